What follows belongs to an exercise in optimizing a design on an open flow for small area, a short achievable clock period and few clock cycles per item; a production flow would make more cautious choices.
Where RTL was checked, it was by simulation tests only, not by an equivalence proof against the original.
Order is by start time. A run may have started before the one above it ended, and the first run may already hold edits.
Not every run is shown, and edits may drop behaviour that the tests do not exercise.
No functional check of the RTL was part of runs 1 to 4.
No activity file was given, so power comes from the tool's default toggle rates.

==> flow/design.v <==
module divmod
#(parameter WIDTH = 32)
(
    input   wire    [(WIDTH-1):0]  q,            
    input   wire    [(WIDTH-1):0]  b,            
    input   wire    [(WIDTH-1):0]  r,            
    output  wire    [(WIDTH-1):0]  ro,           
    output  wire    [(WIDTH-1):0]  qo            
);
wire [(WIDTH-1):0] next = {r[(WIDTH-2):0], q[WIDTH-1]};
wire [ WIDTH   :0] subt = next - b;
assign ro = subt[WIDTH] ? next : subt[(WIDTH-1):0];
assign qo = {q[(WIDTH-2):0], ~subt[WIDTH]};
endmodule
module div32
(
    input  wire        clk,
    input  wire        rst,
    input  wire        in_valid,
    output wire        in_ready,
    input  wire [31:0] in_q,
    input  wire [31:0] in_b,
    output reg         out_valid,
    output reg  [31:0] out_q,
    output reg  [31:0] out_r
);
localparam depth = 32;
localparam width = 32;
wire [(width-1):0] ro[depth];
wire [(width-1):0] qo[depth];
reg  [(width-1):0] q;
reg  [(width-1):0] b;
reg                v;
wire [(width-1):0] zero = 1'b0;
assign in_ready = 1'b1;
divmod #(.WIDTH( width )) UnitDivMod
(
    .b  (b),
    .q  (q),     .r  (zero),
    .qo (qo[0]), .ro (ro[0])
);
genvar i;
generate
for (i = 0; i < depth-1; i=i+1) begin : DivModX
divmod #(.WIDTH(width)) UnitDivMod
(
    .b  (b),
    .q  (qo[i  ]), .r  (ro[i  ]),
    .qo (qo[i+1]), .ro (ro[i+1])
);
end
endgenerate
always @(posedge clk) begin
    if (rst) begin
        v         <= 1'b0;
        out_valid <= 1'b0;
    end else begin
        v         <= in_valid;
        out_valid <= v;
    end
    if (in_valid) begin
        q <= in_q;
        b <= in_b;
    end
    if (v) begin
        out_q <= qo[depth-1];
        out_r <= ro[depth-1];
    end
end
endmodule
==> flow/run.sh <==
#!/bin/bash
# synth_recipe.tcl (not shown) runs the flow's synth.tcl, then flattens the netlist and writes it again
# the make line also repeats each setting of config.mk as NAME=value (left out here)
make -C /OpenROAD-flow-scripts/flow DESIGN_CONFIG=/design/flow/config.mk WORK_HOME=/design/flow/orfs CLKGATE_MAP_FILE= SYNTH_SCRIPT=/design/flow/synth_recipe.tcl finish
==> flow/config.mk <==
export PLATFORM = sky130hd
export DESIGN_NAME = div32
export DESIGN_NICKNAME = div32
export VERILOG_FILES = /design/flow/design.v
export SDC_FILE = /design/flow/constraint.sdc
export NUM_CORES = 4
export LEC_CHECK = 0
export CAP_MARGIN = 20
export CORE_MARGIN = 2
export CORE_UTILIZATION = 50
export CTS_BUF_LIST = sky130_fd_sc_hd__clkbuf_8 sky130_fd_sc_hd__clkbuf_16
export CTS_CLUSTER_SIZE = 10
export SLEW_MARGIN = 20
==> flow/constraint.sdc <==
create_clock -name core_clock -period 140.0 [get_ports {clk}]
set_input_delay 28.0000 -clock core_clock [delete_from_list [all_inputs] [get_ports {clk}]]
set_output_delay 28.0000 -clock core_clock [all_outputs]
set_load 0.01 [all_outputs]
==> impl_metrics.py, run 1 <==
metrics = {
    "outcome": {
        "outcome": "finished clean",
    },
    "global_route": {
        "grt_use_total_pct": 42.0,
        "antenna_found_initial": 6,
        "grt_pass1_wl_um": 423000,
        "grt_pass1_vias": 67800,
        "grt_use_met1_pct": 57.4,
        "grt_util_met2_pct": 61.5,
        "gr-usage-met3_pct": 9.67,
        "grt-ovfl-total": 0,
        "grt_max_degree": 50,
        "grt-busiest-layer": "met2",
    },
    "yosys": {
        "synth_cells": 9218,
        "synthSimpleGateAreaFrac_pct": 23.0,
        "syn_area_um2": 64300,
        "syn_avg_cell_area_um2": 6.97,
        "synthAdderAreaFrac_pct": 20.3,
        "yosysTopAreaCellShare_pct": 19.3,
        "synth-seq-area-share_pct": 6.04,
        "synth-xor-area-share_pct": 9.50,
        "synth-compound-area-share_pct": 35.0,
        "synthMuxAreaShare_pct": 2.33,
        "synth_warnings": 1,
        "synthTopCellsByArea": "ha_1 (19%), a21oi_1 (6.8%), xnor2_1 (6.3%)",
        "synth_top_family_by_area": "compound AO/OA/AOI/OAI gates",
        "async_flop_share_pct": 0,
        "synth_edf_count": 128,
        "synthFlopType": "edfxtp_1",
        "synth_cell_types": 100,
        "ys_seq_elements": 130,
        "yosysTopAreaCell": "ha_1",
    },
    "sta": {
        "fmaxAchievable_mhz": 8.64,
        "finalCriticalPeriod_ns": 115.70,
        "post-route-period-util_pct": 82.6,
        "setup_violations": 0,
        "setup_ws_ns": 24.30,
        "relSlewSlack_pct": 19.2,
        "setup_tns_ns": 0,
        "tightest_slew_ns": 1.21,
        "hold_viol": 0,
        "rsz0062_at_grt": "false",
        "worst_clock_skew_ns": 0.0357,
        "maxSlewViolCount": 0,
    },
    "setup_path": {
        "cp_data_required_time_ns": 140.26,
        "rr_worst_depth": 408,
        "crit_path_end_kind": "register",
        "critPathArrivalTime_ns": 115.97,
        "crit_path_frequent_cell": "buf_4",
        "critPathLaunchType": "register",
        "slowest_stage": "a221oi_1",
        "critPathMaxFanout": 46,
        "path_class": "register to register",
        "cp_slowest_stage_delay_ns": 0.96,
    },
    "cells_and_area": {
        "area_delta_synth_final_pct": 6.53,
        "nets": 10400,
        "final_common_cell": "ha_1",
        "layout_common_cells": "ha_1 (994), nor2_1 (945), nand2_1 (938)",
        "num_antenna_cells": 0,
        "fin_util_pct": 53.7,
        "instances_no_fill": 10900,
        "layout-drive-gt1-share_pct": 5.02,
    },
    "routing": {
        "viasPerCell": 6.82,
        "drt_iter0_drc": 9652,
        "vias": 74700,
        "detail_route.wl_per_cell_um": 26.4,
        "drt.antenna.violating_nets": 0,
        "drtPass1Iterations": 9,
        "wirelength_um": 289000,
        "drc": 0,
    },
    "worst_hold_path": {
        "holdPathStages": 2,
        "holdCritPathClass": "register to register",
    },
    "floorplanning": {
        "core_area_um2": 128000,
        "initial_core_util_pct": 50.4,
        "die_w_um": 363,
        "die_y_um": 363,
        "die_area_um2": 131000,
        "pin_count": 133,
        "rows": 131,
    },
    "clock_tree": {
        "path_clk_slew_ns": 0.09,
        "cts_tree": "yes",
        "cts_resized": 0,
        "hold_buffers": 0,
        "ctsHtreeMaxLevel": 4,
        "clk_latency_ns": 0.57,
        "postCtsSetupRepairBufs": 0,
        "cts_buffers": 17,
        "clock_path_buffers": 2,
        "clkSinkCount": 130,
        "cts_root_buf": "clkbuf_16",
    },
    "job": {
        "drv_cap": 0,
    },
    "place": {
        "placedCellCount": 10900,
        "preCtsSetupSlack_ns": 28.31,
        "gp_congestion": 1.06,
        "io_buffers": 131,
        "dpl.hpwl_um": 226000,
    },
}
-- worst max-delay path: cells and delay by family (launching register included) --
kind | cells | cell delay (ns)
AO/OA/AOI/OAI | 193 | 56.35
XOR/XNOR | 1 | 0.20
adder cells (fa/ha/maj) | 33 | 11.33
buffers and inverters | 75 | 20.77
flip-flops | 1 | 0.36
multiplexers | 2 | 0.73
AND/OR/NAND/NOR | 104 | 24.92
-- cells in the mapped netlist (all sizes together), types with 32 or more instances --
cell type / number
a2111oi: 32
a31oi: 145
a21o: 357
or2: 50
a311oi: 32
o21a: 262
o31a: 54
a21boi: 52
and3: 90
or3: 92
o31ai: 94
o2111ai: 39
nand3: 220
o21bai: 85
ha: 994
xor2: 235
clkbuf: 175
a211o: 51
a211oi: 104
nor2b: 128
a21oi: 874
and2: 79
nand4: 74
o21ai: 668
edfxtp: 128
o211ai: 128
nor2: 949
nand2b: 155
nor3: 240
mux2i: 45
o221ai: 33
buf: 71
inv: 413
nor4: 41
nand2: 938
mux2: 93
xnor2: 462
-- stage by stage --
stage	hold slack [ns]	area [um^2]
finish	0.653	68500
global route	0.732	68500
CTS	0.663	68500
detailed placement	0.646	67900
global placement	0.669	67900
floorplan	0.568	64300
-- per-layer routing --
layer	part of all wire, %	vias up
li1	-	34600
met1	42	35000
met2	40	4193
met3	12	831
met4	5.8	10
met5	0.024	-
-- sequential cells by signal, indices dropped and copies added, names as in the netlist --
signal     cells
q             32
v              1
b             32
out_q         32
out_r         32
out_valid      1
-- area by class of cell --
class,instances,area (um^2)
fill,12900,59000
multi-input combinational,8439,58100
sequential,130,3890
timing repair buffer,269,2340
tap,1662,2080
inverter,417,1570
clock buffer,17,425
clock inverter,15,128
-- worst paths after layout --
check	startpoint	end	slack [ns]
setup / recovery	b[0]	out_r[12]	24.30
hold / removal	q[0]	out_r[0]	0.65
setup reg to reg	b[0]	out_r[12]	24.30
hold reg to reg	q[0]	out_r[0]	0.65
-- cell families after synthesis --
| logic type | Yosys count |
|---|---|
| simple gates | 3170 |
| flops | 130 |
| xor+xnor | 697 |
| other cells | 2 |
| compound gates | 3393 |
| mux | 138 |
| fa+ha+maj | 1025 |
| buf+inv | 663 |
Power of run 1 is left out: the tool's default activity adds up to more than one toggle a clock period on the data nets, which glitch-free logic cannot reach.
==> run 2: changes to the inputs <==
==> flow/design.v (replaced) <==
module divmod
#(parameter W = 32)
(
    input  wire [W-1:0] n,    
    input  wire [31:0]  b,    
    output wire [W-1:0] ro,   
    output wire         qo    
);
wire [W:0]   c;
wire [W-1:0] x = c[W-1:0] ^ ~b[W-1:0];
assign c[0] = 1'b1;
genvar k;
generate for (k = 0; k < W; k = k + 1) begin : chain
    assign c[k+1] = x[k] ? n[k] : c[k];
end endgenerate
generate if (W < 32) begin : narrow
    assign qo = c[W] & ~|b[31:W];
end else begin : full
    assign qo = c[W];
end endgenerate
assign ro = n ^ ({W{qo}} & x);
endmodule
module div32
(
    input  wire        clk,
    input  wire        rst,
    input  wire        in_valid,
    output wire        in_ready,
    input  wire [31:0] in_q,
    input  wire [31:0] in_b,
    output reg         out_valid,
    output reg  [31:0] out_q,
    output reg  [31:0] out_r
);
assign in_ready = 1'b1;
reg        v0;
reg [31:0] d0;
reg [31:0] b0;
always @(posedge clk) begin
    v0 <= in_valid & ~rst;
    d0 <= in_q;
    b0 <= in_b;
end
wire [0:0] r0;
wire        q0;
divmod #(.W(1)) Stage0 (.n(d0[31]), .b(b0), .ro(r0), .qo(q0));
wire [31:0] e0 = {d0[30:0], q0};
wire [1:0] r1;
wire        q1;
divmod #(.W(2)) Stage1 (.n({r0, e0[31]}), .b(b0), .ro(r1), .qo(q1));
wire [31:0] e1 = {e0[30:0], q1};
wire [2:0] r2;
wire        q2;
divmod #(.W(3)) Stage2 (.n({r1, e1[31]}), .b(b0), .ro(r2), .qo(q2));
wire [31:0] e2 = {e1[30:0], q2};
wire [3:0] r3;
wire        q3;
divmod #(.W(4)) Stage3 (.n({r2, e2[31]}), .b(b0), .ro(r3), .qo(q3));
wire [31:0] e3 = {e2[30:0], q3};
wire [4:0] r4;
wire        q4;
divmod #(.W(5)) Stage4 (.n({r3, e3[31]}), .b(b0), .ro(r4), .qo(q4));
wire [31:0] e4 = {e3[30:0], q4};
wire [5:0] r5;
wire        q5;
divmod #(.W(6)) Stage5 (.n({r4, e4[31]}), .b(b0), .ro(r5), .qo(q5));
wire [31:0] e5 = {e4[30:0], q5};
wire [6:0] r6;
wire        q6;
divmod #(.W(7)) Stage6 (.n({r5, e5[31]}), .b(b0), .ro(r6), .qo(q6));
wire [31:0] e6 = {e5[30:0], q6};
wire [7:0] r7;
wire        q7;
divmod #(.W(8)) Stage7 (.n({r6, e6[31]}), .b(b0), .ro(r7), .qo(q7));
wire [31:0] e7 = {e6[30:0], q7};
wire [8:0] r8;
wire        q8;
divmod #(.W(9)) Stage8 (.n({r7, e7[31]}), .b(b0), .ro(r8), .qo(q8));
wire [31:0] e8 = {e7[30:0], q8};
wire [9:0] r9;
wire        q9;
divmod #(.W(10)) Stage9 (.n({r8, e8[31]}), .b(b0), .ro(r9), .qo(q9));
wire [31:0] e9 = {e8[30:0], q9};
wire [10:0] r10;
wire        q10;
divmod #(.W(11)) Stage10 (.n({r9, e9[31]}), .b(b0), .ro(r10), .qo(q10));
wire [31:0] e10 = {e9[30:0], q10};
wire [11:0] r11;
wire        q11;
divmod #(.W(12)) Stage11 (.n({r10, e10[31]}), .b(b0), .ro(r11), .qo(q11));
wire [31:0] e11 = {e10[30:0], q11};
wire [12:0] r12;
wire        q12;
divmod #(.W(13)) Stage12 (.n({r11, e11[31]}), .b(b0), .ro(r12), .qo(q12));
wire [31:0] e12 = {e11[30:0], q12};
reg        v1;
reg [31:0] d1;
reg [31:0] b1;
reg [12:0] r1_q;
always @(posedge clk) begin
    v1 <= v0 & ~rst;
    d1 <= e12;
    b1 <= b0;
    r1_q <= r12;
end
wire [13:0] r13;
wire        q13;
divmod #(.W(14)) Stage13 (.n({r1_q, d1[31]}), .b(b1), .ro(r13), .qo(q13));
wire [31:0] e13 = {d1[30:0], q13};
wire [14:0] r14;
wire        q14;
divmod #(.W(15)) Stage14 (.n({r13, e13[31]}), .b(b1), .ro(r14), .qo(q14));
wire [31:0] e14 = {e13[30:0], q14};
wire [15:0] r15;
wire        q15;
divmod #(.W(16)) Stage15 (.n({r14, e14[31]}), .b(b1), .ro(r15), .qo(q15));
wire [31:0] e15 = {e14[30:0], q15};
wire [16:0] r16;
wire        q16;
divmod #(.W(17)) Stage16 (.n({r15, e15[31]}), .b(b1), .ro(r16), .qo(q16));
wire [31:0] e16 = {e15[30:0], q16};
wire [17:0] r17;
wire        q17;
divmod #(.W(18)) Stage17 (.n({r16, e16[31]}), .b(b1), .ro(r17), .qo(q17));
wire [31:0] e17 = {e16[30:0], q17};
wire [18:0] r18;
wire        q18;
divmod #(.W(19)) Stage18 (.n({r17, e17[31]}), .b(b1), .ro(r18), .qo(q18));
wire [31:0] e18 = {e17[30:0], q18};
wire [19:0] r19;
wire        q19;
divmod #(.W(20)) Stage19 (.n({r18, e18[31]}), .b(b1), .ro(r19), .qo(q19));
wire [31:0] e19 = {e18[30:0], q19};
wire [20:0] r20;
wire        q20;
divmod #(.W(21)) Stage20 (.n({r19, e19[31]}), .b(b1), .ro(r20), .qo(q20));
wire [31:0] e20 = {e19[30:0], q20};
reg        v2;
reg [31:0] d2;
reg [31:0] b2;
reg [20:0] r2_q;
always @(posedge clk) begin
    v2 <= v1 & ~rst;
    d2 <= e20;
    b2 <= b1;
    r2_q <= r20;
end
wire [21:0] r21;
wire        q21;
divmod #(.W(22)) Stage21 (.n({r2_q, d2[31]}), .b(b2), .ro(r21), .qo(q21));
wire [31:0] e21 = {d2[30:0], q21};
wire [22:0] r22;
wire        q22;
divmod #(.W(23)) Stage22 (.n({r21, e21[31]}), .b(b2), .ro(r22), .qo(q22));
wire [31:0] e22 = {e21[30:0], q22};
wire [23:0] r23;
wire        q23;
divmod #(.W(24)) Stage23 (.n({r22, e22[31]}), .b(b2), .ro(r23), .qo(q23));
wire [31:0] e23 = {e22[30:0], q23};
wire [24:0] r24;
wire        q24;
divmod #(.W(25)) Stage24 (.n({r23, e23[31]}), .b(b2), .ro(r24), .qo(q24));
wire [31:0] e24 = {e23[30:0], q24};
wire [25:0] r25;
wire        q25;
divmod #(.W(26)) Stage25 (.n({r24, e24[31]}), .b(b2), .ro(r25), .qo(q25));
wire [31:0] e25 = {e24[30:0], q25};
wire [26:0] r26;
wire        q26;
divmod #(.W(27)) Stage26 (.n({r25, e25[31]}), .b(b2), .ro(r26), .qo(q26));
wire [31:0] e26 = {e25[30:0], q26};
reg        v3;
reg [31:0] d3;
reg [31:0] b3;
reg [26:0] r3_q;
always @(posedge clk) begin
    v3 <= v2 & ~rst;
    d3 <= e26;
    b3 <= b2;
    r3_q <= r26;
end
wire [27:0] r27;
wire        q27;
divmod #(.W(28)) Stage27 (.n({r3_q, d3[31]}), .b(b3), .ro(r27), .qo(q27));
wire [31:0] e27 = {d3[30:0], q27};
wire [28:0] r28;
wire        q28;
divmod #(.W(29)) Stage28 (.n({r27, e27[31]}), .b(b3), .ro(r28), .qo(q28));
wire [31:0] e28 = {e27[30:0], q28};
wire [29:0] r29;
wire        q29;
divmod #(.W(30)) Stage29 (.n({r28, e28[31]}), .b(b3), .ro(r29), .qo(q29));
wire [31:0] e29 = {e28[30:0], q29};
wire [30:0] r30;
wire        q30;
divmod #(.W(31)) Stage30 (.n({r29, e29[31]}), .b(b3), .ro(r30), .qo(q30));
wire [31:0] e30 = {e29[30:0], q30};
wire [31:0] r31;
wire        q31;
divmod #(.W(32)) Stage31 (.n({r30, e30[31]}), .b(b3), .ro(r31), .qo(q31));
wire [31:0] e31 = {e30[30:0], q31};
always @(posedge clk) begin
    out_valid <= v3 & ~rst;
    out_q     <= e31;
    out_r     <= r31;
end
endmodule
--- a/flow/config.mk
+++ b/flow/config.mk
@@ -5,6 +5,7 @@
 export SDC_FILE = /design/flow/constraint.sdc
 export NUM_CORES = 4
 export LEC_CHECK = 0
+export ABC_AREA = 1
 export CAP_MARGIN = 20
 export CORE_MARGIN = 2
 export CORE_UTILIZATION = 50
==> run 2 against run 1 <==
  * Still clean on timing, DRC and antenna
  * Area after synthesis fell by 57%
  * Setup slack improved by 83 ns
  * Non-clock buffer count fell by 133
  * Largest cell class unchanged
==> impl_metrics.py, run 2 <==
metrics = {
    "sta": {
        "rsz0062_at_grt": "false",
        "setup_ws_ns": 107.25,
        "maxSlewViolCount": 0,
        "fmaxAchievable_mhz": 30.5,
        "relSlewSlack_pct": 28.3,
        "setup_violations": 0,
        "setup_tns_ns": 0,
        "hold_viol": 0,
        "tightest_slew_ns": 1.07,
        "worst_clock_skew_ns": 0.0148,
        "post-route-period-util_pct": 23.4,
        "finalCriticalPeriod_ns": 32.75,
    },
    "routing": {
        "drc": 0,
        "vias": 25900,
        "drt.antenna.violating_nets": 0,
        "wirelength_um": 70200,
        "drt_iter0_drc": 1283,
        "drtPass1Iterations": 6,
        "viasPerCell": 5.03,
        "detail_route.wl_per_cell_um": 13.7,
    },
    "setup_path": {
        "cp_slowest_stage_delay_ns": 0.83,
        "crit_family": "simple AND/OR/NAND/NOR gates",
        "reg2reg_slack_ns": 107.25,
        "path_class": "register to register",
        "crit_path_frequent_cell": "nand2_1",
        "critPathMaxFanout": 22,
        "startpoint": "b1[0]",
        "cp_data_required_time_ns": 140.45,
        "slowest_stage": "dfxtp_1",
        "rr_worst_depth": 295,
        "critPathLaunchType": "register",
        "crit_path_end_kind": "register",
        "r2r-start": "b1[0]",
        "r2r-end": "r2_q[1]",
        "crit_buf_inv": 6,
        "critPathArrivalTime_ns": 33.20,
    },
    "cells_and_area": {
        "layout-drive-gt1-share_pct": 5.55,
        "area_delta_synth_final_pct": 9.96,
        "multiInputGateArea_um2": 16900,
        "final_common_cell": "nand2_1",
        "seq_area_um2": 7730,
        "nets": 4486,
        "fillers": 5613,
        "layout_common_cells": "nand2_1 (1610), nand3_1 (839), inv_1 (513)",
        "num_antenna_cells": 0,
    },
    "clock_tree": {
        "clkSinkCount": 386,
        "clk_latency_ns": 0.58,
        "hold_buffers": 0,
        "ctsHtreeMaxLevel": 2,
        "clock_path_buffers": 3,
        "cts_buffers": 48,
        "postCtsSetupRepairBufs": 0,
        "cts_resized": 0,
        "cts_tree": "yes",
        "path_clk_slew_ns": 0.06,
        "cts_root_buf": "clkbuf_16",
    },
    "worst_hold_path": {
        "hp-start": "d3[20]",
        "holdPathStages": 0,
        "holdCritPathClass": "register to register",
        "worstHoldEndpoint": "out_q[25]",
    },
    "yosys": {
        "yosysMostFrequentCell": "nand2_1",
        "yosysTopAreaCell": "dfxtp_1",
        "synth-seq-area-share_pct": 28.0,
        "synth_cells": 4342,
        "yosysTopAreaCellShare_pct": 28.0,
        "synthFlopType": "dfxtp_1",
        "syn_area_um2": 27600,
        "synth_edf_count": 0,
        "synth_warnings": 1,
        "synth_common_cells": "nand2_1 (1610), nand3_1 (839), inv_1 (506)",
        "syn_avg_cell_area_um2": 6.35,
        "synthTopCellsByArea": "dfxtp_1 (28%), nand2_1 (22%), nand3_1 (15%)",
        "ys_seq_elements": 386,
        "synth_cell_types": 54,
        "async_flop_share_pct": 0,
    },
    "outcome": {
        "outcome": "finished clean",
    },
    "floorplanning": {
        "die_w_um": 239,
        "pin_count": 133,
        "die_area_um2": 57000,
        "rows": 86,
        "die_y_um": 239,
        "initial_core_util_pct": 50.3,
        "core_area_um2": 54800,
    },
    "global_route": {
        "grt_pass1_wl_um": 115000,
        "grt_max_degree": 66,
        "grt_pass1_vias": 23600,
        "antenna_found_initial": 0,
        "grt_use_total_pct": 24.6,
        "grt-ovfl-total": 0,
    },
    "pwr": {
        "power_density_nw_per_um2": 10.9,
        "vdd_drop_max_mv": 0.0122,
        "p_leak_nw": 15.4,
    },
    "place": {
        "io_buffers": 131,
        "preCtsSetupSlack_ns": 107.58,
        "gp_congestion": 0.949,
        "dpl.hpwl_um": 54600,
    },
    "job": {
        "drv_cap": 0,
    },
}
run 2: changes by cell type in the layout (fill, tap and decap cells not counted), sizes merged, moves of 619 or more:
| cell | previous run | this run |
|---|---|---|
| nand2 | 938 | 1657 |
| nand3 | 220 | 860 |
| a21oi | 874 | 25 |
| ha | 994 | 0 |
| nor2 | 949 | 104 |
| o21ai | 668 | 49 |
run 2: cells by family (layout without fill, tap and decap cells):
group                     count (synthesis)  in the layout  synth area share (%)
DFF                                     386            386                  28.0
and+or+nand+nor                        2750           2750                  43.6
AOI/OAI and AO/OA                       108            108                  2.41
buffers and inverters                   644            738                  10.6
other                                     1              1                0.0136
xor gates and xnor gates                453            453                  15.4
run 2: how the worst max path moves through the flow:
stage	to	cells past startpoint
after floorplan	out_q[0]	0
after global placement	r2_q[3]	295
final	r2_q[1]	295
after detailed placement	r2_q[2]	295
after global routing	r2_q[2]	296
after CTS	r2_q[2]	295
run 2: final cells by class:
type | instances | area share [%]
multi-input combinational | 3312 | 55.8
timing repair buffer | 136 | 4.45
sequential | 386 | 25.5
clock buffer | 49 | 4.04
clock inverter | 18 | 0.487
tap | 704 | 2.91
inverter | 535 | 6.79
run 2: metrics by stage:
stage          utilization [%]  std cells  hold slack (ns)  power (mW)  instance area [um^2]
2_1_floorplan                -       4342            0.310       0.197                 27600
5_1_grt                   55.3       5140            0.322       0.352                 30300
3_5_place_dp              52.8       5073            0.312       0.220                 28900
3_3_place_gp              52.8       5073            0.310       0.220                 28900
4_1_cts                   55.3       5140            0.320       0.333                 30300
6_report                  55.3       5140            0.319       0.329                 30300
run 2: layer usage:
layer	vias to the layer above	track usage [%]	wire, um	share of wire, %
met5	-	0	0	0
met4	0	7.05	1620	2.3
met3	100	2.75	2570	3.7
met2	419	44.9	34300	49
met1	11600	30.4	31700	45
li1	13800	-	-	-
run 2: report_power, final:
group / switching [mW] / total (mW) / internal, mW
Sequential: 0.00691 / 0.126 / 0.119
Combinational: 0.0572 / 0.0923 / 0.0350
Clock: 0.0457 / 0.111 / 0.0658
==> run 3: changes to the inputs <==
--- a/flow/design.v
+++ b/flow/design.v
@@ -7,11 +7,13 @@
     output wire         qo    
 );
 wire [W:0]   c;
+wire [W-1:0] g = n & ~b[W-1:0];
+wire [W-1:0] p = n | ~b[W-1:0];
 wire [W-1:0] x = c[W-1:0] ^ ~b[W-1:0];
 assign c[0] = 1'b1;
 genvar k;
 generate for (k = 0; k < W; k = k + 1) begin : chain
-    assign c[k+1] = x[k] ? n[k] : c[k];
+    assign c[k+1] = g[k] | (p[k] & c[k]);
 end endgenerate
 generate if (W < 32) begin : narrow
     assign qo = c[W] & ~|b[31:W];
@@ -93,32 +95,32 @@
 wire        q12;
 divmod #(.W(13)) Stage12 (.n({r11, e11[31]}), .b(b0), .ro(r12), .qo(q12));
 wire [31:0] e12 = {e11[30:0], q12};
+wire [13:0] r13;
+wire        q13;
+divmod #(.W(14)) Stage13 (.n({r12, e12[31]}), .b(b0), .ro(r13), .qo(q13));
+wire [31:0] e13 = {e12[30:0], q13};
+wire [14:0] r14;
+wire        q14;
+divmod #(.W(15)) Stage14 (.n({r13, e13[31]}), .b(b0), .ro(r14), .qo(q14));
+wire [31:0] e14 = {e13[30:0], q14};
+wire [15:0] r15;
+wire        q15;
+divmod #(.W(16)) Stage15 (.n({r14, e14[31]}), .b(b0), .ro(r15), .qo(q15));
+wire [31:0] e15 = {e14[30:0], q15};
 reg        v1;
 reg [31:0] d1;
 reg [31:0] b1;
-reg [12:0] r1_q;
+reg [15:0] r1_q;
 always @(posedge clk) begin
     v1 <= v0 & ~rst;
-    d1 <= e12;
+    d1 <= e15;
     b1 <= b0;
-    r1_q <= r12;
+    r1_q <= r15;
 end
-wire [13:0] r13;
-wire        q13;
-divmod #(.W(14)) Stage13 (.n({r1_q, d1[31]}), .b(b1), .ro(r13), .qo(q13));
-wire [31:0] e13 = {d1[30:0], q13};
-wire [14:0] r14;
-wire        q14;
-divmod #(.W(15)) Stage14 (.n({r13, e13[31]}), .b(b1), .ro(r14), .qo(q14));
-wire [31:0] e14 = {e13[30:0], q14};
-wire [15:0] r15;
-wire        q15;
-divmod #(.W(16)) Stage15 (.n({r14, e14[31]}), .b(b1), .ro(r15), .qo(q15));
-wire [31:0] e15 = {e14[30:0], q15};
 wire [16:0] r16;
 wire        q16;
-divmod #(.W(17)) Stage16 (.n({r15, e15[31]}), .b(b1), .ro(r16), .qo(q16));
-wire [31:0] e16 = {e15[30:0], q16};
+divmod #(.W(17)) Stage16 (.n({r1_q, d1[31]}), .b(b1), .ro(r16), .qo(q16));
+wire [31:0] e16 = {d1[30:0], q16};
 wire [17:0] r17;
 wire        q17;
 divmod #(.W(18)) Stage17 (.n({r16, e16[31]}), .b(b1), .ro(r17), .qo(q17));
@@ -135,72 +137,62 @@
 wire        q20;
 divmod #(.W(21)) Stage20 (.n({r19, e19[31]}), .b(b1), .ro(r20), .qo(q20));
 wire [31:0] e20 = {e19[30:0], q20};
+wire [21:0] r21;
+wire        q21;
+divmod #(.W(22)) Stage21 (.n({r20, e20[31]}), .b(b1), .ro(r21), .qo(q21));
+wire [31:0] e21 = {e20[30:0], q21};
+wire [22:0] r22;
+wire        q22;
+divmod #(.W(23)) Stage22 (.n({r21, e21[31]}), .b(b1), .ro(r22), .qo(q22));
+wire [31:0] e22 = {e21[30:0], q22};
+wire [23:0] r23;
+wire        q23;
+divmod #(.W(24)) Stage23 (.n({r22, e22[31]}), .b(b1), .ro(r23), .qo(q23));
+wire [31:0] e23 = {e22[30:0], q23};
+wire [24:0] r24;
+wire        q24;
+divmod #(.W(25)) Stage24 (.n({r23, e23[31]}), .b(b1), .ro(r24), .qo(q24));
+wire [31:0] e24 = {e23[30:0], q24};
 reg        v2;
 reg [31:0] d2;
 reg [31:0] b2;
-reg [20:0] r2_q;
+reg [24:0] r2_q;
 always @(posedge clk) begin
     v2 <= v1 & ~rst;
-    d2 <= e20;
+    d2 <= e24;
     b2 <= b1;
-    r2_q <= r20;
+    r2_q <= r24;
 end
-wire [21:0] r21;
-wire        q21;
-divmod #(.W(22)) Stage21 (.n({r2_q, d2[31]}), .b(b2), .ro(r21), .qo(q21));
-wire [31:0] e21 = {d2[30:0], q21};
-wire [22:0] r22;
-wire        q22;
-divmod #(.W(23)) Stage22 (.n({r21, e21[31]}), .b(b2), .ro(r22), .qo(q22));
-wire [31:0] e22 = {e21[30:0], q22};
-wire [23:0] r23;
-wire        q23;
-divmod #(.W(24)) Stage23 (.n({r22, e22[31]}), .b(b2), .ro(r23), .qo(q23));
-wire [31:0] e23 = {e22[30:0], q23};
-wire [24:0] r24;
-wire        q24;
-divmod #(.W(25)) Stage24 (.n({r23, e23[31]}), .b(b2), .ro(r24), .qo(q24));
-wire [31:0] e24 = {e23[30:0], q24};
 wire [25:0] r25;
 wire        q25;
-divmod #(.W(26)) Stage25 (.n({r24, e24[31]}), .b(b2), .ro(r25), .qo(q25));
-wire [31:0] e25 = {e24[30:0], q25};
+divmod #(.W(26)) Stage25 (.n({r2_q, d2[31]}), .b(b2), .ro(r25), .qo(q25));
+wire [31:0] e25 = {d2[30:0], q25};
 wire [26:0] r26;
 wire        q26;
 divmod #(.W(27)) Stage26 (.n({r25, e25[31]}), .b(b2), .ro(r26), .qo(q26));
 wire [31:0] e26 = {e25[30:0], q26};
-reg        v3;
-reg [31:0] d3;
-reg [31:0] b3;
-reg [26:0] r3_q;
-always @(posedge clk) begin
-    v3 <= v2 & ~rst;
-    d3 <= e26;
-    b3 <= b2;
-    r3_q <= r26;
-end
 wire [27:0] r27;
 wire        q27;
-divmod #(.W(28)) Stage27 (.n({r3_q, d3[31]}), .b(b3), .ro(r27), .qo(q27));
-wire [31:0] e27 = {d3[30:0], q27};
+divmod #(.W(28)) Stage27 (.n({r26, e26[31]}), .b(b2), .ro(r27), .qo(q27));
+wire [31:0] e27 = {e26[30:0], q27};
 wire [28:0] r28;
 wire        q28;
-divmod #(.W(29)) Stage28 (.n({r27, e27[31]}), .b(b3), .ro(r28), .qo(q28));
+divmod #(.W(29)) Stage28 (.n({r27, e27[31]}), .b(b2), .ro(r28), .qo(q28));
 wire [31:0] e28 = {e27[30:0], q28};
 wire [29:0] r29;
 wire        q29;
-divmod #(.W(30)) Stage29 (.n({r28, e28[31]}), .b(b3), .ro(r29), .qo(q29));
+divmod #(.W(30)) Stage29 (.n({r28, e28[31]}), .b(b2), .ro(r29), .qo(q29));
 wire [31:0] e29 = {e28[30:0], q29};
 wire [30:0] r30;
 wire        q30;
-divmod #(.W(31)) Stage30 (.n({r29, e29[31]}), .b(b3), .ro(r30), .qo(q30));
+divmod #(.W(31)) Stage30 (.n({r29, e29[31]}), .b(b2), .ro(r30), .qo(q30));
 wire [31:0] e30 = {e29[30:0], q30};
 wire [31:0] r31;
 wire        q31;
-divmod #(.W(32)) Stage31 (.n({r30, e30[31]}), .b(b3), .ro(r31), .qo(q31));
+divmod #(.W(32)) Stage31 (.n({r30, e30[31]}), .b(b2), .ro(r31), .qo(q31));
 wire [31:0] e31 = {e30[30:0], q31};
 always @(posedge clk) begin
-    out_valid <= v3 & ~rst;
+    out_valid <= v2 & ~rst;
     out_q     <= e31;
     out_r     <= r31;
 end
==> run 3 against run 2 <==
  * Global-route usage fell by 0.46 points
  * Via count rose by 18%
  * Critical path depth fell by 65
  * Flip-flop and latch count fell by 85
  * Worst hold slack barely moved
  * Register-to-register slack improved by 2.9 ns
  * Non-clock buffer count rose by 26
  * Setup slack improved by 2.9 ns
  * First-iteration DRC count rose by 10%
  * Utilization fell by 1.6 points
  * Combinational power rose by 21%
  * Critical path type unchanged
  * Critical endpoint is now r2_q[21]
==> impl_metrics.py, run 3 <==
metrics = {
    "outcome": {
        "outcome": "finished clean",
    },
    "global_route": {
        "grt_use_total_pct": 24.2,
        "grt_max_degree": 65,
        "antenna_found_initial": 0,
        "grt-ovfl-total": 0,
        "grt_pass1_vias": 28800,
        "grt_pass1_wl_um": 135000,
    },
    "floorplanning": {
        "rows": 92,
        "die_w_um": 256,
        "pin_count": 133,
        "core_area_um2": 62900,
        "die_area_um2": 65500,
        "die_y_um": 256,
        "initial_core_util_pct": 50.5,
    },
    "cells_and_area": {
        "fillers": 6775,
        "fin_util_pct": 53.8,
        "area_delta_synth_final_pct": 6.50,
        "layout_common_cells": "nand2_1 (1750), nand3_1 (886), inv_1 (736)",
        "layout-drive-gt1-share_pct": 8.58,
        "num_antenna_cells": 0,
        "nets": 5424,
        "final_common_cell": "nand2_1",
    },
    "routing": {
        "wl_met1_um": 35800,
        "drc": 0,
        "drt.antenna.violating_nets": 0,
        "wl_met2_um": 39600,
        "drtPass1Iterations": 6,
        "wirelength_um": 79600,
        "drt_iter0_drc": 1416,
        "detail_route.wl_per_cell_um": 12.8,
        "vias": 30600,
        "viasPerCell": 4.93,
        "wl_met3_um": 2420,
        "top_layer": "met4",
    },
    "pwr": {
        "vdd_drop_max_mv": 0.00986,
        "p_leak_nw": 17.3,
        "power_density_nw_per_um2": 9.17,
        "finalPower_uw": 310,
    },
    "place": {
        "preCtsSetupSlack_ns": 109.88,
        "io_buffers": 131,
        "dpl.hpwl_um": 63100,
        "gp_congestion": 0.889,
    },
    "yosys": {
        "syn_area_um2": 31700,
        "synth_warnings": 1,
        "synth_edf_count": 0,
        "async_flop_share_pct": 0,
        "synthFlopType": "dfxtp_1",
        "synth_cell_types": 60,
        "synthTopCellsByArea": "nand2_1 (21%), dfxtp_1 (19%), nand3_1 (14%)",
        "syn_avg_cell_area_um2": 5.93,
        "yosysTopAreaCell": "nand2_1",
        "synth_common_cells": "nand2_1 (1750), nand3_1 (886), inv_1 (732)",
        "ys_seq_elements": 301,
        "synth-seq-area-share_pct": 19.0,
        "yosysMostFrequentCell": "nand2_1",
        "synth_cells": 5353,
        "yosysTopAreaCellShare_pct": 20.7,
    },
    "clock_tree": {
        "clkSinkCount": 301,
        "postCtsSetupRepairBufs": 0,
        "clock_path_buffers": 3,
        "path_clk_slew_ns": 0.06,
        "cts_root_buf": "clkbuf_16",
        "cts_tree": "yes",
        "ctsHtreeMaxLevel": 2,
        "hold_buffers": 0,
        "cts_resized": 0,
        "clk_latency_ns": 0.59,
        "cts_buffers": 39,
    },
    "sta": {
        "finalCriticalPeriod_ns": 29.82,
        "maxSlewViolCount": 0,
        "rsz0062_at_grt": "false",
        "post-route-period-util_pct": 21.3,
        "relSlewSlack_pct": 30.9,
        "hold_viol": 0,
        "setup_tns_ns": 0,
        "hold_slack_ns": 0.318,
        "worst_clock_skew_ns": 0.0369,
        "setup_ws_ns": 110.18,
        "fmaxAchievable_mhz": 33.5,
        "tightest_slew_ns": 1.03,
        "setup_violations": 0,
    },
    "setup_path": {
        "critPathArrivalTime_ns": 30.25,
        "slowest_stage": "dfxtp_1",
        "path_class": "register to register",
        "rr_worst_depth": 230,
        "crit_path_frequent_cell": "nand3_1",
        "critPathMaxFanout": 49,
        "cp_slowest_stage_delay_ns": 0.78,
        "crit_path_end_kind": "register",
        "cp_data_required_time_ns": 140.43,
        "critPathLaunchType": "register",
    },
    "job": {
        "drv_cap": 0,
    },
    "worst_hold_path": {
        "holdPathStages": 0,
        "holdCritPathClass": "register to register",
    },
}
[run 3: critical path: cells and delay by family (launching register included)]
family / cells / cell delay (ns)
flip-flops: 1 / 0.78
adder cells (fa/ha/maj): 2 / 0.72
AO/OA/AOI/OAI: 9 / 1.28
buffers and inverters: 15 / 3.13
AND/OR/NAND/NOR: 198 / 22.52
XOR/XNOR: 6 / 1.11
[run 3: through the flow]
| step | instances | area, um^2 |
|---|---|---|
| final | 6220 | 33800 |
| after global routing | 6220 | 33800 |
| after global placement | 6162 | 32600 |
| after detailed placement | 6162 | 32600 |
| after CTS | 6220 | 33800 |
| after floorplan | 5353 | 31700 |
[run 3: power breakdown]
part / total [mW] / switching, mW / leakage [nW] / internal [mW]
clock: 0.0974 / 0.0403 / 0.613 / 0.0571
combinational: 0.112 / 0.0703 / 14.2 / 0.0420
sequential: 0.100 / 0.00664 / 2.51 / 0.0935
total: 0.310 / 0.117 / 17.3 / 0.193
[run 3: final cells by class]
class	count	area (um^2)	area share, %
clock inverter	14	173	0.511
clock buffer	44	1040	3.09
tap	846	1060	3.13
timing repair buffer	162	1540	4.57
sequential	301	6030	17.8
inverter	794	3020	8.95
multi-input combinational	4059	20900	61.9
[run 3: cell families after synthesis]
logic type	share of synthesized area (%)
buffers and inverters	15.1
flip-flops	19.0
other	0.0118
XOR/XNOR	15.9
AO/OA/AOI/OAI	2.28
adder cells (fa/ha/maj)	0.0631
AND/OR/NAND/NOR	47.6
[run 3: worst paths after layout]
kind	slack (ns)	endpoint	from
setup / recovery	110.18	r2_q[21]	b1[2]
hold / removal	0.32	d2[31]	d1[22]
setup reg to reg	110.18	r2_q[21]	b1[2]
hold reg to reg	0.32	d2[31]	d1[22]
[run 3: routing by layer]
| metal | GRT usage [%] | vias up |
|---|---|---|
| met1 | 29.0 | 13700 |
| met5 | 0 | - |
| met3 | 2.31 | 96 |
| met2 | 45.7 | 390 |
| li1 | - | 16400 |
| met4 | 6.22 | 0 |
==> run 4: changes to the inputs <==
==> flow/design.v: back to that of run 2 <==
--- a/flow/config.mk
+++ b/flow/config.mk
@@ -8,7 +8,8 @@
 export ABC_AREA = 1
 export CAP_MARGIN = 20
 export CORE_MARGIN = 2
-export CORE_UTILIZATION = 50
+export CORE_UTILIZATION = 70
 export CTS_BUF_LIST = sky130_fd_sc_hd__clkbuf_8 sky130_fd_sc_hd__clkbuf_16
 export CTS_CLUSTER_SIZE = 10
+export PLACE_DENSITY = 0.8
 export SLEW_MARGIN = 20
==> run 4 against run 3 <==
  * Flip-flop and latch count up 85
  * Sequential power up 26%
  * Total power up 3.9%
  * Fmax down 6.8%
  * Final area down 11%
  * Area after synthesis down 13%
  * Via count down 12%
  * Critical endpoint is now r3_q[7]
==> impl_metrics.py, run 4 <==
metrics = {
    "cells_and_area": {
        "area_delta_synth_final_pct": 8.52,
        "instances_no_fill": 4937,
        "layout_common_cells": "nand2_1 (1610), nand3_1 (839), inv_1 (509)",
        "final_common_cell": "nand2_1",
        "nets": 4479,
        "num_antenna_cells": 0,
        "fillers": 3198,
        "layout-drive-gt1-share_pct": 5.27,
    },
    "sta": {
        "post-route-period-util_pct": 22.8,
        "hold_viol": 0,
        "setup_ws_ns": 108.02,
        "worst_clock_skew_ns": 0.0300,
        "setup_tns_ns": 0,
        "fmaxAchievable_mhz": 31.3,
        "finalCriticalPeriod_ns": 31.98,
        "setup_violations": 0,
        "hold_slack_ns": 0.321,
        "tightest_slew_ns": 1.02,
        "maxSlewViolCount": 0,
        "relSlewSlack_pct": 31.2,
        "rsz0062_at_grt": "false",
    },
    "pwr": {
        "finalPower_uw": 322,
        "power_density_nw_per_um2": 10.8,
        "vdd_drop_max_mv": 0.00990,
        "p_leak_nw": 15.3,
    },
    "clock_tree": {
        "postCtsSetupRepairBufs": 0,
        "path_clk_slew_ns": 0.06,
        "cts_buffers": 45,
        "clock_path_buffers": 3,
        "clkSinkCount": 386,
        "cts_resized": 0,
        "ctsHtreeMaxLevel": 2,
        "hold_buffers": 0,
        "cts_tree": "yes",
        "cts_root_buf": "clkbuf_16",
        "clk_latency_ns": 0.58,
    },
    "setup_path": {
        "crit_path_frequent_cell": "nand2_1",
        "critPathLaunchType": "register",
        "cp_data_required_time_ns": 140.46,
        "crit_path_end_kind": "register",
        "path_class": "register to register",
        "cp_slowest_stage_delay_ns": 0.76,
        "slowest_stage": "dfxtp_1",
        "critPathMaxFanout": 53,
        "critPathArrivalTime_ns": 32.44,
    },
    "floorplanning": {
        "die_area_um2": 41000,
        "rows": 72,
        "initial_core_util_pct": 71.2,
        "pin_count": 133,
        "core_area_um2": 38700,
        "die_w_um": 202,
        "die_y_um": 202,
    },
    "yosys": {
        "synth_edf_count": 0,
        "synthSimpleGateAreaFrac_pct": 43.6,
        "synth-seq-area-share_pct": 28.0,
        "ys_seq_elements": 386,
        "async_flop_share_pct": 0,
        "synth_cell_types": 54,
        "synthTopCellsByArea": "dfxtp_1 (28%), nand2_1 (22%), nand3_1 (15%)",
        "synth_common_cells": "nand2_1 (1610), nand3_1 (839), inv_1 (506)",
        "synth-compound-area-share_pct": 2.41,
        "yosysTopAreaCellShare_pct": 28.0,
        "synthMuxAreaShare_pct": 0,
        "yosysTopAreaCell": "dfxtp_1",
        "syn_area_um2": 27600,
        "synthAdderAreaFrac_pct": 0,
        "synth_top_family_by_area": "simple AND/OR/NAND/NOR gates",
        "synth_warnings": 1,
        "synth_cells": 4342,
        "syn_avg_cell_area_um2": 6.35,
        "synth-xor-area-share_pct": 15.4,
        "yosysMostFrequentCell": "nand2_1",
        "synthFlopType": "dfxtp_1",
    },
    "place": {
        "placedCellCount": 4883,
        "io_buffers": 131,
        "dpl.hpwl_um": 49900,
        "gp_congestion": 0.948,
        "preCtsSetupSlack_ns": 108.75,
    },
    "global_route": {
        "grt_max_degree": 65,
        "grt_pass1_wl_um": 112000,
        "grt_pass1_vias": 25000,
        "grt_use_total_pct": 32.4,
        "antenna_found_initial": 0,
        "grt-ovfl-total": 0,
    },
    "routing": {
        "drc": 0,
        "detail_route.wl_per_cell_um": 13.5,
        "vias": 26900,
        "wirelength_um": 66500,
        "drtPass1Iterations": 7,
        "viasPerCell": 5.44,
        "drt_iter0_drc": 2048,
        "drt.antenna.violating_nets": 0,
    },
    "worst_hold_path": {
        "holdCritPathClass": "register to register",
    },
    "outcome": {
        "outcome": "finished clean",
    },
    "job": {
        "drv_cap": 0,
    },
}
==> run 4: cell count changes after synthesis, sizes merged, moves of 22 or more <==
cell and delta:
xor2 -141, dfxtp +85, inv -247, nand3 -91
nor2 -225, xnor2 +22, nand2 -310, buf -71
==> run 4: per-stage QoR <==
step / area (um^2) / utilization, %
3_3_place_gp: 28700 / 74.0
4_1_cts: 29900 / 77.2
3_5_place_dp: 28700 / 74.0
5_1_grt: 29900 / 77.2
2_1_floorplan: 27600 / -
6_report: 29900 / 77.2
==> run 4: where the power goes <==
group | internal, mW | switching [mW]
logic | 0.0350 | 0.0575
clock network | 0.0607 | 0.0429
registers | 0.119 | 0.00690
==> run 4: kinds of logic after synthesis <==
group	Yosys count
AOI/OAI and AO/OA	108
xor gates and xnor gates	453
buffers and inverters	644
DFF	386
other	1
and+or+nand+nor	2750
==> run 4: critical path: cells and delay by family, from the launching register on <==
family | cells | cell delay (ns)
flip-flops | 1 | 0.76
AO/OA/AOI/OAI | 9 | 1.98
AND/OR/NAND/NOR | 272 | 26.03
buffers and inverters | 6 | 1.75
XOR/XNOR | 5 | 1.14
==> run 4: worst paths after layout <==
check,startpoint,to,slack [ns],depth (start not counted)
worst min register to register,d2[18],d3[24],0.32,0
worst max-delay path,b2[0],r3_q[7],108.02,292
worst max register to register,b2[0],r3_q[7],108.02,292
worst min-delay path,d2[18],d3[24],0.32,0
==> run 4: final cells by class <==
class / instances / area, um^2 / share of cell area (%)
clock buffers: 48 / 1180 / 3.94
clock inverters: 6 / 62.6 / 0.209
inverters: 535 / 2060 / 6.88
multi-input cells: 3312 / 16900 / 56.6
flip-flops and latches: 386 / 7730 / 25.8
well taps: 518 / 648 / 2.17
repair buffers: 132 / 1320 / 4.41
==> run 4: layer usage <==
metal	wire length [um]	vias to the layer above	track usage (%)
met5	0	-	0
met1	27900	12100	38.2
li1	-	13800	-
met3	3600	194	3.82
met2	32100	796	58.3
met4	2830	0	16.1
==> run 5: changes to the inputs <==
--- a/flow/design.v
+++ b/flow/design.v
@@ -89,24 +89,24 @@
 wire        q11;
 divmod #(.W(12)) Stage11 (.n({r10, e10[31]}), .b(b0), .ro(r11), .qo(q11));
 wire [31:0] e11 = {e10[30:0], q11};
-wire [12:0] r12;
-wire        q12;
-divmod #(.W(13)) Stage12 (.n({r11, e11[31]}), .b(b0), .ro(r12), .qo(q12));
-wire [31:0] e12 = {e11[30:0], q12};
 reg        v1;
 reg [31:0] d1;
 reg [31:0] b1;
-reg [12:0] r1_q;
+reg [11:0] r1_q;
 always @(posedge clk) begin
     v1 <= v0 & ~rst;
-    d1 <= e12;
+    d1 <= e11;
     b1 <= b0;
-    r1_q <= r12;
-end
+    r1_q <= r11;
+end
+wire [12:0] r12;
+wire        q12;
+divmod #(.W(13)) Stage12 (.n({r1_q, d1[31]}), .b(b1), .ro(r12), .qo(q12));
+wire [31:0] e12 = {d1[30:0], q12};
 wire [13:0] r13;
 wire        q13;
-divmod #(.W(14)) Stage13 (.n({r1_q, d1[31]}), .b(b1), .ro(r13), .qo(q13));
-wire [31:0] e13 = {d1[30:0], q13};
+divmod #(.W(14)) Stage13 (.n({r12, e12[31]}), .b(b1), .ro(r13), .qo(q13));
+wire [31:0] e13 = {e12[30:0], q13};
 wire [14:0] r14;
 wire        q14;
 divmod #(.W(15)) Stage14 (.n({r13, e13[31]}), .b(b1), .ro(r14), .qo(q14));
@@ -127,28 +127,28 @@
 wire        q18;
 divmod #(.W(19)) Stage18 (.n({r17, e17[31]}), .b(b1), .ro(r18), .qo(q18));
 wire [31:0] e18 = {e17[30:0], q18};
-wire [19:0] r19;
-wire        q19;
-divmod #(.W(20)) Stage19 (.n({r18, e18[31]}), .b(b1), .ro(r19), .qo(q19));
-wire [31:0] e19 = {e18[30:0], q19};
-wire [20:0] r20;
-wire        q20;
-divmod #(.W(21)) Stage20 (.n({r19, e19[31]}), .b(b1), .ro(r20), .qo(q20));
-wire [31:0] e20 = {e19[30:0], q20};
 reg        v2;
 reg [31:0] d2;
 reg [31:0] b2;
-reg [20:0] r2_q;
+reg [18:0] r2_q;
 always @(posedge clk) begin
     v2 <= v1 & ~rst;
-    d2 <= e20;
+    d2 <= e18;
     b2 <= b1;
-    r2_q <= r20;
-end
+    r2_q <= r18;
+end
+wire [19:0] r19;
+wire        q19;
+divmod #(.W(20)) Stage19 (.n({r2_q, d2[31]}), .b(b2), .ro(r19), .qo(q19));
+wire [31:0] e19 = {d2[30:0], q19};
+wire [20:0] r20;
+wire        q20;
+divmod #(.W(21)) Stage20 (.n({r19, e19[31]}), .b(b2), .ro(r20), .qo(q20));
+wire [31:0] e20 = {e19[30:0], q20};
 wire [21:0] r21;
 wire        q21;
-divmod #(.W(22)) Stage21 (.n({r2_q, d2[31]}), .b(b2), .ro(r21), .qo(q21));
-wire [31:0] e21 = {d2[30:0], q21};
+divmod #(.W(22)) Stage21 (.n({r20, e20[31]}), .b(b2), .ro(r21), .qo(q21));
+wire [31:0] e21 = {e20[30:0], q21};
 wire [22:0] r22;
 wire        q22;
 divmod #(.W(23)) Stage22 (.n({r21, e21[31]}), .b(b2), .ro(r22), .qo(q22));
@@ -157,50 +157,60 @@
 wire        q23;
 divmod #(.W(24)) Stage23 (.n({r22, e22[31]}), .b(b2), .ro(r23), .qo(q23));
 wire [31:0] e23 = {e22[30:0], q23};
+reg        v3;
+reg [31:0] d3;
+reg [31:0] b3;
+reg [23:0] r3_q;
+always @(posedge clk) begin
+    v3 <= v2 & ~rst;
+    d3 <= e23;
+    b3 <= b2;
+    r3_q <= r23;
+end
 wire [24:0] r24;
 wire        q24;
-divmod #(.W(25)) Stage24 (.n({r23, e23[31]}), .b(b2), .ro(r24), .qo(q24));
-wire [31:0] e24 = {e23[30:0], q24};
+divmod #(.W(25)) Stage24 (.n({r3_q, d3[31]}), .b(b3), .ro(r24), .qo(q24));
+wire [31:0] e24 = {d3[30:0], q24};
 wire [25:0] r25;
 wire        q25;
-divmod #(.W(26)) Stage25 (.n({r24, e24[31]}), .b(b2), .ro(r25), .qo(q25));
+divmod #(.W(26)) Stage25 (.n({r24, e24[31]}), .b(b3), .ro(r25), .qo(q25));
 wire [31:0] e25 = {e24[30:0], q25};
 wire [26:0] r26;
 wire        q26;
-divmod #(.W(27)) Stage26 (.n({r25, e25[31]}), .b(b2), .ro(r26), .qo(q26));
+divmod #(.W(27)) Stage26 (.n({r25, e25[31]}), .b(b3), .ro(r26), .qo(q26));
 wire [31:0] e26 = {e25[30:0], q26};
-reg        v3;
-reg [31:0] d3;
-reg [31:0] b3;
-reg [26:0] r3_q;
-always @(posedge clk) begin
-    v3 <= v2 & ~rst;
-    d3 <= e26;
-    b3 <= b2;
-    r3_q <= r26;
-end
 wire [27:0] r27;
 wire        q27;
-divmod #(.W(28)) Stage27 (.n({r3_q, d3[31]}), .b(b3), .ro(r27), .qo(q27));
-wire [31:0] e27 = {d3[30:0], q27};
+divmod #(.W(28)) Stage27 (.n({r26, e26[31]}), .b(b3), .ro(r27), .qo(q27));
+wire [31:0] e27 = {e26[30:0], q27};
+reg        v4;
+reg [31:0] d4;
+reg [31:0] b4;
+reg [27:0] r4_q;
+always @(posedge clk) begin
+    v4 <= v3 & ~rst;
+    d4 <= e27;
+    b4 <= b3;
+    r4_q <= r27;
+end
 wire [28:0] r28;
 wire        q28;
-divmod #(.W(29)) Stage28 (.n({r27, e27[31]}), .b(b3), .ro(r28), .qo(q28));
-wire [31:0] e28 = {e27[30:0], q28};
+divmod #(.W(29)) Stage28 (.n({r4_q, d4[31]}), .b(b4), .ro(r28), .qo(q28));
+wire [31:0] e28 = {d4[30:0], q28};
 wire [29:0] r29;
 wire        q29;
-divmod #(.W(30)) Stage29 (.n({r28, e28[31]}), .b(b3), .ro(r29), .qo(q29));
+divmod #(.W(30)) Stage29 (.n({r28, e28[31]}), .b(b4), .ro(r29), .qo(q29));
 wire [31:0] e29 = {e28[30:0], q29};
 wire [30:0] r30;
 wire        q30;
-divmod #(.W(31)) Stage30 (.n({r29, e29[31]}), .b(b3), .ro(r30), .qo(q30));
+divmod #(.W(31)) Stage30 (.n({r29, e29[31]}), .b(b4), .ro(r30), .qo(q30));
 wire [31:0] e30 = {e29[30:0], q30};
 wire [31:0] r31;
 wire        q31;
-divmod #(.W(32)) Stage31 (.n({r30, e30[31]}), .b(b3), .ro(r31), .qo(q31));
+divmod #(.W(32)) Stage31 (.n({r30, e30[31]}), .b(b4), .ro(r31), .qo(q31));
 wire [31:0] e31 = {e30[30:0], q31};
 always @(posedge clk) begin
-    out_valid <= v3 & ~rst;
+    out_valid <= v4 & ~rst;
     out_q     <= e31;
     out_r     <= r31;
 end
==> flow/config.mk (replaced) <==
export PLATFORM = sky130hd
export DESIGN_NAME = div32
export DESIGN_NICKNAME = div32
export VERILOG_FILES = /design/flow/design.v
export SDC_FILE = /design/flow/constraint.sdc
export NUM_CORES = 4
export LEC_CHECK = 0
export ABC_AREA = 1
export CAP_MARGIN = 20
export CORE_MARGIN = 2
export CORE_UTILIZATION = 65
export CTS_BUF_LIST = sky130_fd_sc_hd__clkbuf_4 sky130_fd_sc_hd__clkbuf_8
export CTS_CLUSTER_SIZE = 30
export PLACE_DENSITY = 0.75
export SLEW_MARGIN = 20
==> run 5 against run 4 <==
  * Highest routed layer unchanged
  * Sequential power rose by about 20%
  * Via count fell by 5.5%
  * Fmax rose by 8.3%
  * Cell count rose by 3.1%
  * Largest cell class unchanged
  * Synthesized cell count barely moved
  * Setup slack improved by 2.5 ns
  * Worst hold slack got worse by 0.013 ns
  * Utilization fell by 5.1 points
  * Largest power group unchanged
  * Final area rose by 5.9%
  * Still clean on timing, DRC and antenna
  * Critical path depth fell by 291
  * Wire length fell by 18%
  * Critical endpoint is now out_q[17]
  * Clock skew fell by 0.0045 ns
==> impl_metrics.py, run 5 <==
metrics = {
    "global_route": {
        "grt_use_total_pct": 24.3,
        "grt_max_degree": 63,
        "grt_util_met2_pct": 44.2,
        "grt-ovfl-total": 0,
        "grt_pass1_wl_um": 97000,
        "gr-usage-met3_pct": 3.94,
        "antenna_found_initial": 2,
        "grt_use_met1_pct": 27.9,
        "grt_pass1_vias": 23100,
        "grt-busiest-layer": "met2",
    },
    "cells_and_area": {
        "nets": 4507,
        "fillers": 3832,
        "area_delta_synth_final_pct": 10.3,
        "layout_common_cells": "nand2_1 (1595), nand3_1 (737), dfxtp_1 (473)",
        "layout-drive-gt1-share_pct": 6.39,
        "instances_no_fill": 5088,
        "stdcell_area_um2": 31700,
        "final_common_cell": "nand2_1",
    },
    "routing": {
        "drt.antenna.violating_nets": 0,
        "drc": 0,
        "wirelength_um": 54200,
        "detail_route.wl_per_cell_um": 10.6,
        "vias": 25400,
        "viasPerCell": 4.99,
        "drt_iter0_drc": 1222,
        "drtPass1Iterations": 5,
    },
    "yosys": {
        "async_flop_share_pct": 0,
        "synth_cell_types": 53,
        "synth_edf_count": 0,
        "synth_cells": 4345,
        "syn_avg_cell_area_um2": 6.61,
        "syn_area_um2": 28700,
        "yosysTopAreaCell": "dfxtp_1",
        "yosysTopAreaCellShare_pct": 33.0,
        "synth_common_cells": "nand2_1 (1595), nand3_1 (737), dfxtp_1 (473)",
        "synthTopCellsByArea": "dfxtp_1 (33%), nand2_1 (21%), nand3_1 (13%)",
        "ys_seq_elements": 473,
        "synth-seq-area-share_pct": 33.0,
        "yosysMostFrequentCell": "nand2_1",
        "synth_warnings": 1,
        "synthFlopType": "dfxtp_1",
    },
    "floorplanning": {
        "core_area_um2": 43900,
        "rows": 77,
        "die_w_um": 214,
        "die_y_um": 214,
        "die_area_um2": 45900,
        "pin_count": 133,
        "initial_core_util_pct": 65.4,
    },
    "setup_path": {
        "critPathLaunchType": "register",
        "critPathArrivalTime_ns": 1.52,
        "crit_path_end_kind": "output pin",
        "cp_slowest_stage_delay_ns": 0.55,
        "crit_family": "buffers and inverters",
        "crit_buf_inv": 1,
        "slowest_stage": "clkdlybuf4s50_1",
        "r2r-start": "b1[0]",
        "path_class": "register to output pin",
        "critPathMaxFanout": 1,
        "cp_data_required_time_ns": 112.00,
        "path_depth": 1,
        "startpoint": "out_q[17]",
        "rr_worst_depth": 238,
        "crit_chain": "clkdlybuf4s50_1",
    },
    "clock_tree": {
        "path_clk_slew_ns": 0.06,
        "cts_tree": "yes",
        "cts_root_buf": "clkbuf_8",
        "cts_resized": 0,
        "clk_latency_ns": 0.65,
        "hold_buffers": 0,
        "clkSinkCount": 473,
        "ctsHtreeMaxLevel": 3,
        "clock_path_buffers": 3,
        "cts_buffers": 73,
        "postCtsSetupRepairBufs": 0,
    },
    "outcome": {
        "outcome": "finished clean",
    },
    "sta": {
        "maxSlewViolCount": 0,
        "tightest_slew_ns": 1.13,
        "fmaxAchievable_mhz": 33.9,
        "setup_tns_ns": 0,
        "setup_violations": 0,
        "worst_clock_skew_ns": 0.0255,
        "finalCriticalPeriod_ns": 29.52,
        "post-route-period-util_pct": 21.1,
        "rsz0062_at_grt": "false",
        "hold_viol": 0,
        "relSlewSlack_pct": 24.3,
    },
    "pwr": {
        "p_leak_nw": 15.9,
        "power_density_nw_per_um2": 11.3,
        "vdd_drop_max_mv": 0.0138,
    },
    "place": {
        "dpl.hpwl_um": 43600,
        "place_area_um2": 30100,
        "gp_congestion": 0.876,
        "placedCellCount": 4957,
        "io_buffers": 131,
    },
    "worst_hold_path": {
        "hp-start": "d2[8]",
        "holdPathStages": 0,
        "holdCritPathClass": "register to register",
    },
    "job": {
        "drv_cap": 0,
    },
}
==> run 5: cells by family after synthesis <==
family                 count (synthesis)  share of synthesized area [%]
AO/OA/AOI/OAI                        154                           3.44
XOR/XNOR                             493                           15.6
flip-flops                           473                           33.0
AND/OR/NAND/NOR                     2617                           39.2
other                                  1                         0.0131
buffers and inverters                607                           8.88
==> run 5: stage by stage <==
| step | hold WS [ns] | util [%] | total power, mW | setup WS (ns) |
|---|---|---|---|---|
| after global routing | 0.309 | 72.1 | 0.382 | 110.41 |
| after floorplan | 0.310 | - | 0.222 | 111.67 |
| final | 0.308 | 72.1 | 0.357 | 110.48 |
| after detailed placement | 0.312 | 68.5 | 0.241 | 111.16 |
| after CTS | 0.308 | 72.1 | 0.361 | 110.41 |
| after global placement | 0.310 | 68.5 | 0.239 | 111.18 |
==> run 5: per-layer routing <==
metal | routed length [um] | part of all wire (%)
met1 | 24400 | 45
met2 | 25500 | 47
met3 | 1900 | 3.5
met4 | 2380 | 4.4
met5 | 0 | 0
==> run 5: final cells by class <==
class / instances / area, um^2 / share of cell area (%)
flip-flops and latches: 473 / 9470 / 29.9
well taps: 592 / 741 / 2.34
repair buffers: 133 / 1330 / 4.19
clock inverters: 22 / 216 / 0.683
multi-input cells: 3265 / 16700 / 52.7
diodes: 2 / 5.00 / 0.0158
clock buffers: 107 / 1360 / 4.29
inverters: 494 / 1860 / 5.87
==> run 5: worst paths after layout <==
kind              slack (ns)        end
hold reg to reg         0.31     d3[13]
setup reg to reg      114.98    r2_q[8]
setup / recovery      110.48  out_q[17]
hold / removal          0.31     d3[13]
==> run 5: report_power, final <==
group          total (mW)  leakage, nW  switching (mW)  internal [mW]
logic              0.0869         11.1          0.0529         0.0340
clock network       0.120        0.829          0.0512         0.0684
registers           0.151         3.95         0.00660          0.144
Testbench counts for the RTL of run 5, summed over its fixed seeds: cycles 16,048, items 16,000.
==> run 6: changes to the inputs <==
==> flow/flow/run.sh (new file) <==
#!/bin/bash
# The standard layout, with plain buf_1 cells as the port buffers.
set -euo pipefail
export BUFFER_PORTS_ARGS="-buffer_cell sky130_fd_sc_hd__buf_1"
bash standard.sh finish > flow.log 2>&1
==> flow/standard.sh (new file) <==
#!/bin/bash
# synth_recipe.tcl (not shown) runs the flow's synth.tcl, then flattens the netlist and writes it again
# the make line also repeats each setting of config.mk as NAME=value (left out here)
make -C /OpenROAD-flow-scripts/flow DESIGN_CONFIG=/design/flow/config.mk WORK_HOME=/design/flow/orfs CLKGATE_MAP_FILE= SYNTH_SCRIPT=/design/flow/synth_recipe.tcl "${@:-finish}"
==> flow/config.mk (replaced) <==
export PLATFORM = sky130hd
export DESIGN_NAME = div32
export DESIGN_NICKNAME = div32
export VERILOG_FILES = /design/flow/design.v
export SDC_FILE = /design/flow/constraint.sdc
export NUM_CORES = 4
export LEC_CHECK = 0
export ABC_AREA = 1
export CAP_MARGIN = 20
export CORE_MARGIN = 2
export CORE_UTILIZATION = 50
export CTS_BUF_LIST = sky130_fd_sc_hd__clkbuf_8 sky130_fd_sc_hd__clkbuf_16
export CTS_CLUSTER_SIZE = 10
export SLEW_MARGIN = 20
removed: flow/run.sh
==> run 6 against run 5 <==
  * Critical path depth is the same
  * Final area shrank 1.9%
  * Synthesized cell count is the same
  * Largest power group unchanged
  * Register-to-register slack gained 0.21 ns
  * Non-clock buffer count grew 1
  * Critical path type unchanged
  * Critical endpoint is now out_q[12]
  * Via count shrank 2.4%
  * Still clean on timing, DRC and antenna
  * Count of clock-buffer cells in the layout shrank 48
  * First-iteration DRC count shrank 33%
==> impl_metrics.py, run 6 <==
metrics = {
    "setup_path": {
        "crit_family": "flip-flops",
        "crit_buf_inv": 1,
        "crit_chain": "buf_1",
        "crit_path_end_kind": "output pin",
        "critPathMaxFanout": 1,
        "cp_data_required_time_ns": 112.00,
        "path_class": "register to output pin",
        "slowest_stage": "dfxtp_1",
        "reg2reg_slack_ns": 115.19,
        "critPathLaunchType": "register",
        "critPathArrivalTime_ns": 1.08,
        "cp_slowest_stage_delay_ns": 0.30,
    },
    "yosys": {
        "yosysMostFrequentCell": "nand2_1",
        "synthAdderAreaFrac_pct": 0,
        "synth_edf_count": 0,
        "synth-compound-area-share_pct": 3.44,
        "synth_cell_types": 53,
        "synthTopCellsByArea": "dfxtp_1 (33%), nand2_1 (21%), nand3_1 (13%)",
        "synth_cells": 4345,
        "synthSimpleGateAreaFrac_pct": 39.2,
        "synthFlopType": "dfxtp_1",
        "synth_warnings": 1,
        "ys_seq_elements": 473,
        "yosysTopAreaCell": "dfxtp_1",
        "syn_avg_cell_area_um2": 6.61,
        "async_flop_share_pct": 0,
        "yosysTopAreaCellShare_pct": 33.0,
        "synthMuxAreaShare_pct": 0,
        "synth_common_cells": "nand2_1 (1595), nand3_1 (737), dfxtp_1 (473)",
        "synth-xor-area-share_pct": 15.6,
        "synth_top_family_by_area": "simple AND/OR/NAND/NOR gates",
        "synth-seq-area-share_pct": 33.0,
        "syn_area_um2": 28700,
    },
    "clock_tree": {
        "clock_path_buffers": 3,
        "path_clk_slew_ns": 0.05,
        "cts_resized": 0,
        "ctsHtreeMaxLevel": 2,
        "postCtsSetupRepairBufs": 0,
        "cts_buffers": 56,
        "clkSinkCount": 473,
        "clk_latency_ns": 0.63,
        "hold_buffers": 0,
        "cts_tree": "yes",
        "cts_root_buf": "clkbuf_16",
    },
    "sta": {
        "relSlewSlack_pct": 35.0,
        "maxSlewViolCount": 0,
        "worst_clock_skew_ns": 0.0211,
        "finalCriticalPeriod_ns": 29.08,
        "rsz0062_at_grt": "false",
        "tightest_slew_ns": 0.973,
        "hold_viol": 0,
        "post-route-period-util_pct": 20.8,
        "setup_violations": 0,
        "setup_tns_ns": 0,
        "fmaxAchievable_mhz": 34.4,
        "setup_ws_ns": 110.92,
    },
    "global_route": {
        "grt_max_degree": 63,
        "grt_pass1_vias": 23200,
        "grt_pass1_wl_um": 103000,
        "grt-ovfl-total": 0,
        "grt_use_total_pct": 20.0,
        "antenna_found_initial": 0,
    },
    "routing": {
        "drt.antenna.violating_nets": 0,
        "drc": 0,
        "wirelength_um": 57700,
        "viasPerCell": 4.77,
        "detail_route.wl_per_cell_um": 11.1,
        "vias": 24800,
        "drtPass1Iterations": 5,
        "drt_iter0_drc": 819,
    },
    "cells_and_area": {
        "multiInputGateArea_um2": 16700,
        "num_antenna_cells": 0,
        "layout-drive-gt1-share_pct": 5.11,
        "nets": 4491,
        "fillers": 5736,
        "area_delta_synth_final_pct": 8.23,
        "layout_common_cells": "nand2_1 (1595), nand3_1 (737), dfxtp_1 (473)",
        "final_common_cell": "nand2_1",
        "seq_area_um2": 9470,
    },
    "place": {
        "dpl.hpwl_um": 46900,
        "preCtsSetupSlack_ns": 111.55,
        "gp_congestion": 0.893,
        "io_buffers": 131,
    },
    "outcome": {
        "outcome": "finished clean",
    },
    "floorplanning": {
        "initial_core_util_pct": 50.8,
        "die_w_um": 244,
        "core_area_um2": 56600,
        "die_area_um2": 59400,
        "die_y_um": 244,
        "pin_count": 133,
        "rows": 87,
    },
    "worst_hold_path": {
        "holdCritPathClass": "register to register",
    },
    "job": {
        "drv_cap": 0,
    },
    "pwr": {
        "finalPower_uw": 359,
        "p_leak_nw": 15.5,
        "power_density_nw_per_um2": 11.5,
        "vdd_drop_max_mv": 0.0104,
    },
}
==> run 6: report_power, final <==
| part | switching [mW] | internal, mW | leakage (nW) |
|---|---|---|---|
| Combinational | 0.0531 | 0.0277 | 10.8 |
| Clock | 0.0524 | 0.0747 | 0.797 |
| Sequential | 0.00666 | 0.144 | 3.95 |
==> run 6: logic make-up (layout without fill, tap and decap cells) <==
| kind of cell | Yosys count | after routing |
|---|---|---|
| and+or+nand+nor | 2617 | 2617 |
| xor gates and xnor gates | 493 | 493 |
| AOI/OAI and AO/OA | 154 | 154 |
| other | 1 | 1 |
| DFF | 473 | 473 |
| buffers and inverters | 607 | 702 |
==> run 6: path summary, 6_finish.rpt <==
check,startpoint,to,cells after the start
max reg2reg,b1[1],r2_q[8],238
min,d3[1],d4[5],0
max,out_q[12],out_q[12],1
min reg2reg,d3[1],d4[5],0
==> run 6: final cells by class <==
class	instances	area share, %
clock inverter	15	0.499
multi-input combinational	3265	53.7
timing repair buffer	134	1.65
clock buffer	59	4.64
tap	756	3.04
inverter	494	5.98
sequential	473	30.4
==> run 6: stage by stage <==
step	instances	cell area (um^2)	util [%]	hold WS [ns]
floorplan	4345	28700	-	0.310
global placement	5122	29500	52.1	0.310
detailed placement	5122	29500	52.1	0.312
CTS	5196	31100	54.9	0.309
global route	5196	31100	54.9	0.327
finish	5196	31100	54.9	0.311
==> run 6: layer usage <==
layer | vias to the layer above | GRT usage [%] | part of all wire, %
li1 | 13700 | - | -
met1 | 10700 | 24.2 | 47
met2 | 233 | 37.0 | 48
met3 | 69 | 2.62 | 2.9
met4 | 0 | 5.51 | 2.0
met5 | - | 0 | 0
==> run 7: changes to the inputs <==
==> flow/run.sh (new file) <==
#!/bin/bash
# synth_recipe.tcl (not shown) runs the flow's synth.tcl, then flattens the netlist and writes it again
# the make line also repeats each setting of config.mk as NAME=value (left out here)
make -C /OpenROAD-flow-scripts/flow DESIGN_CONFIG=/design/flow/config.mk WORK_HOME=/design/flow/orfs CLKGATE_MAP_FILE= SYNTH_SCRIPT=/design/flow/synth_recipe.tcl finish
removed: flow/flow/run.sh
removed: flow/standard.sh
==> run 7 against run 6 <==
  * Area after synthesis stayed put
  * Combinational power up 7.7%
  * First-iteration DRC count up 8.7%
  * Fmax decreased by 1.3%
  * Synthesized cell count unchanged
  * Count of clock-buffer cells in the layout increased by 2
  * Cell count hardly changed
  * Critical path type unchanged
  * Critical endpoint is now out_q[23]
  * Largest cell class unchanged
==> impl_metrics.py, run 7 <==
metrics = {
    "cells_and_area": {
        "fillers": 5607,
        "instances_no_fill": 5191,
        "area_delta_synth_final_pct": 10.9,
        "fin_util_pct": 56.3,
        "nets": 4489,
        "layout_common_cells": "nand2_1 (1595), nand3_1 (737), dfxtp_1 (473)",
        "layout-drive-gt1-share_pct": 5.10,
        "num_antenna_cells": 0,
        "final_common_cell": "nand2_1",
        "stdcell_area_um2": 31900,
    },
    "routing": {
        "drt_iter0_drc": 890,
        "wirelength_um": 58000,
        "drc": 0,
        "viasPerCell": 4.77,
        "vias": 24800,
        "drtPass1Iterations": 5,
        "drt.antenna.violating_nets": 0,
        "detail_route.wl_per_cell_um": 11.2,
    },
    "sta": {
        "finalCriticalPeriod_ns": 29.46,
        "fmaxAchievable_mhz": 33.9,
        "hold_slack_ns": 0.321,
        "post-route-period-util_pct": 21.0,
        "rsz0062_at_grt": "false",
        "worst_clock_skew_ns": 0.0219,
        "setup_violations": 0,
        "setup_ws_ns": 110.55,
        "relSlewSlack_pct": 35.4,
        "setup_tns_ns": 0,
        "tightest_slew_ns": 0.967,
        "maxSlewViolCount": 0,
        "hold_viol": 0,
    },
    "yosys": {
        "synth_common_cells": "nand2_1 (1595), nand3_1 (737), dfxtp_1 (473)",
        "yosysMostFrequentCell": "nand2_1",
        "synth-seq-area-share_pct": 33.0,
        "synthFlopType": "dfxtp_1",
        "synth_cell_types": 53,
        "yosysTopAreaCellShare_pct": 33.0,
        "synth_warnings": 1,
        "syn_avg_cell_area_um2": 6.61,
        "synth_edf_count": 0,
        "ys_seq_elements": 473,
        "synthTopCellsByArea": "dfxtp_1 (33%), nand2_1 (21%), nand3_1 (13%)",
        "yosysTopAreaCell": "dfxtp_1",
        "synth_cells": 4345,
        "syn_area_um2": 28700,
        "async_flop_share_pct": 0,
    },
    "global_route": {
        "grt-ovfl-total": 0,
        "grt_pass1_wl_um": 104000,
        "grt_pass1_vias": 23700,
        "antenna_found_initial": 1,
        "grt_max_degree": 63,
        "grt_use_total_pct": 20.2,
    },
    "floorplanning": {
        "die_w_um": 244,
        "initial_core_util_pct": 50.8,
        "rows": 87,
        "pin_count": 133,
        "die_area_um2": 59400,
        "die_y_um": 244,
        "core_area_um2": 56600,
    },
    "clock_tree": {
        "postCtsSetupRepairBufs": 0,
        "cts_resized": 0,
        "ctsHtreeMaxLevel": 2,
        "clock_path_buffers": 3,
        "cts_tree": "yes",
        "clk_latency_ns": 0.61,
        "cts_root_buf": "clkbuf_16",
        "clkSinkCount": 473,
        "cts_buffers": 55,
        "path_clk_slew_ns": 0.05,
        "hold_buffers": 0,
    },
    "job": {
        "drv_cap": 0,
    },
    "setup_path": {
        "cp_slowest_stage_delay_ns": 0.55,
        "path_class": "register to output pin",
        "critPathArrivalTime_ns": 1.46,
        "crit_buf_inv": 1,
        "cp_data_required_time_ns": 112.00,
        "critPathLaunchType": "register",
        "critPathMaxFanout": 1,
        "crit_family": "buffers and inverters",
        "crit_chain": "clkdlybuf4s50_1",
        "crit_path_end_kind": "output pin",
        "slowest_stage": "clkdlybuf4s50_1",
    },
    "place": {
        "dpl.hpwl_um": 47300,
        "io_buffers": 131,
        "gp_congestion": 0.915,
        "place_area_um2": 30300,
        "placedCellCount": 5121,
        "preCtsSetupSlack_ns": 111.16,
    },
    "worst_hold_path": {
        "holdCritPathClass": "register to register",
    },
    "pwr": {
        "p_leak_nw": 15.9,
        "finalPower_uw": 364,
        "vdd_drop_max_mv": 0.0106,
        "power_density_nw_per_um2": 11.4,
    },
    "outcome": {
        "outcome": "finished clean",
    },
}
-- run 7: cell counts after synthesis --
Identical to the previous run, type by type.
-- run 7: final timing paths --
check	end	cells past startpoint	slack [ns]	startpoint
max	out_q[23]	1	110.55	out_q[23]
min	out_q[7]	0	0.32	d4[3]
max reg2reg	r2_q[8]	238	114.90	b1[1]
min reg2reg	out_q[7]	0	0.32	d4[3]
-- run 7: power by group --
| group | switching (mW) | internal (mW) | leakage [nW] |
|---|---|---|---|
| sequential | 0.00666 | 0.144 | 3.95 |
| combinational | 0.0531 | 0.0340 | 11.1 |
| clock | 0.0513 | 0.0746 | 0.781 |
-- run 7: logic make-up (layout without fill, tap and decap cells) --
group / Yosys count / count (layout) / share of synthesized area [%]
AOI/OAI and AO/OA: 154 / 154 / 3.44
xor gates and xnor gates: 493 / 493 / 15.6
buffers and inverters: 607 / 697 / 8.88
DFF: 473 / 473 / 33.0
other: 1 / 1 / 0.0131
and+or+nand+nor: 2617 / 2617 / 39.2
-- run 7: layout make-up --
type	instances	area, um^2	area share [%]
timing repair buffer	133	1330	4.16
sequential	473	9470	29.7
tap	756	946	2.97
multi-input combinational	3265	16700	52.4
clock buffer	61	1460	4.58
inverter	494	1860	5.83
clock inverter	9	105	0.330
-- run 7: per-layer routing --
metal  GRT usage [%]  vias to the layer above  routed length, um
li1                -                    13700                  -
met1            24.0                    10800              27200
met2            38.2                      236              28000
met3            2.61                       57               1750
met4            4.93                        0               1030
met5               0                        -                  0
==> run 8: changes to the inputs <==
==> flow/flow/run.sh (new file) <==
#!/bin/bash
# The standard layout, with plain buf_1 cells as the port buffers.
set -euo pipefail
export BUFFER_PORTS_ARGS="-buffer_cell sky130_fd_sc_hd__buf_1"
bash standard.sh finish > flow.log 2>&1
==> flow/standard.sh (new file) <==
#!/bin/bash
# synth_recipe.tcl (not shown) runs the flow's synth.tcl, then flattens the netlist and writes it again
# the make line also repeats each setting of config.mk as NAME=value (left out here)
make -C /OpenROAD-flow-scripts/flow DESIGN_CONFIG=/design/flow/config.mk WORK_HOME=/design/flow/orfs CLKGATE_MAP_FILE= SYNTH_SCRIPT=/design/flow/synth_recipe.tcl "${@:-finish}"
--- a/flow/config.mk
+++ b/flow/config.mk
@@ -8,7 +8,7 @@
 export ABC_AREA = 1
 export CAP_MARGIN = 20
 export CORE_MARGIN = 2
-export CORE_UTILIZATION = 50
-export CTS_BUF_LIST = sky130_fd_sc_hd__clkbuf_8 sky130_fd_sc_hd__clkbuf_16
-export CTS_CLUSTER_SIZE = 10
+export CORE_UTILIZATION = 60
+export CTS_BUF_LIST = sky130_fd_sc_hd__clkbuf_16
+export CTS_CLUSTER_SIZE = 25
 export SLEW_MARGIN = 20
removed: flow/run.sh
==> run 8 against run 7 <==
  * Still clean
  * Count of clock-buffer cells in the layout fell by 11
  * Clock skew shrank 0.0044 ns
  * Clock power up 5%
  * Sequential share of layout area grew 0.88 points
  * Fmax grew 1.3%
  * Via count up 1.1%
  * Utilization up 8.8 points
  * Register-to-register slack gained 0.11 ns
  * Critical endpoint is now out_q[22]
==> impl_metrics.py, run 8 <==
metrics = {
    "global_route": {
        "grt_use_met1_pct": 28.3,
        "grt_use_total_pct": 23.0,
        "gr-usage-met3_pct": 2.90,
        "grt-ovfl-total": 0,
        "grt-busiest-layer": "met2",
        "grt_pass1_vias": 22700,
        "grt_max_degree": 63,
        "grt_pass1_wl_um": 98800,
        "antenna_found_initial": 0,
        "grt_util_met2_pct": 41.1,
    },
    "clock_tree": {
        "clk_latency_ns": 0.60,
        "cts_root_buf": "clkbuf_16",
        "hold_buffers": 0,
        "cts_buffers": 50,
        "postCtsSetupRepairBufs": 0,
        "ctsHtreeMaxLevel": 2,
        "cts_resized": 0,
        "clkSinkCount": 473,
        "path_clk_slew_ns": 0.06,
        "clock_path_buffers": 3,
        "cts_tree": "yes",
    },
    "yosys": {
        "synth-compound-area-share_pct": 3.44,
        "synthSimpleGateAreaFrac_pct": 39.2,
        "synth_cells": 4345,
        "synth_edf_count": 0,
        "synthFlopType": "dfxtp_1",
        "synth_top_family_by_area": "simple AND/OR/NAND/NOR gates",
        "yosysTopAreaCell": "dfxtp_1",
        "synth-xor-area-share_pct": 15.6,
        "synthTopCellsByArea": "dfxtp_1 (33%), nand2_1 (21%), nand3_1 (13%)",
        "synth_warnings": 1,
        "synth-seq-area-share_pct": 33.0,
        "syn_area_um2": 28700,
        "yosysTopAreaCellShare_pct": 33.0,
        "synth_common_cells": "nand2_1 (1595), nand3_1 (737), dfxtp_1 (473)",
        "yosysMostFrequentCell": "nand2_1",
        "synthAdderAreaFrac_pct": 0,
        "async_flop_share_pct": 0,
        "synth_cell_types": 53,
        "ys_seq_elements": 473,
        "synthMuxAreaShare_pct": 0,
        "syn_avg_cell_area_um2": 6.61,
    },
    "place": {
        "dpl.hpwl_um": 44400,
        "gp_congestion": 0.881,
        "place_area_um2": 29300,
        "io_buffers": 131,
        "preCtsSetupSlack_ns": 111.55,
        "placedCellCount": 4978,
    },
    "sta": {
        "tightest_slew_ns": 1.09,
        "hold_slack_ns": 0.317,
        "setup_violations": 0,
        "maxSlewViolCount": 0,
        "relSlewSlack_pct": 26.9,
        "worst_clock_skew_ns": 0.0174,
        "finalCriticalPeriod_ns": 29.08,
        "fmaxAchievable_mhz": 34.4,
        "post-route-period-util_pct": 20.8,
        "rsz0062_at_grt": "false",
        "hold_viol": 0,
        "setup_ws_ns": 110.92,
        "setup_tns_ns": 0,
    },
    "setup_path": {
        "reg2reg_slack_ns": 115.01,
        "crit_buf_inv": 1,
        "rr_worst_depth": 238,
        "critPathLaunchType": "register",
        "crit_path_end_kind": "output pin",
        "r2r-end": "r2_q[0]",
        "slowest_stage": "dfxtp_1",
        "cp_data_required_time_ns": 112.00,
        "cp_slowest_stage_delay_ns": 0.32,
        "critPathMaxFanout": 1,
        "critPathArrivalTime_ns": 1.08,
        "path_class": "register to output pin",
        "startpoint": "out_q[22]",
        "crit_family": "flip-flops",
        "crit_chain": "buf_1",
        "r2r-start": "b1[0]",
    },
    "floorplanning": {
        "rows": 80,
        "die_y_um": 223,
        "die_w_um": 223,
        "die_area_um2": 49700,
        "core_area_um2": 47500,
        "initial_core_util_pct": 60.4,
        "pin_count": 133,
    },
    "cells_and_area": {
        "final_common_cell": "nand2_1",
        "stdcell_area_um2": 31000,
        "layout_common_cells": "nand2_1 (1595), nand3_1 (737), dfxtp_1 (473)",
        "num_antenna_cells": 0,
        "layout-drive-gt1-share_pct": 5.12,
        "fin_util_pct": 65.1,
        "area_delta_synth_final_pct": 7.76,
        "nets": 4482,
        "instances_no_fill": 5069,
    },
    "routing": {
        "viasPerCell": 4.94,
        "detail_route.wl_per_cell_um": 11.0,
        "wirelength_um": 55600,
        "drc": 0,
        "drt_iter0_drc": 1122,
        "drtPass1Iterations": 5,
        "vias": 25100,
        "drt.antenna.violating_nets": 0,
    },
    "outcome": {
        "outcome": "finished clean",
    },
    "pwr": {
        "p_leak_nw": 15.6,
        "vdd_drop_max_mv": 0.0112,
        "finalPower_uw": 364,
        "power_density_nw_per_um2": 11.7,
    },
    "job": {
        "drv_cap": 0,
    },
    "worst_hold_path": {
        "worstHoldEndpoint": "d3[30]",
        "holdPathStages": 0,
        "holdCritPathClass": "register to register",
        "hp-start": "d2[25]",
    },
}
run 8: layout make-up:
class,count,area [um^2]
multi-input cells,3265,16700
fillers,4434,16600
flip-flops and latches,473,9470
inverters,494,1860
clock buffers,50,1250
well taps,615,769
repair buffers,131,492
clock inverters,41,409
run 8: power breakdown:
part | internal [mW] | switching [mW] | total, mW
clock | 0.0782 | 0.0539 | 0.132
sequential | 0.144 | 0.00659 | 0.151
combinational | 0.0277 | 0.0531 | 0.0808
total | 0.250 | 0.114 | 0.364
run 8: cell families (layout without fill, tap and decap cells):
kind of cell    Yosys count  after routing
simple gates           2617           2617
buf+inv                 607            716
xor+xnor                493            493
flops                   473            473
compound gates          154            154
other cells               1              1
run 8: how the worst max path moves through the flow:
stage / endpoint / slack (ns) / cells after the start
after floorplan: out_q[0] / 111.67 / 0
after global placement: out_valid / 111.56 / 1
after detailed placement: out_q[26] / 111.55 / 1
after CTS: out_q[22] / 110.87 / 1
after global routing: out_q[22] / 110.87 / 1
final: out_q[22] / 110.92 / 1
run 8: layer usage:
layer	routed length, um	up-vias
met5	0	-
met4	1890	0
met3	1690	82
met2	25700	279
met1	26300	10900
li1	-	13800
==> run 9: changes to the inputs <==
--- a/flow/config.mk
+++ b/flow/config.mk
@@ -9,6 +9,7 @@
 export CAP_MARGIN = 20
 export CORE_MARGIN = 2
 export CORE_UTILIZATION = 60
-export CTS_BUF_LIST = sky130_fd_sc_hd__clkbuf_16
-export CTS_CLUSTER_SIZE = 25
+export CTS_BUF_LIST = sky130_fd_sc_hd__clkbuf_8
+export CTS_CLUSTER_DIAMETER = 50
+export CTS_CLUSTER_SIZE = 20
 export SLEW_MARGIN = 20
==> run 9 against run 8 <==
  * Still clean on timing, DRC and antenna
  * Clock skew grew 0.017 ns
  * Flip-flop and latch count unchanged
  * Worst hold slack improved by 0.011 ns
  * First-iteration DRC count grew 1.2%
  * Die area unchanged
  * Clock power down 31%
  * Utilization shrank 1.3 points
  * Critical endpoint is now out_q[25]
  * Largest power group unchanged
  * Highest routed layer unchanged
==> impl_metrics.py, run 9 <==
metrics = {
    "outcome": {
        "outcome": "finished clean",
    },
    "global_route": {
        "grt_use_total_pct": 22.6,
        "antenna_found_initial": 0,
        "grt-ovfl-total": 0,
        "grt_max_degree": 63,
        "grt_pass1_vias": 22300,
        "grt_pass1_wl_um": 97100,
    },
    "clock_tree": {
        "clk_latency_ns": 0.66,
        "postCtsSetupRepairBufs": 0,
        "clock_path_buffers": 3,
        "path_clk_slew_ns": 0.11,
        "cts_root_buf": "clkbuf_8",
        "cts_resized": 0,
        "cts_buffers": 44,
        "ctsHtreeMaxLevel": 2,
        "clkSinkCount": 473,
        "cts_tree": "yes",
        "hold_buffers": 0,
    },
    "yosys": {
        "async_flop_share_pct": 0,
        "ys_seq_elements": 473,
        "yosysMostFrequentCell": "nand2_1",
        "synthTopCellsByArea": "dfxtp_1 (33%), nand2_1 (21%), nand3_1 (13%)",
        "synth_cells": 4345,
        "synth_common_cells": "nand2_1 (1595), nand3_1 (737), dfxtp_1 (473)",
        "synth_edf_count": 0,
        "synthSimpleGateAreaFrac_pct": 39.2,
        "synth-xor-area-share_pct": 15.6,
        "synth-seq-area-share_pct": 33.0,
        "synthAdderAreaFrac_pct": 0,
        "synth_warnings": 1,
        "synthMuxAreaShare_pct": 0,
        "synthFlopType": "dfxtp_1",
        "syn_area_um2": 28700,
        "synth_cell_types": 53,
        "syn_avg_cell_area_um2": 6.61,
        "synth_top_family_by_area": "simple AND/OR/NAND/NOR gates",
        "synth-compound-area-share_pct": 3.44,
        "yosysTopAreaCellShare_pct": 33.0,
        "yosysTopAreaCell": "dfxtp_1",
    },
    "cells_and_area": {
        "instances_no_fill": 5058,
        "layout-drive-gt1-share_pct": 5.27,
        "layout_common_cells": "nand2_1 (1595), nand3_1 (737), dfxtp_1 (473)",
        "final_common_cell": "nand2_1",
        "multiInputGateArea_um2": 16700,
        "fin_util_pct": 63.8,
        "area_delta_synth_final_pct": 5.61,
        "fillers": 4529,
        "num_antenna_cells": 0,
        "seq_area_um2": 9470,
        "nets": 4476,
    },
    "floorplanning": {
        "pin_count": 133,
        "die_w_um": 223,
        "die_area_um2": 49700,
        "rows": 80,
        "die_y_um": 223,
        "core_area_um2": 47500,
        "initial_core_util_pct": 60.4,
    },
    "sta": {
        "relSlewSlack_pct": 24.8,
        "worst_clock_skew_ns": 0.0349,
        "maxSlewViolCount": 0,
        "fmaxAchievable_mhz": 34.3,
        "rsz0062_at_grt": "false",
        "post-route-period-util_pct": 20.8,
        "setup_tns_ns": 0,
        "tightest_slew_ns": 1.12,
        "finalCriticalPeriod_ns": 29.13,
        "hold_viol": 0,
        "setup_violations": 0,
    },
    "job": {
        "drv_cap": 0,
    },
    "routing": {
        "drt.antenna.violating_nets": 0,
        "wl_met3_um": 1540,
        "top_layer": "met4",
        "viasPerCell": 4.92,
        "drc": 0,
        "vias": 24900,
        "wirelength_um": 54400,
        "detail_route.wl_per_cell_um": 10.8,
        "wl_met2_um": 25500,
        "wl_met1_um": 26100,
        "drtPass1Iterations": 5,
        "drt_iter0_drc": 1135,
    },
    "setup_path": {
        "cp_slowest_stage_delay_ns": 0.33,
        "r2r-start": "b1[0]",
        "critPathMaxFanout": 1,
        "crit_chain": "buf_1",
        "path_class": "register to output pin",
        "cp_data_required_time_ns": 112.00,
        "critPathArrivalTime_ns": 1.13,
        "critPathLaunchType": "register",
        "slowest_stage": "dfxtp_1",
        "startpoint": "out_q[25]",
        "crit_family": "flip-flops",
        "crit_buf_inv": 1,
        "crit_path_end_kind": "output pin",
    },
    "pwr": {
        "vdd_drop_max_mv": 0.00963,
        "p_leak_nw": 15.2,
        "power_density_nw_per_um2": 10.6,
    },
    "place": {
        "dpl.hpwl_um": 44400,
        "placedCellCount": 4978,
        "io_buffers": 131,
        "gp_congestion": 0.881,
    },
    "worst_hold_path": {
        "holdCritPathClass": "register to register",
        "hp-start": "d3[25]",
    },
}
-- run 9: kinds of logic (layout without fill, tap and decap cells) --
kind of cell	after synthesis	count (layout)
buffers and inverters	607	705
and+or+nand+nor	2617	2617
other	1	1
AOI/OAI and AO/OA	154	154
xor gates and xnor gates	493	493
DFF	473	473
-- run 9: metrics by stage --
step                instance area (um^2)  power (mW)  setup slack (ns)  hold slack (ns)
floorplan                          28700       0.222            111.67            0.310
global placement                   29300       0.233            111.56            0.310
detailed placement                 29300       0.235            111.55            0.312
CTS                                30300       0.326            110.80            0.318
global route                       30300       0.346            110.78            0.331
finish                             30300       0.322            110.87            0.328
-- run 9: cell type report --
cell class | instances | area share [%]
multi-input cells | 3265 | 55.1
flip-flops and latches | 473 | 31.2
inverters | 494 | 6.13
well taps | 615 | 2.54
clock buffers | 46 | 2.09
repair buffers | 131 | 1.62
clock inverters | 34 | 1.35
-- run 9: worst paths after layout --
| kind | slack, ns | cells past startpoint | end |
|---|---|---|---|
| max | 110.87 | 1 | out_q[25] |
| min reg2reg | 0.33 | 0 | d4[29] |
| min | 0.33 | 0 | d4[29] |
| max reg2reg | 115.08 | 238 | r2_q[0] |
-- run 9: metal layers --
metal | GRT usage [%] | up-vias
li1 | - | 13700
met1 | 28.0 | 10900
met2 | 40.8 | 243
met3 | 3.05 | 65
met4 | 6.30 | 0
met5 | 0 | -
-- run 9: power breakdown --
group	switching (mW)	internal, mW
clock network	0.0538	0.0375
logic	0.0529	0.0277
registers	0.00656	0.144
==> run 10: changes to the inputs <==
==> flow/flow/run.sh (replaced) <==
#!/bin/bash
# Own layout flow: the standard layout (standard.sh) with two changes.
#  1. Synthesis is the standard synthesis script (synth_recipe.tcl) except
#     that ABC maps with flow/abc.script (area-oriented mapping without
#     ABC's own buffering and sizing; the placer's repair fixes fanout).
#     Everything else, registers and their names included, is as standard.
#  2. The port buffers are plain sky130_fd_sc_hd__buf_1 cells.
# Each tool's output goes to its own log in this folder (and ORFS's logs).
set -euo pipefail
here=$(pwd)
abc_script=$here/flow/abc.script
# synthesis script: synth_recipe.tcl with the ABC script swapped
{
  head -n 1 synth_recipe.tcl
  cat <<TCL
proc abc {args} {
  set i [lsearch -exact \$args -script]
  if {\$i >= 0} { lset args [expr {\$i + 1}] $abc_script }
  yosys abc {*}\$args
}
TCL
  tail -n +2 synth_recipe.tcl
} > own_synth.tcl
sed "s#SYNTH_SCRIPT=[^ ]*synth_recipe.tcl#SYNTH_SCRIPT=$here/own_synth.tcl#" standard.sh > own_standard.sh
grep -q "own_synth.tcl" own_standard.sh
export BUFFER_PORTS_ARGS="-buffer_cell sky130_fd_sc_hd__buf_1"
bash own_standard.sh synth > synth.log 2>&1
bash own_standard.sh finish > layout.log 2>&1
==> flow/flow/abc.script (new file) <==
strash
dch
map -B 0.9
--- a/flow/config.mk
+++ b/flow/config.mk
@@ -8,8 +8,7 @@
 export ABC_AREA = 1
 export CAP_MARGIN = 20
 export CORE_MARGIN = 2
-export CORE_UTILIZATION = 60
-export CTS_BUF_LIST = sky130_fd_sc_hd__clkbuf_8
-export CTS_CLUSTER_DIAMETER = 50
-export CTS_CLUSTER_SIZE = 20
+export CORE_UTILIZATION = 50
+export CTS_BUF_LIST = sky130_fd_sc_hd__clkbuf_8 sky130_fd_sc_hd__clkbuf_16
+export CTS_CLUSTER_SIZE = 10
 export SLEW_MARGIN = 20
==> run 10 against run 9 <==
  * Still clean on timing, DRC and antenna
  * Clock power rose by about 40%
  * Sequential power is essentially flat
  * First-iteration DRC count is 34% lower
  * Cell count is 1.8% higher
  * Global-route usage decreased by 2.3 points
  * Worst hold slack worse by 0.011 ns
==> impl_metrics.py, run 10 <==
metrics = {
    "outcome": {
        "outcome": "finished clean",
    },
    "pwr": {
        "vdd_drop_max_mv": 0.00953,
        "switching_share_pct": 30.4,
        "p_leak_nw": 13.7,
        "finalPower_uw": 358,
        "p_seq_share_pct": 42.2,
        "power_density_nw_per_um2": 11.7,
        "p_clk_share_pct": 35.9,
        "power.net_switching_uw": 109,
        "pwr-share-comb_pct": 22.0,
        "intPower_uw": 249,
    },
    "routing": {
        "drc": 0,
        "drt.antenna.violating_nets": 0,
        "wirelength_um": 55700,
        "detail_route.wl_per_cell_um": 10.8,
        "vias": 24800,
        "drt_iter0_drc": 746,
        "drtPass1Iterations": 5,
        "viasPerCell": 4.81,
    },
    "sta": {
        "setup_tns_ns": 0,
        "fmaxAchievable_mhz": 34.4,
        "maxSlewViolCount": 0,
        "worst_clock_skew_ns": 0.0175,
        "setup_violations": 0,
        "tightest_slew_ns": 1.14,
        "hold_viol": 0,
        "rsz0062_at_grt": "false",
        "relSlewSlack_pct": 23.2,
        "post-route-period-util_pct": 20.8,
        "finalCriticalPeriod_ns": 29.06,
    },
    "setup_path": {
        "crit_path_end_kind": "output pin",
        "critPathLaunchType": "register",
        "critPathArrivalTime_ns": 1.06,
        "path_class": "register to output pin",
        "crit_buf_inv": 1,
        "cp_data_required_time_ns": 112.00,
        "slowest_stage": "dfxtp_1",
        "crit_chain": "buf_1",
        "crit_family": "flip-flops",
        "cp_slowest_stage_delay_ns": 0.32,
        "critPathMaxFanout": 1,
    },
    "clock_tree": {
        "cts_tree": "yes",
        "clk_latency_ns": 0.60,
        "clock_path_buffers": 3,
        "cts_resized": 0,
        "clkSinkCount": 473,
        "hold_buffers": 0,
        "ctsHtreeMaxLevel": 2,
        "postCtsSetupRepairBufs": 0,
        "cts_buffers": 56,
        "path_clk_slew_ns": 0.05,
        "cts_root_buf": "clkbuf_16",
    },
    "cells_and_area": {
        "layout_common_cells": "nand2_1 (1617), nand3_1 (743), clkinv_1 (494)",
        "stdcell_area_um2": 30600,
        "nets": 4494,
        "num_antenna_cells": 0,
        "area_delta_synth_final_pct": 11.0,
        "final_common_cell": "nand2_1",
        "layout-drive-gt1-share_pct": 2.63,
    },
    "floorplanning": {
        "die_w_um": 239,
        "rows": 86,
        "pin_count": 133,
        "die_area_um2": 57100,
        "die_y_um": 239,
        "core_area_um2": 54800,
        "initial_core_util_pct": 50.4,
    },
    "yosys": {
        "synthMuxAreaShare_pct": 0,
        "synthFlopType": "dfxtp_1",
        "synth_top_family_by_area": "simple AND/OR/NAND/NOR gates",
        "synth-xor-area-share_pct": 15.7,
        "yosysMostFrequentCell": "nand2_1",
        "synth_cell_types": 28,
        "async_flop_share_pct": 0,
        "synth_cells": 4233,
        "syn_area_um2": 27600,
        "ys_seq_elements": 473,
        "syn_avg_cell_area_um2": 6.52,
        "yosysTopAreaCellShare_pct": 34.3,
        "yosysTopAreaCell": "dfxtp_1",
        "synthSimpleGateAreaFrac_pct": 39.9,
        "synthTopCellsByArea": "dfxtp_1 (34%), nand2_1 (22%), nand3_1 (13%)",
        "synth_warnings": 1,
        "synthAdderAreaFrac_pct": 0,
        "synth-seq-area-share_pct": 34.3,
        "synth-compound-area-share_pct": 3.40,
        "synth_common_cells": "nand2_1 (1619), nand3_1 (743), clkinv_1 (494)",
        "synth_edf_count": 0,
    },
    "global_route": {
        "grt_pass1_vias": 22700,
        "grt_max_degree": 63,
        "grt-ovfl-total": 0,
        "grt_pass1_wl_um": 99400,
        "grt_use_total_pct": 20.3,
        "antenna_found_initial": 0,
    },
    "place": {
        "io_buffers": 131,
        "dpl.hpwl_um": 45700,
        "place_area_um2": 29000,
        "gp_congestion": 0.859,
    },
    "job": {
        "drv_cap": 0,
    },
    "worst_hold_path": {
        "holdCritPathClass": "register to register",
    },
}
-- run 10: power by group through the flow --
stage	Clock (mW)	Combinational [mW]	Sequential (mW)
after floorplan	0	0.0626	0.154
after CTS	0.133	0.0794	0.151
after global placement	0	0.0782	0.154
after detailed placement	0	0.0792	0.154
final	0.128	0.0787	0.151
after global routing	0.138	0.0929	0.153
-- run 10: per-layer routing --
| metal | vias up | routed length [um] | part of all wire (%) | track usage [%] |
|---|---|---|---|---|
| li1 | 13800 | - | - | - |
| met1 | 10700 | 26400 | 47 | 24.1 |
| met2 | 220 | 26600 | 48 | 37.6 |
| met3 | 74 | 1510 | 2.7 | 3.09 |
| met4 | 0 | 1290 | 2.3 | 5.61 |
| met5 | - | 0 | 0 | 0 |
-- run 10: logic make-up after synthesis --
kind of cell	count (synthesis)
simple gates	2617
buf+inv	495
xor+xnor	493
flops	473
compound gates	154
other cells	1
-- run 10: per-stage QoR --
step           setup WS, ns  hold WS, ns  cells  utilization (%)
3_5_place_dp         111.56        0.312   5073             52.9
3_3_place_gp         111.56        0.310   5073             52.9
4_1_cts              110.89        0.319   5147             55.9
6_report             110.94        0.317   5147             55.9
5_1_grt              108.75        0.324   5147             55.9
2_1_floorplan        111.67        0.310   4233                -
-- run 10: cell type report --
type / instances / area, um^2
Sequential cell: 473 / 9470
Clock inverter: 12 / 144
Tap cell: 704 / 881
Fill cell: 5495 / 24100
Multi-Input combinational cell: 3265 / 16300
Inverter: 494 / 1850
Timing Repair Buffer: 137 / 537
Clock buffer: 62 / 1480
-- run 10: path summary, 6_finish.rpt --
kind / from / endpoint / slack (ns) / cells after the start
worst min-delay path: d2[13] / d3[18] / 0.32 / 0
worst max-delay path: out_q[15] / out_q[15] / 110.94 / 1
worst max register to register: b0[28] / r1_q[9] / 112.84 / 184
worst min register to register: d2[13] / d3[18] / 0.32 / 0
==> run 11: changes to the inputs <==
--- a/flow/config.mk
+++ b/flow/config.mk
@@ -8,7 +8,8 @@
 export ABC_AREA = 1
 export CAP_MARGIN = 20
 export CORE_MARGIN = 2
-export CORE_UTILIZATION = 50
-export CTS_BUF_LIST = sky130_fd_sc_hd__clkbuf_8 sky130_fd_sc_hd__clkbuf_16
-export CTS_CLUSTER_SIZE = 10
+export CORE_UTILIZATION = 60
+export CTS_BUF_LIST = sky130_fd_sc_hd__clkbuf_8
+export CTS_CLUSTER_DIAMETER = 50
+export CTS_CLUSTER_SIZE = 20
 export SLEW_MARGIN = 20
==> run 11 against run 10 <==
  * Final area is 2.5% lower
  * Die area is 16% lower
  * Sequential share of layout area is 0.80 points higher
  * Global-route usage is 2.8 points higher
  * Via count is 0.65% higher
  * Sequential power hardly changed
  * First-iteration DRC count is 31% higher
  * Combinational power hardly changed
  * Setup slack worse by 0.071 ns
==> impl_metrics.py, run 11 <==
metrics = {
    "global_route": {
        "grt_pass1_wl_um": 94600,
        "grt_pass1_vias": 22300,
        "antenna_found_initial": 2,
        "grt_max_degree": 63,
        "grt_use_total_pct": 23.1,
        "grt-ovfl-total": 0,
    },
    "yosys": {
        "synthTopCellsByArea": "dfxtp_1 (34%), nand2_1 (22%), nand3_1 (13%)",
        "synth_edf_count": 0,
        "synth_common_cells": "nand2_1 (1619), nand3_1 (743), clkinv_1 (494)",
        "syn_area_um2": 27600,
        "synthMuxAreaShare_pct": 0,
        "synth_cell_types": 28,
        "yosysTopAreaCellShare_pct": 34.3,
        "synth_warnings": 1,
        "yosysMostFrequentCell": "nand2_1",
        "yosysTopAreaCell": "dfxtp_1",
        "syn_avg_cell_area_um2": 6.52,
        "ys_seq_elements": 473,
        "synth_cells": 4233,
        "synth-xor-area-share_pct": 15.7,
        "async_flop_share_pct": 0,
        "synth-compound-area-share_pct": 3.40,
        "synth-seq-area-share_pct": 34.3,
        "synthSimpleGateAreaFrac_pct": 39.9,
        "synth_top_family_by_area": "simple AND/OR/NAND/NOR gates",
        "synthFlopType": "dfxtp_1",
        "synthAdderAreaFrac_pct": 0,
    },
    "cells_and_area": {
        "area_delta_synth_final_pct": 8.24,
        "nets": 4481,
        "layout_common_cells": "nand2_1 (1618), nand3_1 (743), clkinv_1 (494)",
        "layout-drive-gt1-share_pct": 2.66,
        "final_common_cell": "nand2_1",
        "instances_no_fill": 5044,
        "fillers": 4308,
    },
    "sta": {
        "rsz0062_at_grt": "false",
        "relSlewSlack_pct": 31.1,
        "fmaxAchievable_mhz": 34.3,
        "maxSlewViolCount": 0,
        "worst_clock_skew_ns": 0.0297,
        "setup_tns_ns": 0,
        "finalCriticalPeriod_ns": 29.14,
        "tightest_slew_ns": 1.02,
        "post-route-period-util_pct": 20.8,
        "hold_viol": 0,
        "setup_violations": 0,
    },
    "setup_path": {
        "crit_path_end_kind": "output pin",
        "startpoint": "out_q[31]",
        "crit_family": "flip-flops",
        "critPathLaunchType": "register",
        "crit_chain": "buf_1",
        "path_class": "register to output pin",
        "critPathMaxFanout": 1,
        "cp_data_required_time_ns": 112.00,
        "slowest_stage": "dfxtp_1",
        "critPathArrivalTime_ns": 1.14,
        "crit_buf_inv": 1,
        "r2r-start": "b0[28]",
        "cp_slowest_stage_delay_ns": 0.33,
    },
    "routing": {
        "detail_route.wl_per_cell_um": 10.5,
        "drtPass1Iterations": 5,
        "wirelength_um": 53100,
        "drc": 0,
        "drt_iter0_drc": 975,
        "vias": 24900,
        "viasPerCell": 4.94,
        "drt.antenna.violating_nets": 0,
    },
    "floorplanning": {
        "rows": 78,
        "die_w_um": 218,
        "pin_count": 133,
        "die_area_um2": 47700,
        "die_y_um": 218,
        "core_area_um2": 45400,
        "initial_core_util_pct": 60.8,
    },
    "place": {
        "placedCellCount": 4970,
        "gp_congestion": 0.885,
        "dpl.hpwl_um": 43600,
        "io_buffers": 131,
    },
    "clock_tree": {
        "clk_latency_ns": 0.65,
        "clock_path_buffers": 3,
        "clkSinkCount": 473,
        "cts_buffers": 42,
        "cts_resized": 0,
        "cts_root_buf": "clkbuf_8",
        "cts_tree": "yes",
        "postCtsSetupRepairBufs": 0,
        "hold_buffers": 0,
        "ctsHtreeMaxLevel": 2,
        "path_clk_slew_ns": 0.11,
    },
    "pwr": {
        "p_leak_nw": 13.4,
        "finalPower_uw": 318,
        "vdd_drop_max_mv": 0.0111,
        "power_density_nw_per_um2": 10.7,
    },
    "outcome": {
        "outcome": "finished clean",
    },
    "worst_hold_path": {
        "hp-start": "d1[15]",
        "holdCritPathClass": "register to register",
    },
    "job": {
        "drv_cap": 0,
    },
}
## run 11: power by group
group / internal, mW / switching [mW] / leakage (nW)
registers: 0.144 / 0.00651 / 3.95
clock network: 0.0380 / 0.0507 / 0.496
logic: 0.0272 / 0.0518 / 8.99
total: 0.209 / 0.109 / 13.4
## run 11: path summary, 6_finish.rpt
kind	end	slack (ns)	cells past startpoint
min reg2reg	d2[22]	0.32	0
max reg2reg	r1_q[10]	112.62	183
min	d2[22]	0.32	0
max	out_q[31]	110.86	1
## run 11: cell type report
| class | count | area [um^2] | area share [%] |
|---|---|---|---|
| timing repair buffer | 138 | 544 | 1.82 |
| sequential | 473 | 9470 | 31.7 |
| inverter | 494 | 1850 | 6.21 |
| multi-input combinational | 3265 | 16300 | 54.4 |
| antenna | 1 | 2.50 | 0.00838 |
| clock buffer | 46 | 633 | 2.12 |
| clock inverter | 27 | 347 | 1.16 |
| tap | 600 | 751 | 2.51 |
## run 11: per-stage QoR
step           hold slack (ns)  worst slack [ns]  instance area [um^2]  util [%]
2_1_floorplan            0.310            111.67                 27600         -
3_3_place_gp             0.310            111.56                 28900      63.6
3_5_place_dp             0.312            111.53                 28900      63.6
4_1_cts                  0.325            110.81                 29900      65.8
5_1_grt                  0.328            108.95                 29900      65.8
6_report                 0.322            110.86                 29900      65.8
## run 11: cell families after synthesis
logic type / Yosys count
other: 1
DFF: 473
buffers and inverters: 495
AOI/OAI and AO/OA: 154
and+or+nand+nor: 2617
xor gates and xnor gates: 493
## run 11: layer usage
| metal | share of wire (%) | GRT usage [%] | up-vias | wire length (um) |
|---|---|---|---|---|
| met2 | 48 | 43.5 | 229 | 25700 |
| li1 | - | - | 13800 | - |
| met3 | 2.7 | 2.76 | 77 | 1440 |
| met1 | 46 | 26.7 | 10800 | 24500 |
| met4 | 2.8 | 7.89 | 2 | 1480 |
| met5 | 0.024 | 0 | - | 13 |
==> run 12: changes to the inputs <==
--- a/flow/config.mk
+++ b/flow/config.mk
@@ -8,7 +8,7 @@
 export ABC_AREA = 1
 export CAP_MARGIN = 20
 export CORE_MARGIN = 2
-export CORE_UTILIZATION = 60
+export CORE_UTILIZATION = 75
 export CTS_BUF_LIST = sky130_fd_sc_hd__clkbuf_8
 export CTS_CLUSTER_DIAMETER = 50
 export CTS_CLUSTER_SIZE = 20
==> run 12 against run 11 <==
  * Critical path depth stayed put
  * Sequential power hardly changed
  * Via count is 3.7% higher
  * Register-to-register slack worse by 0.64 ns
  * Utilization is 16 points higher
  * Total power is 0.27% higher
  * Wire length is 5.8% higher
  * Clock power is 0.6% lower
  * Area after synthesis stayed put
  * Die area is 20% lower
  * First-iteration DRC count is 4.8% higher
  * Synthesized cell count stayed put
  * Critical endpoint is now out_q[23]
  * Largest cell class unchanged
  * Highest routed layer is now met4
==> impl_metrics.py, run 12 <==
metrics = {
    "sta": {
        "fmaxAchievable_mhz": 34.3,
        "tightest_slew_ns": 0.938,
        "setup_tns_ns": 0,
        "hold_viol": 0,
        "worst_clock_skew_ns": 0.0274,
        "rsz0062_at_grt": "false",
        "relSlewSlack_pct": 36.9,
        "maxSlewViolCount": 0,
        "hold_slack_ns": 0.319,
        "post-route-period-util_pct": 20.8,
        "finalCriticalPeriod_ns": 29.17,
        "setup_violations": 0,
    },
    "clock_tree": {
        "cts_root_buf": "clkbuf_8",
        "cts_buffers": 40,
        "clk_latency_ns": 0.65,
        "clkSinkCount": 473,
        "cts_resized": 0,
        "clock_path_buffers": 3,
        "hold_buffers": 0,
        "postCtsSetupRepairBufs": 0,
        "path_clk_slew_ns": 0.11,
        "ctsHtreeMaxLevel": 2,
        "cts_tree": "yes",
    },
    "routing": {
        "drt.antenna.violating_nets": 0,
        "drt_iter0_drc": 1022,
        "drtPass1Iterations": 5,
        "detail_route.wl_per_cell_um": 11.5,
        "vias": 25900,
        "wirelength_um": 56200,
        "viasPerCell": 5.27,
        "drc": 0,
    },
    "setup_path": {
        "crit_family": "flip-flops",
        "crit_buf_inv": 1,
        "cp_slowest_stage_delay_ns": 0.35,
        "r2r-start": "b0[24]",
        "reg2reg_slack_ns": 111.98,
        "crit_chain": "buf_1",
        "rr_worst_depth": 184,
        "critPathMaxFanout": 1,
        "cp_data_required_time_ns": 112.00,
        "slowest_stage": "dfxtp_1",
        "path_class": "register to output pin",
        "r2r-end": "r1_q[9]",
        "critPathArrivalTime_ns": 1.17,
        "crit_path_end_kind": "output pin",
        "critPathLaunchType": "register",
    },
    "cells_and_area": {
        "nets": 4479,
        "num_antenna_cells": 0,
        "area_delta_synth_final_pct": 7.54,
        "layout-drive-gt1-share_pct": 2.55,
        "fillers": 2713,
        "layout_common_cells": "nand2_1 (1618), nand3_1 (743), clkinv_1 (494)",
        "final_common_cell": "nand2_1",
    },
    "yosys": {
        "synth_common_cells": "nand2_1 (1619), nand3_1 (743), clkinv_1 (494)",
        "synthMuxAreaShare_pct": 0,
        "synth_warnings": 1,
        "ys_seq_elements": 473,
        "yosysTopAreaCell": "dfxtp_1",
        "async_flop_share_pct": 0,
        "syn_area_um2": 27600,
        "synth_edf_count": 0,
        "synth_top_family_by_area": "simple AND/OR/NAND/NOR gates",
        "synthSimpleGateAreaFrac_pct": 39.9,
        "synthFlopType": "dfxtp_1",
        "synth-xor-area-share_pct": 15.7,
        "yosysMostFrequentCell": "nand2_1",
        "yosysTopAreaCellShare_pct": 34.3,
        "synth-seq-area-share_pct": 34.3,
        "synth_cell_types": 28,
        "synth-compound-area-share_pct": 3.40,
        "syn_avg_cell_area_um2": 6.52,
        "synthAdderAreaFrac_pct": 0,
        "synthTopCellsByArea": "dfxtp_1 (34%), nand2_1 (22%), nand3_1 (13%)",
        "synth_cells": 4233,
    },
    "worst_hold_path": {
        "worstHoldEndpoint": "d2[8]",
        "holdCritPathClass": "register to register",
        "hp-start": "d1[1]",
        "holdPathStages": 0,
    },
    "place": {
        "dpl.hpwl_um": 43900,
        "io_buffers": 131,
        "gp_congestion": 0.892,
    },
    "outcome": {
        "outcome": "finished clean",
    },
    "global_route": {
        "antenna_found_initial": 0,
        "grt_pass1_vias": 23500,
        "grt-ovfl-total": 0,
        "grt_pass1_wl_um": 99200,
        "grt_use_total_pct": 30.0,
        "grt_max_degree": 63,
    },
    "pwr": {
        "power.net_switching_uw": 110,
        "p_clk_share_pct": 27.6,
        "pwr-share-comb_pct": 25.1,
        "intPower_uw": 209,
        "switching_share_pct": 34.5,
        "vdd_drop_max_mv": 0.0106,
        "power_density_nw_per_um2": 10.8,
        "p_leak_nw": 13.4,
        "p_seq_share_pct": 47.2,
    },
    "floorplanning": {
        "pin_count": 133,
        "core_area_um2": 36400,
        "die_y_um": 196,
        "die_w_um": 196,
        "initial_core_util_pct": 75.7,
        "die_area_um2": 38300,
        "rows": 70,
    },
    "job": {
        "drv_cap": 0,
    },
}
run 12: how the worst max path moves through the flow:
stage | from | endpoint | slack [ns] | cells past startpoint
after floorplan | out_q[0] | out_q[0] | 111.67 | 0
after global placement | out_q[12] | out_q[12] | 111.56 | 1
after detailed placement | out_q[23] | out_q[23] | 111.49 | 1
after CTS | out_q[23] | out_q[23] | 110.78 | 1
after global routing | b1[1] | r2_q[5] | 108.48 | 241
final | out_q[23] | out_q[23] | 110.83 | 1
run 12: final cells by class:
class / instances / area [um^2] / area share (%)
Multi-Input combinational cell: 3265 / 16300 / 54.8
Clock buffer: 43 / 592 / 2.00
Inverter: 494 / 1850 / 6.25
Clock inverter: 24 / 363 / 1.22
Tap cell: 468 / 586 / 1.97
Sequential cell: 473 / 9470 / 31.9
Timing Repair Buffer: 138 / 544 / 1.83
run 12: per-layer routing:
metal / wire length (um) / global-route usage (%) / up-vias
li1: - / - / 13800
met4: 1730 / 10.9 / 0
met5: 0 / 0 / -
met1: 24200 / 33.2 / 11500
met2: 28400 / 58.4 / 423
met3: 1850 / 3.94 / 104
run 12: logic make-up after synthesis:
family                 Yosys count
AND/OR/NAND/NOR               2617
buffers and inverters          495
XOR/XNOR                       493
flip-flops                     473
AO/OA/AOI/OAI                  154
other                            1
run 12: per-stage QoR:
step	instance area, um^2	setup slack (ns)	std cells	utilization [%]	power (mW)
2_1_floorplan	27600	111.67	4233	-	0.217
3_3_place_gp	28700	111.56	4838	78.8	0.231
3_5_place_dp	28700	111.49	4838	78.8	0.233
4_1_cts	29700	110.78	4905	81.4	0.320
5_1_grt	29700	108.48	4905	81.4	0.340
6_report	29700	110.83	4905	81.4	0.319
run 12: power groups by stage:
stage          registers (mW)  clock network (mW)  logic (mW)
2_1_floorplan           0.154                   0      0.0626
3_3_place_gp            0.154                   0      0.0770
3_5_place_dp            0.154                   0      0.0792
4_1_cts                 0.151              0.0898      0.0799
5_1_grt                 0.152              0.0948      0.0934
6_report                0.151              0.0882      0.0801
==> run 13: changes to the inputs <==
--- a/flow/flow/run.sh
+++ b/flow/flow/run.sh
@@ -24,5 +24,6 @@
 sed "s#SYNTH_SCRIPT=[^ ]*synth_recipe.tcl#SYNTH_SCRIPT=$here/own_synth.tcl#" standard.sh > own_standard.sh
 grep -q "own_synth.tcl" own_standard.sh
 export BUFFER_PORTS_ARGS="-buffer_cell sky130_fd_sc_hd__buf_1"
+export CTS_ARGS="-sink_clustering_enable -repair_clock_nets -sink_clustering_size 20 -sink_clustering_max_diameter 50 -buf_list sky130_fd_sc_hd__clkbuf_8 -dont_use_dummy_load"
 bash own_standard.sh synth > synth.log 2>&1
 bash own_standard.sh finish > layout.log 2>&1
--- a/flow/config.mk
+++ b/flow/config.mk
@@ -8,7 +8,7 @@
 export ABC_AREA = 1
 export CAP_MARGIN = 20
 export CORE_MARGIN = 2
-export CORE_UTILIZATION = 75
+export CORE_UTILIZATION = 60
 export CTS_BUF_LIST = sky130_fd_sc_hd__clkbuf_8
 export CTS_CLUSTER_DIAMETER = 50
 export CTS_CLUSTER_SIZE = 20
==> run 13 against run 12 <==
  * Final area down 0.70%
  * Critical path depth unchanged
  * Combinational power down 1%
  * Synthesized cell count unchanged
  * Clock skew up 0.046 ns
  * Count of clock-buffer cells in the layout down 1
  * Still clean on timing, DRC and antenna
  * Highest routed layer is now met5
  * Critical endpoint is now out_q[31]
  * Total power down 7.3%
  * Clock power down 25%
==> impl_metrics.py, run 13 <==
metrics = {
    "outcome": {
        "outcome": "finished clean",
    },
    "cells_and_area": {
        "final_common_cell": "nand2_1",
        "layout-drive-gt1-share_pct": 2.02,
        "area_delta_synth_final_pct": 6.78,
        "nets": 4481,
        "layout_common_cells": "nand2_1 (1618), nand3_1 (743), clkinv_1 (494)",
    },
    "floorplanning": {
        "die_y_um": 218,
        "initial_core_util_pct": 60.8,
        "core_area_um2": 45400,
        "die_w_um": 218,
        "pin_count": 133,
        "die_area_um2": 47700,
        "rows": 78,
    },
    "yosys": {
        "synth_warnings": 1,
        "yosysTopAreaCell": "dfxtp_1",
        "syn_avg_cell_area_um2": 6.52,
        "ys_seq_elements": 473,
        "synth_cells": 4233,
        "synth_edf_count": 0,
        "synth_common_cells": "nand2_1 (1619), nand3_1 (743), clkinv_1 (494)",
        "synthTopCellsByArea": "dfxtp_1 (34%), nand2_1 (22%), nand3_1 (13%)",
        "async_flop_share_pct": 0,
        "synth-seq-area-share_pct": 34.3,
        "synthFlopType": "dfxtp_1",
        "syn_area_um2": 27600,
        "synth_cell_types": 28,
        "yosysMostFrequentCell": "nand2_1",
        "yosysTopAreaCellShare_pct": 34.3,
    },
    "worst_hold_path": {
        "holdPathStages": 0,
        "holdCritPathClass": "register to register",
    },
    "sta": {
        "post-route-period-util_pct": 20.8,
        "rsz0062_at_grt": "false",
        "setup_violations": 0,
        "fmaxAchievable_mhz": 34.3,
        "tightest_slew_ns": 1.01,
        "hold_slack_ns": 0.297,
        "maxSlewViolCount": 0,
        "relSlewSlack_pct": 32.1,
        "setup_tns_ns": 0,
        "worst_clock_skew_ns": 0.0735,
        "hold_viol": 0,
        "finalCriticalPeriod_ns": 29.13,
    },
    "setup_path": {
        "critPathArrivalTime_ns": 1.13,
        "critPathLaunchType": "register",
        "path_depth": 1,
        "crit_path_end_kind": "output pin",
        "crit_family": "flip-flops",
        "critPathMaxFanout": 1,
        "cp_slowest_stage_delay_ns": 0.33,
        "crit_buf_inv": 1,
        "crit_chain": "buf_1",
        "path_class": "register to output pin",
        "rr_worst_depth": 183,
        "slowest_stage": "dfxtp_1",
        "cp_data_required_time_ns": 112.00,
    },
    "pwr": {
        "vdd_drop_max_mv": 0.00967,
        "intPower_uw": 198,
        "p_seq_share_pct": 50.9,
        "switching_share_pct": 33.1,
        "p_clk_share_pct": 22.4,
        "power_density_nw_per_um2": 10.0,
        "p_leak_nw": 13.2,
        "pwr-share-comb_pct": 26.7,
        "power.net_switching_uw": 97.9,
    },
    "clock_tree": {
        "cts_buffers": 42,
        "clock_path_buffers": 3,
        "hold_buffers": 0,
        "postCtsSetupRepairBufs": 0,
        "cts_tree": "yes",
        "clkSinkCount": 473,
        "cts_root_buf": "clkbuf_8",
        "path_clk_slew_ns": 0.11,
        "clk_latency_ns": 0.64,
        "ctsHtreeMaxLevel": 2,
        "cts_resized": 0,
    },
    "place": {
        "gp_congestion": 0.885,
        "dpl.hpwl_um": 43600,
        "io_buffers": 131,
    },
    "routing": {
        "drt_iter0_drc": 979,
        "drc": 0,
        "viasPerCell": 4.95,
        "drt.antenna.violating_nets": 0,
        "wirelength_um": 52800,
        "detail_route.wl_per_cell_um": 10.5,
        "vias": 24800,
        "drtPass1Iterations": 6,
    },
    "global_route": {
        "grt_pass1_wl_um": 94300,
        "grt_use_total_pct": 23.0,
        "grt_pass1_vias": 22200,
        "antenna_found_initial": 2,
        "grt_max_degree": 63,
        "grt-ovfl-total": 0,
    },
    "job": {
        "drv_cap": 0,
    },
}
-- run 13: final cells by class --
type,instances,area (um^2)
Fill cell,4354,15900
Tap cell,600,751
Inverter,494,1850
Sequential cell,473,9470
Timing Repair Buffer,138,544
Multi-Input combinational cell,3265,16300
Antenna cell,1,2.50
Clock buffer,42,578
-- run 13: kinds of logic after synthesis --
logic type | after synthesis | share of synthesized area (%)
other | 1 | 0.0136
and+or+nand+nor | 2617 | 39.9
xor gates and xnor gates | 493 | 15.7
AOI/OAI and AO/OA | 154 | 3.40
buffers and inverters | 495 | 6.75
DFF | 473 | 34.3
-- run 13: worst paths after layout --
kind,from,to,slack (ns)
setup / recovery,out_q[31],out_q[31],110.87
setup reg to reg,b0[28],r1_q[6],112.56
hold reg to reg,d4[12],out_q[16],0.30
hold / removal,d4[12],out_q[16],0.30
-- run 13: routing by layer --
layer  routed length (um)  GRT usage, %  part of all wire [%]  vias up
met4                 1520          7.91                   2.9        2
met3                 1430          2.76                   2.7       78
li1                     -             -                     -    13800
met5                   13             0                 0.025        -
met1                24500          26.7                    46    10700
met2                25400          43.2                    48      228
-- run 13: power groups by stage --
stage | combinational [mW] | sequential (mW) | clock, mW
floorplan | 0.0626 | 0.154 | 0
global placement | 0.0778 | 0.154 | 0
detailed placement | 0.0792 | 0.154 | 0
CTS | 0.0793 | 0.151 | 0.0696
global route | 0.0930 | 0.152 | 0.0741
finish | 0.0789 | 0.151 | 0.0664
-- run 13: metrics by stage --
stage	utilization, %	cell area (um^2)	setup slack, ns	instances	power, mW
finish	64.9	29500	110.87	5013	0.296
CTS	64.9	29500	110.80	5012	0.300
global route	64.9	29500	108.92	5013	0.319
global placement	63.6	28900	111.56	4970	0.232
floorplan	-	27600	111.67	4233	0.217
detailed placement	63.6	28900	111.53	4970	0.233
==> run 14: changes to the inputs <==
==> flow/flow/run.sh (replaced) <==
#!/bin/bash
# Own layout flow: the standard layout (standard.sh) with three changes.
#  1. Synthesis is the standard synthesis script (synth_recipe.tcl) except
#     that ABC maps with flow/abc.script (area-oriented mapping without
#     ABC's own buffering and sizing; the placer's repair fixes fanout).
#     Everything else, registers and their names included, is as standard.
#  2. The port buffers are plain sky130_fd_sc_hd__buf_1 cells.
#  3. Clock tree synthesis gets explicit arguments (flow/cts_args.txt):
#     clkbuf_8 cells in sink clusters, without dummy loads.
# Each tool's output goes to its own log in this folder (synth.log,
# layout.log) besides ORFS's own logs under orfs/logs.
set -euo pipefail
here=$(pwd)
abc_script=$here/flow/abc.script
# synthesis script: synth_recipe.tcl with the ABC script swapped
{
  head -n 1 synth_recipe.tcl
  cat <<TCL
proc abc {args} {
  set i [lsearch -exact \$args -script]
  if {\$i >= 0} { lset args [expr {\$i + 1}] $abc_script }
  yosys abc {*}\$args
}
TCL
  tail -n +2 synth_recipe.tcl
} > own_synth.tcl
sed "s#SYNTH_SCRIPT=[^ ]*\.tcl#SYNTH_SCRIPT=$here/own_synth.tcl#" standard.sh > own_standard.sh
if ! grep -q "own_synth.tcl" own_standard.sh; then
  cp standard.sh own_standard.sh   # fall back to the standard synthesis
fi
export BUFFER_PORTS_ARGS="-buffer_cell sky130_fd_sc_hd__buf_1"
export CTS_ARGS="$(cat flow/cts_args.txt)"
bash own_standard.sh synth > synth.log 2>&1
bash own_standard.sh finish > layout.log 2>&1
==> flow/flow/cts_args.txt (new file) <==
-sink_clustering_enable -repair_clock_nets -sink_clustering_size 20 -sink_clustering_max_diameter 50 -buf_list sky130_fd_sc_hd__clkbuf_8 -dont_use_dummy_load
--- a/flow/config.mk
+++ b/flow/config.mk
@@ -8,8 +8,9 @@
 export ABC_AREA = 1
 export CAP_MARGIN = 20
 export CORE_MARGIN = 2
-export CORE_UTILIZATION = 60
+export CORE_UTILIZATION = 70
 export CTS_BUF_LIST = sky130_fd_sc_hd__clkbuf_8
 export CTS_CLUSTER_DIAMETER = 50
 export CTS_CLUSTER_SIZE = 20
+export PLACE_DENSITY = 0.7
 export SLEW_MARGIN = 20
==> run 14 against run 13 <==
  * Wire length grew 1.6%
  * Area after synthesis unchanged
  * Sequential share of layout area is 0.13 points higher
  * Fmax hardly changed
  * Largest power group unchanged
  * Synthesized cell count did not move
  * Still clean on timing, DRC and antenna
  * Highest routed layer is now met4
  * Die area down 14%
  * Critical path depth stayed put
  * Sequential power barely moved
==> impl_metrics.py, run 14 <==
metrics = {
    "worst_hold_path": {
        "holdCritPathClass": "register to register",
        "worstHoldEndpoint": "d3[5]",
        "hp-start": "d2[0]",
        "holdPathStages": 0,
    },
    "floorplanning": {
        "core_area_um2": 38700,
        "die_area_um2": 41000,
        "rows": 72,
        "initial_core_util_pct": 71.2,
        "die_y_um": 203,
        "pin_count": 133,
        "die_w_um": 203,
    },
    "yosys": {
        "synth_cell_types": 28,
        "synthFlopType": "dfxtp_1",
        "yosysTopAreaCell": "dfxtp_1",
        "synth_common_cells": "nand2_1 (1619), nand3_1 (743), clkinv_1 (494)",
        "async_flop_share_pct": 0,
        "synthTopCellsByArea": "dfxtp_1 (34%), nand2_1 (22%), nand3_1 (13%)",
        "synth-seq-area-share_pct": 34.3,
        "yosysTopAreaCellShare_pct": 34.3,
        "synth_warnings": 1,
        "yosysMostFrequentCell": "nand2_1",
        "syn_area_um2": 27600,
        "synth_edf_count": 0,
        "synth_cells": 4233,
        "ys_seq_elements": 473,
        "syn_avg_cell_area_um2": 6.52,
    },
    "sta": {
        "fmaxAchievable_mhz": 34.3,
        "setup_tns_ns": 0,
        "setup_violations": 0,
        "maxSlewViolCount": 0,
        "rsz0062_at_grt": "false",
        "worst_clock_skew_ns": 0.0941,
        "hold_slack_ns": 0.288,
        "hold_viol": 0,
        "relSlewSlack_pct": 33.3,
        "tightest_slew_ns": 0.991,
        "finalCriticalPeriod_ns": 29.14,
        "post-route-period-util_pct": 20.8,
    },
    "routing": {
        "drc": 0,
        "drtPass1Iterations": 5,
        "vias": 25400,
        "viasPerCell": 5.16,
        "drt_iter0_drc": 1198,
        "wirelength_um": 53700,
        "drt.antenna.violating_nets": 0,
        "detail_route.wl_per_cell_um": 10.9,
    },
    "place": {
        "dpl.hpwl_um": 43200,
        "gp_congestion": 0.911,
        "io_buffers": 131,
    },
    "clock_tree": {
        "clk_latency_ns": 0.66,
        "cts_root_buf": "clkbuf_8",
        "hold_buffers": 0,
        "cts_resized": 0,
        "postCtsSetupRepairBufs": 0,
        "cts_tree": "yes",
        "ctsHtreeMaxLevel": 2,
        "cts_buffers": 42,
        "clock_path_buffers": 3,
        "clkSinkCount": 473,
        "path_clk_slew_ns": 0.11,
    },
    "global_route": {
        "grt_use_total_pct": 26.8,
        "antenna_found_initial": 0,
        "grt_pass1_wl_um": 95000,
        "grt_max_degree": 63,
        "grt-ovfl-total": 0,
        "grt_pass1_vias": 22800,
    },
    "pwr": {
        "vdd_drop_max_mv": 0.0111,
        "p_leak_nw": 13.2,
        "power_density_nw_per_um2": 10.1,
    },
    "setup_path": {
        "crit_path_end_kind": "output pin",
        "path_depth": 1,
        "r2r-end": "r1_q[10]",
        "path_class": "register to output pin",
        "critPathArrivalTime_ns": 1.14,
        "crit_chain": "buf_1",
        "slowest_stage": "dfxtp_1",
        "r2r-start": "b0[28]",
        "cp_slowest_stage_delay_ns": 0.33,
        "reg2reg_slack_ns": 111.97,
        "crit_buf_inv": 1,
        "critPathMaxFanout": 1,
        "crit_family": "flip-flops",
        "critPathLaunchType": "register",
        "cp_data_required_time_ns": 112.00,
        "rr_worst_depth": 183,
    },
    "cells_and_area": {
        "layout_common_cells": "nand2_1 (1618), nand3_1 (743), clkinv_1 (494)",
        "layout-drive-gt1-share_pct": 1.97,
        "nets": 4479,
        "final_common_cell": "nand2_1",
        "area_delta_synth_final_pct": 6.35,
        "fillers": 3290,
        "num_antenna_cells": 0,
    },
    "job": {
        "drv_cap": 0,
    },
    "outcome": {
        "outcome": "finished clean",
    },
}
-- run 14: cell counts after synthesis --
Identical to the previous run, type by type.
-- run 14: area by class of cell --
type | instances | area [um^2] | share of cell area, %
inverters | 494 | 1850 | 6.32
flip-flops and latches | 473 | 9470 | 32.3
clock buffers | 42 | 578 | 1.97
multi-input cells | 3265 | 16300 | 55.4
well taps | 518 | 648 | 2.21
repair buffers | 136 | 529 | 1.80
-- run 14: cells by family after synthesis --
group	after synthesis	share of synthesized area, %
AO/OA/AOI/OAI	154	3.40
XOR/XNOR	493	15.7
buffers and inverters	495	6.75
flip-flops	473	34.3
other	1	0.0136
AND/OR/NAND/NOR	2617	39.9
-- run 14: worst max-delay path by stage --
stage	from	to
floorplan	out_q[0]	out_q[0]
global placement	out_q[23]	out_q[23]
detailed placement	out_q[21]	out_q[21]
CTS	out_q[21]	out_q[21]
global route	b1[1]	r2_q[9]
finish	out_q[21]	out_q[21]
-- run 14: per-layer routing --
metal  vias to the layer above  part of all wire [%]  global-route usage, %
met4                         0                   3.0                   8.58
li1                      13800                     -                      -
met3                       104                   3.3                   3.68
met2                       324                    49                   51.3
met1                     11200                    45                   30.4
met5                         -                     0                      0
-- run 14: per-stage QoR --
step	power (mW)	utilization (%)	setup slack, ns	instances	cell area (um^2)
final	0.297	75.7	110.86	4928	29300
after global routing	0.318	75.7	108.56	4928	29300
after CTS	0.299	75.7	110.81	4928	29300
after detailed placement	0.233	74.2	111.55	4886	28800
after global placement	0.231	74.2	111.56	4886	28800
after floorplan	0.217	-	111.67	4233	27600
-- run 14: report_power, final --
part | internal, mW | switching [mW] | total (mW) | leakage (nW)
Sequential | 0.144 | 0.00663 | 0.151 | 3.95
Combinational | 0.0272 | 0.0523 | 0.0795 | 8.98
Clock | 0.0267 | 0.0401 | 0.0669 | 0.302
Total | 0.198 | 0.0991 | 0.297 | 13.2
==> run 15: changes to the inputs <==
==> flow/flow/cts_args.txt (replaced) <==
-sink_clustering_enable -repair_clock_nets -sink_clustering_size 24 -sink_clustering_max_diameter 60 -buf_list sky130_fd_sc_hd__clkbuf_8 -dont_use_dummy_load
--- a/flow/config.mk
+++ b/flow/config.mk
@@ -8,9 +8,8 @@
 export ABC_AREA = 1
 export CAP_MARGIN = 20
 export CORE_MARGIN = 2
-export CORE_UTILIZATION = 70
+export CORE_UTILIZATION = 60
 export CTS_BUF_LIST = sky130_fd_sc_hd__clkbuf_8
 export CTS_CLUSTER_DIAMETER = 50
 export CTS_CLUSTER_SIZE = 20
-export PLACE_DENSITY = 0.7
 export SLEW_MARGIN = 20
==> run 15 against run 14 <==
  * Cell count up 1.6%
  * Count of clock-buffer cells in the layout down 4
  * First-iteration DRC count fell by 21%
  * Global-route usage fell by 3.8 points
  * Non-clock buffer count up 2
  * Worst hold slack better by 0.00051 ns
  * Flip-flop and latch count unchanged
  * Final area is 0.22% higher
  * Setup slack got worse by 0.014 ns
  * Critical endpoint is now out_q[31]
  * Largest cell class unchanged
==> impl_metrics.py, run 15 <==
metrics = {
    "outcome": {
        "outcome": "finished clean",
    },
    "job": {
        "drv_cap": 0,
    },
    "sta": {
        "relSlewSlack_pct": 31.8,
        "setup_tns_ns": 0,
        "hold_viol": 0,
        "tightest_slew_ns": 1.01,
        "setup_violations": 0,
        "hold_slack_ns": 0.288,
        "post-route-period-util_pct": 20.8,
        "finalCriticalPeriod_ns": 29.15,
        "maxSlewViolCount": 0,
        "rsz0062_at_grt": "false",
        "setup_ws_ns": 110.85,
        "fmaxAchievable_mhz": 34.3,
        "worst_clock_skew_ns": 0.0870,
    },
    "cells_and_area": {
        "final_common_cell": "nand2_1",
        "area_delta_synth_final_pct": 6.58,
        "layout_common_cells": "nand2_1 (1618), nand3_1 (743), clkinv_1 (494)",
        "layout-drive-gt1-share_pct": 1.93,
        "stdcell_area_um2": 29400,
        "fillers": 4349,
        "nets": 4477,
    },
    "setup_path": {
        "cp_data_required_time_ns": 112.00,
        "critPathMaxFanout": 1,
        "slowest_stage": "dfxtp_1",
        "crit_path_end_kind": "output pin",
        "path_class": "register to output pin",
        "rr_worst_depth": 183,
        "path_depth": 1,
        "critPathArrivalTime_ns": 1.15,
        "cp_slowest_stage_delay_ns": 0.34,
        "crit_buf_inv": 1,
        "critPathLaunchType": "register",
        "crit_chain": "buf_1",
        "crit_family": "flip-flops",
    },
    "place": {
        "dpl.hpwl_um": 43600,
        "gp_congestion": 0.885,
        "io_buffers": 131,
        "preCtsSetupSlack_ns": 111.53,
        "place_area_um2": 28900,
    },
    "routing": {
        "drt_iter0_drc": 942,
        "drtPass1Iterations": 5,
        "wirelength_um": 52700,
        "vias": 24800,
        "detail_route.wl_per_cell_um": 10.5,
        "drc": 0,
        "drt.antenna.violating_nets": 0,
        "viasPerCell": 4.96,
    },
    "pwr": {
        "vdd_drop_max_mv": 0.0102,
        "p_leak_nw": 13.2,
        "power_density_nw_per_um2": 9.95,
        "finalPower_uw": 293,
    },
    "yosys": {
        "synthMuxAreaShare_pct": 0,
        "syn_area_um2": 27600,
        "synth_common_cells": "nand2_1 (1619), nand3_1 (743), clkinv_1 (494)",
        "synthSimpleGateAreaFrac_pct": 39.9,
        "synth_top_family_by_area": "simple AND/OR/NAND/NOR gates",
        "synth-seq-area-share_pct": 34.3,
        "yosysMostFrequentCell": "nand2_1",
        "synth-xor-area-share_pct": 15.7,
        "synth_edf_count": 0,
        "synth_cell_types": 28,
        "synth_warnings": 1,
        "syn_avg_cell_area_um2": 6.52,
        "synthFlopType": "dfxtp_1",
        "synthAdderAreaFrac_pct": 0,
        "synthTopCellsByArea": "dfxtp_1 (34%), nand2_1 (22%), nand3_1 (13%)",
        "ys_seq_elements": 473,
        "yosysTopAreaCell": "dfxtp_1",
        "async_flop_share_pct": 0,
        "synth_cells": 4233,
        "synth-compound-area-share_pct": 3.40,
        "yosysTopAreaCellShare_pct": 34.3,
    },
    "clock_tree": {
        "postCtsSetupRepairBufs": 0,
        "clock_path_buffers": 3,
        "hold_buffers": 0,
        "clkSinkCount": 473,
        "cts_resized": 0,
        "ctsHtreeMaxLevel": 2,
        "cts_root_buf": "clkbuf_8",
        "path_clk_slew_ns": 0.12,
        "clk_latency_ns": 0.65,
        "cts_tree": "yes",
        "cts_buffers": 38,
    },
    "floorplanning": {
        "initial_core_util_pct": 60.8,
        "core_area_um2": 45400,
        "pin_count": 133,
        "die_w_um": 218,
        "rows": 78,
        "die_y_um": 218,
        "die_area_um2": 47700,
    },
    "global_route": {
        "antenna_found_initial": 2,
        "grt_pass1_wl_um": 94100,
        "grt_use_total_pct": 22.9,
        "grt_max_degree": 63,
        "grt-ovfl-total": 0,
        "grt_pass1_vias": 22200,
    },
    "worst_hold_path": {
        "holdCritPathClass": "register to register",
        "holdPathStages": 0,
    },
}
==> run 15: cell type report <==
| class | count | area (um^2) | area share (%) |
|---|---|---|---|
| antenna | 1 | 2.50 | 0.00851 |
| timing repair buffer | 138 | 544 | 1.85 |
| tap | 600 | 751 | 2.55 |
| clock buffer | 38 | 523 | 1.78 |
| multi-input combinational | 3265 | 16300 | 55.3 |
| inverter | 494 | 1850 | 6.31 |
| sequential | 473 | 9470 | 32.2 |
==> run 15: layer usage <==
metal	part of all wire, %	track usage [%]	routed length (um)	up-vias
li1	-	-	-	13800
met1	46	26.6	24500	10800
met2	48	43.2	25400	222
met3	2.7	2.80	1410	74
met4	2.7	7.76	1430	2
met5	0.025	0	13	-
==> run 15: cell families after synthesis <==
group	Yosys count
AND/OR/NAND/NOR	2617
buffers and inverters	495
XOR/XNOR	493
flip-flops	473
AO/OA/AOI/OAI	154
other	1
==> run 15: power breakdown <==
group,switching (mW),internal (mW)
logic,0.0517,0.0272
clock network,0.0388,0.0243
registers,0.00649,0.144
total,0.0970,0.196
==> run 15: through the flow <==
stage	utilization [%]	std cells
global route	64.8	5009
floorplan	-	4233
finish	64.8	5009
detailed placement	63.6	4970
CTS	64.8	5008
global placement	63.6	4970
==> run 15: final timing paths <==
kind	startpoint	to	slack [ns]
worst max register to register	b0[28]	r1_q[7]	112.53
worst max-delay path	out_q[31]	out_q[31]	110.85
worst min-delay path	d2[13]	d3[18]	0.29
worst min register to register	d2[13]	d3[18]	0.29
==> run 15: worst register-to-register path, delay by kind of cell, from the launching register on <==
kind            cells  cell delay (ns)
buf+inv            19             2.42
xor+xnor            9             1.97
flops               1             0.33
simple gates      120            15.95
compound gates     35             6.71
==> run 16: changes to the inputs <==
==> flow/flow/cts_args.txt (replaced) <==
-sink_clustering_enable -repair_clock_nets -sink_clustering_size 20 -sink_clustering_max_diameter 50 -buf_list sky130_fd_sc_hd__clkbuf_8 -dont_use_dummy_load
==> run 16 against run 15 <==
  * Worst hold slack better by 0.0092 ns
  * Synthesized cell count unchanged
  * Fmax about the same
  * Clock skew decreased by 0.014 ns
  * Via count is essentially flat
  * First-iteration DRC count grew 3.9%
  * Highest routed layer unchanged
==> impl_metrics.py, run 16 <==
metrics = {
    "outcome": {
        "outcome": "finished clean",
    },
    "clock_tree": {
        "cts_resized": 0,
        "clk_latency_ns": 0.64,
        "ctsHtreeMaxLevel": 2,
        "cts_buffers": 42,
        "cts_root_buf": "clkbuf_8",
        "postCtsSetupRepairBufs": 0,
        "hold_buffers": 0,
        "clock_path_buffers": 3,
        "clkSinkCount": 473,
        "cts_tree": "yes",
        "path_clk_slew_ns": 0.11,
    },
    "yosys": {
        "synth-seq-area-share_pct": 34.3,
        "yosysTopAreaCellShare_pct": 34.3,
        "synthFlopType": "dfxtp_1",
        "synth_warnings": 1,
        "ys_seq_elements": 473,
        "async_flop_share_pct": 0,
        "syn_avg_cell_area_um2": 6.52,
        "synthTopCellsByArea": "dfxtp_1 (34%), nand2_1 (22%), nand3_1 (13%)",
        "synth_common_cells": "nand2_1 (1619), nand3_1 (743), clkinv_1 (494)",
        "yosysTopAreaCell": "dfxtp_1",
        "synth_cell_types": 28,
        "yosysMostFrequentCell": "nand2_1",
        "synth_edf_count": 0,
        "synth_cells": 4233,
        "syn_area_um2": 27600,
    },
    "routing": {
        "viasPerCell": 4.95,
        "drtPass1Iterations": 6,
        "wirelength_um": 52800,
        "drt.antenna.violating_nets": 0,
        "detail_route.wl_per_cell_um": 10.5,
        "drt_iter0_drc": 979,
        "vias": 24800,
        "drc": 0,
    },
    "sta": {
        "finalCriticalPeriod_ns": 29.13,
        "maxSlewViolCount": 0,
        "tightest_slew_ns": 1.01,
        "worst_clock_skew_ns": 0.0735,
        "rsz0062_at_grt": "false",
        "setup_violations": 0,
        "post-route-period-util_pct": 20.8,
        "relSlewSlack_pct": 32.1,
        "fmaxAchievable_mhz": 34.3,
        "setup_tns_ns": 0,
        "hold_viol": 0,
    },
    "setup_path": {
        "path_class": "register to output pin",
        "cp_slowest_stage_delay_ns": 0.33,
        "rr_worst_depth": 183,
        "slowest_stage": "dfxtp_1",
        "crit_chain": "buf_1",
        "crit_buf_inv": 1,
        "critPathMaxFanout": 1,
        "crit_path_end_kind": "output pin",
        "reg2reg_slack_ns": 112.56,
        "critPathArrivalTime_ns": 1.13,
        "r2r-end": "r1_q[6]",
        "cp_data_required_time_ns": 112.00,
        "crit_family": "flip-flops",
        "startpoint": "out_q[31]",
        "critPathLaunchType": "register",
        "r2r-start": "b0[28]",
    },
    "worst_hold_path": {
        "holdPathStages": 0,
        "worstHoldEndpoint": "out_q[16]",
        "hp-start": "d4[12]",
        "holdCritPathClass": "register to register",
    },
    "pwr": {
        "p_leak_nw": 13.2,
        "vdd_drop_max_mv": 0.00967,
        "power_density_nw_per_um2": 10.0,
    },
    "global_route": {
        "antenna_found_initial": 2,
        "grt_pass1_wl_um": 94300,
        "grt-ovfl-total": 0,
        "grt_pass1_vias": 22200,
        "grt_use_total_pct": 23.0,
        "grt_max_degree": 63,
    },
    "cells_and_area": {
        "nets": 4481,
        "layout-drive-gt1-share_pct": 2.02,
        "fin_util_pct": 64.9,
        "layout_common_cells": "nand2_1 (1618), nand3_1 (743), clkinv_1 (494)",
        "final_common_cell": "nand2_1",
        "area_delta_synth_final_pct": 6.78,
    },
    "place": {
        "io_buffers": 131,
        "gp_congestion": 0.885,
        "dpl.hpwl_um": 43600,
    },
    "floorplanning": {
        "die_area_um2": 47700,
        "die_w_um": 218,
        "core_area_um2": 45400,
        "pin_count": 133,
        "rows": 78,
        "initial_core_util_pct": 60.8,
        "die_y_um": 218,
    },
    "job": {
        "drv_cap": 0,
    },
}
==> run 16: how the worst max path moves through the flow <==
stage / end / slack (ns) / cells past startpoint
floorplan: out_q[0] / 111.67 / 0
global placement: out_q[25] / 111.56 / 1
detailed placement: out_q[31] / 111.53 / 1
CTS: out_q[31] / 110.80 / 1
global route: r1_q[7] / 108.92 / 183
finish: out_q[31] / 110.87 / 1
==> run 16: worst register-to-register path, delay by kind of cell (launching register included) <==
kind	cells	cell delay (ns)
AND/OR/NAND/NOR	120	15.90
buffers and inverters	19	2.42
flip-flops	1	0.33
XOR/XNOR	9	1.99
AO/OA/AOI/OAI	35	6.70
==> run 16: routing by layer <==
metal | global-route usage (%) | part of all wire, % | vias to the layer above
met2 | 43.2 | 48 | 228
met1 | 26.7 | 46 | 10700
met4 | 7.91 | 2.9 | 2
li1 | - | - | 13800
met3 | 2.76 | 2.7 | 78
met5 | 0 | 0.025 | -
==> run 16: power breakdown <==
group | total, mW | internal, mW | switching, mW
Sequential | 0.151 | 0.144 | 0.00649
Combinational | 0.0789 | 0.0272 | 0.0517
Clock | 0.0664 | 0.0267 | 0.0397
==> run 16: cell families after synthesis <==
family	Yosys count	share of synthesized area, %
AND/OR/NAND/NOR	2617	39.9
buffers and inverters	495	6.75
XOR/XNOR	493	15.7
flip-flops	473	34.3
AO/OA/AOI/OAI	154	3.40
other	1	0.0136
==> run 16: metrics by stage <==
step | instances | setup slack, ns | hold slack (ns) | power (mW) | area, um^2
floorplan | 4233 | 111.67 | 0.310 | 0.217 | 27600
finish | 5013 | 110.87 | 0.297 | 0.296 | 29500
global placement | 4970 | 111.56 | 0.310 | 0.232 | 28900
detailed placement | 4970 | 111.53 | 0.312 | 0.233 | 28900
global route | 5013 | 108.92 | 0.298 | 0.319 | 29500
CTS | 5012 | 110.80 | 0.299 | 0.300 | 29500
==> run 16: final cells by class <==
| type | count | area (um^2) |
|---|---|---|
| fill | 4354 | 15900 |
| multi-input combinational | 3265 | 16300 |
| inverter | 494 | 1850 |
| timing repair buffer | 138 | 544 |
| clock buffer | 42 | 578 |
| sequential | 473 | 9470 |
| antenna | 1 | 2.50 |
| tap | 600 | 751 |
==> run 17: changes to the inputs <==
==> flow/flow/cts_args.txt (replaced) <==
-sink_clustering_enable -repair_clock_nets -sink_clustering_size 20 -sink_clustering_max_diameter 50 -buf_list sky130_fd_sc_hd__clkbuf_8 -root_buf sky130_fd_sc_hd__clkbuf_16 -dont_use_dummy_load
==> run 17 against run 16 <==
  * Non-clock buffer count is the same
  * Cell count is essentially flat
  * Wire length barely moved
  * Total power increased by 1.3%
  * Fmax is 0.26% higher
  * Critical path type unchanged
  * Largest cell class unchanged
  * Largest power group unchanged
==> impl_metrics.py, run 17 <==
metrics = {
    "place": {
        "dpl.hpwl_um": 43600,
        "gp_congestion": 0.885,
        "io_buffers": 131,
    },
    "cells_and_area": {
        "final_common_cell": "nand2_1",
        "fillers": 4346,
        "layout-drive-gt1-share_pct": 2.02,
        "layout_common_cells": "nand2_1 (1618), nand3_1 (743), clkinv_1 (494)",
        "seq_area_um2": 9470,
        "multiInputGateArea_um2": 16300,
        "num_antenna_cells": 0,
        "nets": 4481,
        "area_delta_synth_final_pct": 6.98,
    },
    "yosys": {
        "async_flop_share_pct": 0,
        "yosysTopAreaCellShare_pct": 34.3,
        "synth_edf_count": 0,
        "syn_avg_cell_area_um2": 6.52,
        "synth-seq-area-share_pct": 34.3,
        "synthTopCellsByArea": "dfxtp_1 (34%), nand2_1 (22%), nand3_1 (13%)",
        "syn_area_um2": 27600,
        "yosysMostFrequentCell": "nand2_1",
        "ys_seq_elements": 473,
        "synth_warnings": 1,
        "yosysTopAreaCell": "dfxtp_1",
        "synth_cells": 4233,
        "synthFlopType": "dfxtp_1",
        "synth_common_cells": "nand2_1 (1619), nand3_1 (743), clkinv_1 (494)",
        "synth_cell_types": 28,
    },
    "pwr": {
        "power_density_nw_per_um2": 10.2,
        "p_seq_share_pct": 50.3,
        "switching_share_pct": 32.8,
        "pwr-share-comb_pct": 26.3,
        "p_clk_share_pct": 23.4,
        "p_leak_nw": 13.3,
        "finalPower_uw": 300,
        "intPower_uw": 201,
        "vdd_drop_max_mv": 0.00973,
        "power.net_switching_uw": 98.2,
    },
    "sta": {
        "hold_viol": 0,
        "post-route-period-util_pct": 20.8,
        "relSlewSlack_pct": 31.5,
        "worst_clock_skew_ns": 0.0693,
        "finalCriticalPeriod_ns": 29.06,
        "setup_tns_ns": 0,
        "tightest_slew_ns": 1.02,
        "rsz0062_at_grt": "false",
        "setup_violations": 0,
        "fmaxAchievable_mhz": 34.4,
        "maxSlewViolCount": 0,
    },
    "setup_path": {
        "crit_family": "flip-flops",
        "crit_buf_inv": 1,
        "r2r-end": "r1_q[6]",
        "critPathMaxFanout": 1,
        "crit_chain": "buf_1",
        "critPathLaunchType": "register",
        "critPathArrivalTime_ns": 1.05,
        "cp_data_required_time_ns": 112.00,
        "path_class": "register to output pin",
        "r2r-start": "b0[28]",
        "reg2reg_slack_ns": 112.63,
        "slowest_stage": "dfxtp_1",
        "rr_worst_depth": 183,
        "cp_slowest_stage_delay_ns": 0.33,
        "crit_path_end_kind": "output pin",
    },
    "worst_hold_path": {
        "worstHoldEndpoint": "out_q[16]",
        "holdPathStages": 0,
        "holdCritPathClass": "register to register",
        "hp-start": "d4[12]",
    },
    "clock_tree": {
        "hold_buffers": 0,
        "cts_buffers": 42,
        "cts_resized": 0,
        "clk_latency_ns": 0.56,
        "cts_tree": "yes",
        "postCtsSetupRepairBufs": 0,
        "ctsHtreeMaxLevel": 2,
        "cts_root_buf": "clkbuf_16",
        "path_clk_slew_ns": 0.11,
        "clock_path_buffers": 3,
        "clkSinkCount": 473,
    },
    "floorplanning": {
        "die_w_um": 218,
        "pin_count": 133,
        "rows": 78,
        "initial_core_util_pct": 60.8,
        "die_area_um2": 47700,
        "die_y_um": 218,
        "core_area_um2": 45400,
    },
    "routing": {
        "drt.antenna.violating_nets": 0,
        "drtPass1Iterations": 5,
        "vias": 24800,
        "drt_iter0_drc": 1047,
        "viasPerCell": 4.95,
        "wirelength_um": 52900,
        "drc": 0,
        "detail_route.wl_per_cell_um": 10.5,
    },
    "global_route": {
        "grt_pass1_vias": 22200,
        "grt_pass1_wl_um": 94400,
        "grt_max_degree": 63,
        "grt_use_total_pct": 23.0,
        "antenna_found_initial": 1,
        "grt-ovfl-total": 0,
    },
    "job": {
        "drv_cap": 0,
    },
    "outcome": {
        "outcome": "finished clean",
    },
}
[run 17: cell count changes in the layout (fill, tap and decap cells not counted)]
cell | before | now
diode_2 | 1 | 0
clkbuf_8 | 42 | 37
clkbuf_16 | 0 | 5
[run 17: area by class of cell]
cell class,instances,share of cell area (%)
clock buffer,42,2.15
inverter,494,6.28
multi-input combinational,3265,55.1
sequential,473,32.1
tap,600,2.54
timing repair buffer,138,1.84
[run 17: logic make-up (layout without fill, tap and decap cells)]
group	count (synthesis)	count (layout)	synth area share [%]
AO/OA/AOI/OAI	154	154	3.40
buffers and inverters	495	674	6.75
XOR/XNOR	493	493	15.7
flip-flops	473	473	34.3
other	1	1	0.0136
AND/OR/NAND/NOR	2617	2617	39.9
[run 17: power by group through the flow]
stage | Sequential, mW | Combinational, mW | Clock, mW
detailed placement | 0.154 | 0.0792 | 0
finish | 0.151 | 0.0789 | 0.0700
CTS | 0.151 | 0.0793 | 0.0733
floorplan | 0.154 | 0.0626 | 0
global placement | 0.154 | 0.0778 | 0
global route | 0.152 | 0.0930 | 0.0779
[run 17: worst max-delay path by stage]
stage | startpoint | to | slack [ns] | cells past startpoint
after floorplan | out_q[0] | out_q[0] | 111.67 | 0
after global placement | out_q[25] | out_q[25] | 111.56 | 1
after detailed placement | out_q[31] | out_q[31] | 111.53 | 1
after CTS | out_q[31] | out_q[31] | 110.90 | 1
after global routing | b0[28] | r1_q[7] | 108.94 | 183
final | out_q[31] | out_q[31] | 110.95 | 1
[run 17: routing by layer]
metal	part of all wire (%)	track usage, %	routed length, um
met1	47	26.7	24600
met2	48	43.2	25400
met3	2.7	2.81	1400
met4	2.8	7.87	1470
met5	0.025	0	13
[run 17: per-stage QoR]
step | area, um^2 | worst slack [ns] | util (%) | hold slack, ns | instances
global route | 29500 | 108.94 | 65.0 | 0.298 | 5012
detailed placement | 28900 | 111.53 | 63.6 | 0.312 | 4970
global placement | 28900 | 111.56 | 63.6 | 0.310 | 4970
CTS | 29500 | 110.90 | 65.0 | 0.299 | 5012
finish | 29500 | 110.95 | 65.0 | 0.296 | 5012
floorplan | 27600 | 111.67 | - | 0.310 | 4233
==> run 18: changes to the inputs <==
==> flow/flow/cts_args.txt (replaced) <==
-sink_clustering_enable -repair_clock_nets -sink_clustering_size 30 -sink_clustering_max_diameter 60 -buf_list sky130_fd_sc_hd__clkbuf_16 -dont_use_dummy_load
==> run 18 against run 17 <==
  * Still clean on timing, DRC and antenna
  * Worst hold slack got worse by 0.027 ns
  * Die area unchanged
  * Wire length increased by 0.51%
  * Critical path depth is the same
  * Synthesized cell count did not move
  * Setup slack worse by 0.031 ns
  * Total power up 6.3%
  * Critical endpoint unchanged
  * Largest cell class unchanged
==> impl_metrics.py, run 18 <==
metrics = {
    "yosys": {
        "yosysTopAreaCell": "dfxtp_1",
        "synth_warnings": 1,
        "syn_avg_cell_area_um2": 6.52,
        "synth_cells": 4233,
        "synth-seq-area-share_pct": 34.3,
        "synth_common_cells": "nand2_1 (1619), nand3_1 (743), clkinv_1 (494)",
        "yosysMostFrequentCell": "nand2_1",
        "syn_area_um2": 27600,
        "async_flop_share_pct": 0,
        "yosysTopAreaCellShare_pct": 34.3,
        "synth_cell_types": 28,
        "synthFlopType": "dfxtp_1",
        "synth_edf_count": 0,
        "ys_seq_elements": 473,
        "synthTopCellsByArea": "dfxtp_1 (34%), nand2_1 (22%), nand3_1 (13%)",
    },
    "floorplanning": {
        "pin_count": 133,
        "rows": 78,
        "die_area_um2": 47700,
        "die_w_um": 218,
        "die_y_um": 218,
        "core_area_um2": 45400,
        "initial_core_util_pct": 60.8,
    },
    "setup_path": {
        "r2r-end": "r1_q[10]",
        "path_class": "register to output pin",
        "cp_slowest_stage_delay_ns": 0.33,
        "reg2reg_slack_ns": 112.67,
        "cp_data_required_time_ns": 112.00,
        "slowest_stage": "dfxtp_1",
        "crit_chain": "buf_1",
        "critPathArrivalTime_ns": 1.09,
        "crit_path_end_kind": "output pin",
        "r2r-start": "b0[28]",
        "critPathLaunchType": "register",
        "crit_buf_inv": 1,
        "rr_worst_depth": 183,
        "critPathMaxFanout": 1,
        "crit_family": "flip-flops",
    },
    "cells_and_area": {
        "final_common_cell": "nand2_1",
        "layout_common_cells": "nand2_1 (1618), nand3_1 (743), clkinv_1 (494)",
        "nets": 4476,
        "layout-drive-gt1-share_pct": 1.91,
        "num_antenna_cells": 0,
        "fillers": 4278,
        "area_delta_synth_final_pct": 8.03,
    },
    "sta": {
        "rsz0062_at_grt": "false",
        "tightest_slew_ns": 1.02,
        "hold_viol": 0,
        "setup_tns_ns": 0,
        "finalCriticalPeriod_ns": 29.09,
        "worst_clock_skew_ns": 0.0829,
        "maxSlewViolCount": 0,
        "setup_violations": 0,
        "relSlewSlack_pct": 31.6,
        "post-route-period-util_pct": 20.8,
        "fmaxAchievable_mhz": 34.4,
    },
    "pwr": {
        "vdd_drop_max_mv": 0.0107,
        "power_density_nw_per_um2": 10.7,
        "p_seq_share_pct": 47.3,
        "pwr-share-comb_pct": 24.8,
        "p_leak_nw": 13.4,
        "power.net_switching_uw": 101,
        "intPower_uw": 218,
        "switching_share_pct": 31.6,
        "finalPower_uw": 319,
        "p_clk_share_pct": 27.9,
    },
    "worst_hold_path": {
        "hp-start": "d4[4]",
        "worstHoldEndpoint": "out_q[8]",
        "holdCritPathClass": "register to register",
        "holdPathStages": 0,
    },
    "clock_tree": {
        "cts_resized": 0,
        "postCtsSetupRepairBufs": 0,
        "clock_path_buffers": 3,
        "clkSinkCount": 473,
        "cts_buffers": 37,
        "cts_tree": "yes",
        "cts_root_buf": "clkbuf_16",
        "clk_latency_ns": 0.59,
        "ctsHtreeMaxLevel": 2,
        "hold_buffers": 0,
        "path_clk_slew_ns": 0.10,
    },
    "routing": {
        "drc": 0,
        "wirelength_um": 53100,
        "viasPerCell": 4.96,
        "detail_route.wl_per_cell_um": 10.6,
        "vias": 24800,
        "drt_iter0_drc": 1015,
        "drtPass1Iterations": 5,
        "drt.antenna.violating_nets": 0,
    },
    "global_route": {
        "grt_pass1_vias": 22300,
        "grt_max_degree": 63,
        "antenna_found_initial": 0,
        "grt-ovfl-total": 0,
        "grt_use_total_pct": 23.0,
        "grt_pass1_wl_um": 94700,
    },
    "place": {
        "io_buffers": 131,
        "dpl.hpwl_um": 43600,
        "gp_congestion": 0.885,
    },
    "outcome": {
        "outcome": "finished clean",
    },
    "job": {
        "drv_cap": 0,
    },
}
-- run 18: cells by family after synthesis --
| logic type | Yosys count | share of synthesized area (%) |
|---|---|---|
| simple gates | 2617 | 39.9 |
| compound gates | 154 | 3.40 |
| xor+xnor | 493 | 15.7 |
| flops | 473 | 34.3 |
| buf+inv | 495 | 6.75 |
| other cells | 1 | 0.0136 |
-- run 18: cell type report --
cell class              count  area [um^2]  area share (%)
repair buffers            138          544            1.83
clock buffers              37          926            3.11
inverters                 494         1850            6.22
flip-flops and latches    473         9470            31.8
well taps                 600          751            2.52
multi-input cells        3265        16300            54.5
-- run 18: routing by layer --
layer,vias to the layer above,wire (um),global-route usage [%]
li1,13800,-,-
met1,10800,24700,26.7
met2,236,25800,43.9
met3,64,1380,2.62
met4,0,1230,6.85
met5,-,0,0
-- run 18: power groups by stage --
stage	clock, mW	combinational, mW	sequential [mW]
after floorplan	0	0.0626	0.154
after global placement	0	0.0778	0.154
after detailed placement	0	0.0792	0.154
after CTS	0.0916	0.0794	0.151
after global routing	0.0962	0.0930	0.152
final	0.0887	0.0791	0.151
-- run 18: per-stage QoR --
stage / instances / instance area [um^2] / hold WS (ns) / setup slack (ns) / util, %
global placement: 4970 / 28900 / 0.310 / 111.56 / 63.6
finish: 5007 / 29800 / 0.269 / 110.91 / 65.7
global route: 5007 / 29800 / 0.265 / 108.99 / 65.7
floorplan: 4233 / 27600 / 0.310 / 111.67 / -
CTS: 5007 / 29800 / 0.260 / 110.87 / 65.7
detailed placement: 4970 / 28900 / 0.312 / 111.53 / 63.6
-- run 18: worst register-to-register path, delay by kind of cell (launching register included) --
kind / cells / cell delay (ns)
simple gates: 120 / 15.80
buf+inv: 19 / 2.41
xor+xnor: 9 / 1.98
flops: 1 / 0.32
compound gates: 35 / 6.67
-- run 18: worst max path at each step --
stage | to | from | cells past startpoint | slack (ns)
3_5_place_dp | out_q[31] | out_q[31] | 1 | 111.53
5_1_grt | r1_q[7] | b0[28] | 183 | 108.99
6_report | out_q[31] | out_q[31] | 1 | 110.91
3_3_place_gp | out_q[25] | out_q[25] | 1 | 111.56
2_1_floorplan | out_q[0] | out_q[0] | 0 | 111.67
4_1_cts | out_q[31] | out_q[31] | 1 | 110.87

-- afterwards: timing with drivers on the ports --
Ports are ideal in the flow. The routed layouts listed here were re-timed in OpenROAD. Step 1 sets driving cells, clkbuf_16 on the clock port and buf_2 on the other inputs (assumed; they add their load-dependent delay and slew). Step 2 times the ports against the registers' clock, not the clock port: input delays grow and output delays shrink by t, the midpoint of the rising clock arrivals with the driver on. a / b / c = no drivers / after step 1 / after step 2; a / b = the first two.
run | t (ns) | slack for setup (ns) | worst setup path after step 2 | latest minus earliest clock arrival (ns) | worst slew at a driven data input, ns
run 1 | 0.640 | 24.297 / 24.297 / 24.297 | register to register | 0.036 / 0.036 | 0.07
run 2 | 0.639 | 107.247 / 107.247 / 107.247 | register to register | 0.015 / 0.015 | 0.05
run 3 | 0.639 | 110.181 / 110.181 / 110.181 | register to register | 0.037 / 0.037 | 0.05
run 4 | 0.626 | 108.021 / 108.021 / 108.021 | register to register | 0.030 / 0.030 | 0.05
run 5 | 0.698 | 110.476 / 110.422 / 111.120 | register to output | 0.031 / 0.031 | 0.04
run 6 | 0.677 | 110.922 / 110.861 / 111.538 | register to output | 0.021 / 0.021 | 0.04
run 7 | 0.659 | 110.545 / 110.486 / 111.144 | register to output | 0.023 / 0.023 | 0.05
run 8 | 0.652 | 110.922 / 110.864 / 111.516 | register to output | 0.019 / 0.018 | 0.03
run 9 | 0.694 | 110.867 / 110.815 / 111.509 | register to output | 0.035 / 0.034 | 0.03
run 10 | 0.653 | 110.935 / 110.878 / 111.531 | register to output | 0.017 / 0.018 | 0.04
run 11 | 0.689 | 110.864 / 110.811 / 111.500 | register to output | 0.031 / 0.032 | 0.04
run 12 | 0.686 | 110.831 / 110.778 / 111.464 | register to output | 0.027 / 0.028 | 0.04
run 13 | 0.656 | 110.868 / 110.815 / 111.472 | register to output | 0.073 / 0.073 | 0.04
run 14 | 0.661 | 110.860 / 110.810 / 111.471 | register to output | 0.095 / 0.095 | 0.04
run 15 | 0.661 | 110.846 / 110.793 / 111.455 | register to output | 0.087 / 0.087 | 0.04
run 16 | 0.656 | 110.868 / 110.815 / 111.472 | register to output | 0.073 / 0.073 | 0.04
run 17 | 0.582 | 110.945 / 110.889 / 111.470 | register to output | 0.069 / 0.069 | 0.04
run 18 | 0.603 | 110.914 / 110.858 / 111.461 | register to output | 0.084 / 0.084 | 0.04
After both steps every run listed still meets setup and hold.
